From an optimization exercise on the open Yosys and OpenROAD flow, aimed at small area; shortcuts taken in it are not production practice. At most, simulation tests tie the RTL to the original design; equivalence was not proved. Runs are listed by start time; runs that overlapped did not see each other's results, and the first one shown may already differ from the original design. Not every run is shown, and edits may drop behaviour that the tests do not exercise. No functional check of the RTL was part of runs 2 and 5 to 8. No activity file was given, so power comes from the tool's default toggle rates.

`flow/config.mk`:
```
export PLATFORM = sky130hd
export DESIGN_NAME = rgb2ycbcr
export DESIGN_NICKNAME = rgb2ycbcr
export VERILOG_FILES = /design/flow/design.v
export SDC_FILE = /design/flow/constraint.sdc
export NUM_CORES = 4
export LEC_CHECK = 0
export CAP_MARGIN = 20
export CORE_MARGIN = 2
export CORE_UTILIZATION = 40
export SLEW_MARGIN = 20
```
`flow/constraint.sdc`:
```
create_clock -name core_clock -period 5.0 [get_ports {clk}]
set_input_delay 1.0000 -clock core_clock [delete_from_list [all_inputs] [get_ports {clk}]]
set_output_delay 1.0000 -clock core_clock [all_outputs]
set_load 0.01 [all_outputs]
```
`flow/design.v`:
```
module rgb2ycbcr
(
    input clk,
    input rst_n,
    input [7:0] R,
    input [7:0] G,
    input [7:0] B,
    output reg [7:0] Y,
    output reg [7:0] Cb,
    output reg [7:0] Cr
);
reg [7:0] R_ff, G_ff, B_ff;
reg [7:0] Y_ff, Cb_ff, Cr_ff;
reg [15:0] r0, r1, r2;
reg [15:0] g0, g1, g2;
reg [15:0] b0, b1, b2;
reg [15:0] r0_next, r1_next, r2_next;
reg [15:0] g0_next, g1_next, g2_next;
reg [15:0] b0_next, b1_next, b2_next;
always @(posedge clk) begin
    if(!rst_n) begin
        r0 <= 0;
        r1 <= 0;
        r2 <= 0;
        g0 <= 0;
        g1 <= 0;
        g2 <= 0;
        b0 <= 0;
        b1 <= 0;
        b2 <= 0;
    end
    else begin
        r0 <= r0_next;
        r1 <= r1_next;
        r2 <= r2_next;
        g0 <= g0_next;
        g1 <= g1_next;
        g2 <= g2_next;
        b0 <= b0_next;
        b1 <= b1_next;
        b2 <= b2_next;
    end
end
always @(posedge clk) begin
    if(!rst_n) begin
        R_ff <= 0;
        G_ff <= 0;
        B_ff <= 0;
    end
    else begin
        R_ff <= R;
        G_ff <= G;
        B_ff <= B;
    end
end
always @* begin
    r0_next = R_ff * 8'd66;
    r1_next = R_ff * 8'd38;
    r2_next = R_ff * 8'd112;
    g0_next = G_ff * 8'd129;
    g1_next = G_ff * 8'd74;
    g2_next = G_ff * 8'd94;
    b0_next = B_ff * 8'd25;
    b1_next = B_ff * 8'd112;
    b2_next = B_ff * 8'd18;
end
reg [15:0] Y0, Y0_next;
reg [15:0] Cb0, Cb0_next;
reg [15:0] Cr0, Cr0_next;
always @(posedge clk) begin
    if(!rst_n) begin
        Y0 <= 0;
        Cb0 <= 0;
        Cr0 <= 0;
    end
    else begin
        Y0 <= Y0_next;
        Cb0 <= Cb0_next;
        Cr0 <= Cr0_next;
    end
end
always@* begin
    Y0_next = r0 + g0 + b0 + 16'd4096;
    Cb0_next = b1 - r1 - g1 + 16'd32768;
    Cr0_next = r2 - g2 - b2 + 16'd32768;
end
reg [7:0] Y1, Cb1, Cr1;
always @(posedge clk) begin
    if(!rst_n) begin
        Y <= 0;
        Cb <= 0;
        Cr <= 0;
    end
    else begin
        Y <= Y_ff;
        Cb <= Cb_ff;
        Cr <= Cr_ff;
    end
end
always @* begin
    Y_ff = Y0[15:8] + Y0[7];
    Cb_ff = Cb0[15:8] + Cb0[7];
    Cr_ff = Cr0[15:8] + Cr0[7];
end
endmodule 
```
`flow/run.sh`:
```
#!/bin/bash
# synth_recipe.tcl (not shown) runs the flow's synth.tcl, then flattens the netlist and writes it again
# the make line also repeats each setting of config.mk as NAME=value (left out here)
make -C /OpenROAD-flow-scripts/flow DESIGN_CONFIG=/design/flow/config.mk WORK_HOME=/design/flow/orfs CLKGATE_MAP_FILE= SYNTH_SCRIPT=/design/flow/synth_recipe.tcl finish
```
==> impl_metrics.toml, run 1 <==
[worst_setup_path]
path_max_fanout = 10
crit_family = "adder cells"
worstPathArrival_ns = 4.29
crit_chain = "inv_1 -> fa_1 -> inv_1 -> ha_1 -> fa_1 -> fa_1 -> a21o_1 -> a211oi_1 -> nor2_1 -> nor4_2 -> o31ai_1 -> xor2_1 -> and2_1"
path_depth = 13
setup.worst_path.class = "register to register"
cp.buffers_inverters = 2
cp_common_cell = "fa_1"
cpPeakStageDelay_ns = 0.63
critical_path_required_ns = 5.33
r2r_cells = 13
regToRegStartpoint = "G_ff[4]"
start_kind = "register"
cpMaxStageDelayCell = "dfxtp_1"
crit_path_end = "g2[14]"
startpoint = "G_ff[4]"
reg2reg_slack_ns = 1.04
cp-end-kind = "register"
regToRegEndpoint = "g2[14]"

[cells_and_area]
stdcell_count = 1677
fin_area_um2 = 13600
nets = 1583
drive_gt1_share_pct = 3.96
antenna_cells = 0
syn2layout_area_growth_pct = 12.5

[sta]
maxSlewViolCount = 0
max_slew_margin_pct = 40.2
finalSetupViolCount = 0
min_period_ns = 3.96
tightest_slew_ns = 0.896
rsz0062_at_grt = "false"
hold_violations = 0
fin_skew_ns = 0.00836
fmaxAchievable_ghz = 0.253
period_share_pct = 79.2
setup_tns_ns = 0
setup_slack_ns = 1.04

[route]
drt_iter0_drc = 301
remaining_drc_errors = 0
via_per_inst = 4.64
wl_per_cell_um = 14.1
wl_mm = 23.7
antenna_left = 0
num_vias = 7774
dr.pass1.iters = 4

[yosys]
ys.flop_type = "dfxtp_1"
synth_mux_area_share_pct = 0.0825
synth_compound_area_share_pct = 8.34
syn_inst = 1226
synth_edf_count = 0
syn-num-nets = 1535
synthArstFlopShare_pct = 0
synth_warnings = 1
synth_cell_types = 50
synth-adder-area-share_pct = 34.0
synth-seq-cells = 182
synthTopCellsByArea = "dfxtp_1, ha_1, fa_1"
synth_top_area_share_pct = 30.0
synth.cell_area_um2 = 12100
avgSynthCellArea_um2 = 9.89
synth_area_leader_cell = "dfxtp_1"
seq_area_frac_synth_pct = 30.0
synth-simple-area-share_pct = 14.9
synthXorXnorAreaFrac_pct = 5.85
synth_top_family_by_area = "adder cells"

[cts]
tritoncts = "built"
htree_levels = 4
post_cts_buffers = 0
numCtsBuffers = 17
postCtsHoldBufs = 0
cts.sinks = 182
cts.path.max_buffers = 2
clk-insertion-delay-late_ns = 0.43
clkTransAtPathRegs_ns = 0.07
clock-root-buffer = "clkbuf_16"
cts_resized = 0

[die]
die_area_um2 = 31700
core_um2 = 29700
die_y_um = 178
die_w_um = 178
std_cell_rows = 63
initial_utilization_pct = 40.8
top_level_ports = 50

[global_routing]
grt_util_met1_pct = 21.5
grt_pass1_vias = 7936
grtUsageMet2_pct = 26.9
use_met3_pct = 2.58
overflow = 0
grt_usage_pct = 16.1
grt_busiest_layer = "met2"
grt_first_pass_wirelength_mm = 39.7
grt_max_degree = 113
antenna_found_initial = 1

[pwr]
swShare_pct = 33.5
pwr-share-clk_pct = 27.3
p_per_area_nw_per_um2 = 372
seq_power_share_pct = 35.7
power.leakage_nw = 6.64
p_int_mw = 3.37
comb_power_share_pct = 37.1
netSwitchingPower_mw = 1.70
ir_drop_mv = 0.241
power_mw = 5.07

[run]
cap_violations = 0

[place]
portBuffers = 49
gp_congestion = 0.832
place_worst_setup_slack_ns = 1.05
hpwl_mm = 18.9
placed_cell_area_um2 = 13000
placed_cells_incl_taps = 1645

[min_path]
hold_class = "register to register"

[status]
status = "timing/DRC/antenna clean"
[stage by stage]
step | utilization, % | hold slack (ns)
finish | 45.9 | 0.553
global placement | 43.9 | 0.539
CTS | 45.9 | 0.558
global route | 45.9 | 0.598
floorplan | - | 0.520
detailed placement | 43.9 | 0.541
[tightest hold or removal path, stage by stage, from the launching register on]
cell     delay, ns
dfxtp_1       0.31
ha_1          0.11
and2_1        0.11
[worst min-delay path by stage]
stage | cells past startpoint | end | from | slack, ns
floorplan | 1 | g0[2] | G_ff[2] | 0.52
global placement | 2 | Cr[0] | Cr0[8] | 0.54
detailed placement | 2 | Cr[0] | Cr0[8] | 0.54
CTS | 2 | Cr[0] | Cr0[8] | 0.56
global route | 2 | Cr[0] | Cr0[8] | 0.60
finish | 2 | Cr[0] | Cr0[8] | 0.55
[cells in the mapped netlist, types with 2 or more instances]
library cell / n
nor2b_1: 25
o31ai_1: 2
and3_1: 13
dfxtp_1: 182
o41ai_2: 2
nand2b_1: 8
nand3_1: 22
and3b_1: 3
and2_1: 146
inv_1: 198
o41a_1: 2
ha_1: 206
nor3_1: 11
nand4_1: 3
clkbuf_1: 23
nand2_1: 22
o2111ai_1: 2
or3_1: 7
a21o_1: 26
a21oi_2: 2
nor2_1: 32
xnor2_1: 56
o21ai_0: 24
xor2_1: 25
fa_1: 77
o211ai_1: 2
o21ai_1: 6
a31oi_1: 4
a2111oi_0: 2
a21oi_1: 40
nor3b_1: 10
a211oi_1: 5
o21a_1: 12
o311a_1: 2
or2_2: 4
o21bai_1: 6
[layout make-up]
class                      instances  area, um2
fill                            2850      16100
multi-input combinational        823       7650
sequential                       182       3640
inverter                         198        743
timing repair buffer              52        510
tap                              390        488
clock buffer                      19        453
clock inverter                    13        148
[registers in the layout, summed over array words and instances (netlist names), 9 cells and up]
register,count
r1,13
b1,10
b0,13
g1,12
r2,9
Cr0,9
g2,13
Cb0,9
g0,16
Y0,9
r0,13
[power groups by stage]
| stage | Clock [mW] | Combinational (mW) | Sequential, mW |
|---|---|---|---|
| 2_1_floorplan | 0 | 1.43 | 1.83 |
| 3_3_place_gp | 0 | 1.86 | 1.84 |
| 3_5_place_dp | 0 | 1.89 | 1.85 |
| 4_1_cts | 1.42 | 1.91 | 1.81 |
| 5_1_grt | 1.48 | 2.17 | 1.84 |
| 6_report | 1.38 | 1.88 | 1.81 |
[placed cells by master (no fill, tap or decap), types with 3 or more instances in the layout]
master / n
ha_1: 206
inv_1: 198
dfxtp_1: 182
and2_1: 146
fa_1: 77
xnor2_1: 56
clkdlybuf4s50_1: 48
a21oi_1: 40
nor2_1: 32
a21o_1: 26
xor2_1: 25
nor2b_1: 25
o21ai_0: 24
nand3_1: 22
nand2_1: 22
clkbuf_16: 17
and3_1: 13
o21a_1: 12
nor3_1: 11
nor3b_1: 10
nand2b_1: 8
or3_1: 7
o21bai_1: 6
o21ai_1: 6
a211oi_1: 5
a31oi_1: 4
or2_2: 4
buf_4: 4
nand4_1: 3
and3b_1: 3
clkinv_4: 3
clkinvlp_4: 3
[metal layers]
| metal | vias up | wire length, um |
|---|---|---|
| li1 | 4055 | - |
| met4 | 0 | 406 |
| met2 | 103 | 11100 |
| met1 | 3592 | 11300 |
| met5 | - | 0 |
| met3 | 24 | 876 |
[cells by family after synthesis]
family | after synthesis
xor gates and xnor gates | 81
DFF | 182
muxes | 1
adders and majority gates | 283
and+or+nand+nor | 311
buffers and inverters | 221
AOI/OAI and AO/OA | 147
==> run 2: changes to the inputs <==
==> flow/design.v (replaced) <==
module rgb2ycbcr
(
    input clk,
    input rst_n,
    input [7:0] R,
    input [7:0] G,
    input [7:0] B,
    output [7:0] Y,
    output [7:0] Cb,
    output [7:0] Cr
);
reg [7:0] R_ff, G_ff, B_ff;
reg [7:0] Y1_ff;
reg [8:0] D_ff, E_ff;
reg [23:0] s2, s3;
reg [2:0] ph;
wire y1;
an2 u_y1 (.a(G_ff[0]), .b(B_ff[0]), .y(y1));
wire y2, y3;
fa u_y2 (.a(R_ff[0]), .b(G_ff[1]), .c(B_ff[1]), .y(y2), .z(y3));
wire y4;
an2 u_y4 (.a(y1), .b(y2), .y(y4));
wire y5, y6;
fa u_y5 (.a(R_ff[1]), .b(G_ff[2]), .c(B_ff[2]), .y(y5), .z(y6));
wire y7;
mj3 u_y7 (.a(y3), .b(y5), .c(y4), .y(y7));
wire y8, y9;
fa u_y8 (.a(R_ff[2]), .b(G_ff[3]), .c(B_ff[0]), .y(y8), .z(y9));
wire y10, y11;
fa u_y10 (.a(B_ff[3]), .b(y6), .c(y8), .y(y10), .z(y11));
wire y12;
an2 u_y12 (.a(y7), .b(y10), .y(y12));
wire y13, y14;
fa u_y13 (.a(R_ff[3]), .b(G_ff[4]), .c(B_ff[0]), .y(y13), .z(y14));
wire y15, y16;
fa u_y15 (.a(B_ff[1]), .b(B_ff[4]), .c(y9), .y(y15), .z(y16));
wire y17, y18;
fa u_y17 (.a(y13), .b(y11), .c(y15), .y(y17), .z(y18));
wire y19;
an2 u_y19 (.a(y12), .b(y17), .y(y19));
wire y20, y21;
fa u_y20 (.a(R_ff[4]), .b(G_ff[5]), .c(B_ff[1]), .y(y20), .z(y21));
wire y22, y23;
fa u_y22 (.a(B_ff[2]), .b(B_ff[5]), .c(y14), .y(y22), .z(y23));
wire y24, y25;
fa u_y24 (.a(y20), .b(y16), .c(y22), .y(y24), .z(y25));
wire y26;
mj3 u_y26 (.a(y18), .b(y24), .c(y19), .y(y26));
wire y27, y28;
fa u_y27 (.a(R_ff[0]), .b(R_ff[5]), .c(G_ff[6]), .y(y27), .z(y28));
wire y29, y30;
fa u_y29 (.a(B_ff[2]), .b(B_ff[3]), .c(B_ff[6]), .y(y29), .z(y30));
wire y31, y32;
fa u_y31 (.a(y21), .b(y27), .c(y29), .y(y31), .z(y32));
wire y33, y34;
fa u_y33 (.a(y23), .b(y31), .c(y25), .y(y33), .z(y34));
wire y35;
an2 u_y35 (.a(y26), .b(y33), .y(y35));
wire y36;
xn2 u_y36 (.a(R_ff[1]), .b(R_ff[6]), .y(y36));
wire y37;
or2 u_y37 (.a(R_ff[1]), .b(R_ff[6]), .y(y37));
wire y38, y39;
fa u_y38 (.a(G_ff[0]), .b(G_ff[7]), .c(B_ff[3]), .y(y38), .z(y39));
wire y40, y41;
fa u_y40 (.a(B_ff[4]), .b(B_ff[7]), .c(y36), .y(y40), .z(y41));
wire y42, y43;
fa u_y42 (.a(y28), .b(y30), .c(y38), .y(y42), .z(y43));
wire y44, y45;
fa u_y44 (.a(y40), .b(y32), .c(y42), .y(y44), .z(y45));
wire y46;
mj3 u_y46 (.a(y44), .b(y34), .c(y35), .y(y46));
wire y47, y48;
fa u_y47 (.a(R_ff[2]), .b(R_ff[7]), .c(G_ff[1]), .y(y47), .z(y48));
wire y49, y50;
fa u_y49 (.a(B_ff[4]), .b(B_ff[5]), .c(y37), .y(y49), .z(y50));
wire y51, y52;
fa u_y51 (.a(y39), .b(y47), .c(y41), .y(y51), .z(y52));
wire y53, y54;
fa u_y53 (.a(y49), .b(y43), .c(y51), .y(y53), .z(y54));
wire y55, y56;
fa u_y55 (.a(y45), .b(y53), .c(y46), .y(y55), .z(y56));
wire y57, y58;
fa u_y57 (.a(R_ff[3]), .b(G_ff[2]), .c(B_ff[5]), .y(y57), .z(y58));
wire y59, y60;
fa u_y59 (.a(B_ff[6]), .b(y48), .c(y57), .y(y59), .z(y60));
wire y61, y62;
fa u_y61 (.a(y50), .b(y52), .c(y59), .y(y61), .z(y62));
wire y63, y64;
fa u_y63 (.a(y54), .b(y61), .c(y56), .y(y63), .z(y64));
wire y65, y66;
fa u_y65 (.a(R_ff[4]), .b(G_ff[3]), .c(B_ff[6]), .y(y65), .z(y66));
wire y67, y68;
fa u_y67 (.a(B_ff[7]), .b(y58), .c(y65), .y(y67), .z(y68));
wire y69, y70;
fa u_y69 (.a(y60), .b(y67), .c(y62), .y(y69), .z(y70));
wire y71, y72;
ha u_y71 (.a(y64), .b(y69), .y(y71), .z(y72));
wire y73, y74;
fa u_y73 (.a(R_ff[5]), .b(G_ff[4]), .c(B_ff[7]), .y(y73), .z(y74));
wire y75, y76;
fa u_y75 (.a(y66), .b(y73), .c(y68), .y(y75), .z(y76));
wire y77, y78;
fa u_y77 (.a(y75), .b(y70), .c(y72), .y(y77), .z(y78));
wire y79;
xn2 u_y79 (.a(R_ff[6]), .b(G_ff[5]), .y(y79));
wire y80;
or2 u_y80 (.a(R_ff[6]), .b(G_ff[5]), .y(y80));
wire y81, y82;
fa u_y81 (.a(y79), .b(y74), .c(y76), .y(y81), .z(y82));
wire y83, y84;
ha u_y83 (.a(y78), .b(y81), .y(y83), .z(y84));
wire y85, y86;
fa u_y85 (.a(R_ff[7]), .b(G_ff[6]), .c(y80), .y(y85), .z(y86));
wire y87, y88;
fa u_y87 (.a(y85), .b(y82), .c(y84), .y(y87), .z(y88));
wire y89, y90;
fa u_y89 (.a(G_ff[7]), .b(y86), .c(y88), .y(y89), .z(y90));
wire d91;
xn2 u_d91 (.a(B_ff[0]), .b(G_ff[0]), .y(d91));
wire d92;
an2 u_d92 (.a(B_ff[0]), .b(~G_ff[0]), .y(d92));
wire d93, d94;
fa u_d93 (.a(B_ff[1]), .b(~G_ff[1]), .c(d92), .y(d93), .z(d94));
wire d95, d96;
fa u_d95 (.a(B_ff[2]), .b(~G_ff[2]), .c(d94), .y(d95), .z(d96));
wire d97, d98;
fa u_d97 (.a(B_ff[3]), .b(~G_ff[3]), .c(d96), .y(d97), .z(d98));
wire d99, d100;
fa u_d99 (.a(B_ff[4]), .b(~G_ff[4]), .c(d98), .y(d99), .z(d100));
wire d101, d102;
fa u_d101 (.a(B_ff[5]), .b(~G_ff[5]), .c(d100), .y(d101), .z(d102));
wire d103, d104;
fa u_d103 (.a(B_ff[6]), .b(~G_ff[6]), .c(d102), .y(d103), .z(d104));
wire d105, d106;
fa u_d105 (.a(B_ff[7]), .b(~G_ff[7]), .c(d104), .y(d105), .z(d106));
wire e107;
xn2 u_e107 (.a(R_ff[0]), .b(G_ff[0]), .y(e107));
wire e108;
an2 u_e108 (.a(R_ff[0]), .b(~G_ff[0]), .y(e108));
wire e109, e110;
fa u_e109 (.a(R_ff[1]), .b(~G_ff[1]), .c(e108), .y(e109), .z(e110));
wire e111, e112;
fa u_e111 (.a(R_ff[2]), .b(~G_ff[2]), .c(e110), .y(e111), .z(e112));
wire e113, e114;
fa u_e113 (.a(R_ff[3]), .b(~G_ff[3]), .c(e112), .y(e113), .z(e114));
wire e115, e116;
fa u_e115 (.a(R_ff[4]), .b(~G_ff[4]), .c(e114), .y(e115), .z(e116));
wire e117, e118;
fa u_e117 (.a(R_ff[5]), .b(~G_ff[5]), .c(e116), .y(e117), .z(e118));
wire e119, e120;
fa u_e119 (.a(R_ff[6]), .b(~G_ff[6]), .c(e118), .y(e119), .z(e120));
wire e121, e122;
fa u_e121 (.a(R_ff[7]), .b(~G_ff[7]), .c(e120), .y(e121), .z(e122));
wire cb123;
or2 u_cb123 (.a(E_ff[0]), .b(E_ff[1]), .y(cb123));
wire cb124;
mj3 u_cb124 (.a(E_ff[1]), .b(E_ff[2]), .c(cb123), .y(cb124));
wire cb125;
xn2 u_cb125 (.a(D_ff[0]), .b(E_ff[2]), .y(cb125));
wire cb126;
or2 u_cb126 (.a(D_ff[0]), .b(E_ff[2]), .y(cb126));
wire cb127;
mj3 u_cb127 (.a(E_ff[3]), .b(cb125), .c(cb124), .y(cb127));
wire cb128;
xn2 u_cb128 (.a(D_ff[1]), .b(E_ff[0]), .y(cb128));
wire cb129;
or2 u_cb129 (.a(D_ff[1]), .b(E_ff[0]), .y(cb129));
wire cb130, cb131;
fa u_cb130 (.a(E_ff[3]), .b(E_ff[4]), .c(cb126), .y(cb130), .z(cb131));
wire cb132;
mj3 u_cb132 (.a(cb128), .b(cb130), .c(cb127), .y(cb132));
wire cb133, cb134;
fa u_cb133 (.a(D_ff[2]), .b(E_ff[1]), .c(E_ff[4]), .y(cb133), .z(cb134));
wire cb135, cb136;
fa u_cb135 (.a(E_ff[5]), .b(cb129), .c(cb133), .y(cb135), .z(cb136));
wire cb137;
mj3 u_cb137 (.a(cb131), .b(cb135), .c(cb132), .y(cb137));
wire cb138;
xr2 u_cb138 (.a(D_ff[0]), .b(D_ff[3]), .y(cb138));
wire cb139;
or2 u_cb139 (.a(D_ff[3]), .b(~D_ff[0]), .y(cb139));
wire cb140, cb141;
fa u_cb140 (.a(E_ff[2]), .b(E_ff[5]), .c(E_ff[6]), .y(cb140), .z(cb141));
wire cb142, cb143;
fa u_cb142 (.a(cb138), .b(cb134), .c(cb140), .y(cb142), .z(cb143));
wire cb144;
mj3 u_cb144 (.a(cb136), .b(cb142), .c(cb137), .y(cb144));
wire cb145;
xr2 u_cb145 (.a(D_ff[1]), .b(D_ff[4]), .y(cb145));
wire cb146;
or2 u_cb146 (.a(D_ff[4]), .b(~D_ff[1]), .y(cb146));
wire cb147, cb148;
fa u_cb147 (.a(E_ff[3]), .b(E_ff[6]), .c(E_ff[7]), .y(cb147), .z(cb148));
wire cb149, cb150;
fa u_cb149 (.a(cb139), .b(cb145), .c(cb141), .y(cb149), .z(cb150));
wire cb151, cb152;
fa u_cb151 (.a(cb147), .b(cb143), .c(cb149), .y(cb151), .z(cb152));
wire cb153, cb154;
ha u_cb153 (.a(cb144), .b(cb151), .y(cb153), .z(cb154));
wire cb155, cb156;
fa u_cb155 (.a(D_ff[5]), .b(E_ff[4]), .c(E_ff[7]), .y(cb155), .z(cb156));
wire cb157, cb158;
fa u_cb157 (.a(~D_ff[2]), .b(E_ff[8]), .c(cb146), .y(cb157), .z(cb158));
wire cb159, cb160;
fa u_cb159 (.a(cb148), .b(cb155), .c(cb150), .y(cb159), .z(cb160));
wire cb161, cb162;
fa u_cb161 (.a(cb157), .b(cb152), .c(cb159), .y(cb161), .z(cb162));
wire cb163, cb164;
ha u_cb163 (.a(cb154), .b(cb161), .y(cb163), .z(cb164));
wire cb165, cb166;
fa u_cb165 (.a(D_ff[6]), .b(E_ff[5]), .c(E_ff[8]), .y(cb165), .z(cb166));
wire cb167, cb168;
fa u_cb167 (.a(~D_ff[3]), .b(cb156), .c(cb165), .y(cb167), .z(cb168));
wire cb169, cb170;
fa u_cb169 (.a(cb158), .b(cb167), .c(cb160), .y(cb169), .z(cb170));
wire cb171, cb172;
fa u_cb171 (.a(cb162), .b(cb169), .c(cb164), .y(cb171), .z(cb172));
wire cb173;
xr2 u_cb173 (.a(D_ff[4]), .b(D_ff[7]), .y(cb173));
wire cb174;
or2 u_cb174 (.a(D_ff[7]), .b(~D_ff[4]), .y(cb174));
wire cb175, cb176;
fa u_cb175 (.a(E_ff[6]), .b(cb173), .c(cb166), .y(cb175), .z(cb176));
wire cb177, cb178;
fa u_cb177 (.a(cb168), .b(cb175), .c(cb170), .y(cb177), .z(cb178));
wire cb179, cb180;
ha u_cb179 (.a(cb172), .b(cb177), .y(cb179), .z(cb180));
wire cb181, cb182;
fa u_cb181 (.a(~D_ff[5]), .b(D_ff[8]), .c(E_ff[7]), .y(cb181), .z(cb182));
wire cb183, cb184;
fa u_cb183 (.a(cb174), .b(cb181), .c(cb176), .y(cb183), .z(cb184));
wire cb185, cb186;
fa u_cb185 (.a(cb183), .b(cb178), .c(cb180), .y(cb185), .z(cb186));
wire cb187, cb188;
fa u_cb187 (.a(~D_ff[6]), .b(E_ff[8]), .c(cb182), .y(cb187), .z(cb188));
wire cb189, cb190;
fa u_cb189 (.a(cb187), .b(cb184), .c(cb186), .y(cb189), .z(cb190));
wire cb191;
xr2 u_cb191 (.a(D_ff[7]), .b(cb188), .y(cb191));
wire cb192;
or2 u_cb192 (.a(cb188), .b(~D_ff[7]), .y(cb192));
wire cb193, cb194;
ha u_cb193 (.a(cb190), .b(cb191), .y(cb193), .z(cb194));
wire cb195;
xr2 u_cb195 (.a(D_ff[8]), .b(cb192), .y(cb195));
wire cb196;
xr2 u_cb196 (.a(cb194), .b(cb195), .y(cb196));
wire cr197;
mj3 u_cr197 (.a(E_ff[0]), .b(D_ff[0]), .c(D_ff[3]), .y(cr197));
wire cr198;
xn2 u_cr198 (.a(E_ff[1]), .b(D_ff[1]), .y(cr198));
wire cr199;
or2 u_cr199 (.a(E_ff[1]), .b(D_ff[1]), .y(cr199));
wire cr200;
mj3 u_cr200 (.a(D_ff[4]), .b(cr198), .c(cr197), .y(cr200));
wire cr201, cr202;
fa u_cr201 (.a(E_ff[2]), .b(D_ff[2]), .c(D_ff[5]), .y(cr201), .z(cr202));
wire cr203;
mj3 u_cr203 (.a(cr199), .b(cr201), .c(cr200), .y(cr203));
wire cr204;
xr2 u_cr204 (.a(E_ff[0]), .b(E_ff[3]), .y(cr204));
wire cr205;
or2 u_cr205 (.a(E_ff[3]), .b(~E_ff[0]), .y(cr205));
wire cr206, cr207;
fa u_cr206 (.a(D_ff[3]), .b(D_ff[6]), .c(cr204), .y(cr206), .z(cr207));
wire cr208;
mj3 u_cr208 (.a(cr202), .b(cr206), .c(cr203), .y(cr208));
wire cr209;
xr2 u_cr209 (.a(E_ff[1]), .b(E_ff[4]), .y(cr209));
wire cr210;
or2 u_cr210 (.a(E_ff[4]), .b(~E_ff[1]), .y(cr210));
wire cr211, cr212;
fa u_cr211 (.a(D_ff[4]), .b(D_ff[7]), .c(cr205), .y(cr211), .z(cr212));
wire cr213, cr214;
fa u_cr213 (.a(cr209), .b(cr207), .c(cr211), .y(cr213), .z(cr214));
wire cr215, cr216;
ha u_cr215 (.a(cr208), .b(cr213), .y(cr215), .z(cr216));
wire cr217, cr218;
fa u_cr217 (.a(E_ff[5]), .b(D_ff[5]), .c(D_ff[8]), .y(cr217), .z(cr218));
wire cr219, cr220;
fa u_cr219 (.a(~E_ff[2]), .b(cr210), .c(cr217), .y(cr219), .z(cr220));
wire cr221, cr222;
fa u_cr221 (.a(cr212), .b(cr219), .c(cr214), .y(cr221), .z(cr222));
wire cr223, cr224;
ha u_cr223 (.a(cr216), .b(cr221), .y(cr223), .z(cr224));
wire cr225;
xr2 u_cr225 (.a(E_ff[3]), .b(E_ff[6]), .y(cr225));
wire cr226;
or2 u_cr226 (.a(E_ff[6]), .b(~E_ff[3]), .y(cr226));
wire cr227, cr228;
fa u_cr227 (.a(D_ff[6]), .b(cr225), .c(cr218), .y(cr227), .z(cr228));
wire cr229, cr230;
fa u_cr229 (.a(cr220), .b(cr227), .c(cr222), .y(cr229), .z(cr230));
wire cr231, cr232;
ha u_cr231 (.a(cr224), .b(cr229), .y(cr231), .z(cr232));
wire cr233;
xr2 u_cr233 (.a(E_ff[4]), .b(E_ff[7]), .y(cr233));
wire cr234;
or2 u_cr234 (.a(E_ff[7]), .b(~E_ff[4]), .y(cr234));
wire cr235, cr236;
fa u_cr235 (.a(D_ff[7]), .b(cr226), .c(cr233), .y(cr235), .z(cr236));
wire cr237, cr238;
fa u_cr237 (.a(cr228), .b(cr235), .c(cr230), .y(cr237), .z(cr238));
wire cr239, cr240;
ha u_cr239 (.a(cr232), .b(cr237), .y(cr239), .z(cr240));
wire cr241;
xr2 u_cr241 (.a(E_ff[5]), .b(E_ff[8]), .y(cr241));
wire cr242;
or2 u_cr242 (.a(E_ff[8]), .b(~E_ff[5]), .y(cr242));
wire cr243, cr244;
fa u_cr243 (.a(D_ff[8]), .b(cr234), .c(cr241), .y(cr243), .z(cr244));
wire cr245, cr246;
fa u_cr245 (.a(cr236), .b(cr243), .c(cr238), .y(cr245), .z(cr246));
wire cr247, cr248;
ha u_cr247 (.a(cr240), .b(cr245), .y(cr247), .z(cr248));
wire cr249, cr250;
fa u_cr249 (.a(~E_ff[6]), .b(cr242), .c(cr244), .y(cr249), .z(cr250));
wire cr251, cr252;
fa u_cr251 (.a(cr249), .b(cr246), .c(cr248), .y(cr251), .z(cr252));
wire cr253;
xr2 u_cr253 (.a(E_ff[7]), .b(cr250), .y(cr253));
wire cr254;
or2 u_cr254 (.a(cr250), .b(~E_ff[7]), .y(cr254));
wire cr255, cr256;
ha u_cr255 (.a(cr252), .b(cr253), .y(cr255), .z(cr256));
wire cr257;
xr2 u_cr257 (.a(E_ff[8]), .b(cr254), .y(cr257));
wire cr258;
xr2 u_cr258 (.a(cr256), .b(cr257), .y(cr258));
always @(posedge clk) begin
    R_ff <= R;
    G_ff <= G;
    B_ff <= B;
    Y1_ff <= {y90, y89, y87, y83, y77, y71, y63, y55};
    D_ff <= {d106, d105, d103, d101, d99, d97, d95, d93, d91};
    E_ff <= {e122, e121, e119, e117, e115, e113, e111, e109, e107};
    s2 <= {Y1_ff, {cb196, cb193, cb189, cb185, cb179, cb171, cb163, cb153}, {cr258, cr255, cr251, cr247, cr239, cr231, cr223, cr215}};
    s3 <= s2;
end
always @(posedge clk) begin
    ph[0] <= rst_n & ~ph[2];
    ph[1] <= rst_n & (ph[0] | ph[1]);
    ph[2] <= rst_n & ph[1];
end
wire on = ph[2] & ~ph[0];     
wire blk = ph[1] & ph[0];     
assign Y[0] = (on & s3[16]);
assign Y[1] = (on & s3[17]);
assign Y[2] = (on & s3[18]);
assign Y[3] = (on & s3[19]);
assign Y[4] = (on & s3[20]) | blk;
assign Y[5] = (on & s3[21]);
assign Y[6] = (on & s3[22]);
assign Y[7] = (on & s3[23]);
assign Cb[0] = (on & ~s3[8]);
assign Cb[1] = (on & ~s3[9]);
assign Cb[2] = (on & ~s3[10]);
assign Cb[3] = (on & ~s3[11]);
assign Cb[4] = (on & ~s3[12]);
assign Cb[5] = (on & ~s3[13]);
assign Cb[6] = (on & ~s3[14]);
assign Cb[7] = (on & ~s3[15]) | blk;
assign Cr[0] = (on & ~s3[0]);
assign Cr[1] = (on & ~s3[1]);
assign Cr[2] = (on & ~s3[2]);
assign Cr[3] = (on & ~s3[3]);
assign Cr[4] = (on & ~s3[4]);
assign Cr[5] = (on & ~s3[5]);
assign Cr[6] = (on & ~s3[6]);
assign Cr[7] = (on & ~s3[7]) | blk;
endmodule
module an2 (input a, input b, output y);
assign y = a & b;
endmodule
module fa (input a, input b, input c, output y, output z);
assign y = a ^ b ^ c;
assign z = (a & b) | (a & c) | (b & c);
endmodule
module ha (input a, input b, output y, output z);
assign y = a ^ b;
assign z = a & b;
endmodule
module mj3 (input a, input b, input c, output y);
assign y = (a & b) | (a & c) | (b & c);
endmodule
module or2 (input a, input b, output y);
assign y = a | b;
endmodule
module xn2 (input a, input b, output y);
assign y = ~(a ^ b);
endmodule
module xr2 (input a, input b, output y);
assign y = a ^ b;
endmodule
--- a/flow/config.mk
+++ b/flow/config.mk
@@ -11 +11,2 @@
 export SLEW_MARGIN = 20
+export SYNTH_HIERARCHICAL = 1
==> run 2 against run 1 <==
Power is 37% lower. Still clean. Die area is 60% lower. Critical path depth is 1 higher. Largest power group is now registers. Fmax is 19% lower. Via count is 70% lower. Sequential share of layout area is 7.4 points higher. Clock-buffer cell count is 10 lower. Clock power is 44% lower. Clock skew hardly changed. Worst hold slack worse by 0.23 ns. Final area is 57% lower.
==> impl_metrics.toml, run 2 <==
[status]
status = "timing/DRC/antenna clean"

[yosys]
synth_area_leader_cell = "dfxtp_1"
synthTopCellsByArea = "dfxtp_1, fa_1, ha_1"
seq_area_frac_synth_pct = 42.3
synthArstFlopShare_pct = 0
avgSynthCellArea_um2 = 15.2
synth_edf_count = 0
syn-num-nets = 442
ys.flop_type = "dfxtp_1"
synth.cell_area_um2 = 4770
syn_inst = 315
synthTopCellsByCount = "dfxtp_1, fa_1, inv_1, or2_1, and2_1"
synth_warnings = 7
synth_cell_types = 19
synth-seq-cells = 101
synth_top_area_share_pct = 42.3
synth.most_common_cell = "dfxtp_1"

[sta]
max_slew_margin_pct = 70.8
hold_violations = 0
fmaxAchievable_ghz = 0.206
min_period_ns = 4.86
maxSlewViolCount = 0
finalSetupViolCount = 0
fin_skew_ns = 0.00874
tightest_slew_ns = 0.437
rsz0062_at_grt = "false"
period_share_pct = 97.2

[route]
wl_mm = 7.29
remaining_drc_errors = 0
antenna_left = 0
dr.pass1.iters = 17
drt_iter0_drc = 62
wl_per_cell_um = 13.5
via_per_inst = 4.26
num_vias = 2303

[pwr]
netSwitchingPower_mw = 1.01
comb_power_share_pct = 36.4
power_mw = 3.19
pwr-share-clk_pct = 24.2
p_int_mw = 2.18
p_per_area_nw_per_um2 = 538
seq_power_share_pct = 39.4
power.leakage_nw = 2.40
swShare_pct = 31.7
ir_drop_mv = 0.168

[cells_and_area]
fillers = 1001
antenna_cells = 0
syn2layout_area_growth_pct = 24.2
final_cell_mix = "dfxtp_1, fa_1, clkdlybuf4s50_1"
mostFrequentLayoutCell = "dfxtp_1"
drive_gt1_share_pct = 18.1
nets = 520
fin_util_pct = 51.5
reg_top3 = "s2 x24, s3 x24"

[die]
die_y_um = 113
initial_utilization_pct = 41.5
die_w_um = 113
die_area_um2 = 12800
top_level_ports = 50
std_cell_rows = 39
core_um2 = 11500

[worst_setup_path]
crit_chain = "fa_2 -> fa_1 -> fa_1 -> and2_1 -> maj3_2 -> and2_1 -> maj3_2 -> fa_2 -> fa_2 -> ha_2 -> fa_2 -> ha_2 -> fa_2 -> fa_1"
crit_family = "adder cells"
worstPathArrival_ns = 5.08
cp.buffers_inverters = 0
cpPeakStageDelay_ns = 0.50
setup.worst_path.class = "register to register"
cp-end-kind = "register"
cpMaxStageDelayCell = "fa_1"
cp_common_cell = "fa_2"
critical_path_required_ns = 5.22
path_max_fanout = 2
start_kind = "register"

[global_routing]
grt_usage_pct = 13.0
overflow = 0
grt_max_degree = 20
grt_pass1_vias = 2613
antenna_found_initial = 0
grt_first_pass_wirelength_mm = 12.8

[place]
hpwl_mm = 6.13
gp_congestion = 0.836
portBuffers = 49

[cts]
clkTransAtPathRegs_ns = 0.07
tritoncts = "built"
clock-root-buffer = "clkbuf_16"
post_cts_buffers = 0
postCtsHoldBufs = 0
cts.sinks = 101
cts.path.max_buffers = 2
clk-insertion-delay-late_ns = 0.34
numCtsBuffers = 9
htree_levels = 3

[run]
cap_violations = 0

[min_path]
hold_class = "register to register"
## run 2: cell count changes in the layout (fill, tap and decap cells not counted), moves of 21 or more
cell | before | now
nand2_1 | 22 | 1
nand3_1 | 22 | 0
dfxtp_1 | 182 | 98
a21o_1 | 26 | 0
o21ai_0 | 24 | 3
and2_1 | 146 | 15
nor2_1 | 32 | 4
inv_1 | 198 | 25
a21oi_1 | 40 | 0
nor2b_1 | 25 | 1
ha_1 | 206 | 10
xnor2_1 | 56 | 7
## run 2: modules after synthesis, one instance, submodules excluded
| module | flip-flops and latches | cells inside | times used |
|---|---|---|---|
| ha | 0 | 1 | 12 |
| xr2 | 0 | 1 | 14 |
| fa | 0 | 1 | 89 |
| an2 | 0 | 1 | 7 |
| or2 | 0 | 1 | 16 |
| xn2 | 0 | 1 | 7 |
| mj3 | 0 | 1 | 12 |
| rgb2ycbcr | 101 | 158 | 1 |
## run 2: logic make-up (layout without fill, tap and decap cells)
kind of cell / Yosys count / in the layout / synth area share [%]
flip-flops: 101 / 101 / 42.3
XOR/XNOR: 21 / 21 / 3.85
adder cells (fa/ha/maj): 113 / 113 / 43.3
buffers and inverters: 27 / 110 / 2.62
AND/OR/NAND/NOR: 49 / 49 / 7.42
AO/OA/AOI/OAI: 4 / 4 / 0.472
## run 2: routing by layer
layer  GRT usage [%]  up-vias  part of all wire (%)
met5               0        -                     0
met4            3.41        0                  0.81
met3            3.11        7                   4.5
met2            22.0       58                    51
met1            16.8     1126                    44
li1                -     1112                     -
## run 2: timing repair
item,CTS,global route
gates cloned,0,0
endpoints found under the setup margin,2,2
resized for setup,6,6
pin swaps,0,0
## run 2: power groups by stage
stage                     clock network [mW]  registers (mW)  logic [mW]
after global placement                     0            1.28        1.16
after floorplan                            0            1.26       0.849
after global routing                   0.830            1.29        1.43
final                                  0.771            1.26        1.16
after detailed placement                   0            1.29        1.17
after CTS                              0.796            1.27        1.20
## run 2: worst register-to-register path: cells and delay by family, from the launching register on
kind                       cells  cell delay [ns]
DFF                            1             0.33
and+or+nand+nor                2             0.31
adders and majority gates     12             4.09
## run 2: metrics by stage
| stage | hold slack [ns] | setup TNS [ns] | cell area (um2) | std cells | worst slack, ns |
|---|---|---|---|---|---|
| after floorplan | 0.310 | 0 | 4770 | 315 | 0.00656 |
| after global placement | 0.310 | -0.0485 | 5560 | 525 | -0.0485 |
| after detailed placement | 0.312 | -0.187 | 5560 | 525 | -0.128 |
| after CTS | 0.325 | 0 | 5920 | 541 | 0.0124 |
| after global routing | 0.327 | 0 | 5930 | 541 | 0.0131 |
| final | 0.323 | 0 | 5930 | 541 | 0.138 |
## run 2: worst paths after layout
| check | to | depth (start not counted) | slack, ns | start |
|---|---|---|---|---|
| max | Y1_ff[6] | 14 | 0.14 | R_ff[2] |
| min | s2[21] | 0 | 0.32 | Y1_ff[5] |
| max reg2reg | Y1_ff[6] | 14 | 0.14 | R_ff[2] |
| min reg2reg | s2[21] | 0 | 0.32 | Y1_ff[5] |
## run 2: layout make-up
type	count	area (um2)	area share, %
clock buffers	9	225	3.80
clock inverters	7	118	1.98
inverters	25	93.8	1.58
multi-input cells	187	2650	44.7
flip-flops and latches	101	2030	34.1
well taps	143	179	3.02
repair buffers	69	641	10.8
==> run 3: changes to the inputs <==
--- a/flow/design.v
+++ b/flow/design.v
@@ -121,3 +121,3 @@
 wire d92;
-an2 u_d92 (.a(B_ff[0]), .b(~G_ff[0]), .y(d92));
+a2b u_d92 (.a(B_ff[0]), .b(G_ff[0]), .y(d92));
 wire d93, d94;
@@ -139,3 +139,3 @@
 wire e108;
-an2 u_e108 (.a(R_ff[0]), .b(~G_ff[0]), .y(e108));
+a2b u_e108 (.a(R_ff[0]), .b(G_ff[0]), .y(e108));
 wire e109, e110;
@@ -181,3 +181,3 @@
 wire cb139;
-or2 u_cb139 (.a(D_ff[3]), .b(~D_ff[0]), .y(cb139));
+o2b u_cb139 (.a(D_ff[3]), .b(D_ff[0]), .y(cb139));
 wire cb140, cb141;
@@ -191,3 +191,3 @@
 wire cb146;
-or2 u_cb146 (.a(D_ff[4]), .b(~D_ff[1]), .y(cb146));
+o2b u_cb146 (.a(D_ff[4]), .b(D_ff[1]), .y(cb146));
 wire cb147, cb148;
@@ -221,3 +221,3 @@
 wire cb174;
-or2 u_cb174 (.a(D_ff[7]), .b(~D_ff[4]), .y(cb174));
+o2b u_cb174 (.a(D_ff[7]), .b(D_ff[4]), .y(cb174));
 wire cb175, cb176;
@@ -241,3 +241,3 @@
 wire cb192;
-or2 u_cb192 (.a(cb188), .b(~D_ff[7]), .y(cb192));
+o2b u_cb192 (.a(cb188), .b(D_ff[7]), .y(cb192));
 wire cb193, cb194;
@@ -263,3 +263,3 @@
 wire cr205;
-or2 u_cr205 (.a(E_ff[3]), .b(~E_ff[0]), .y(cr205));
+o2b u_cr205 (.a(E_ff[3]), .b(E_ff[0]), .y(cr205));
 wire cr206, cr207;
@@ -271,3 +271,3 @@
 wire cr210;
-or2 u_cr210 (.a(E_ff[4]), .b(~E_ff[1]), .y(cr210));
+o2b u_cr210 (.a(E_ff[4]), .b(E_ff[1]), .y(cr210));
 wire cr211, cr212;
@@ -289,3 +289,3 @@
 wire cr226;
-or2 u_cr226 (.a(E_ff[6]), .b(~E_ff[3]), .y(cr226));
+o2b u_cr226 (.a(E_ff[6]), .b(E_ff[3]), .y(cr226));
 wire cr227, cr228;
@@ -299,3 +299,3 @@
 wire cr234;
-or2 u_cr234 (.a(E_ff[7]), .b(~E_ff[4]), .y(cr234));
+o2b u_cr234 (.a(E_ff[7]), .b(E_ff[4]), .y(cr234));
 wire cr235, cr236;
@@ -309,3 +309,3 @@
 wire cr242;
-or2 u_cr242 (.a(E_ff[8]), .b(~E_ff[5]), .y(cr242));
+o2b u_cr242 (.a(E_ff[8]), .b(E_ff[5]), .y(cr242));
 wire cr243, cr244;
@@ -323,3 +323,3 @@
 wire cr254;
-or2 u_cr254 (.a(cr250), .b(~E_ff[7]), .y(cr254));
+o2b u_cr254 (.a(cr250), .b(E_ff[7]), .y(cr254));
 wire cr255, cr256;
@@ -346,27 +346,31 @@
 wire on = ph[2] & ~ph[0];     
+wire off = ~on;
 wire blk = ph[1] & ph[0];     
-assign Y[0] = (on & s3[16]);
-assign Y[1] = (on & s3[17]);
-assign Y[2] = (on & s3[18]);
-assign Y[3] = (on & s3[19]);
-assign Y[4] = (on & s3[20]) | blk;
-assign Y[5] = (on & s3[21]);
-assign Y[6] = (on & s3[22]);
-assign Y[7] = (on & s3[23]);
-assign Cb[0] = (on & ~s3[8]);
-assign Cb[1] = (on & ~s3[9]);
-assign Cb[2] = (on & ~s3[10]);
-assign Cb[3] = (on & ~s3[11]);
-assign Cb[4] = (on & ~s3[12]);
-assign Cb[5] = (on & ~s3[13]);
-assign Cb[6] = (on & ~s3[14]);
-assign Cb[7] = (on & ~s3[15]) | blk;
-assign Cr[0] = (on & ~s3[0]);
-assign Cr[1] = (on & ~s3[1]);
-assign Cr[2] = (on & ~s3[2]);
-assign Cr[3] = (on & ~s3[3]);
-assign Cr[4] = (on & ~s3[4]);
-assign Cr[5] = (on & ~s3[5]);
-assign Cr[6] = (on & ~s3[6]);
-assign Cr[7] = (on & ~s3[7]) | blk;
+an2 u_Y0 (.a(on), .b(s3[16]), .y(Y[0]));
+an2 u_Y1 (.a(on), .b(s3[17]), .y(Y[1]));
+an2 u_Y2 (.a(on), .b(s3[18]), .y(Y[2]));
+an2 u_Y3 (.a(on), .b(s3[19]), .y(Y[3]));
+ao1 u_Y4 (.a(on), .b(s3[20]), .c(blk), .y(Y[4]));
+an2 u_Y5 (.a(on), .b(s3[21]), .y(Y[5]));
+an2 u_Y6 (.a(on), .b(s3[22]), .y(Y[6]));
+an2 u_Y7 (.a(on), .b(s3[23]), .y(Y[7]));
+nr2 u_Cb0 (.a(off), .b(s3[8]), .y(Cb[0]));
+nr2 u_Cb1 (.a(off), .b(s3[9]), .y(Cb[1]));
+nr2 u_Cb2 (.a(off), .b(s3[10]), .y(Cb[2]));
+nr2 u_Cb3 (.a(off), .b(s3[11]), .y(Cb[3]));
+nr2 u_Cb4 (.a(off), .b(s3[12]), .y(Cb[4]));
+nr2 u_Cb5 (.a(off), .b(s3[13]), .y(Cb[5]));
+nr2 u_Cb6 (.a(off), .b(s3[14]), .y(Cb[6]));
+ao2 u_Cb7 (.a(on), .b(s3[15]), .c(blk), .y(Cb[7]));
+nr2 u_Cr0 (.a(off), .b(s3[0]), .y(Cr[0]));
+nr2 u_Cr1 (.a(off), .b(s3[1]), .y(Cr[1]));
+nr2 u_Cr2 (.a(off), .b(s3[2]), .y(Cr[2]));
+nr2 u_Cr3 (.a(off), .b(s3[3]), .y(Cr[3]));
+nr2 u_Cr4 (.a(off), .b(s3[4]), .y(Cr[4]));
+nr2 u_Cr5 (.a(off), .b(s3[5]), .y(Cr[5]));
+nr2 u_Cr6 (.a(off), .b(s3[6]), .y(Cr[6]));
+ao2 u_Cr7 (.a(on), .b(s3[7]), .c(blk), .y(Cr[7]));
+endmodule
+module a2b (input a, input b, output y);
+assign y = a & ~b;
 endmodule
@@ -375,2 +379,8 @@
 endmodule
+module ao1 (input a, input b, input c, output y);
+assign y = (a & b) | c;
+endmodule
+module ao2 (input a, input b, input c, output y);
+assign y = (a & ~b) | c;
+endmodule
 module fa (input a, input b, input c, output y, output z);
@@ -386,2 +396,8 @@
 endmodule
+module nr2 (input a, input b, output y);
+assign y = ~(a | b);
+endmodule
+module o2b (input a, input b, output y);
+assign y = a | ~b;
+endmodule
 module or2 (input a, input b, output y);
--- a/flow/config.mk
+++ b/flow/config.mk
@@ -9,3 +9,5 @@
 export CORE_MARGIN = 2
-export CORE_UTILIZATION = 40
+export CORE_UTILIZATION = 60
+export CTS_BUF_LIST = sky130_fd_sc_hd__clkbuf_8
+export PLACE_DENSITY = 0.7
 export SLEW_MARGIN = 20
==> run 3 against run 2 <==
Power down 7.5%. Cell count is 9.4% lower. Clock-buffer cell count did not move. Sequential share of layout area rose by 1.7 points.
==> impl_metrics.toml, run 3 <==
[status]
status = "timing/DRC/antenna clean"

[place]
gp_congestion = 0.855
placed_cell_area_um2 = 5420
placed_cells_incl_taps = 474
portBuffers = 49
hpwl_mm = 5.94

[sta]
fmaxAchievable_ghz = 0.205
period_share_pct = 97.4
fin_skew_ns = 0.00843
rsz0062_at_grt = "false"
tightest_slew_ns = 0.512
maxSlewViolCount = 0
hold_violations = 0
finalSetupViolCount = 0
max_slew_margin_pct = 65.8
min_period_ns = 4.87
setup_tns_ns = 0

[yosys]
seq_area_frac_synth_pct = 43.5
synth.cell_area_um2 = 4650
syn_inst = 303
synth_area_leader_cell = "dfxtp_1"
synthTopCellsByArea = "dfxtp_1, fa_1, ha_1"
synth-seq-cells = 101
ys.flop_type = "dfxtp_1"
avgSynthCellArea_um2 = 15.3
synth_cell_types = 16
synth_top_area_share_pct = 43.5
synth.most_common_cell = "dfxtp_1"
synth_edf_count = 0
synthArstFlopShare_pct = 0
synthTopCellsByCount = "dfxtp_1, fa_1, inv_1"
syn-num-nets = 430
synth_warnings = 7

[worst_setup_path]
cpMaxStageDelayCell = "fa_1"
cp.buffers_inverters = 0
path_max_fanout = 2
crit_family = "adder cells"
critical_path_required_ns = 5.25
setup.worst_path.class = "register to register"
cpPeakStageDelay_ns = 0.51
cp-end-kind = "register"
cp_common_cell = "fa_2"
crit_chain = "fa_2 -> fa_1 -> fa_1 -> and2_1 -> maj3_2 -> and2_1 -> maj3_2 -> fa_2 -> fa_2 -> ha_2 -> fa_2 -> ha_2 -> fa_2 -> fa_1"
start_kind = "register"
startpoint = "R_ff[2]"
worstPathArrival_ns = 5.12
regToRegStartpoint = "R_ff[2]"

[cells_and_area]
antenna_cells = 0
fin_util_pct = 74.3
stdcell_count = 490
reg_top3 = "s2 x24, s3 x24"
drive_gt1_share_pct = 16.0
syn2layout_area_growth_pct = 21.6
mostFrequentLayoutCell = "dfxtp_1"
fillers = 498
final_cell_mix = "dfxtp_1, fa_1, clkdlybuf4s50_1"
fin_area_um2 = 5650
nets = 510

[route]
drt_iter0_drc = 74
wl_per_cell_um = 14.5
wl_mm = 7.12
antenna_left = 0
via_per_inst = 4.67
dr.pass1.iters = 4
remaining_drc_errors = 0
num_vias = 2289

[run]
cap_violations = 0

[die]
std_cell_rows = 32
die_area_um2 = 8470
die_w_um = 92.0
top_level_ports = 50
die_y_um = 92.0
initial_utilization_pct = 61.1
core_um2 = 7610

[pwr]
p_per_area_nw_per_um2 = 523
power.leakage_nw = 2.32
ir_drop_mv = 0.244
power_mw = 2.95

[global_routing]
grt_busiest_layer = "met2"
grt_pass1_vias = 2673
use_met3_pct = 3.29
overflow = 0
grt_first_pass_wirelength_mm = 12.5
grt_util_met1_pct = 23.5
antenna_found_initial = 0
grtUsageMet2_pct = 35.8
grt_usage_pct = 19.6
grt_max_degree = 20

[min_path]
hp-start = "s2[11]"
hold_class = "register to register"

[cts]
numCtsBuffers = 9
clock-root-buffer = "clkbuf_8"
cts.sinks = 101
clk-insertion-delay-late_ns = 0.36
clkTransAtPathRegs_ns = 0.10
tritoncts = "built"
cts.path.max_buffers = 2
htree_levels = 3
## run 3: cell count changes after synthesis, sizes merged
cell	previous run	this run
inv	25	15
nand2b	1	11
or2	16	6
a21o	0	3
o21ai	3	0
buf	2	0
nor2b	1	3
and2	15	14
nand2	1	0
## run 3: timing repair
action                     4_1_cts  5_1_grt
pin swaps                        1        1
resized for setup                8        3
buffers inserted                 0        0
setup endpoints to repair        2        2
hold buffers                     0        0
## run 3: routing by layer
metal,up-vias,part of all wire (%)
li1,1090,-
met5,-,0
met3,13,2.9
met4,0,1.5
met1,1130,42
met2,56,54
## run 3: logic make-up (layout without fill, tap and decap cells)
family / count (synthesis) / in the layout / synth area share (%)
AO/OA/AOI/OAI: 4 / 4 / 0.646
XOR/XNOR: 21 / 21 / 3.96
adder cells (fa/ha/maj): 113 / 113 / 44.5
buffers and inverters: 15 / 100 / 1.21
flip-flops: 101 / 101 / 43.5
AND/OR/NAND/NOR: 49 / 49 / 6.22
## run 3: per-stage QoR
stage	setup slack [ns]	hold slack, ns
detailed placement	-0.123	0.312
global placement	-0.0277	0.310
CTS	0.00394	0.333
floorplan	0.00656	0.310
finish	0.130	0.333
global route	0.00363	0.338
## run 3: per-module statistics from Yosys (local to each module, per instance), a selection
module	area, um2	times used
ha	12.5	12
o2b	6.26	10
an2	6.26	12
rgb2ycbcr	2110	1
mj3	11.3	12
xr2	8.76	14
ao2	11.3	2
## run 3: path summary, 6_finish.rpt
| check | endpoint | slack [ns] | cells after the start |
|---|---|---|---|
| max | Y1_ff[6] | 0.13 | 14 |
| min | s3[11] | 0.33 | 0 |
| max reg2reg | Y1_ff[6] | 0.13 | 14 |
| min reg2reg | s3[11] | 0.33 | 0 |
## run 3: power breakdown
part,total (mW),internal (mW),switching [mW]
clock network,0.534,0.243,0.291
logic,1.19,0.615,0.571
registers,1.23,1.12,0.117
## run 3: cell type report
type	instances	area (um2)	area share, %
well taps	102	128	2.26
clock buffers	9	124	2.19
multi-input cells	187	2590	45.8
repair buffers	69	641	11.3
clock inverters	7	86.3	1.53
inverters	15	56.3	0.996
flip-flops and latches	101	2030	35.9
==> run 4: changes to the inputs <==
==> flow/flow/run.sh (new file) <==
#!/bin/bash
# Layout: the standard ORFS flow (standard.sh, unchanged synthesis and
# steps), except that the input and output port buffers use the smallest
# buffer cell, sky130_fd_sc_hd__buf_1. The make output goes to orfs_make.log;
# each ORFS step keeps its own log under orfs/logs/.
set -euo pipefail
bash standard.sh "BUFFER_PORTS_ARGS=-buffer_cell sky130_fd_sc_hd__buf_1" finish > orfs_make.log 2>&1
==> flow/standard.sh (new file) <==
#!/bin/bash
# synth_recipe.tcl (not shown) runs the flow's synth.tcl, then flattens the netlist and writes it again
# the make line also repeats each setting of config.mk as NAME=value (left out here)
make -C /OpenROAD-flow-scripts/flow DESIGN_CONFIG=/design/flow/config.mk WORK_HOME=/design/flow/orfs CLKGATE_MAP_FILE= SYNTH_SCRIPT=/design/flow/synth_recipe.tcl "${@:-finish}"
removed: flow/run.sh
==> run 4 against run 3 <==
First-iteration DRC count decreased by 26%. Clock skew rose by 0.0043 ns. Fmax decreased by 0.73%. Register-to-register slack got worse by 0.04 ns. Synthesized area is the same. Still clean. Flip-flop and latch count is the same. Synthesized cell count is the same. Cell count shrank 0.20%.
==> impl_metrics.toml, run 4 <==
[die]
core_um2 = 7610
die_area_um2 = 8470
std_cell_rows = 32
die_w_um = 92.0
die_y_um = 92.0
initial_utilization_pct = 61.1
top_level_ports = 50

[min_path]
hold_class = "register to register"
whs_path_depth = 0
hp-start = "s2[10]"

[cells_and_area]
antenna_cells = 0
syn2layout_area_growth_pct = 14.8
stdcell_count = 489
fin_area_um2 = 5330
nets = 509
drive_gt1_share_pct = 15.5
fillers = 551
mostFrequentLayoutCell = "dfxtp_1"
reg_top3 = "s2 x24, s3 x24"
final_cell_mix = "dfxtp_1, fa_1, buf_1"

[pwr]
ir_drop_mv = 0.208
power.leakage_nw = 2.19
power_mw = 2.92
p_per_area_nw_per_um2 = 547

[cts]
numCtsBuffers = 9
cts.sinks = 101
clk-insertion-delay-late_ns = 0.37
cts.path.max_buffers = 2
htree_levels = 3
clock-root-buffer = "clkbuf_8"
tritoncts = "built"
clkTransAtPathRegs_ns = 0.10

[worst_setup_path]
cp.buffers_inverters = 0
critical_path_required_ns = 5.26
startpoint = "G_ff[3]"
setup.worst_path.class = "register to register"
cpMaxStageDelayCell = "fa_1"
path_depth = 14
start_kind = "register"
crit_family = "adder cells"
path_max_fanout = 2
cp-end-kind = "register"
worstPathArrival_ns = 5.17
reg2reg_slack_ns = 0.09
crit_chain = "fa_2 -> fa_1 -> fa_1 -> and2_4 -> maj3_2 -> and2_1 -> maj3_2 -> fa_2 -> fa_2 -> ha_2 -> fa_1 -> ha_2 -> fa_2 -> fa_1"
cpPeakStageDelay_ns = 0.53
regToRegStartpoint = "G_ff[3]"
r2r_cells = 14

[place]
placed_cells_incl_taps = 472
placed_cell_area_um2 = 5090
portBuffers = 49
gp_congestion = 0.887
hpwl_mm = 5.74

[global_routing]
grt_first_pass_wirelength_mm = 12.2
overflow = 0
grt_usage_pct = 19.7
grt_max_degree = 19
grt_pass1_vias = 2547
antenna_found_initial = 0

[route]
wl_per_cell_um = 14.4
dr.pass1.iters = 4
via_per_inst = 4.73
wl_mm = 7.07
drt_iter0_drc = 55
remaining_drc_errors = 0
antenna_left = 0
num_vias = 2315

[yosys]
synthTopCellsByCount = "dfxtp_1, fa_1, inv_1"
syn-num-nets = 430
synth.cell_area_um2 = 4650
synth-seq-cells = 101
synth_top_area_share_pct = 43.5
synthArstFlopShare_pct = 0
synth.most_common_cell = "dfxtp_1"
ys.flop_type = "dfxtp_1"
synth_cell_types = 16
avgSynthCellArea_um2 = 15.3
synthTopCellsByArea = "dfxtp_1, fa_1, ha_1"
synth_edf_count = 0
seq_area_frac_synth_pct = 43.5
synth_area_leader_cell = "dfxtp_1"
synth_warnings = 7
syn_inst = 303

[sta]
max_slew_margin_pct = 61.6
setup_tns_ns = 0
fmaxAchievable_ghz = 0.204
min_period_ns = 4.91
hold_violations = 0
fin_skew_ns = 0.0127
maxSlewViolCount = 0
period_share_pct = 98.1
finalSetupViolCount = 0
tightest_slew_ns = 0.575

[status]
status = "timing/DRC/antenna clean"

[run]
cap_violations = 0
run 4: changes by cell type in the layout (fill, tap and decap cells not counted), sizes merged:
cell	before	now
buf	20	68
clkinv	1	2
inv	19	18
clkdlybuf4s50	49	0
run 4: area by class of cell:
class                   instances  area (um2)  share of cell area (%)
repair buffers                 68         327                    6.12
multi-input cells             187        2590                    48.6
clock buffers                   9         124                    2.32
flip-flops and latches        101        2030                    38.0
clock inverters                 7        83.8                    1.57
well taps                     102         128                    2.39
inverters                      15        56.3                    1.06
run 4: kinds of logic (layout without fill, tap and decap cells):
kind of cell / count (synthesis) / count (layout) / share of synthesized area [%]
adder cells (fa/ha/maj): 113 / 113 / 44.5
flip-flops: 101 / 101 / 43.5
AND/OR/NAND/NOR: 49 / 49 / 6.22
XOR/XNOR: 21 / 21 / 3.96
buffers and inverters: 15 / 99 / 1.21
AO/OA/AOI/OAI: 4 / 4 / 0.646
run 4: final timing paths:
path,end
max,Y1_ff[6]
min,s3[10]
max reg2reg,Y1_ff[6]
min reg2reg,s3[10]
run 4: routing by layer:
layer / vias up / track usage, % / routed length [um]
li1: 1091 / - / -
met4: 0 / 8.46 / 132
met2: 52 / 33.6 / 3740
met3: 12 / 4.19 / 248
met1: 1160 / 24.4 / 2940
met5: - / 0 / 0
run 4: power breakdown:
| group | internal, mW | switching (mW) |
|---|---|---|
| clock | 0.238 | 0.286 |
| combinational | 0.589 | 0.571 |
| sequential | 1.12 | 0.118 |
| total | 1.94 | 0.975 |
run 4: through the flow:
stage,hold WS (ns),setup slack [ns],utilization [%]
floorplan,0.310,0.00656,-
global placement,0.310,-0.0317,67.0
detailed placement,0.312,-0.0851,67.0
CTS,0.333,0.0108,69.9
global route,0.342,-0.0107,70.1
finish,0.332,0.0941,70.1
run 4: per-module statistics from Yosys (local to each module, per instance), a selection:
| module | flops+latches | copies in the design | cells | area (um2) |
|---|---|---|---|---|
| a2b | 0 | 2 | 1 | 13.8 |
| mj3 | 0 | 12 | 1 | 11.3 |
| ao2 | 0 | 2 | 2 | 11.3 |
| xn2 | 0 | 7 | 1 | 8.76 |
| o2b | 0 | 10 | 1 | 6.26 |
| or2 | 0 | 6 | 1 | 6.26 |
run 4: what timing repair did:
| item | 4_1_cts | 5_1_grt |
|---|---|---|
| hold endpoints to repair | 0 | 0 |
| hold buffers | 0 | 0 |
| resized for setup | 6 | 5 |
| pin swaps | 0 | 5 |
| buffers inserted | 0 | 1 |
| endpoints found under the setup margin | 2 | 2 |
==> run 5: changes to the inputs <==
--- a/flow/design.v
+++ b/flow/design.v
@@ -247,3 +247,3 @@
 wire cb196;
-xr2 u_cb196 (.a(cb194), .b(cb195), .y(cb196));
+xn2 u_cb196 (.a(cb194), .b(cb195), .y(cb196));
 wire cr197;
@@ -329,3 +329,3 @@
 wire cr258;
-xr2 u_cr258 (.a(cr256), .b(cr257), .y(cr258));
+xn2 u_cr258 (.a(cr256), .b(cr257), .y(cr258));
 always @(posedge clk) begin
@@ -363,3 +363,3 @@
 nr2 u_Cb6 (.a(off), .b(s3[14]), .y(Cb[6]));
-ao2 u_Cb7 (.a(on), .b(s3[15]), .c(blk), .y(Cb[7]));
+ao1 u_Cb7 (.a(on), .b(s3[15]), .c(blk), .y(Cb[7]));
 nr2 u_Cr0 (.a(off), .b(s3[0]), .y(Cr[0]));
@@ -371,3 +371,3 @@
 nr2 u_Cr6 (.a(off), .b(s3[6]), .y(Cr[6]));
-ao2 u_Cr7 (.a(on), .b(s3[7]), .c(blk), .y(Cr[7]));
+ao1 u_Cr7 (.a(on), .b(s3[7]), .c(blk), .y(Cr[7]));
 endmodule
@@ -382,5 +382,2 @@
 endmodule
-module ao2 (input a, input b, input c, output y);
-assign y = (a & ~b) | c;
-endmodule
 module fa (input a, input b, input c, output y, output z);
--- a/flow/config.mk
+++ b/flow/config.mk
@@ -11,2 +11,3 @@
 export CTS_BUF_LIST = sky130_fd_sc_hd__clkbuf_8
+export GPL_TIMING_DRIVEN = 0
 export PLACE_DENSITY = 0.7
==> run 5 against run 4 <==
Cell count is 3.7% lower. Combinational power hardly changed. Global-route usage is 0.92 points lower. Synthesized area is 0.16% lower. Non-clock buffer count is 16 lower. Setup slack better by 0.026 ns. Clock skew is 0.0038 ns lower. Power is 1.4% higher. Synthesized cell count is 0.66% lower. Clock-buffer cell count is 2 higher. Largest cell class unchanged. Largest power group unchanged.
==> impl_metrics.toml, run 5 <==
[yosys]
seq_area_frac_synth_pct = 43.6
synth_warnings = 7
synthTopCellsByArea = "dfxtp_1, fa_1, ha_1"
synth_edf_count = 0
synth-seq-cells = 101
avgSynthCellArea_um2 = 15.4
ys.flop_type = "dfxtp_1"
synth_area_leader_cell = "dfxtp_1"
synth_cell_types = 16
syn_inst = 301
synth.cell_area_um2 = 4640
synth_top_area_share_pct = 43.6
synthArstFlopShare_pct = 0
synthTopCellsByCount = "dfxtp_1, fa_1, and2_1, nor2_1, inv_1"
syn-num-nets = 428
synth.most_common_cell = "dfxtp_1"

[worst_setup_path]
path_max_fanout = 2
setup.worst_path.class = "register to register"
worstPathArrival_ns = 5.14
start_kind = "register"
r2r_cells = 14
critical_path_required_ns = 5.26
cp-end-kind = "register"

[cells_and_area]
fin_area_um2 = 5270
mostFrequentLayoutCell = "dfxtp_1"
antenna_cells = 0
stdcell_count = 471
fillers = 573
fin_util_pct = 69.3
drive_gt1_share_pct = 14.1
final_cell_mix = "dfxtp_1, fa_1, buf_1"
syn2layout_area_growth_pct = 13.6
regArea_um2 = 2040
reg_top3 = "s2 x24, s3 x24"
nets = 491
multiInputGateArea_um2 = 2620

[route]
via_per_inst = 4.59
wl_mm = 6.72
num_vias = 2164
drt_iter0_drc = 30
dr.pass1.iters = 4
remaining_drc_errors = 0
wl_per_cell_um = 14.3
antenna_left = 0

[min_path]
hold_class = "register to register"
whs_path_depth = 0

[die]
die_area_um2 = 8450
initial_utilization_pct = 61.0
top_level_ports = 50
die_y_um = 91.9
die_w_um = 91.9
core_um2 = 7610
std_cell_rows = 32

[global_routing]
grt_first_pass_wirelength_mm = 11.7
overflow = 0
grt_pass1_vias = 2468
antenna_found_initial = 0
grt_usage_pct = 18.8
grt_max_degree = 19

[sta]
period_share_pct = 97.6
fin_skew_ns = 0.00891
whs_ns = 0.333
fmaxAchievable_ghz = 0.205
setup_tns_ns = 0
hold_violations = 0
finalSetupViolCount = 0
tightest_slew_ns = 0.560
min_period_ns = 4.88
maxSlewViolCount = 0
rsz0062_at_grt = "false"
setup_slack_ns = 0.120
max_slew_margin_pct = 62.6

[place]
hpwl_mm = 5.38
gp_congestion = 0.852
placed_cell_area_um2 = 4950
place_worst_setup_slack_ns = -0.240
placed_cells_incl_taps = 452
portBuffers = 49

[run]
cap_violations = 0

[cts]
cts.sinks = 101
postCtsHoldBufs = 0
tritoncts = "built"
clkTransAtPathRegs_ns = 0.10
clk-insertion-delay-late_ns = 0.37
clock-root-buffer = "clkbuf_8"
cts.path.max_buffers = 2
htree_levels = 3
numCtsBuffers = 9

[pwr]
ir_drop_mv = 0.283
power.leakage_nw = 2.11
p_per_area_nw_per_um2 = 562
power_mw = 2.96

[status]
status = "timing/DRC/antenna clean"
-- run 5: changes by cell type in the layout (fill, tap and decap cells not counted), moves of 2 or more --
| cell | previous run | this run |
|---|---|---|
| inv_1 | 16 | 13 |
| fa_2 | 5 | 8 |
| xor2_1 | 14 | 12 |
| ha_2 | 2 | 0 |
| dfxtp_2 | 3 | 1 |
| xnor2_1 | 7 | 9 |
| buf_4 | 19 | 3 |
| clkbuf_8 | 9 | 11 |
| ha_4 | 0 | 2 |
| dfxtp_1 | 98 | 95 |
| fa_1 | 84 | 81 |
| dfxtp_4 | 0 | 5 |
-- run 5: final timing paths --
check | from | slack [ns] | to
max | G_ff[3] | 0.12 | Y1_ff[6]
min | s2[1] | 0.33 | s3[1]
max reg2reg | G_ff[3] | 0.12 | Y1_ff[6]
min reg2reg | s2[1] | 0.33 | s3[1]
-- run 5: where the power goes --
group / total, mW / leakage [nW] / internal [mW] / switching [mW]
registers: 1.25 / 0.854 / 1.12 / 0.134
clock network: 0.559 / 0.115 / 0.270 / 0.289
logic: 1.15 / 1.15 / 0.597 / 0.555
-- run 5: cell families (layout without fill, tap and decap cells) --
kind of cell | Yosys count | after routing | synth area share, %
AO/OA/AOI/OAI | 4 | 4 | 0.647
AND/OR/NAND/NOR | 49 | 49 | 6.23
adder cells (fa/ha/maj) | 113 | 113 | 44.5
buffers and inverters | 13 | 81 | 1.05
XOR/XNOR | 21 | 21 | 3.96
flip-flops | 101 | 101 | 43.6
-- run 5: area by class of cell --
| class | count | area share, % |
|---|---|---|
| Timing Repair Buffer | 52 | 3.92 |
| Multi-Input combinational cell | 187 | 49.7 |
| Inverter | 13 | 0.926 |
| Sequential cell | 101 | 38.7 |
| Clock buffer | 11 | 2.87 |
| Clock inverter | 5 | 1.42 |
| Tap cell | 102 | 2.42 |
-- run 5: worst max-delay path, cell delays in order, from the launching register on --
cell and delay (ns):
dfxtp_4 0.36, fa_2 0.38, fa_1 0.50, fa_1 0.42, and2_4 0.15, maj3_2 0.30
and2_4 0.15, maj3_2 0.31, fa_2 0.35, fa_2 0.38, ha_4 0.18, fa_2 0.36
ha_4 0.18, fa_2 0.33, fa_1 0.42
-- run 5: modules after synthesis (local to each module, per instance), excerpt --
module     copies in the design  cells inside
an2                          12             1
a2b                           2             1
nr2                          14             1
xr2                          12             1
rgb2ycbcr                     1           120
ha                           12             1
o2b                          10             1
xn2                           9             1
fa                           89             1
or2                           6             1
mj3                          12             1
-- run 5: metal layers --
layer | routed length, um | GRT usage [%] | vias up
met5 | 0 | 0 | -
met4 | 138 | 7.46 | 0
met3 | 233 | 4.27 | 12
met2 | 3460 | 31.7 | 47
met1 | 2880 | 23.7 | 1054
li1 | - | - | 1051
-- run 5: timing repair --
action,4_1_cts,5_1_grt
resized for setup,19,6
setup buffers,2,1
setup endpoints to repair,2,2
pin swaps,5,3
==> run 6: changes to the inputs <==
==> flow/flow/run.sh (replaced) <==
#!/bin/bash
# Layout: the standard ORFS flow (standard.sh, unchanged synthesis and
# steps), except that the input and output port buffers use the smallest
# buffer cell, sky130_fd_sc_hd__buf_1, and clock tree synthesis inserts no
# dummy loads. The make output goes to orfs_make.log; each ORFS step keeps its
# own log under orfs/logs/.
set -euo pipefail
bash standard.sh "BUFFER_PORTS_ARGS=-buffer_cell sky130_fd_sc_hd__buf_1" \
  "CTS_ARGS=-sink_clustering_enable -repair_clock_nets -buf_list sky130_fd_sc_hd__clkbuf_8 -dont_use_dummy_load" \
  finish > orfs_make.log 2>&1
--- a/flow/config.mk
+++ b/flow/config.mk
@@ -11,3 +11,2 @@
 export CTS_BUF_LIST = sky130_fd_sc_hd__clkbuf_8
-export GPL_TIMING_DRIVEN = 0
 export PLACE_DENSITY = 0.7
==> run 6 against run 5 <==
Highest routed layer unchanged. Synthesized area is the same. Largest cell class unchanged. Sequential share of layout area is 0.22 points lower. Critical endpoint unchanged. Still clean on timing, DRC and antenna. Cell count rose by 2.3%. Critical path depth did not move. Flip-flop and latch count is the same. Clock-buffer cell count down 2. Power decreased by 6.1%. Largest power group unchanged. Utilization fell by 0.20 points. Die area unchanged. Global-route usage decreased by 0.16 points.
==> impl_metrics.toml, run 6 <==
[global_routing]
grt_first_pass_wirelength_mm = 11.5
grt_usage_pct = 18.6
overflow = 0
grt_pass1_vias = 2493
antenna_found_initial = 0
grt_max_degree = 19

[sta]
fmaxAchievable_ghz = 0.204
finalSetupViolCount = 0
setup_slack_ns = 0.108
fin_skew_ns = 0.0284
maxSlewViolCount = 0
setup_tns_ns = 0
whs_ns = 0.319
period_share_pct = 97.8
min_period_ns = 4.89
max_slew_margin_pct = 65.0
tightest_slew_ns = 0.523
hold_violations = 0

[yosys]
synth-seq-cells = 101
synthTopCellsByCount = "dfxtp_1, fa_1, and2_1, nor2_1, inv_1"
avgSynthCellArea_um2 = 15.4
synth_top_area_share_pct = 43.6
synthTopCellsByArea = "dfxtp_1, fa_1, ha_1"
synth.most_common_cell = "dfxtp_1"
syn-num-nets = 428
synthArstFlopShare_pct = 0
seq_area_frac_synth_pct = 43.6
ys.flop_type = "dfxtp_1"
synth_area_leader_cell = "dfxtp_1"
synth.cell_area_um2 = 4640
synth_edf_count = 0
syn_inst = 301
synth_cell_types = 16
synth_warnings = 7

[worst_setup_path]
crit_path_end = "Y1_ff[6]"
critical_path_required_ns = 5.25
regToRegStartpoint = "R_ff[1]"
start_kind = "register"
regToRegEndpoint = "Y1_ff[6]"
setup.worst_path.class = "register to register"
startpoint = "R_ff[1]"
r2r_cells = 14
path_max_fanout = 2
cp-end-kind = "register"
worstPathArrival_ns = 5.14
reg2reg_slack_ns = 0.11

[cts]
htree_levels = 3
tritoncts = "built"
cts.sinks = 101
cts.path.max_buffers = 2
clk-insertion-delay-late_ns = 0.36
clock-root-buffer = "clkbuf_8"
clkTransAtPathRegs_ns = 0.09
post_cts_buffers = 0
numCtsBuffers = 9
postCtsHoldBufs = 0

[cells_and_area]
drive_gt1_share_pct = 14.5
reg_top3 = "s2 x24, s3 x24"
multiInputGateArea_um2 = 2590
nets = 509
final_cell_mix = "dfxtp_1, fa_1, buf_1"
fin_util_pct = 69.1
fillers = 565
antenna_cells = 0
syn2layout_area_growth_pct = 13.3
regArea_um2 = 2020
mostFrequentLayoutCell = "dfxtp_1"

[pwr]
netSwitchingPower_mw = 0.910
power_mw = 2.78
swShare_pct = 32.7
pwr-share-clk_pct = 14.0
ir_drop_mv = 0.207
power.leakage_nw = 2.14
p_int_mw = 1.87
comb_power_share_pct = 41.6
seq_power_share_pct = 44.3
p_per_area_nw_per_um2 = 529

[route]
dr.pass1.iters = 4
wl_per_cell_um = 14.1
drt_iter0_drc = 54
remaining_drc_errors = 0
antenna_left = 0
wl_mm = 6.80
num_vias = 2227
via_per_inst = 4.62

[place]
place_worst_setup_slack_ns = -0.116
gp_congestion = 0.883
portBuffers = 49
hpwl_mm = 5.81

[status]
status = "timing/DRC/antenna clean"

[die]
initial_utilization_pct = 61.0
die_y_um = 91.9
top_level_ports = 50
die_area_um2 = 8450
std_cell_rows = 32
die_w_um = 91.9
core_um2 = 7610

[run]
cap_violations = 0

[min_path]
whs_path_depth = 0
hold_class = "register to register"
[run 6: cell counts after synthesis]
Identical to the previous run, type by type.
[run 6: how the worst min path moves through the flow]
stage	start	to	slack, ns
final	Y1_ff[0]	s2[16]	0.32
after CTS	Y1_ff[0]	s2[16]	0.32
after global placement	s2[0]	s3[0]	0.31
after detailed placement	Y1_ff[0]	s2[16]	0.31
after global routing	Y1_ff[0]	s2[16]	0.32
after floorplan	Y1_ff[0]	s2[16]	0.31
[run 6: area by class of cell]
cell class                      count  area share, %
Sequential cell                   101           38.5
Inverter                           13          0.928
Tap cell                          102           2.43
Multi-Input combinational cell    187           49.3
Clock buffer                        9           2.36
Timing Repair Buffer               70           6.50
[run 6: layer usage]
layer | vias to the layer above | global-route usage [%] | share of wire [%]
li1 | 1079 | - | -
met1 | 1092 | 21.5 | 42
met2 | 44 | 33.5 | 53
met3 | 12 | 4.27 | 3.2
met4 | 0 | 7.71 | 2.4
met5 | - | 0 | 0
[run 6: repair_timing]
action / in CTS / in global routing
resized for setup: 8 / 2
setup endpoints to repair: 2 / 2
pin swaps: 3 / 1
cloned: 0 / 0
[run 6: power groups by stage]
stage               clock (mW)  sequential, mW  combinational (mW)
floorplan                    0            1.23               0.844
global placement             0            1.25                1.11
detailed placement           0            1.26                1.17
CTS                      0.405            1.24                1.20
global route             0.429            1.26                1.40
finish                   0.390            1.23                1.16
[run 6: critical path: stages, from the launching register on]
cell	delay (ns)
dfxtp_1	0.34
fa_1	0.46
fa_1	0.43
fa_1	0.44
and2_1	0.15
maj3_2	0.29
and2_1	0.16
maj3_2	0.33
fa_2	0.35
fa_2	0.33
ha_2	0.19
fa_1	0.36
ha_2	0.20
fa_2	0.33
fa_1	0.42
[run 6: logic make-up (layout without fill, tap and decap cells)]
logic type / Yosys count / in the layout / share of synthesized area, %
simple gates: 49 / 49 / 6.23
xor+xnor: 21 / 21 / 3.96
compound gates: 4 / 4 / 0.647
fa+ha+maj: 113 / 113 / 44.5
buf+inv: 13 / 92 / 1.05
flops: 101 / 101 / 43.6
[run 6: per-stage QoR]
| stage | std cells | cell area [um2] |
|---|---|---|
| after floorplan | 301 | 4640 |
| after global placement | 473 | 5110 |
| after detailed placement | 473 | 5110 |
| after CTS | 482 | 5250 |
| after global routing | 482 | 5260 |
| final | 482 | 5260 |
[run 6: modules after synthesis, one instance, submodules excluded, a selection]
module / times used / cell area [um2] / cells inside
fa: 89 / 20.0 / 1
a2b: 2 / 13.8 / 1
mj3: 12 / 11.3 / 1
xr2: 12 / 8.76 / 1
xn2: 9 / 8.76 / 1
ao1: 3 / 7.51 / 1
o2b: 10 / 6.26 / 1
nr2: 14 / 3.75 / 1
==> run 7: changes to the inputs <==
--- a/flow/config.mk
+++ b/flow/config.mk
@@ -11,2 +11,3 @@
 export CTS_BUF_LIST = sky130_fd_sc_hd__clkbuf_8
+export GPL_TIMING_DRIVEN = 0
 export PLACE_DENSITY = 0.7
==> run 7 against run 6 <==
Still clean. Clock power is essentially flat. Highest routed layer unchanged. Power shrank 0.70%. Critical path depth is the same. Setup slack gained 0.032 ns.
==> impl_metrics.toml, run 7 <==
[pwr]
seq_power_share_pct = 45.3
netSwitchingPower_mw = 0.904
ir_drop_mv = 0.257
p_per_area_nw_per_um2 = 538
p_int_mw = 1.86
pwr-share-clk_pct = 14.1
swShare_pct = 32.8
power.leakage_nw = 2.05
comb_power_share_pct = 40.5
power_mw = 2.76

[sta]
finalSetupViolCount = 0
period_share_pct = 97.2
hold_violations = 0
maxSlewViolCount = 0
whs_ns = 0.317
fmaxAchievable_ghz = 0.206
max_slew_margin_pct = 61.3
rsz0062_at_grt = "true"
min_period_ns = 4.86
fin_skew_ns = 0.0283
tightest_slew_ns = 0.580
setup_tns_ns = 0

[yosys]
synth_cell_types = 16
synth.cell_area_um2 = 4640
synth_edf_count = 0
synth_warnings = 7
avgSynthCellArea_um2 = 15.4
synthArstFlopShare_pct = 0
synth.most_common_cell = "dfxtp_1"
ys.flop_type = "dfxtp_1"
synth_area_leader_cell = "dfxtp_1"
synth-seq-cells = 101
synth_top_area_share_pct = 43.6
synthTopCellsByCount = "dfxtp_1, fa_1, and2_1, nor2_1, inv_1"
syn-num-nets = 428
synthTopCellsByArea = "dfxtp_1, fa_1, ha_1"
seq_area_frac_synth_pct = 43.6
syn_inst = 301

[cells_and_area]
final_cell_mix = "dfxtp_1, fa_1, buf_1"
reg_top3 = "s2 x24, s3 x24"
mostFrequentLayoutCell = "dfxtp_1"
stdcell_count = 462
drive_gt1_share_pct = 11.1
syn2layout_area_growth_pct = 10.5
nets = 489
antenna_cells = 0

[status]
status = "timing/DRC/antenna clean"

[worst_setup_path]
regToRegStartpoint = "R_ff[2]"
start_kind = "register"
reg2reg_slack_ns = 0.14
critical_path_required_ns = 5.25
regToRegEndpoint = "Y1_ff[6]"
path_max_fanout = 2
cp-end-kind = "register"
startpoint = "R_ff[2]"
setup.worst_path.class = "register to register"
crit_path_end = "Y1_ff[6]"
worstPathArrival_ns = 5.11
r2r_cells = 14

[global_routing]
grt_pass1_vias = 2429
grt_first_pass_wirelength_mm = 11.5
overflow = 0
antenna_found_initial = 0
grt_usage_pct = 18.3
grt_max_degree = 19

[route]
drt_iter0_drc = 53
via_per_inst = 4.64
dr.pass1.iters = 4
antenna_left = 0
wl_mm = 6.56
wl_per_cell_um = 14.2
remaining_drc_errors = 0
num_vias = 2143

[cts]
tritoncts = "built"
clock-root-buffer = "clkbuf_8"
postCtsHoldBufs = 0
clk-insertion-delay-late_ns = 0.36
htree_levels = 3
numCtsBuffers = 9
cts.path.max_buffers = 2
clkTransAtPathRegs_ns = 0.09
cts.sinks = 101

[run]
cap_violations = 0

[die]
core_um2 = 7610
die_area_um2 = 8450
top_level_ports = 50
std_cell_rows = 32
die_y_um = 91.9
initial_utilization_pct = 61.0
die_w_um = 91.9

[place]
portBuffers = 49
placed_cells_incl_taps = 452
gp_congestion = 0.852
hpwl_mm = 5.38

[min_path]
hold_class = "register to register"
[run 7: cell counts after synthesis]
Identical to the previous run, type by type.
[run 7: final cells by class]
class / count / area, um2
Multi-Input combinational cell: 187 / 2600
Tap cell: 102 / 128
Sequential cell: 101 / 2030
Inverter: 13 / 48.8
Fill cell: 595 / 2480
Clock buffer: 9 / 124
Timing Repair Buffer: 50 / 191
[run 7: routing by layer]
layer	vias to the layer above	part of all wire, %	track usage [%]
met3	11	2.9	3.53
met4	0	1.9	7.46
li1	1038	-	-
met5	-	0	0
met1	1049	43	23.1
met2	45	52	31.3
[run 7: per-module statistics from Yosys (local to each module, per instance)]
module     cells  times used  cell area (um2)
xn2            1           9             8.76
ha             1          12             12.5
xr2            1          12             8.76
nr2            1          14             3.75
rgb2ycbcr    120           1             2110
or2            1           6             6.26
a2b            1           2             13.8
mj3            1          12             11.3
ao1            1           3             7.51
o2b            1          10             6.26
an2            1          12             6.26
fa             1          89             20.0
[run 7: power groups by stage]
stage | registers, mW | logic, mW | clock network [mW]
2_1_floorplan | 1.23 | 0.844 | 0
3_3_place_gp | 1.27 | 1.07 | 0
3_5_place_dp | 1.28 | 1.12 | 0
4_1_cts | 1.26 | 1.13 | 0.408
5_1_grt | 1.29 | 1.34 | 0.430
6_report | 1.25 | 1.12 | 0.391
[run 7: worst min-delay path by stage]
| stage | from | end | slack, ns | cells past startpoint |
|---|---|---|---|---|
| 5_1_grt | Y1_ff[1] | s2[17] | 0.32 | 0 |
| 4_1_cts | Y1_ff[1] | s2[17] | 0.32 | 0 |
| 2_1_floorplan | Y1_ff[0] | s2[16] | 0.31 | 0 |
| 3_5_place_dp | Y1_ff[2] | s2[18] | 0.31 | 0 |
| 6_report | Y1_ff[1] | s2[17] | 0.32 | 0 |
| 3_3_place_gp | s2[5] | s3[5] | 0.31 | 0 |
[run 7: logic make-up (layout without fill, tap and decap cells)]
family	count (synthesis)	in the layout	synth area share (%)
compound gates	4	4	0.647
xor+xnor	21	21	3.96
fa+ha+maj	113	113	44.5
buf+inv	13	72	1.05
flops	101	101	43.6
simple gates	49	49	6.23
[run 7: worst max-delay path, cell delays in order (launching register included)]
cell     delay [ns]
dfxtp_4        0.36
fa_2           0.38
fa_1           0.51
fa_1           0.40
and2_1         0.15
maj3_2         0.29
and2_1         0.16
maj3_2         0.33
fa_2           0.34
fa_2           0.33
ha_2           0.19
fa_2           0.38
ha_4           0.18
fa_2           0.33
fa_1           0.42
[run 7: what timing repair did]
item                                    in CTS  in global routing
setup buffers                                1                  0
resized for setup                           12                  6
endpoints found under the setup margin       2                  2
pin swaps                                    1                  3
[run 7: per-stage QoR]
stage	cell area, um2	utilization, %	worst slack, ns
6_report	5130	67.4	0.140
5_1_grt	5130	67.4	-0.00162
4_1_cts	5110	67.2	0.0415
3_5_place_dp	4950	65.1	-0.240
3_3_place_gp	4950	65.1	-0.205
2_1_floorplan	4640	-	0.00656
==> run 8: changes to the inputs <==
--- a/flow/config.mk
+++ b/flow/config.mk
@@ -7,3 +7,3 @@
 export LEC_CHECK = 0
-export CAP_MARGIN = 20
+export CAP_MARGIN = 0
 export CORE_MARGIN = 2
@@ -13,3 +13,3 @@
 export PLACE_DENSITY = 0.7
-export SLEW_MARGIN = 20
+export SLEW_MARGIN = 0
 export SYNTH_HIERARCHICAL = 1
==> run 8 against run 7 <==
Still clean. Flip-flop and latch count unchanged. Clock power about the same. First-iteration DRC count unchanged. Clock-buffer cell count unchanged. Fmax unchanged. Synthesized area unchanged. Largest cell class unchanged.
==> impl_metrics.toml, run 8 <==
[status]
status = "timing/DRC/antenna clean"

[sta]
tightest_slew_ns = 0.580
rsz0062_at_grt = "true"
fin_skew_ns = 0.0283
max_slew_margin_pct = 61.3
finalSetupViolCount = 0
whs_ns = 0.317
setup_slack_ns = 0.140
fmaxAchievable_ghz = 0.206
period_share_pct = 97.2
maxSlewViolCount = 0
min_period_ns = 4.86
hold_violations = 0

[worst_setup_path]
critical_path_required_ns = 5.25
worstPathArrival_ns = 5.11
start_kind = "register"
crit_chain = "fa_2 -> fa_1 -> fa_1 -> and2_1 -> maj3_2 -> and2_1 -> maj3_2 -> fa_2 -> fa_2 -> ha_2 -> fa_2 -> ha_4 -> fa_2 -> fa_1"
cp.buffers_inverters = 0
cp_common_cell = "fa_2"
setup.worst_path.class = "register to register"
path_max_fanout = 2
r2r_cells = 14
reg2reg_slack_ns = 0.14
path_depth = 14
crit_family = "adder cells"
cpMaxStageDelayCell = "fa_1"
cp-end-kind = "register"
cpPeakStageDelay_ns = 0.51

[global_routing]
grt_pass1_vias = 2429
grt_first_pass_wirelength_mm = 11.5
grt_usage_pct = 18.3
overflow = 0
grt_max_degree = 19
antenna_found_initial = 0

[yosys]
synthTopCellsByCount = "dfxtp_1, fa_1, and2_1, nor2_1, inv_1"
syn-num-nets = 428
syn_inst = 301
synthTopCellsByArea = "dfxtp_1, fa_1, ha_1"
synth_area_leader_cell = "dfxtp_1"
seq_area_frac_synth_pct = 43.6
synth.most_common_cell = "dfxtp_1"
ys.flop_type = "dfxtp_1"
synth.cell_area_um2 = 4640
avgSynthCellArea_um2 = 15.4
synth_edf_count = 0
synth_cell_types = 16
synth_top_area_share_pct = 43.6
synthArstFlopShare_pct = 0
synth-seq-cells = 101
synth_warnings = 7

[cells_and_area]
mostFrequentLayoutCell = "dfxtp_1"
drive_gt1_share_pct = 11.1
reg_top3 = "s2 x24, s3 x24"
final_cell_mix = "dfxtp_1, fa_1, buf_1"
syn2layout_area_growth_pct = 10.5
nets = 489
antenna_cells = 0

[die]
std_cell_rows = 32
die_area_um2 = 8450
die_y_um = 91.9
core_um2 = 7610
die_w_um = 91.9
top_level_ports = 50
initial_utilization_pct = 61.0

[place]
place_worst_setup_slack_ns = -0.240
gp_congestion = 0.852
hpwl_mm = 5.38
portBuffers = 49

[cts]
cts.sinks = 101
clkTransAtPathRegs_ns = 0.09
tritoncts = "built"
cts.path.max_buffers = 2
clk-insertion-delay-late_ns = 0.36
clock-root-buffer = "clkbuf_8"
htree_levels = 3
numCtsBuffers = 9
postCtsHoldBufs = 0

[route]
via_per_inst = 4.64
antenna_left = 0
num_vias = 2143
remaining_drc_errors = 0
dr.pass1.iters = 4
wl_per_cell_um = 14.2
wl_mm = 6.56
drt_iter0_drc = 53

[run]
cap_violations = 0

[pwr]
ir_drop_mv = 0.257
power.leakage_nw = 2.05
p_per_area_nw_per_um2 = 538

[min_path]
hold_class = "register to register"
whs_path_depth = 0
## run 8: metrics by stage
step / cells / setup TNS (ns) / area [um2] / power (mW) / utilization, %
2_1_floorplan: 301 / 0 / 4640 / 2.08 / -
3_3_place_gp: 452 / -0.339 / 4950 / 2.34 / 65.1
3_5_place_dp: 452 / -0.421 / 4950 / 2.39 / 65.1
4_1_cts: 462 / 0 / 5110 / 2.80 / 67.2
5_1_grt: 462 / -0.00162 / 5130 / 3.05 / 67.4
6_report: 462 / 0 / 5130 / 2.76 / 67.4
## run 8: path summary, 6_finish.rpt
check | start | endpoint
hold / removal | Y1_ff[1] | s2[17]
setup reg to reg | R_ff[2] | Y1_ff[6]
setup / recovery | R_ff[2] | Y1_ff[6]
hold reg to reg | Y1_ff[1] | s2[17]
## run 8: where the power goes
part	internal [mW]	switching [mW]	leakage [nW]
clock network	0.162	0.229	0.0647
registers	1.12	0.134	0.853
logic	0.578	0.542	1.13
total	1.86	0.904	2.05
## run 8: worst reg2reg max path, cell delays in order, from the launching register on
cell and delay, ns:
dfxtp_4 0.36, fa_2 0.38, fa_1 0.51, fa_1 0.40, and2_1 0.15, maj3_2 0.29
and2_1 0.16, maj3_2 0.33, fa_2 0.34, fa_2 0.33, ha_2 0.19, fa_2 0.38
ha_4 0.18, fa_2 0.33, fa_1 0.42
## run 8: Yosys stat by module (local to each module, per instance)
module     times used  flops+latches  cells  area (um2)
rgb2ycbcr           1            101    120        2110
fa                 89              0      1        20.0
a2b                 2              0      1        13.8
ha                 12              0      1        12.5
mj3                12              0      1        11.3
xn2                 9              0      1        8.76
xr2                12              0      1        8.76
ao1                 3              0      1        7.51
an2                12              0      1        6.26
o2b                10              0      1        6.26
or2                 6              0      1        6.26
nr2                14              0      1        3.75
## run 8: what timing repair did
action,in CTS,in global routing
pin swaps,1,3
gates resized for setup,12,6
cloned,0,0
setup buffers,1,0
setup endpoints to repair,2,2
## run 8: routing by layer
metal  up-vias  part of all wire [%]  track usage (%)
li1       1038                     -                -
met1      1049                    43             23.1
met2        45                    52             31.3
met3        11                   2.9             3.53
met4         0                   1.9             7.46
met5         -                     0                0
## run 8: final cells by class
type	count	area, um2
clock buffers	9	124
fillers	595	2480
inverters	13	48.8
multi-input cells	187	2600
flip-flops and latches	101	2030
well taps	102	128
repair buffers	50	191
## run 8: logic make-up after synthesis
group / share of synthesized area [%]
AND/OR/NAND/NOR: 6.23
adder cells (fa/ha/maj): 44.5
buffers and inverters: 1.05
XOR/XNOR: 3.96
flip-flops: 43.6
AO/OA/AOI/OAI: 0.647
==> run 9: changes to the inputs <==
--- a/flow/design.v
+++ b/flow/design.v
@@ -121,3 +121,3 @@
 wire d92;
-a2b u_d92 (.a(B_ff[0]), .b(G_ff[0]), .y(d92));
+nr2 u_d92 (.a(~B_ff[0]), .b(G_ff[0]), .y(d92));
 wire d93, d94;
@@ -139,3 +139,3 @@
 wire e108;
-a2b u_e108 (.a(R_ff[0]), .b(G_ff[0]), .y(e108));
+nr2 u_e108 (.a(~R_ff[0]), .b(G_ff[0]), .y(e108));
 wire e109, e110;
@@ -373,5 +373,2 @@
 endmodule
-module a2b (input a, input b, output y);
-assign y = a & ~b;
-endmodule
 module an2 (input a, input b, output y);
--- a/flow/config.mk
+++ b/flow/config.mk
@@ -7,3 +7,3 @@
 export LEC_CHECK = 0
-export CAP_MARGIN = 0
+export CAP_MARGIN = 20
 export CORE_MARGIN = 2
@@ -13,3 +13,3 @@
 export PLACE_DENSITY = 0.7
-export SLEW_MARGIN = 0
+export SLEW_MARGIN = 20
 export SYNTH_HIERARCHICAL = 1
==> run 9 against run 8 <==
Largest power group unchanged. Highest routed layer unchanged. Clock skew up 0.0095 ns. Critical path depth is the same. Worst hold slack worse by 0.0050 ns. Die area is 0.26% lower. Still clean. Utilization about the same.
==> impl_metrics.toml, run 9 <==
[route]
via_per_inst = 4.79
remaining_drc_errors = 0
wl_per_cell_um = 14.5
antenna_left = 0
dr.pass1.iters = 4
drt_iter0_drc = 91
wl_mm = 6.71
num_vias = 2224

[cells_and_area]
mostFrequentLayoutCell = "dfxtp_1"
stdcell_count = 464
final_cell_mix = "dfxtp_1, fa_1, buf_1"
reg_top3 = "s2 x24, s3 x24"
syn2layout_area_growth_pct = 10.9
antenna_cells = 0
drive_gt1_share_pct = 11.0
nets = 491

[yosys]
synth_cell_types = 15
synthTopCellsByArea = "dfxtp_1, fa_1, ha_1"
synth.cell_area_um2 = 4630
ys.flop_type = "dfxtp_1"
synth_warnings = 7
synth.most_common_cell = "dfxtp_1"
synth_top_area_share_pct = 43.7
synthArstFlopShare_pct = 0
avgSynthCellArea_um2 = 15.3
syn_inst = 303
synth_area_leader_cell = "dfxtp_1"
synth_edf_count = 0
synth-seq-cells = 101
synthTopCellsByCount = "dfxtp_1, fa_1, nor2_1, inv_1, and2_1"
syn-num-nets = 430
seq_area_frac_synth_pct = 43.7

[worst_setup_path]
worstPathArrival_ns = 5.16
setup.worst_path.class = "register to register"
r2r_cells = 14
cp-end-kind = "register"
critical_path_required_ns = 5.25
regToRegEndpoint = "Y1_ff[6]"
regToRegStartpoint = "R_ff[2]"
path_max_fanout = 2
reg2reg_slack_ns = 0.09
start_kind = "register"

[global_routing]
antenna_found_initial = 0
grt_usage_pct = 18.6
overflow = 0
grt_max_degree = 21
grt_first_pass_wirelength_mm = 11.5
grt_pass1_vias = 2455

[die]
core_um2 = 7610
die_area_um2 = 8430
top_level_ports = 50
initial_utilization_pct = 60.8
die_y_um = 91.8
die_w_um = 91.8
std_cell_rows = 32

[cts]
cts.sinks = 101
htree_levels = 3
clock-root-buffer = "clkbuf_8"
tritoncts = "built"
clk-insertion-delay-late_ns = 0.38
cts.path.max_buffers = 2
numCtsBuffers = 9
clkTransAtPathRegs_ns = 0.10

[place]
place_worst_setup_slack_ns = -0.240
placed_cells_incl_taps = 454
portBuffers = 49
hpwl_mm = 5.44
gp_congestion = 0.872

[sta]
setup_tns_ns = 0
hold_violations = 0
whs_ns = 0.312
min_period_ns = 4.91
max_slew_margin_pct = 63.7
finalSetupViolCount = 0
rsz0062_at_grt = "true"
maxSlewViolCount = 0
tightest_slew_ns = 0.544
fin_skew_ns = 0.0377
period_share_pct = 98.3
setup_slack_ns = 0.0854
fmaxAchievable_ghz = 0.203

[min_path]
hold_class = "register to register"
whs_endpoint = "s3[17]"
hp-start = "s2[17]"
whs_path_depth = 0

[run]
cap_violations = 0

[pwr]
power_mw = 2.80
power.leakage_nw = 2.05
ir_drop_mv = 0.240
p_per_area_nw_per_um2 = 545

[status]
status = "timing/DRC/antenna clean"
run 9: report_power, final:
part           internal, mW  switching [mW]  total, mW  leakage, nW
Sequential             1.12           0.136       1.25        0.853
Combinational         0.595           0.556       1.15         1.14
Clock                 0.162           0.232      0.393       0.0647
run 9: stage by stage:
step,util (%),instance area [um2]
floorplan,-,4630
global placement,64.9,4940
detailed placement,64.9,4940
CTS,67.1,5100
global route,67.5,5130
finish,67.5,5130
run 9: area by class of cell:
class,instances,area [um2]
Sequential cell,101,2030
Timing Repair Buffer,50,191
Tap cell,102,128
Multi-Input combinational cell,187,2600
Fill cell,565,2480
Inverter,15,56.3
Clock buffer,9,124
run 9: what timing repair did:
item                                    CTS  global route
buffers inserted                          1             0
hold buffers                              0             0
gates resized for setup                  15             6
endpoints found under the setup margin    2             2
run 9: how the worst max path moves through the flow:
| stage | start | to | cells after the start |
|---|---|---|---|
| after floorplan | R_ff[2] | Y1_ff[6] | 14 |
| after global routing | R_ff[2] | Y1_ff[6] | 14 |
| after detailed placement | R_ff[2] | Y1_ff[6] | 14 |
| after CTS | R_ff[2] | Y1_ff[6] | 14 |
| after global placement | R_ff[2] | Y1_ff[6] | 14 |
| final | R_ff[2] | Y1_ff[6] | 14 |
run 9: kinds of logic (layout without fill, tap and decap cells):
group                    after synthesis  count (layout)  synth area share, %
AND/OR/NAND/NOR                       49              49                 5.81
buffers and inverters                 15              74                 1.22
flip-flops                           101             101                 43.7
XOR/XNOR                              21              21                 3.97
AO/OA/AOI/OAI                          4               4                0.649
adder cells (fa/ha/maj)              113             113                 44.7
run 9: per-layer routing:
| layer | wire, um | GRT usage (%) |
|---|---|---|
| met2 | 3500 | 32.0 |
| met3 | 245 | 3.37 |
| met4 | 204 | 9.70 |
| met1 | 2760 | 22.4 |
| met5 | 0 | 0 |
run 9: critical path: stages (launching register included):
cell     delay, ns
dfxtp_4       0.36
fa_2          0.39
fa_1          0.52
fa_1          0.42
and2_4        0.15
maj3_2        0.30
and2_4        0.16
maj3_2        0.32
fa_2          0.34
fa_2          0.37
ha_4          0.18
fa_2          0.36
ha_4          0.18
fa_2          0.33
fa_1          0.42
run 9: per-module statistics from Yosys (local to each module, per instance):
module	flip-flops and latches	cell area, um2
nr2	0	3.75
ao1	0	7.51
xn2	0	8.76
rgb2ycbcr	101	2120
o2b	0	6.26
mj3	0	11.3
fa	0	20.0
or2	0	6.26
an2	0	6.26
ha	0	12.5
xr2	0	8.76
==> run 10: changes to the inputs <==
==> flow/flow/run.sh (replaced) <==
#!/bin/bash
# Layout: the standard ORFS flow (standard.sh, unchanged synthesis and
# steps), except that the input and output port buffers use the smallest
# buffer cell, sky130_fd_sc_hd__buf_1, clock tree synthesis inserts no dummy
# loads, and global routing downsizes gates off the critical paths
# (RECOVER_POWER). The make output goes to orfs_make.log; each ORFS step keeps
# its own log under orfs/logs/.
set -euo pipefail
bash standard.sh "BUFFER_PORTS_ARGS=-buffer_cell sky130_fd_sc_hd__buf_1" \
  "CTS_ARGS=-sink_clustering_enable -repair_clock_nets -buf_list sky130_fd_sc_hd__clkbuf_8 -dont_use_dummy_load" \
  "RECOVER_POWER=100" \
  finish > orfs_make.log 2>&1
==> run 10 against run 9 <==
Via count fell by 0.13%. Still clean. Worst hold slack about the same. Fmax about the same. Sequential power is essentially flat. Synthesized area unchanged. Non-clock buffer count unchanged. Flip-flop and latch count unchanged. Synthesized cell count unchanged. Utilization down 0.099 points. Cell count unchanged. Wire length grew 0.18%. Clock-buffer cell count is the same.
==> impl_metrics.toml, run 10 <==
[status]
status = "timing/DRC/antenna clean"

[sta]
hold_violations = 0
rsz0062_at_grt = "true"
fin_skew_ns = 0.0379
tightest_slew_ns = 0.563
maxSlewViolCount = 0
max_slew_margin_pct = 62.4
min_period_ns = 4.91
setup_tns_ns = 0
finalSetupViolCount = 0
period_share_pct = 98.3
fmaxAchievable_ghz = 0.204

[global_routing]
grt_pass1_vias = 2455
overflow = 0
grt_usage_pct = 18.6
grt_max_degree = 21
antenna_found_initial = 0
grt_first_pass_wirelength_mm = 11.5

[yosys]
synth.most_common_cell = "dfxtp_1"
synth_edf_count = 0
synth_warnings = 7
synth_mux_area_share_pct = 0
synth_top_area_share_pct = 43.7
synth_compound_area_share_pct = 0.649
synth.cell_area_um2 = 4630
synthArstFlopShare_pct = 0
synth-seq-cells = 101
synth_top_family_by_area = "adder cells"
avgSynthCellArea_um2 = 15.3
synthTopCellsByCount = "dfxtp_1, fa_1, nor2_1, inv_1, and2_1"
ys.flop_type = "dfxtp_1"
synthTopCellsByArea = "dfxtp_1, fa_1, ha_1"
synth_area_leader_cell = "dfxtp_1"
synth_cell_types = 15
synthXorXnorAreaFrac_pct = 3.97
syn_inst = 303
seq_area_frac_synth_pct = 43.7
synth-adder-area-share_pct = 44.7
synth-simple-area-share_pct = 5.81
syn-num-nets = 430

[die]
top_level_ports = 50
core_um2 = 7610
die_y_um = 91.8
die_w_um = 91.8
std_cell_rows = 32
initial_utilization_pct = 60.8
die_area_um2 = 8430

[pwr]
pwr-share-clk_pct = 14.0
p_per_area_nw_per_um2 = 544
ir_drop_mv = 0.239
power_mw = 2.79
seq_power_share_pct = 44.9
p_int_mw = 1.87
power.leakage_nw = 2.04
netSwitchingPower_mw = 0.921
swShare_pct = 33.0
comb_power_share_pct = 41.0

[cts]
tritoncts = "built"
clkTransAtPathRegs_ns = 0.10
numCtsBuffers = 9
htree_levels = 3
clk-insertion-delay-late_ns = 0.37
postCtsHoldBufs = 0
cts.path.max_buffers = 2
cts.sinks = 101
clock-root-buffer = "clkbuf_8"

[place]
gp_congestion = 0.872
portBuffers = 49
hpwl_mm = 5.44

[worst_setup_path]
setup.worst_path.class = "register to register"
cp-end-kind = "register"
path_max_fanout = 2
worstPathArrival_ns = 5.16
critical_path_required_ns = 5.24
start_kind = "register"

[run]
cap_violations = 0

[cells_and_area]
drive_gt1_share_pct = 9.39
reg_top3 = "s2 x24, s3 x24"
syn2layout_area_growth_pct = 10.7
antenna_cells = 0
nets = 491
final_cell_mix = "dfxtp_1, fa_1, buf_1"
mostFrequentLayoutCell = "dfxtp_1"

[route]
num_vias = 2221
antenna_left = 0
wl_per_cell_um = 14.5
dr.pass1.iters = 4
drt_iter0_drc = 69
wl_mm = 6.72
via_per_inst = 4.79
remaining_drc_errors = 0

[min_path]
hold_class = "register to register"
[run 10: final cells by class]
cell class	instances	area (um2)
flip-flops and latches	101	2030
multi-input cells	187	2590
well taps	102	128
inverters	15	56.3
fillers	571	2480
repair buffers	50	191
clock buffers	9	124
[run 10: timing repair]
action | in CTS | in global routing
endpoints found under the setup margin | 2 | 2
gates resized for setup | 15 | 6
setup buffers | 1 | 0
[run 10: metal layers]
layer  vias up  part of all wire [%]  track usage (%)
li1       1044                     -                -
met1      1104                    41             22.4
met2        58                    53             32.0
met3        15                   3.4             3.37
met4         0                   2.6             9.70
met5         -                     0                0
[run 10: worst max-delay path, cell delays in order (launching register included)]
cell and delay, ns:
dfxtp_4 0.36, fa_2 0.39, fa_1 0.52, fa_1 0.42, and2_4 0.15, maj3_2 0.30
and2_4 0.16, maj3_2 0.32, fa_2 0.34, fa_2 0.37, ha_4 0.18, fa_2 0.36
ha_4 0.18, fa_2 0.33, fa_1 0.42
[run 10: per-stage QoR]
step	util, %	setup slack, ns	hold WS [ns]	cell area [um2]	cells
after floorplan	-	0.00656	0.310	4630	303
after global placement	64.9	-0.207	0.310	4940	454
after detailed placement	64.9	-0.240	0.312	4940	454
after CTS	67.1	0.0388	0.313	5100	464
after global routing	67.4	-0.00866	0.310	5120	464
final	67.4	0.0860	0.313	5120	464
[run 10: worst paths after layout]
check	from	endpoint	slack (ns)	cells past startpoint
worst max register to register	R_ff[2]	Y1_ff[6]	0.09	14
worst min register to register	s2[17]	s3[17]	0.31	0
worst max-delay path	R_ff[2]	Y1_ff[6]	0.09	14
worst min-delay path	s2[17]	s3[17]	0.31	0
[run 10: power by group through the flow]
stage          Combinational (mW)  Clock [mW]  Sequential (mW)
3_3_place_gp                 1.07           0             1.27
6_report                     1.14       0.391             1.25
3_5_place_dp                 1.13           0             1.28
2_1_floorplan               0.843           0             1.23
5_1_grt                      1.36       0.435             1.29
4_1_cts                      1.16       0.409             1.26
[run 10: logic make-up after synthesis]
logic type,count (synthesis)
AOI/OAI and AO/OA,4
xor gates and xnor gates,21
adders and majority gates,113
buffers and inverters,15
DFF,101
and+or+nand+nor,49
[run 10: modules after synthesis, one instance, submodules excluded, excerpt]
module	area, um2	cells inside	copies in the design	flip-flops and latches
xn2	8.76	1	9	0
nr2	3.75	1	16	0
ao1	7.51	1	3	0
mj3	11.3	1	12	0
ha	12.5	1	12	0
or2	6.26	1	6	0
==> run 11: changes to the inputs <==
--- a/flow/design.v
+++ b/flow/design.v
@@ -37,3 +37,3 @@
 wire y17, y18;
-fa u_y17 (.a(y13), .b(y11), .c(y15), .y(y17), .z(y18));
+fa u_y17 (.a(y13), .b(y15), .c(y11), .y(y17), .z(y18));
 wire y19;
@@ -87,3 +87,3 @@
 wire y61, y62;
-fa u_y61 (.a(y50), .b(y52), .c(y59), .y(y61), .z(y62));
+fa u_y61 (.a(y50), .b(y59), .c(y52), .y(y61), .z(y62));
 wire y63, y64;
@@ -197,3 +197,3 @@
 wire cb151, cb152;
-fa u_cb151 (.a(cb147), .b(cb143), .c(cb149), .y(cb151), .z(cb152));
+fa u_cb151 (.a(cb147), .b(cb149), .c(cb143), .y(cb151), .z(cb152));
 wire cb153, cb154;
@@ -205,5 +205,5 @@
 wire cb159, cb160;
-fa u_cb159 (.a(cb148), .b(cb155), .c(cb150), .y(cb159), .z(cb160));
+fa u_cb159 (.a(cb148), .b(cb155), .c(cb157), .y(cb159), .z(cb160));
 wire cb161, cb162;
-fa u_cb161 (.a(cb157), .b(cb152), .c(cb159), .y(cb161), .z(cb162));
+fa u_cb161 (.a(cb150), .b(cb159), .c(cb152), .y(cb161), .z(cb162));
 wire cb163, cb164;
@@ -217,115 +217,87 @@
 wire cb171, cb172;
-fa u_cb171 (.a(cb162), .b(cb169), .c(cb164), .y(cb171), .z(cb172));
-wire cb173;
-xr2 u_cb173 (.a(D_ff[4]), .b(D_ff[7]), .y(cb173));
-wire cb174;
-o2b u_cb174 (.a(D_ff[7]), .b(D_ff[4]), .y(cb174));
+fa u_cb171 (.a(cb169), .b(cb162), .c(cb164), .y(cb171), .z(cb172));
+wire cb173, cb174;
+fa u_cb173 (.a(D_ff[7]), .b(E_ff[6]), .c(D_ff[4]), .y(cb173), .z(cb174));
 wire cb175, cb176;
-fa u_cb175 (.a(E_ff[6]), .b(cb173), .c(cb166), .y(cb175), .z(cb176));
+fa u_cb175 (.a(cb166), .b(cb173), .c(cb168), .y(cb175), .z(cb176));
 wire cb177, cb178;
-fa u_cb177 (.a(cb168), .b(cb175), .c(cb170), .y(cb177), .z(cb178));
+fa u_cb177 (.a(cb175), .b(cb170), .c(cb172), .y(cb177), .z(cb178));
 wire cb179, cb180;
-ha u_cb179 (.a(cb172), .b(cb177), .y(cb179), .z(cb180));
+fa u_cb179 (.a(~D_ff[5]), .b(D_ff[8]), .c(E_ff[7]), .y(cb179), .z(cb180));
 wire cb181, cb182;
-fa u_cb181 (.a(~D_ff[5]), .b(D_ff[8]), .c(E_ff[7]), .y(cb181), .z(cb182));
+fa u_cb181 (.a(~D_ff[4]), .b(cb174), .c(cb179), .y(cb181), .z(cb182));
 wire cb183, cb184;
-fa u_cb183 (.a(cb174), .b(cb181), .c(cb176), .y(cb183), .z(cb184));
+fa u_cb183 (.a(cb181), .b(cb176), .c(cb178), .y(cb183), .z(cb184));
 wire cb185, cb186;
-fa u_cb185 (.a(cb183), .b(cb178), .c(cb180), .y(cb185), .z(cb186));
+fa u_cb185 (.a(~D_ff[6]), .b(E_ff[8]), .c(cb180), .y(cb185), .z(cb186));
 wire cb187, cb188;
-fa u_cb187 (.a(~D_ff[6]), .b(E_ff[8]), .c(cb182), .y(cb187), .z(cb188));
+fa u_cb187 (.a(cb185), .b(cb182), .c(cb184), .y(cb187), .z(cb188));
 wire cb189, cb190;
-fa u_cb189 (.a(cb187), .b(cb184), .c(cb186), .y(cb189), .z(cb190));
+fa u_cb189 (.a(D_ff[7]), .b(cb186), .c(cb188), .y(cb189), .z(cb190));
 wire cb191;
-xr2 u_cb191 (.a(D_ff[7]), .b(cb188), .y(cb191));
+xn2 u_cb191 (.a(D_ff[8]), .b(D_ff[7]), .y(cb191));
 wire cb192;
-o2b u_cb192 (.a(cb188), .b(D_ff[7]), .y(cb192));
-wire cb193, cb194;
-ha u_cb193 (.a(cb190), .b(cb191), .y(cb193), .z(cb194));
-wire cb195;
-xr2 u_cb195 (.a(D_ff[8]), .b(cb192), .y(cb195));
-wire cb196;
-xn2 u_cb196 (.a(cb194), .b(cb195), .y(cb196));
-wire cr197;
-mj3 u_cr197 (.a(E_ff[0]), .b(D_ff[0]), .c(D_ff[3]), .y(cr197));
-wire cr198;
-xn2 u_cr198 (.a(E_ff[1]), .b(D_ff[1]), .y(cr198));
+xn2 u_cb192 (.a(cb190), .b(cb191), .y(cb192));
+wire cr193;
+mj3 u_cr193 (.a(E_ff[0]), .b(D_ff[0]), .c(D_ff[3]), .y(cr193));
+wire cr194;
+xn2 u_cr194 (.a(E_ff[1]), .b(D_ff[1]), .y(cr194));
+wire cr195;
+or2 u_cr195 (.a(E_ff[1]), .b(D_ff[1]), .y(cr195));
+wire cr196;
+mj3 u_cr196 (.a(D_ff[4]), .b(cr194), .c(cr193), .y(cr196));
+wire cr197, cr198;
+fa u_cr197 (.a(E_ff[2]), .b(D_ff[2]), .c(D_ff[5]), .y(cr197), .z(cr198));
 wire cr199;
-or2 u_cr199 (.a(E_ff[1]), .b(D_ff[1]), .y(cr199));
+mj3 u_cr199 (.a(cr195), .b(cr197), .c(cr196), .y(cr199));
 wire cr200;
-mj3 u_cr200 (.a(D_ff[4]), .b(cr198), .c(cr197), .y(cr200));
-wire cr201, cr202;
-fa u_cr201 (.a(E_ff[2]), .b(D_ff[2]), .c(D_ff[5]), .y(cr201), .z(cr202));
-wire cr203;
-mj3 u_cr203 (.a(cr199), .b(cr201), .c(cr200), .y(cr203));
+xr2 u_cr200 (.a(E_ff[0]), .b(E_ff[3]), .y(cr200));
+wire cr201;
+o2b u_cr201 (.a(E_ff[3]), .b(E_ff[0]), .y(cr201));
+wire cr202, cr203;
+fa u_cr202 (.a(D_ff[3]), .b(D_ff[6]), .c(cr200), .y(cr202), .z(cr203));
 wire cr204;
-xr2 u_cr204 (.a(E_ff[0]), .b(E_ff[3]), .y(cr204));
-wire cr205;
-o2b u_cr205 (.a(E_ff[3]), .b(E_ff[0]), .y(cr205));
-wire cr206, cr207;
-fa u_cr206 (.a(D_ff[3]), .b(D_ff[6]), .c(cr204), .y(cr206), .z(cr207));
-wire cr208;
-mj3 u_cr208 (.a(cr202), .b(cr206), .c(cr203), .y(cr208));
-wire cr209;
-xr2 u_cr209 (.a(E_ff[1]), .b(E_ff[4]), .y(cr209));
-wire cr210;
-o2b u_cr210 (.a(E_ff[4]), .b(E_ff[1]), .y(cr210));
+mj3 u_cr204 (.a(cr198), .b(cr202), .c(cr199), .y(cr204));
+wire cr205, cr206;
+fa u_cr205 (.a(E_ff[4]), .b(D_ff[4]), .c(D_ff[7]), .y(cr205), .z(cr206));
+wire cr207, cr208;
+fa u_cr207 (.a(E_ff[1]), .b(cr201), .c(cr205), .y(cr207), .z(cr208));
+wire cr209, cr210;
+fa u_cr209 (.a(cr203), .b(cr207), .c(cr204), .y(cr209), .z(cr210));
 wire cr211, cr212;
-fa u_cr211 (.a(D_ff[4]), .b(D_ff[7]), .c(cr205), .y(cr211), .z(cr212));
+fa u_cr211 (.a(E_ff[5]), .b(D_ff[5]), .c(D_ff[8]), .y(cr211), .z(cr212));
 wire cr213, cr214;
-fa u_cr213 (.a(cr209), .b(cr207), .c(cr211), .y(cr213), .z(cr214));
+fa u_cr213 (.a(E_ff[2]), .b(E_ff[1]), .c(~cr206), .y(cr213), .z(cr214));
 wire cr215, cr216;
-ha u_cr215 (.a(cr208), .b(cr213), .y(cr215), .z(cr216));
+fa u_cr215 (.a(cr211), .b(cr208), .c(~cr213), .y(cr215), .z(cr216));
 wire cr217, cr218;
-fa u_cr217 (.a(E_ff[5]), .b(D_ff[5]), .c(D_ff[8]), .y(cr217), .z(cr218));
+ha u_cr217 (.a(cr210), .b(cr215), .y(cr217), .z(cr218));
 wire cr219, cr220;
-fa u_cr219 (.a(~E_ff[2]), .b(cr210), .c(cr217), .y(cr219), .z(cr220));
+fa u_cr219 (.a(E_ff[6]), .b(D_ff[6]), .c(E_ff[3]), .y(cr219), .z(cr220));
 wire cr221, cr222;
-fa u_cr221 (.a(cr212), .b(cr219), .c(cr214), .y(cr221), .z(cr222));
+fa u_cr221 (.a(cr212), .b(cr219), .c(~cr214), .y(cr221), .z(cr222));
 wire cr223, cr224;
-ha u_cr223 (.a(cr216), .b(cr221), .y(cr223), .z(cr224));
-wire cr225;
-xr2 u_cr225 (.a(E_ff[3]), .b(E_ff[6]), .y(cr225));
-wire cr226;
-o2b u_cr226 (.a(E_ff[6]), .b(E_ff[3]), .y(cr226));
+fa u_cr223 (.a(cr216), .b(cr221), .c(cr218), .y(cr223), .z(cr224));
+wire cr225, cr226;
+fa u_cr225 (.a(E_ff[7]), .b(D_ff[7]), .c(E_ff[4]), .y(cr225), .z(cr226));
 wire cr227, cr228;
-fa u_cr227 (.a(D_ff[6]), .b(cr225), .c(cr218), .y(cr227), .z(cr228));
+fa u_cr227 (.a(~E_ff[3]), .b(cr220), .c(cr225), .y(cr227), .z(cr228));
 wire cr229, cr230;
-fa u_cr229 (.a(cr220), .b(cr227), .c(cr222), .y(cr229), .z(cr230));
+fa u_cr229 (.a(cr227), .b(cr222), .c(cr224), .y(cr229), .z(cr230));
 wire cr231, cr232;
-ha u_cr231 (.a(cr224), .b(cr229), .y(cr231), .z(cr232));
-wire cr233;
-xr2 u_cr233 (.a(E_ff[4]), .b(E_ff[7]), .y(cr233));
-wire cr234;
-o2b u_cr234 (.a(E_ff[7]), .b(E_ff[4]), .y(cr234));
+fa u_cr231 (.a(E_ff[8]), .b(D_ff[8]), .c(E_ff[5]), .y(cr231), .z(cr232));
+wire cr233, cr234;
+fa u_cr233 (.a(~E_ff[4]), .b(cr226), .c(cr231), .y(cr233), .z(cr234));
 wire cr235, cr236;
-fa u_cr235 (.a(D_ff[7]), .b(cr226), .c(cr233), .y(cr235), .z(cr236));
+fa u_cr235 (.a(cr228), .b(cr233), .c(cr230), .y(cr235), .z(cr236));
 wire cr237, cr238;
-fa u_cr237 (.a(cr228), .b(cr235), .c(cr230), .y(cr237), .z(cr238));
+fa u_cr237 (.a(E_ff[6]), .b(E_ff[5]), .c(~cr232), .y(cr237), .z(cr238));
 wire cr239, cr240;
-ha u_cr239 (.a(cr232), .b(cr237), .y(cr239), .z(cr240));
-wire cr241;
-xr2 u_cr241 (.a(E_ff[5]), .b(E_ff[8]), .y(cr241));
-wire cr242;
-o2b u_cr242 (.a(E_ff[8]), .b(E_ff[5]), .y(cr242));
-wire cr243, cr244;
-fa u_cr243 (.a(D_ff[8]), .b(cr234), .c(cr241), .y(cr243), .z(cr244));
-wire cr245, cr246;
-fa u_cr245 (.a(cr236), .b(cr243), .c(cr238), .y(cr245), .z(cr246));
-wire cr247, cr248;
-ha u_cr247 (.a(cr240), .b(cr245), .y(cr247), .z(cr248));
-wire cr249, cr250;
-fa u_cr249 (.a(~E_ff[6]), .b(cr242), .c(cr244), .y(cr249), .z(cr250));
-wire cr251, cr252;
-fa u_cr251 (.a(cr249), .b(cr246), .c(cr248), .y(cr251), .z(cr252));
-wire cr253;
-xr2 u_cr253 (.a(E_ff[7]), .b(cr250), .y(cr253));
-wire cr254;
-o2b u_cr254 (.a(cr250), .b(E_ff[7]), .y(cr254));
-wire cr255, cr256;
-ha u_cr255 (.a(cr252), .b(cr253), .y(cr255), .z(cr256));
-wire cr257;
-xr2 u_cr257 (.a(E_ff[8]), .b(cr254), .y(cr257));
-wire cr258;
-xn2 u_cr258 (.a(cr256), .b(cr257), .y(cr258));
+fa u_cr239 (.a(cr234), .b(~cr237), .c(cr236), .y(cr239), .z(cr240));
+wire cr241, cr242;
+fa u_cr241 (.a(E_ff[7]), .b(~cr238), .c(cr240), .y(cr241), .z(cr242));
+wire cr243;
+xn2 u_cr243 (.a(E_ff[8]), .b(E_ff[7]), .y(cr243));
+wire cr244;
+xn2 u_cr244 (.a(cr242), .b(cr243), .y(cr244));
 always @(posedge clk) begin
@@ -337,3 +309,3 @@
     E_ff <= {e122, e121, e119, e117, e115, e113, e111, e109, e107};
-    s2 <= {Y1_ff, {cb196, cb193, cb189, cb185, cb179, cb171, cb163, cb153}, {cr258, cr255, cr251, cr247, cr239, cr231, cr223, cr215}};
+    s2 <= {Y1_ff, {cb192, cb189, cb187, cb183, cb177, cb171, cb163, cb153}, {cr244, cr241, cr239, cr235, cr229, cr223, cr217, cr209}};
     s3 <= s2;
--- a/flow/config.mk
+++ b/flow/config.mk
@@ -9,6 +9,6 @@
 export CORE_MARGIN = 2
-export CORE_UTILIZATION = 60
+export CORE_UTILIZATION = 80
 export CTS_BUF_LIST = sky130_fd_sc_hd__clkbuf_8
 export GPL_TIMING_DRIVEN = 0
-export PLACE_DENSITY = 0.7
+export PLACE_DENSITY = 0.85
 export SLEW_MARGIN = 20
==> run 11 against run 10 <==
The flow now stops in clock tree synthesis. Synthesized cell count shrank 2.3%. Synthesized area fell by 0.57%.
==> impl_metrics.toml, run 11 <==
[yosys]
synth_mux_area_share_pct = 0
synthArstFlopShare_pct = 0
synth_warnings = 7
synthTopCellsByArea = "dfxtp_1, fa_1, maj3_2"
synthTopCellsByCount = "dfxtp_1, fa_1, inv_1, nor2_1, and2_1"
ys.flop_type = "dfxtp_1"
synth_top_family_by_area = "adder cells"
seq_area_frac_synth_pct = 43.9
synth_top_area_share_pct = 43.9
syn-num-nets = 423
synthXorXnorAreaFrac_pct = 2.66
avgSynthCellArea_um2 = 15.5
synth_compound_area_share_pct = 0.653
synth_cell_types = 15
synth-simple-area-share_pct = 4.89
synth-adder-area-share_pct = 46.1
synth-seq-cells = 101
synth_edf_count = 0
synth_area_leader_cell = "dfxtp_1"
synth.most_common_cell = "dfxtp_1"
syn_inst = 296
synth.cell_area_um2 = 4600

[place]
gp_congestion = 0.923
portBuffers = 49
hpwl_mm = 7.08

[die]
top_level_ports = 50
die_y_um = 79.8
die_w_um = 79.8
std_cell_rows = 27
initial_utilization_pct = 83.1

[status]
failed_stage = "clock tree synthesis"
status = "stopped before the end"
tool.error = "[ERROR DPL-0033] detailed placement checks failed during check placement."

[cts]
cts.path.max_buffers = 2
cts_resized = 19
cts.sinks = 101
clock-root-buffer = "clkbuf_8"
numCtsBuffers = 9
post_cts_buffers = 1
htree_levels = 3
postCtsHoldBufs = 0
==> run 11: per-module statistics from Yosys (local to each module, per instance) <==
module	area, um2	copies in the design	cells inside
an2	6.26	12	1
ao1	7.51	3	1
fa	20.0	96	1
ha	12.5	5	1
mj3	11.3	12	1
nr2	3.75	16	1
o2b	6.26	3	1
or2	6.26	6	1
rgb2ycbcr	2150	1	129
xn2	8.76	11	1
xr2	8.76	3	1
==> run 11: power by group through the flow <==
| stage | clock network (mW) | logic, mW | registers [mW] |
|---|---|---|---|
| after floorplan | 0 | 0.846 | 1.24 |
| after global placement | 0 | 1.02 | 1.27 |
| after detailed placement | 0 | 1.21 | 1.29 |
==> run 11: stage by stage <==
| stage | area, um2 | setup WS (ns) | instances | TNS [ns] |
|---|---|---|---|---|
| 2_1_floorplan | 4600 | 0.00967 | 296 | 0 |
| 3_3_place_gp | 4880 | -0.111 | 417 | -0.149 |
| 3_5_place_dp | 4880 | -0.302 | 417 | -0.530 |
==> run 11: logic make-up after synthesis <==
kind of cell | count (synthesis)
compound gates | 4
fa+ha+maj | 113
xor+xnor | 14
buf+inv | 22
flops | 101
simple gates | 42
==> run 11: how the worst min path moves through the flow <==
stage                   from      to  slack [ns]  depth (start not counted)
floorplan           Y1_ff[0]  s2[16]        0.31                          0
global placement       s2[0]   s3[0]        0.31                          0
detailed placement  Y1_ff[1]  s2[17]        0.31                          0
==> run 12: changes to the inputs <==
--- a/flow/config.mk
+++ b/flow/config.mk
@@ -9,6 +9,6 @@
 export CORE_MARGIN = 2
-export CORE_UTILIZATION = 80
+export CORE_UTILIZATION = 60
 export CTS_BUF_LIST = sky130_fd_sc_hd__clkbuf_8
 export GPL_TIMING_DRIVEN = 0
-export PLACE_DENSITY = 0.85
+export PLACE_DENSITY = 0.7
 export SLEW_MARGIN = 20
==> run 12 against run 11 <==
The run now finishes clean. Synthesized cell count did not move. Synthesized area did not move.
==> impl_metrics.toml, run 12 <==
[yosys]
syn_inst = 296
synthTopCellsByArea = "dfxtp_1, fa_1, maj3_2"
synth_area_leader_cell = "dfxtp_1"
seq_area_frac_synth_pct = 43.9
synth_cell_types = 15
synth.most_common_cell = "dfxtp_1"
synth_top_area_share_pct = 43.9
synth-seq-cells = 101
ys.flop_type = "dfxtp_1"
synth_warnings = 7
avgSynthCellArea_um2 = 15.5
synthArstFlopShare_pct = 0
syn-num-nets = 423
synth_edf_count = 0
synthTopCellsByCount = "dfxtp_1, fa_1, inv_1, nor2_1, and2_1"
synth.cell_area_um2 = 4600

[worst_setup_path]
critical_path_required_ns = 5.21
regToRegStartpoint = "R_ff[2]"
reg2reg_slack_ns = 0.11
cp-end-kind = "register"
regToRegEndpoint = "Y1_ff[6]"
worstPathArrival_ns = 5.10
path_max_fanout = 2
start_kind = "register"
setup.worst_path.class = "register to register"
r2r_cells = 14

[sta]
min_period_ns = 4.89
setup_slack_ns = 0.106
tightest_slew_ns = 0.529
rsz0062_at_grt = "true"
hold_violations = 0
max_slew_margin_pct = 64.7
fin_skew_ns = 0.0236
finalSetupViolCount = 0
fmaxAchievable_ghz = 0.204
maxSlewViolCount = 0
period_share_pct = 97.9

[cts]
cts.sinks = 101
numCtsBuffers = 9
clock-root-buffer = "clkbuf_8"
clkTransAtPathRegs_ns = 0.08
htree_levels = 3
postCtsHoldBufs = 0
clk-insertion-delay-late_ns = 0.35
tritoncts = "built"
cts.path.max_buffers = 2

[route]
dr.pass1.iters = 4
drt_iter0_drc = 39
wl_per_cell_um = 13.8
remaining_drc_errors = 0
antenna_left = 0
num_vias = 2110
via_per_inst = 4.65
wl_mm = 6.27

[place]
hpwl_mm = 5.25
gp_congestion = 0.894
portBuffers = 49
place_worst_setup_slack_ns = -0.211

[die]
core_um2 = 7330
top_level_ports = 50
std_cell_rows = 31
die_area_um2 = 8390
die_y_um = 91.6
die_w_um = 91.6
initial_utilization_pct = 62.8

[status]
status = "timing/DRC/antenna clean"

[cells_and_area]
nets = 484
fillers = 532
mostFrequentLayoutCell = "dfxtp_1"
drive_gt1_share_pct = 11.0
reg_top3 = "s2 x24, s3 x24"
fin_util_pct = 69.6
final_cell_mix = "dfxtp_1, fa_1, buf_1"
antenna_cells = 0
syn2layout_area_growth_pct = 10.9

[min_path]
hp-start = "s2[23]"
whs_endpoint = "s3[23]"
hold_class = "register to register"
whs_path_depth = 0

[global_routing]
overflow = 0
grt_max_degree = 19
grt_first_pass_wirelength_mm = 11.0
antenna_found_initial = 0
grt_usage_pct = 17.6
grt_pass1_vias = 2421

[pwr]
p_per_area_nw_per_um2 = 544
power.leakage_nw = 2.03
ir_drop_mv = 0.253

[run]
cap_violations = 0
## run 12: cell counts after synthesis
No cell type changed its count.
## run 12: per-layer routing
| layer | global-route usage (%) | vias to the layer above | wire length (um) |
|---|---|---|---|
| met2 | 30.8 | 49 | 3320 |
| met1 | 21.0 | 1041 | 2610 |
| met4 | 7.20 | 0 | 121 |
| li1 | - | 1009 | - |
| met5 | 0 | - | 0 |
| met3 | 3.98 | 11 | 214 |
## run 12: logic make-up (layout without fill, tap and decap cells)
family	count (synthesis)	count (layout)	share of synthesized area, %
fa+ha+maj	113	113	46.1
buf+inv	22	81	1.79
simple gates	42	42	4.89
flops	101	101	43.9
compound gates	4	4	0.653
xor+xnor	14	14	2.66
## run 12: power by group
part / internal (mW) / switching (mW) / total, mW
combinational: 0.591 / 0.552 / 1.14
clock: 0.162 / 0.218 / 0.380
sequential: 1.12 / 0.137 / 1.26
total: 1.87 / 0.907 / 2.78
## run 12: modules after synthesis, one instance, submodules excluded
| module | area (um2) | flip-flops and latches | copies in the design | cells inside |
|---|---|---|---|---|
| an2 | 6.26 | 0 | 12 | 1 |
| ao1 | 7.51 | 0 | 3 | 1 |
| fa | 20.0 | 0 | 96 | 1 |
| ha | 12.5 | 0 | 5 | 1 |
| mj3 | 11.3 | 0 | 12 | 1 |
| nr2 | 3.75 | 0 | 16 | 1 |
| o2b | 6.26 | 0 | 3 | 1 |
| or2 | 6.26 | 0 | 6 | 1 |
| rgb2ycbcr | 2150 | 101 | 1 | 129 |
| xn2 | 8.76 | 0 | 11 | 1 |
| xr2 | 8.76 | 0 | 3 | 1 |
## run 12: worst max-delay path: stages (launching register included)
cell	delay [ns]
dfxtp_4	0.35
fa_2	0.38
fa_1	0.51
fa_1	0.42
and2_4	0.15
maj3_2	0.30
and2_4	0.15
maj3_2	0.32
fa_2	0.34
fa_2	0.36
ha_4	0.17
fa_2	0.36
ha_4	0.18
fa_2	0.33
fa_1	0.42
## run 12: worst max-delay path by stage
stage               cells after the start  startpoint  slack (ns)  endpoint
finish                                 14     R_ff[2]        0.11  Y1_ff[6]
global route                           14     R_ff[2]      -0.005  Y1_ff[6]
CTS                                    14     R_ff[2]        0.04  Y1_ff[6]
detailed placement                     14     B_ff[0]       -0.21  Y1_ff[6]
global placement                       14     B_ff[0]       -0.18  Y1_ff[6]
floorplan                              14     R_ff[2]        0.01  Y1_ff[6]
## run 12: area by class of cell
class	count	area (um2)	area share [%]
inverters	22	82.6	1.62
clock buffers	9	124	2.43
flip-flops and latches	101	2040	39.9
well taps	99	124	2.43
multi-input cells	173	2540	49.9
repair buffers	50	191	3.75
## run 12: what timing repair did
item,CTS,global route
resized for setup,12,10
hold endpoints to repair,0,0
pin swaps,1,1
endpoints found under the setup margin,2,2
setup buffers,1,0
## run 12: through the flow
step	hold WS, ns	std cells	total power, mW	area, um2	setup TNS, ns
after floorplan	0.310	296	2.08	4600	0
after global placement	0.310	444	2.32	4910	-0.287
after detailed placement	0.312	444	2.40	4910	-0.358
after CTS	0.309	454	2.81	5070	0
after global routing	0.323	454	3.09	5100	-0.00470
final	0.312	454	2.78	5100	0
==> run 13: changes to the inputs <==
--- a/flow/config.mk
+++ b/flow/config.mk
@@ -9,6 +9,6 @@
 export CORE_MARGIN = 2
-export CORE_UTILIZATION = 60
+export CORE_UTILIZATION = 70
 export CTS_BUF_LIST = sky130_fd_sc_hd__clkbuf_8
 export GPL_TIMING_DRIVEN = 0
-export PLACE_DENSITY = 0.7
+export PLACE_DENSITY = 0.8
 export SLEW_MARGIN = 20
==> run 13 against run 12 <==
Highest routed layer unchanged. Final area down 1.2%. Clock-buffer cell count unchanged. Still clean. Global-route usage up 3.6 points. Worst hold slack better by 0.0045 ns.
==> impl_metrics.toml, run 13 <==
[status]
status = "timing/DRC/antenna clean"

[sta]
hold_violations = 0
setup_slack_ns = 0.0528
maxSlewViolCount = 0
fmaxAchievable_ghz = 0.202
tightest_slew_ns = 0.531
min_period_ns = 4.95
max_slew_margin_pct = 64.5
fin_skew_ns = 0.0346
period_share_pct = 98.9
finalSetupViolCount = 0
setup_tns_ns = 0
rsz0062_at_grt = "true"

[yosys]
seq_area_frac_synth_pct = 43.9
synth_cell_types = 15
synth-seq-cells = 101
synthXorXnorAreaFrac_pct = 2.66
synthArstFlopShare_pct = 0
synth_warnings = 7
syn-num-nets = 423
avgSynthCellArea_um2 = 15.5
synth-simple-area-share_pct = 4.89
ys.flop_type = "dfxtp_1"
synth.most_common_cell = "dfxtp_1"
syn_inst = 296
synth_top_family_by_area = "adder cells"
synth-adder-area-share_pct = 46.1
synthTopCellsByCount = "dfxtp_1, fa_1, inv_1, nor2_1, and2_1"
synthTopCellsByArea = "dfxtp_1, fa_1, maj3_2"
synth_mux_area_share_pct = 0
synth_top_area_share_pct = 43.9
synth_compound_area_share_pct = 0.653
synth_edf_count = 0
synth_area_leader_cell = "dfxtp_1"
synth.cell_area_um2 = 4600

[min_path]
hold_class = "register to register"

[pwr]
power.leakage_nw = 2.03
ir_drop_mv = 0.360
p_per_area_nw_per_um2 = 543

[die]
die_area_um2 = 7240
die_w_um = 85.1
initial_utilization_pct = 72.5
top_level_ports = 50
std_cell_rows = 29
core_um2 = 6350
die_y_um = 85.1

[cts]
clkTransAtPathRegs_ns = 0.09
tritoncts = "built"
htree_levels = 3
clk-insertion-delay-late_ns = 0.36
clock-root-buffer = "clkbuf_8"
cts.sinks = 101
cts.path.max_buffers = 2
numCtsBuffers = 9

[route]
wl_per_cell_um = 15.4
maxUsedRoutingLayer = "met4"
dr.pass1.iters = 4
drt-met1-wl_mm = 2.60
num_vias = 2198
via_per_inst = 5.09
met3_length_um = 297
met2WireLength_mm = 3.59
antenna_left = 0
wl_mm = 6.67
remaining_drc_errors = 0
drt_iter0_drc = 68

[place]
hpwl_mm = 5.33
placed_cell_area_um2 = 4880
portBuffers = 49
gp_congestion = 0.927
place_worst_setup_slack_ns = -0.161

[run]
cap_violations = 0

[worst_setup_path]
cp-end-kind = "register"
path_max_fanout = 2
critical_path_required_ns = 5.25
start_kind = "register"
worstPathArrival_ns = 5.20
setup.worst_path.class = "register to register"

[cells_and_area]
antenna_cells = 0
mostFrequentLayoutCell = "dfxtp_1"
syn2layout_area_growth_pct = 9.60
drive_gt1_share_pct = 9.58
reg_top3 = "s2 x24, s3 x24"
final_cell_mix = "dfxtp_1, fa_1, buf_1"
nets = 484
fillers = 355
fin_area_um2 = 5040

[global_routing]
grt_first_pass_wirelength_mm = 11.2
grt_pass1_vias = 2480
grt_usage_pct = 21.2
antenna_found_initial = 0
overflow = 0
grt_max_degree = 19
run 13: timing repair:
item                                    in CTS  in global routing
endpoints found under the setup margin       2                  3
setup buffers                                1                  0
hold buffers                                 0                  0
pin swaps                                    1                  1
resized for setup                           10                  5
run 13: power breakdown:
group	switching (mW)	internal [mW]	leakage, nW	total (mW)
clock	0.230	0.162	0.0647	0.392
combinational	0.531	0.559	1.12	1.09
sequential	0.136	1.12	0.853	1.25
run 13: worst paths after layout:
check                           startpoint  endpoint  slack (ns)  cells after the start
worst max-delay path               R_ff[2]  Y1_ff[6]        0.05                     14
worst min-delay path                 s2[0]     s3[0]        0.32                      0
worst max register to register     R_ff[2]  Y1_ff[6]        0.05                     14
worst min register to register       s2[0]     s3[0]        0.32                      0
run 13: area by class of cell:
type                    instances  area (um2)  area share [%]
multi-input cells             173        2510            49.8
flip-flops and latches        101        2040            40.4
repair buffers                 50         191            3.80
clock buffers                   9         124            2.46
well taps                      77        96.3            1.91
inverters                      22        82.6            1.64
run 13: logic make-up after synthesis:
group,after synthesis
xor+xnor,14
compound gates,4
simple gates,42
buf+inv,22
fa+ha+maj,113
flops,101
run 13: critical path, cell delays in order (launching register included):
cell     delay [ns]
dfxtp_4        0.36
fa_2           0.38
fa_1           0.51
fa_1           0.42
and2_1         0.16
maj3_2         0.30
and2_1         0.16
maj3_2         0.33
fa_2           0.36
fa_1           0.37
ha_2           0.19
fa_2           0.33
ha_2           0.20
fa_2           0.34
fa_1           0.43
run 13: metal layers:
layer | track usage (%) | up-vias
met3 | 6.03 | 16
met5 | 0 | -
li1 | - | 1007
met2 | 37.6 | 66
met1 | 24.1 | 1109
met4 | 8.95 | 0
run 13: modules after synthesis (local to each module, per instance):
module	cell area, um2	times used	cells	flops+latches
an2	6.26	12	1	0
ao1	7.51	3	1	0
fa	20.0	96	1	0
ha	12.5	5	1	0
mj3	11.3	12	1	0
nr2	3.75	16	1	0
o2b	6.26	3	1	0
or2	6.26	6	1	0
rgb2ycbcr	2150	1	129	101
xn2	8.76	11	1	0
xr2	8.76	3	1	0
run 13: through the flow:
step / util [%] / hold slack (ns) / total power, mW / std cells
after detailed placement: 76.9 / 0.312 / 2.38 / 422
final: 79.4 / 0.316 / 2.74 / 432
after CTS: 79.3 / 0.322 / 2.78 / 432
after global routing: 79.4 / 0.320 / 3.00 / 432
after floorplan: - / 0.310 / 2.08 / 296
after global placement: 76.9 / 0.310 / 2.31 / 422
==> run 14: changes to the inputs <==
--- a/flow/config.mk
+++ b/flow/config.mk
@@ -9,6 +9,6 @@
 export CORE_MARGIN = 2
-export CORE_UTILIZATION = 70
+export CORE_UTILIZATION = 75
 export CTS_BUF_LIST = sky130_fd_sc_hd__clkbuf_8
 export GPL_TIMING_DRIVEN = 0
-export PLACE_DENSITY = 0.8
+export PLACE_DENSITY = 0.82
 export SLEW_MARGIN = 20
==> run 14 against run 13 <==
Utilization increased by 6.0 points. First-iteration DRC count is 5.9% higher. Wire length up 18%. Clock skew decreased by 0.0064 ns. Clock power fell by 3%. Worst hold slack worse by 0.011 ns. Setup slack improved by 0.011 ns. Synthesized area is the same. Clock-buffer cell count is the same. Sequential power hardly changed. Final area rose by 0.32%. Critical path type unchanged. Largest cell class unchanged. Highest routed layer unchanged.
==> impl_metrics.toml, run 14 <==
[cells_and_area]
syn2layout_area_growth_pct = 9.95
stdcell_count = 431
fin_util_pct = 85.5
reg_top3 = "s2 x24, s3 x24"
antenna_cells = 0
mostFrequentLayoutCell = "dfxtp_1"
nets = 485
final_cell_mix = "dfxtp_1, fa_1, buf_1"
fin_area_um2 = 5060
drive_gt1_share_pct = 11.0

[cts]
clk-insertion-delay-late_ns = 0.35
tritoncts = "built"
clock-root-buffer = "clkbuf_8"
htree_levels = 3
postCtsHoldBufs = 0
clkTransAtPathRegs_ns = 0.09
cts.path.max_buffers = 2
cts.sinks = 101
numCtsBuffers = 9

[yosys]
synth_area_leader_cell = "dfxtp_1"
avgSynthCellArea_um2 = 15.5
synth.most_common_cell = "dfxtp_1"
syn-num-nets = 423
synth-seq-cells = 101
synth_edf_count = 0
seq_area_frac_synth_pct = 43.9
synthTopCellsByArea = "dfxtp_1, fa_1, maj3_2"
synth_warnings = 7
ys.flop_type = "dfxtp_1"
synthTopCellsByCount = "dfxtp_1, fa_1, inv_1, nor2_1, and2_1"
synth_top_area_share_pct = 43.9
synthArstFlopShare_pct = 0
syn_inst = 296
synth_cell_types = 15
synth.cell_area_um2 = 4600

[pwr]
netSwitchingPower_mw = 0.942
seq_power_share_pct = 44.7
ir_drop_mv = 0.371
power_mw = 2.81
p_int_mw = 1.87
pwr-share-clk_pct = 13.6
swShare_pct = 33.5
power.leakage_nw = 2.04
p_per_area_nw_per_um2 = 556
comb_power_share_pct = 41.7

[sta]
hold_violations = 0
setup_tns_ns = 0
setup_slack_ns = 0.0636
max_slew_margin_pct = 62.3
maxSlewViolCount = 0
tightest_slew_ns = 0.565
finalSetupViolCount = 0
min_period_ns = 4.94
whs_ns = 0.305
fin_skew_ns = 0.0282
period_share_pct = 98.7
fmaxAchievable_ghz = 0.203

[die]
initial_utilization_pct = 77.7
core_um2 = 5920
die_w_um = 82.3
std_cell_rows = 28
top_level_ports = 50
die_area_um2 = 6780
die_y_um = 82.3

[global_routing]
grt_usage_pct = 27.5
antenna_found_initial = 0
overflow = 0
grt_first_pass_wirelength_mm = 12.6
grt_pass1_vias = 2727
grt_max_degree = 16

[worst_setup_path]
critical_path_required_ns = 5.23
setup.worst_path.class = "register to register"
start_kind = "register"
cpMaxStageDelayCell = "fa_1"
cp_common_cell = "fa_2"
crit_family = "adder cells"
cpPeakStageDelay_ns = 0.53
worstPathArrival_ns = 5.17
cp-end-kind = "register"
cp.buffers_inverters = 0
crit_chain = "fa_2 -> fa_1 -> fa_1 -> and2_4 -> maj3_2 -> and2_1 -> maj3_2 -> fa_2 -> fa_2 -> ha_2 -> fa_2 -> ha_2 -> fa_2 -> fa_1"
path_max_fanout = 2
reg2reg_slack_ns = 0.06

[route]
dr.pass1.iters = 4
antenna_left = 0
drt_iter0_drc = 72
remaining_drc_errors = 0
wl_per_cell_um = 18.2
via_per_inst = 5.34
wl_mm = 7.85
num_vias = 2302

[place]
portBuffers = 49
place_worst_setup_slack_ns = -0.252
hpwl_mm = 6.10
gp_congestion = 0.939
placed_cells_incl_taps = 420
placed_cell_area_um2 = 4880

[status]
status = "timing/DRC/antenna clean"

[run]
cap_violations = 0

[min_path]
hold_class = "register to register"
-- run 14: cell counts after synthesis --
No cell type changed its count.
-- run 14: logic make-up (layout without fill, tap and decap cells) --
group           Yosys count  in the layout  synth area share, %
compound gates            4              4                0.653
buf+inv                  22             82                 1.79
fa+ha+maj               113            113                 46.1
xor+xnor                 14             14                 2.66
simple gates             42             42                 4.89
flops                   101            101                 43.9
-- run 14: layout make-up --
| type | instances | area (um2) |
|---|---|---|
| fillers | 281 | 861 |
| repair buffers | 51 | 199 |
| multi-input cells | 173 | 2520 |
| flip-flops and latches | 101 | 2040 |
| clock buffers | 9 | 124 |
| inverters | 22 | 82.6 |
| well taps | 75 | 93.8 |
-- run 14: path summary, 6_finish.rpt --
path | from | to | depth (start not counted)
worst max register to register | G_ff[3] | Y1_ff[6] | 14
worst max-delay path | G_ff[3] | Y1_ff[6] | 14
worst min register to register | s2[10] | s3[10] | 0
worst min-delay path | s2[10] | s3[10] | 0
-- run 14: routing by layer --
layer	up-vias	wire (um)	global-route usage (%)
met2	98	4420	49.8
met4	0	364	14.8
met1	1158	2710	28.3
met3	35	342	8.15
met5	-	0	0
li1	1011	-	-
-- run 14: per-module statistics from Yosys (local to each module, per instance), a selection --
module / flip-flops and latches / cells
or2: 0 / 1
nr2: 0 / 1
xn2: 0 / 1
ha: 0 / 1
an2: 0 / 1
mj3: 0 / 1
-- run 14: worst reg2reg max path, cell delays in order, from the launching register on --
cell and delay (ns):
dfxtp_4 0.36, fa_2 0.38, fa_1 0.53, fa_1 0.44
and2_4 0.16, maj3_2 0.31, and2_1 0.16, maj3_2 0.32
fa_2 0.37, fa_2 0.34, ha_2 0.18, fa_2 0.33
ha_2 0.18, fa_2 0.33, fa_1 0.43
-- run 14: repair_timing --
item / CTS / global route
setup buffers: 2 / 0
gates resized for setup: 14 / 6
endpoints found under the setup margin: 2 / 3
pin swaps: 7 / 1
-- run 14: power groups by stage --
stage / clock network [mW] / logic (mW) / registers [mW]
2_1_floorplan: 0 / 0.846 / 1.24
3_3_place_gp: 0 / 1.03 / 1.27
3_5_place_dp: 0 / 1.14 / 1.28
4_1_cts: 0.397 / 1.19 / 1.26
5_1_grt: 0.420 / 1.37 / 1.30
6_report: 0.382 / 1.17 / 1.26
==> run 15: changes to the inputs <==
==> flow/run.sh (new file) <==
#!/bin/bash
# synth_recipe.tcl (not shown) runs the flow's synth.tcl, then flattens the netlist and writes it again
# the make line also repeats each setting of config.mk as NAME=value (left out here)
make -C /OpenROAD-flow-scripts/flow DESIGN_CONFIG=/design/flow/config.mk WORK_HOME=/design/flow/orfs CLKGATE_MAP_FILE= SYNTH_SCRIPT=/design/flow/synth_recipe.tcl finish
--- a/flow/config.mk
+++ b/flow/config.mk
@@ -9,6 +9,6 @@
 export CORE_MARGIN = 2
-export CORE_UTILIZATION = 75
+export CORE_UTILIZATION = 70
 export CTS_BUF_LIST = sky130_fd_sc_hd__clkbuf_8
 export GPL_TIMING_DRIVEN = 0
-export PLACE_DENSITY = 0.82
+export PLACE_DENSITY = 0.8
 export SLEW_MARGIN = 20
removed: flow/flow/run.sh
removed: flow/standard.sh
==> run 15 against run 14 <==
Now fails the layout checks on negative setup slack. Die area rose by 6.8%. Clock skew shrank 0.017 ns. Clock power grew 32%. Non-clock buffer count decreased by 1. Final area is 7.9% higher. Sequential power hardly changed. Setup slack worse by 0.081 ns. Utilization increased by 0.51 points. Via count is 0.17% lower. Global-route usage decreased by 3.6 points. Clock-buffer cell count did not move.
==> impl_metrics.toml, run 15 <==
[status]
status = "complete, but fails checks"
failed_checks = "negative setup slack"

[cells_and_area]
stdcell_count = 439
mostFrequentLayoutCell = "dfxtp_1"
antenna_cells = 0
drive_gt1_share_pct = 12.7
syn2layout_area_growth_pct = 18.6
nets = 484
regArea_um2 = 2040
reg_top3 = "s2 x24, s3 x24"
multiInputGateArea_um2 = 2540
fin_util_pct = 86.0
final_cell_mix = "dfxtp_1, fa_1, clkdlybuf4s50_1"
fillers = 293

[global_routing]
antenna_found_initial = 0
grt_usage_pct = 23.9
grt_pass1_vias = 2665
grt_max_degree = 18
overflow = 0
grt_first_pass_wirelength_mm = 12.5

[route]
num_vias = 2298
wl_mm = 7.90
remaining_drc_errors = 0
dr.pass1.iters = 4
via_per_inst = 5.23
wl_per_cell_um = 18.0
drt_iter0_drc = 40
antenna_left = 0

[pwr]
power.leakage_nw = 2.19
ir_drop_mv = 0.409
p_per_area_nw_per_um2 = 540

[worst_setup_path]
start_kind = "register"
critical_path_required_ns = 5.25
path_max_fanout = 2
cp-end-kind = "register"
setup.worst_path.class = "register to register"
worstPathArrival_ns = 5.26

[sta]
finalSetupViolCount = 1
whs_ns = 0.325
rsz0062_at_grt = "true"
period_share_pct = 100
hold_violations = 0
fin_skew_ns = 0.0108
fmaxAchievable_ghz = 0.199
min_period_ns = 5.02
maxSlewViolCount = 0
setup_slack_ns = -0.0171
max_slew_margin_pct = 65.4
tightest_slew_ns = 0.518

[yosys]
synthTopCellsByCount = "dfxtp_1, fa_1, inv_1, nor2_1, and2_1"
synth_top_area_share_pct = 43.9
seq_area_frac_synth_pct = 43.9
synth_area_leader_cell = "dfxtp_1"
synthArstFlopShare_pct = 0
synth_edf_count = 0
synth_cell_types = 15
syn_inst = 296
avgSynthCellArea_um2 = 15.5
synth-seq-cells = 101
ys.flop_type = "dfxtp_1"
syn-num-nets = 423
synthTopCellsByArea = "dfxtp_1, fa_1, maj3_2"
synth.most_common_cell = "dfxtp_1"
synth.cell_area_um2 = 4600
synth_warnings = 7

[place]
portBuffers = 49
hpwl_mm = 5.92
placed_cells_incl_taps = 422
place_worst_setup_slack_ns = -0.300
gp_congestion = 0.927

[cts]
clk-insertion-delay-late_ns = 0.37
clock-root-buffer = "clkbuf_8"
cts.sinks = 101
cts.path.max_buffers = 2
postCtsHoldBufs = 0
tritoncts = "built"
clkTransAtPathRegs_ns = 0.09
numCtsBuffers = 9
htree_levels = 3

[min_path]
hold_class = "register to register"

[run]
cap_violations = 0

[die]
top_level_ports = 50
core_um2 = 6350
die_area_um2 = 7240
die_y_um = 85.1
std_cell_rows = 29
die_w_um = 85.1
initial_utilization_pct = 72.5
[run 15: changes by cell type in the layout (fill, tap and decap cells not counted), moves of 2 or more]
cell / previous run / this run
clkdlybuf4s50_1: 0 / 49
ha_2: 2 / 0
maj3_2: 10 / 12
buf_1: 49 / 0
ha_4: 0 / 2
clkinvlp_4: 0 / 3
maj3_1: 2 / 0
[run 15: Yosys stat by module, one instance, submodules excluded, a selection]
module,cells inside,area [um2],times used
ao1,1,7.51,3
nr2,1,3.75,16
mj3,1,11.3,12
xr2,1,8.76,3
or2,1,6.26,6
ha,1,12.5,5
xn2,1,8.76,11
an2,1,6.26,12
[run 15: critical path, cell delays in order (launching register included)]
cell and delay, ns:
dfxtp_4 0.36, fa_2 0.39, fa_1 0.54, fa_1 0.45, and2_4 0.16, maj3_2 0.31
and2_4 0.16, maj3_2 0.32, fa_2 0.35, fa_2 0.37, ha_4 0.18, fa_2 0.36
ha_4 0.17, fa_2 0.34, fa_1 0.44
[run 15: layer usage]
layer / part of all wire, % / global-route usage, % / vias to the layer above / wire length [um]
li1: - / - / 1017 / -
met1: 36 / 26.0 / 1192 / 2810
met2: 57 / 44.1 / 69 / 4500
met3: 4.3 / 6.23 / 20 / 336
met4: 3.2 / 9.38 / 0 / 255
met5: 0 / 0 / - / 0
[run 15: cell type report]
class | instances | area share, %
Tap cell | 77 | 1.76
Inverter | 22 | 1.51
Clock buffer | 9 | 2.27
Multi-Input combinational cell | 173 | 46.6
Clock inverter | 7 | 1.40
Timing Repair Buffer | 50 | 9.12
Sequential cell | 101 | 37.3
[run 15: cell families after synthesis]
kind of cell               count (synthesis)  share of synthesized area (%)
xor gates and xnor gates                  14                           2.66
AOI/OAI and AO/OA                          4                          0.653
and+or+nand+nor                           42                           4.89
DFF                                      101                           43.9
adders and majority gates                113                           46.1
buffers and inverters                     22                           1.79
[run 15: where the power goes]
group          switching [mW]  internal, mW  leakage (nW)
Clock                   0.271         0.233        0.0948
Sequential              0.141          1.12         0.853
Combinational           0.561         0.625          1.25
Total                   0.972          1.98          2.19
[run 15: what timing repair did]
action / CTS / global route
gates resized for setup: 14 / 7
setup buffers: 1 / 0
setup endpoints to repair: 2 / 3
pin swaps: 2 / 1
[run 15: worst paths after layout]
path	cells past startpoint	slack [ns]	start	endpoint
hold reg to reg	0	0.32	s2[20]	s3[20]
setup / recovery	14	-0.02	R_ff[2]	Y1_ff[6]
setup reg to reg	14	-0.02	R_ff[2]	Y1_ff[6]
hold / removal	0	0.32	s2[20]	s3[20]
[run 15: through the flow]
stage | cell area, um2 | power [mW] | setup TNS, ns
after detailed placement | 5190 | 2.42 | -0.512
after floorplan | 4600 | 2.08 | 0
after global placement | 5190 | 2.34 | -0.250
final | 5460 | 2.95 | -0.0171
after CTS | 5430 | 2.94 | -0.0422
after global routing | 5460 | 3.20 | -0.101

-- static timing again, ports no longer ideal --
How much do the figures lean on ideal ports? The routed layouts below were timed once more, with nothing changed but the port constraints. Step 1 assumes that a clkbuf_16 drives the clock port and a buf_2 every other input. Step 2 moves the port delays by t, midway between the first and last clock arrival at a register: inputs arrive t later, outputs are due t later. That takes back most of the time a late clock gives input paths. Three values: ideal, step 1, step 2; two values: the first two.
| run | t (ns) | slack for setup (ns) | hold WS [ns] | latest minus earliest clock arrival (ns) | slew at the worst register clock pin (ns) |
|---|---|---|---|---|---|
| run 1 | 0.475 | 1.041 / 1.041 / 1.041 | 0.553 / 0.553 / 0.553 | 0.009 / 0.009 | 0.07 / 0.07 |
| run 2 | 0.371 | 0.138 / 0.138 / 0.138 | 0.323 / 0.323 / 0.323 | 0.009 / 0.009 | 0.07 / 0.07 |
| run 3 | 0.387 | 0.130 / 0.130 / 0.130 | 0.333 / 0.333 / 0.333 | 0.011 / 0.010 | 0.10 / 0.10 |
| run 4 | 0.399 | 0.094 / 0.094 / 0.094 | 0.332 / 0.332 / 0.332 | 0.014 / 0.014 | 0.10 / 0.10 |
| run 5 | 0.400 | 0.120 / 0.120 / 0.120 | 0.333 / 0.333 / 0.333 | 0.011 / 0.010 | 0.10 / 0.10 |
| run 6 | 0.380 | 0.108 / 0.108 / 0.108 | 0.319 / 0.319 / 0.319 | 0.038 / 0.037 | 0.10 / 0.10 |
| run 7 | 0.379 | 0.140 / 0.140 / 0.140 | 0.317 / 0.317 / 0.317 | 0.029 / 0.028 | 0.10 / 0.10 |
| run 8 | 0.379 | 0.140 / 0.140 / 0.140 | 0.317 / 0.317 / 0.317 | 0.029 / 0.028 | 0.10 / 0.10 |
| run 9 | 0.390 | 0.085 / 0.085 / 0.085 | 0.312 / 0.312 / 0.312 | 0.037 / 0.038 | 0.10 / 0.10 |
| run 10 | 0.384 | 0.086 / 0.086 / 0.086 | 0.313 / 0.313 / 0.313 | 0.038 / 0.037 | 0.10 / 0.10 |
| run 12 | 0.369 | 0.106 / 0.106 / 0.106 | 0.312 / 0.312 / 0.312 | 0.028 / 0.028 | 0.09 / 0.09 |
| run 13 | 0.375 | 0.053 / 0.053 / 0.053 | 0.316 / 0.316 / 0.316 | 0.036 / 0.036 | 0.10 / 0.10 |
| run 14 | 0.362 | 0.064 / 0.064 / 0.064 | 0.305 / 0.305 / 0.305 | 0.028 / 0.028 | 0.09 / 0.09 |
| run 15 | 0.391 | -0.017 / -0.017 / -0.017 | 0.325 / 0.325 / 0.325 | 0.011 / 0.010 | 0.09 / 0.09 |
